This design comes from an exercise in tuning for small area, a short achievable clock period and few clock cycles per item on the open sky130 flow, not from production work.
At most, simulation tests tie the RTL to the original design; equivalence was not proved.
Runs are listed by start time; runs that overlapped did not see each other's results, and the first one shown may already differ from the original design.
The series may have gaps, and a smaller design here may also do less where the tests do not look.
No functional check of the RTL was part of run 14.
No activity file was given, so power comes from the tool's default toggle rates.

<file path="flow/config.mk">
export PLATFORM = sky130hd
export DESIGN_NAME = multdiv
export DESIGN_NICKNAME = multdiv
export VERILOG_FILES = /design/flow/design.v
export SDC_FILE = /design/flow/constraint.sdc
export NUM_CORES = 4
export LEC_CHECK = 0
export CAP_MARGIN = 20
export CORE_MARGIN = 2
export CORE_UTILIZATION = 40
export SLEW_MARGIN = 20
</file>
<file path="flow/constraint.sdc">
create_clock -name core_clock -period 6.0 [get_ports {clock}]
set_input_delay 1.2000 -clock core_clock [delete_from_list [all_inputs] [get_ports {clock}]]
set_output_delay 1.2000 -clock core_clock [all_outputs]
set_load 0.01 [all_outputs]
</file>
<file path="flow/design.v">
module multdiv(data_operandA, data_operandB, ctrl_MULT, ctrl_DIV, clock, reset,
               data_result, data_exception, data_resultRDY);
    input [31:0] data_operandA, data_operandB;
    input ctrl_MULT, ctrl_DIV, clock, reset;
    output [31:0] data_result;
    output data_exception, data_resultRDY;
    reg busy, done, mult, negres, bzero;
    reg [5:0] count;
    reg [31:0] hi, lo, m;
    wire start;
    assign start = ctrl_MULT | ctrl_DIV;
    wire [31:0] magA, magB;
    assign magA = data_operandA[31] ? (~data_operandA + 32'd1) : data_operandA;
    assign magB = data_operandB[31] ? (~data_operandB + 32'd1) : data_operandB;
    wire [32:0] msum;
    assign msum = {1'b0, hi} + {1'b0, m};
    wire [31:0] rsh;
    wire [32:0] dsub;
    assign rsh  = {hi[30:0], lo[31]};
    assign dsub = {1'b0, rsh} - {1'b0, m};
    always @(posedge clock) begin
        if (reset) begin
            busy <= 1'b0;
            done <= 1'b0;
        end else begin
            done <= 1'b0;
            if (start) begin
                busy   <= 1'b1;
                mult   <= ctrl_MULT;
                count  <= 6'd0;
                hi     <= 32'd0;
                m      <= ctrl_MULT ? magA : magB;
                lo     <= ctrl_MULT ? magB : magA;
                negres <= data_operandA[31] ^ data_operandB[31];
                bzero  <= ~|data_operandB;
            end else if (busy) begin
                if (mult) begin
                    if (lo[0])
                        {hi, lo} <= {msum, lo[31:1]};
                    else
                        {hi, lo} <= {1'b0, hi, lo[31:1]};
                end else begin
                    hi <= dsub[32] ? rsh : dsub[31:0];
                    lo <= {lo[30:0], ~dsub[32]};
                end
                count <= count + 6'd1;
                if (count == 6'd31) begin
                    busy <= 1'b0;
                    done <= 1'b1;
                end
            end
        end
    end
    wire [31:0] res;
    assign res = negres ? (~lo + 32'd1) : lo;
    wire multovf;
    assign multovf = (|hi) | (negres ? (lo[31] & (|lo[30:0])) : lo[31]);
    assign data_resultRDY = done;
    assign data_result    = (~mult & bzero) ? 32'd0 : res;
    assign data_exception = mult ? multovf : bzero;
endmodule
</file>
<file path="flow/run.sh">
#!/bin/bash
# synth_recipe.tcl (not shown) runs the flow's synth.tcl, then flattens the netlist and writes it again
# the make line also repeats each setting of config.mk as NAME=value (left out here)
make -C /OpenROAD-flow-scripts/flow DESIGN_CONFIG=/design/flow/config.mk WORK_HOME=/design/flow/orfs CLKGATE_MAP_FILE= SYNTH_SCRIPT=/design/flow/synth_recipe.tcl finish
</file>
==> impl_metrics.csv, run 1 <==
group,metric,value,unit
setup_path,crit_arrival,3.68,ns
die,die_area,29500,sq um
setup_path,worstSetupStartpointType,"flip-flop",
run,maxCapViolations,0,
logic_synthesis,ys_seq_elements,107,
layout,n_antenna_cell,0,
cts,cts.sinks,107,
layout,fill_cells,2702,
drt,vias,10600,
cts,h-tree-depth,3,
power,p_leak,4.94,nW
hold_path,worstHoldStart,"busy$_SDFF_PP0_",
sta,fin_crit_sh,81.3,%
cts,cts_resized,0,
setup_path,timing.rr.end,"hi[20]$_SDFFCE_PN0P_",
setup_path,crit_path_max_incr_delay,0.57,ns
layout,nets,1591,
logic_synthesis,synth_flop_cell,"edfxtp_1",
drt,via_per_inst,5.75,
die,pin_count,102,
logic_synthesis,yosysWarnings,1,
setup_path,r2r-start,"lo[31]$_DFFE_PP_",
logic_synthesis,synthesis.area,11200,sq um
hold_path,min_to,"done$_SDFF_PP0_",
layout,layoutNonFillerInstCount,1836,
sta,fmax,0.205,GHz
drt,wire_per_inst,18.6,microns
placement,gp_congestion,0.898,
setup_path,cp.buffers_inverters,1,
sta,grt_setup_unrepaired,"false",
die,dieWidth,172,microns
placement,dp.cells,1820,
logic_synthesis,avgSynthCellArea,8.07,sq um
power,finalPower,2.91,mW
hold_path,hold_class,"reg -> reg",
global_route,grt_pass1_vias,10000,
setup_path,required,4.80,ns
die,die_h,172,microns
sta,worst_slew_pin_slew,1.02,ns
placement,place.port_buffers,101,
cts,path_clk_slew,0.08,ns
layout,area_delta_synth_final,14.8,%
cts,cts_setup_buffers,0,
drt,drc,0,
run_status,status,"timing/DRC/antenna clean",
logic_synthesis,seq_area_frac_synth,28.4,%
global_route,grt_usage,23.4,%
die,core,27700,sq um
logic_synthesis,ys_types,65,
setup_path,critPathMaxFanout,5,
die,floorplan.initialDensity,40.6,%
sta,finalCriticalPeriod,4.88,ns
setup_path,crit_chain,"or4_1 -> nor4b_1 -> nand3_1 -> nor3_1 -> nand3_1 -> o31ai_1 -> xor2_1 -> nor2_1 -> clkdlybuf4s50_1",
drt,final_antenna_net_count,0,
sta,fin_tns_setup,0,ns
sta,drv_slew,0,
setup_path,reg2regPathDepth,13,
drt,first_pass_iters,6,
cts,clk_path_buf_depth,2,
setup_path,crit_family,"simple AND/OR/NAND/NOR gates",
sta,setup_viol,0,
drt,drt-total-wl,34.2,mm
logic_synthesis,synth-edff-count,105,
cts,insertion_delay,0.36,ns
cts,tritoncts,"built",
die,rows,61,
setup_path,crit_top_cell,"nand3_1",
cts,cts-root-buf,"clkbuf_16",
layout,post-route-util,46.6,%
layout,multi_input_area,7630,sq um
cts,cts-hold-fix-buffers,0,
global_route,antenna_found_initial,0,
logic_synthesis,async_reset_ff_share,0,%
layout,drive_gt1_share,5.56,%
logic_synthesis,synth_cells,1393,
sta,maxSlewHeadroom,31.8,%
hold_path,min_path_cells,1,
setup_path,cp_slowest_cell,"or4_1",
global_route,grt_max_degree,88,
global_route,grt_first_pass_wirelength,54.6,mm
logic_synthesis,syn_nets,1531,
sta,skew,0.0186,ns
placement,dp_hpwl,25.7,mm
global_route,grt_overflow_total,0,
layout,regArea,3190,sq um
power,p_per_area,226,nW/um^2
setup_path,critical_path_class,"reg -> out",
setup_path,regToRegSetupSlack,1.67,ns
cts,numCtsBuffers,9,
drt,drtIter0Drc,996,
power,ir_drop,0.133,mV
sta,hold_viol,0,
setup_path,critPathCaptureType,"primary output",
synth_stat cells, types with 3 or more instances:
master | number | area share, %
a211o_1 | 4 | 0.31
a211oi_1 | 42 | 2.8
a21o_1 | 26 | 1.7
a21oi_1 | 102 | 4.5
a221oi_1 | 4 | 0.31
a22oi_1 | 5 | 0.33
a311oi_1 | 4 | 0.31
a31oi_1 | 13 | 0.72
and2_1 | 4 | 0.22
and3_1 | 14 | 0.78
buf_1 | 9 | 0.30
clkbuf_1 | 60 | 2.0
edfxtp_1 | 105 | 28
ha_1 | 68 | 7.6
inv_1 | 52 | 1.7
mux2_2 | 30 | 3.0
mux2i_1 | 19 | 1.7
nand2_1 | 161 | 5.4
nand2b_1 | 17 | 0.95
nand3_1 | 28 | 1.2
nand3b_1 | 3 | 0.20
nand4_1 | 13 | 0.72
nand4b_1 | 3 | 0.23
nor2_1 | 134 | 4.5
nor2b_1 | 16 | 0.89
nor3_1 | 18 | 0.80
nor3b_1 | 3 | 0.20
nor4_1 | 16 | 0.89
o2111ai_1 | 3 | 0.23
o211ai_1 | 12 | 0.80
o21a_1 | 13 | 0.87
o21ai_0 | 124 | 5.5
o21bai_1 | 5 | 0.33
o22ai_1 | 3 | 0.17
o31a_1 | 3 | 0.23
o31ai_1 | 40 | 2.7
o41ai_1 | 10 | 0.78
or2_2 | 7 | 0.39
or3_1 | 19 | 1.1
or4_1 | 11 | 0.73
xnor2_1 | 58 | 4.5
xor2_1 | 79 | 6.2
routing by layer:
metal  track usage, %  share of wire [%]  up-vias
li1                 -                  -     5266
met1             34.4                 49     4925
met2             37.5                 45      346
met3             2.39                5.3       17
met4             4.35               0.95        0
met5                0                  0        -
state kept, by name (all words and copies together) (netlist names):
name and cells:
busy 1, bzero 1, count 6, done 1, hi 32, lo 32
m 32, mult 1, negres 1
kinds of logic after synthesis:
family	share of synthesized area, %
simple gates	20.0
compound gates	24.3
buf+inv	4.04
flops	28.4
fa+ha+maj	7.92
mux	4.69
xor+xnor	10.7
where the power goes:
group	total (mW)	leakage [nW]	switching, mW	internal, mW
Clock	0.596	0.137	0.306	0.290
Combinational	1.30	3.75	0.744	0.561
Sequential	1.01	1.05	0.0998	0.914
Total	2.91	4.94	1.15	1.77
worst max path at each step:
| stage | startpoint | endpoint | slack (ns) | cells past startpoint |
|---|---|---|---|---|
| 2_1_floorplan | ctrl_DIV | count[0]$_SDFFCE_PN0P_ | 0.64 | 5 |
| 3_3_place_gp | data_operandB[0] | lo[26]$_DFFE_PP_ | 1.30 | 11 |
| 3_5_place_dp | data_operandB[1] | lo[27]$_DFFE_PP_ | 1.25 | 10 |
| 4_1_cts | lo[11]$_DFFE_PP_ | data_result[30] | 1.12 | 9 |
| 5_1_grt | lo[11]$_DFFE_PP_ | data_result[30] | 0.95 | 9 |
| 6_report | lo[10]$_DFFE_PP_ | data_result[30] | 1.12 | 9 |
cell usage in the layout (no fill, tap or decap), drive strengths merged, types with 14 or more instances in the layout:
| cell | n |
|---|---|
| nand3 | 28 |
| nor2b | 16 |
| buf | 19 |
| inv | 55 |
| mux2 | 30 |
| o31ai | 40 |
| nor2 | 134 |
| xor2 | 79 |
| clkdlybuf4s50 | 99 |
| nor3 | 18 |
| mux2i | 19 |
| xnor2 | 58 |
| a21o | 26 |
| nor4 | 16 |
| nand2 | 161 |
| a211oi | 42 |
| a21oi | 102 |
| edfxtp | 105 |
| or3 | 20 |
| and3 | 14 |
| ha | 68 |
| o21ai | 126 |
| nand2b | 17 |
metrics by stage:
step / area, sq um / hold WS [ns] / worst slack (ns)
2_1_floorplan: 11200 / 0.491 / 0.642
3_3_place_gp: 12600 / 0.499 / 1.30
3_5_place_dp: 12600 / 0.499 / 1.25
4_1_cts: 12900 / 0.510 / 1.12
5_1_grt: 12900 / 0.532 / 0.950
6_report: 12900 / 0.511 / 1.12
area by class of cell:
cell class | count | area share (%)
inverter | 52 | 1.51
clock inverter | 7 | 0.465
tap | 378 | 3.66
sequential | 107 | 24.7
timing repair buffer | 118 | 8.76
clock buffer | 9 | 1.74
multi-input combinational | 1165 | 59.1
Testbench counts, summed over its fixed seeds: cycles 105,608, ops 3,200.
==> inputs of run 2 (changes only) <==
==> flow/design.v (replaced) <==
module multdiv(data_operandA, data_operandB, ctrl_MULT, ctrl_DIV, clock, reset,
               data_result, data_exception, data_resultRDY);
    input [31:0] data_operandA, data_operandB;
    input ctrl_MULT, ctrl_DIV, clock, reset;
    output [31:0] data_result;
    output data_exception, data_resultRDY;
    localparam S_IDLE = 3'd0, S_FIRST = 3'd1, S_MUL = 3'd2, S_DIV = 3'd3, S_INC = 3'd4;
    reg [2:0] state;
    reg done, mult, neg, prev, bzero, big;
    reg [4:0] cnt;
    reg [33:0] x, y;
    reg [31:0] z;
    wire start = ctrl_MULT | ctrl_DIV;
    wire sa = data_operandA[31], sb = data_operandB[31];
    wire [30:0] nA = data_operandA[30:0] ^ {31{sa}};
    wire [30:0] nB = data_operandB[30:0] ^ {31{sb}};
    wire swap = ctrl_MULT & (nA < nB);    
    function [4:0] slen;
        input [30:0] v;
        reg [31:0] w;
        reg [4:0] n;
        begin
            w = {v, 1'b1};
            n[4] = |w[31:16];
            w = n[4] ? {w[31:16], 16'd0} : {w[15:0], 16'd0};
            n[3] = |w[31:24];
            w = n[3] ? w : {w[23:0], 8'd0};
            n[2] = |w[31:28];
            w = n[2] ? w : {w[27:0], 4'd0};
            n[1] = |w[31:30];
            w = n[1] ? w : {w[29:0], 2'd0};
            n[0] = w[31];
            slen = n;
        end
    endfunction
    wire ys = y[31], zs = z[31];
    wire [4:0] ly = slen(y[30:0] ^ {31{ys}});
    wire [4:0] lz = slen(z[30:0] ^ {31{zs}});
    wire [5:0] la = {1'b0, ly} + {5'd0, ys};
    wire [4:0] lb = (lz == 5'd0) ? 5'd1 : lz;
    wire [5:0] sdiff = la - {1'b0, lb};
    wire qzero = sdiff[5];               
    wire bz = ~|z;
    wire b_one = z[0] ^ prev;
    wire b_two = (z[1] & ~z[0] & ~prev) | (~z[1] & z[0] & prev);
    wire b_neg = z[1] & ~(z[0] & prev);
    reg sub;
    reg [33:0] opb;
    always @* begin
        if (state == S_FIRST && !mult) begin         
            opb = y; sub = ys;
        end else if (state == S_DIV) begin           
            opb = y; sub = ~y[33];
        end else if (state == S_INC) begin
            opb = 34'd0; sub = 1'b0;
        end else begin
            opb = b_one ? y : (b_two ? {y[32:0], 1'b0} : 34'd0);
            sub = b_neg;
        end
    end
    wire [33:0] ax = (state == S_FIRST) ? 34'd0 : x;
    wire cin = sub | (state == S_INC);
    wire [33:0] sum = ax + (opb ^ {34{sub}}) + {33'd0, cin};
    wire qbit = ~sum[33];
    wire mlast = (&z[31:1]) | ~|z[31:1];
    wire dlast = cnt == 5'd0;
    wire [31:0] qf = {z[30:0], qbit};
    always @(posedge clock) begin
        if (reset) begin
            state <= S_IDLE;
            done  <= 1'b0;
        end else begin
            done <= 1'b0;
            case (state)
                S_FIRST: begin
                    if (mult) begin
                        big  <= ({1'b0, ly} + {1'b0, lz}) > 6'd33;
                        x    <= sum;
                        y    <= {y[31:0], 2'b00};
                        z    <= {{2{z[31]}}, z[31:2]};
                        prev <= z[1];
                        if (mlast) begin
                            state <= S_IDLE;
                            done  <= 1'b1;
                        end else
                            state <= S_MUL;
                    end else begin
                        bzero <= bz;
                        neg   <= ys ^ zs;
                        if (bz | qzero) begin
                            x     <= 34'd0;
                            state <= S_IDLE;
                            done  <= 1'b1;
                        end else begin
                            x     <= sum;
                            y     <= {{2{z[31]}}, z} << sdiff[4:0];
                            z     <= 32'd0;
                            cnt   <= sdiff[4:0];
                            state <= S_DIV;
                        end
                    end
                end
                S_MUL: begin
                    x    <= sum;
                    y    <= {y[31:0], 2'b00};
                    z    <= {{2{z[31]}}, z[31:2]};
                    prev <= z[1];
                    if (mlast) begin
                        state <= S_IDLE;
                        done  <= 1'b1;
                    end
                end
                S_DIV: begin
                    if (dlast) begin
                        x <= {2'b00, qf ^ {32{neg}}};
                        if (neg) state <= S_INC;
                        else begin
                            state <= S_IDLE;
                            done  <= 1'b1;
                        end
                    end else begin
                        if (qbit)
                            x <= sum;
                        y   <= {y[33], y[33:1]};
                        z   <= {z[30:0], qbit};
                        cnt <= cnt - 5'd1;
                    end
                end
                S_INC: begin
                    x     <= sum;
                    state <= S_IDLE;
                    done  <= 1'b1;
                end
                default: ;
            endcase
            if (start) begin
                state <= S_FIRST;
                mult  <= ctrl_MULT;
                prev  <= 1'b0;
                y     <= swap ? {{2{sb}}, data_operandB} : {{2{sa}}, data_operandA};
                z     <= swap ? data_operandA : data_operandB;
            end
        end
    end
    assign data_resultRDY = done;
    assign data_result    = x[31:0];
    assign data_exception = mult ? (big | ~((&x[33:31]) | ~|x[33:31])) : bzero;
endmodule
==> impl_metrics.csv, run 2 <==
group,metric,value,unit
logic_synthesis,synth_common_cells,"a21oi_1, nand2_1, xnor2_1",
sta,skew,0.0197,ns
logic_synthesis,synthesis.area,14300,sq um
sta,drv_slew,0,
global_route,grt_max_degree,69,
die,core,35400,sq um
sta,fmax,0.170,GHz
setup_path,critPathMaxFanout,13,
power,p_switching,3.61,mW
setup_path,crit_chain,"or4_1 -> mux2i_1 -> o2111a_2 -> inv_4 -> o32a_4 -> o21ai_4 -> nor2_4 -> buf_4 -> a211oi_1 -> o221a_1 -> o21bai_2 -> ha_1 -> ha_1 -> a21o_1 -> a21oi_1 -> or4b_2 -> a31oi_2 -> or2_4 -> o21ai_1 -> buf_4 -> o22ai_1",
run_status,status,"timing/DRC/antenna clean",
layout,fin_area,17500,sq um
logic_synthesis,ys_types,82,
power,p_clk_share,13.6,%
setup_path,critical_path_class,"reg -> reg",
placement,post_dp_cell_area,16500,sq um
setup_path,cp.buffers_inverters,3,
drt,drt-total-wl,56.3,mm
global_route,grt_first_pass_wirelength,84.0,mm
setup_path,timing.rr.end,"x[18]$_DFFE_PP_",
layout,final_common_cell,"buf_4",
sta,grt_setup_unrepaired,"true",
logic_synthesis,synth_top_area_share,23.1,%
die,die_h,193,microns
drt,first_pass_iters,6,
sta,finalCriticalPeriod,5.89,ns
setup_path,worstSetupStartpointType,"flip-flop",
placement,gp_congestion,1.05,
drt,vias,14600,
logic_synthesis,yosysMostFrequentCell,"a21oi_1",
cts,insertion_delay,0.46,ns
hold_path,hold_class,"reg -> reg",
cts,clk_path_buf_depth,2,
drt,via_per_inst,6.35,
run,maxCapViolations,0,
logic_synthesis,async_reset_ff_share,0,%
layout,layoutNonFillerInstCount,2294,
cts,cts-hold-fix-buffers,0,
placement,dp.cells,2240,
hold_path,min_to,"state[1]$_SDFFE_PP0P_",
layout,n_antenna_cell,0,
die,floorplan.initialDensity,40.4,%
layout,area_delta_synth_final,22.5,%
setup_path,cp_slowest_cell,"o21ai_1",
layout,drive_gt1_share,17.3,%
setup_path,required,6.17,ns
setup_path,reg2regPathDepth,21,
placement,dp_hpwl,42.5,mm
sta,fin_tns_setup,0,ns
setup_path,crit_arrival,6.06,ns
logic_synthesis,ys_seq_elements,114,
sta,hold_viol,0,
cts,tritoncts,"built",
setup_path,critPathCaptureType,"flip-flop",
layout,nets,1972,
power,comb_power_share,70.6,%
power,sequentialPowerShare,15.8,%
sta,hold_ws,0.650,ns
logic_synthesis,yosys.area.top_type,"edfxtp_1",
placement,place_ws,0.0445,ns
global_route,antenna_found_initial,1,
setup_path,crit_path_max_incr_delay,0.71,ns
logic_synthesis,yosysWarnings,1,
logic_synthesis,synth-edff-count,110,
drt,drc,0,
drt,wire_per_inst,24.6,microns
die,die_area,37300,sq um
global_route,grt_pass1_vias,13800,
logic_synthesis,syn_nets,1854,
cts,cts.sinks,114,
power,p_per_area,456,nW/um^2
die,pin_count,102,
setup_path,crit_family,"compound AO/OA/AOI/OAI gates",
sta,maxSlewHeadroom,30.4,%
logic_synthesis,avgSynthCellArea,8.40,sq um
sta,setup_viol,0,
cts,path_clk_slew,0.06,ns
logic_synthesis,seq_area_frac_synth,23.7,%
power,p_leak,6.93,nW
setup_path,r2r-start,"y[31]$_DFFE_PP_",
placement,place.port_buffers,101,
cts,cts-root-buf,"clkbuf_16",
global_route,grt_overflow_total,0,
cts,h-tree-depth,4,
setup_path,regToRegSetupSlack,0.11,ns
die,dieWidth,193,microns
logic_synthesis,synth_cells,1702,
hold_path,worstHoldStart,"state[1]$_SDFFE_PP0P_",
drt,final_antenna_net_count,0,
die,rows,69,
sta,worst_slew_pin_slew,1.02,ns
power,finalPower,7.99,mW
hold_path,min_path_cells,2,
global_route,grt_usage,30.0,%
drt,drtIter0Drc,1674,
logic_synthesis,synth_flop_cell,"edfxtp_1",
layout,largestRegisters,"x (34), y (34), z (32)",
power,sw_frac_of_total,45.2,%
layout,post-route-util,49.5,%
sta,setup_ws,0.114,ns
logic_synthesis,yosys-top-cells-area,"edfxtp_1, mux2i_1, xnor2_1",
cts,numCtsBuffers,17,
power,p_int,4.38,mW
sta,fin_crit_sh,98.1,%
layout,final_cell_mix,"buf_4, a21oi_1, nand2_1",
power,ir_drop,0.234,mV
-- run 2: cell types whose count changed after synthesis, sizes merged, moves of 27 or more --
cell	delta
o31ai	-30
a21oi	+62
a221oi	+53
xnor2	+59
o21ai	-73
buf	+76
o22ai	+32
mux2i	+85
a22oi	+30
nand2	-31
inv	-27
and2	+35
clkbuf	+56
-- run 2: what timing repair did --
item | CTS | global route
resized for setup | 0 | 38
setup buffers | 0 | 21
endpoints found under the setup margin | 0 | 125
-- run 2: worst max path at each step --
stage,end,startpoint,depth (start not counted)
detailed placement,y[23]$_DFFE_PP_,y[31]$_DFFE_PP_,23
finish,x[18]$_DFFE_PP_,y[31]$_DFFE_PP_,21
floorplan,y[0]$_DFFE_PP_,y[20]$_DFFE_PP_,23
CTS,y[30]$_DFFE_PP_,y[31]$_DFFE_PP_,23
global route,y[24]$_DFFE_PP_,z[20]$_DFFE_PP_,26
global placement,y[23]$_DFFE_PP_,y[31]$_DFFE_PP_,23
-- run 2: kinds of logic after synthesis --
logic type,share of synthesized area [%]
fa+ha+maj,7.56
xor+xnor,10.8
compound gates,25.2
buf+inv,7.26
simple gates,14.8
flops,23.7
mux,10.8
-- run 2: power groups by stage --
stage | clock network [mW] | registers (mW) | logic, mW
2_1_floorplan | 0 | 1.17 | 3.31
3_3_place_gp | 0 | 1.27 | 5.27
3_5_place_dp | 0 | 1.28 | 5.27
4_1_cts | 1.09 | 1.26 | 5.31
5_1_grt | 1.13 | 1.27 | 6.04
6_report | 1.08 | 1.27 | 5.64
-- run 2: worst min-delay path: cells and delay by family, from the launching register on --
family	cells	cell delay, ns
simple gates	1	0.11
flops	1	0.43
compound gates	1	0.06
-- run 2: cell type report --
type / count / area [sq um]
inverters: 26 / 103
multi-input cells: 1361 / 10100
flip-flops and latches: 114 / 3380
repair buffers: 300 / 2730
clock inverters: 15 / 168
clock buffers: 17 / 425
fillers: 3436 / 17900
well taps: 461 / 577
-- run 2: metal layers --
| layer | vias to the layer above | wire [microns] | track usage [%] |
|---|---|---|---|
| met5 | - | 8 | 0 |
| met3 | 113 | 5030 | 5.65 |
| met1 | 7085 | 24100 | 41.2 |
| li1 | 6608 | - | - |
| met2 | 756 | 25000 | 46.1 |
| met4 | 2 | 2170 | 12.6 |
Testbench counts for the RTL of run 2, summed over its fixed seeds: cycles 28,161, ops 3,200.
==> inputs of run 3 (changes only) <==
==> flow/design.v (replaced) <==
module multdiv(data_operandA, data_operandB, ctrl_MULT, ctrl_DIV, clock, reset,
               data_result, data_exception, data_resultRDY);
    input [31:0] data_operandA, data_operandB;
    input ctrl_MULT, ctrl_DIV, clock, reset;
    output [31:0] data_result;
    output data_exception, data_resultRDY;
    localparam S_IDLE = 3'd0, S_FIRST = 3'd1, S_MUL = 3'd2, S_DIV = 3'd3, S_INC = 3'd4;
    reg [2:0] state;
    reg done, mult, neg, prev, bzero, big;
    reg [4:0] cnt;
    reg [33:0] x, y;
    reg [31:0] z;
    wire start = ctrl_MULT | ctrl_DIV;
    function [4:0] slen;
        input [30:0] v;
        reg [31:0] w;
        reg [4:0] n;
        begin
            w = {v, 1'b1};
            n[4] = |w[31:16];
            w = n[4] ? {w[31:16], 16'd0} : {w[15:0], 16'd0};
            n[3] = |w[31:24];
            w = n[3] ? w : {w[23:0], 8'd0};
            n[2] = |w[31:28];
            w = n[2] ? w : {w[27:0], 4'd0};
            n[1] = |w[31:30];
            w = n[1] ? w : {w[29:0], 2'd0};
            n[0] = w[31];
            slen = n;
        end
    endfunction
    wire first = state == S_FIRST;
    wire mstep = state == S_MUL;
    wire dstep = state == S_DIV;
    wire istep = state == S_INC;
    wire ys = y[33], zs = z[31];
    wire [4:0] ly = slen(y[30:0] ^ {31{ys}});
    wire [4:0] lz = slen(z[30:0] ^ {31{zs}});
    wire zlong = lz > ly;
    wire [5:0] la = {1'b0, ly} + {5'd0, ys};
    wire [4:0] lb = (lz == 5'd0) ? 5'd1 : lz;
    wire [5:0] sdiff = la - {1'b0, lb};
    wire bz = ~|z;
    wire dzero = bz | sdiff[5];           
    wire mswap = first & mult & zlong;    
    wire dfirst = first & ~mult;
    wire [4:0] shamt = mult ? 5'd0 : sdiff[4:0];
    wire [33:0] zal = {{2{zs}}, z} << shamt;
    wire b_one = z[0] ^ prev;
    wire b_two = (z[1] & ~z[0] & ~prev) | (~z[1] & z[0] & prev);
    wire b_neg = z[1] & ~(z[0] & prev);
    wire dsub = dfirst | dstep;                         
    wire [33:0] bsel = b_one ? y : (b_two ? {y[32:0], 1'b0} : 34'd0);
    wire [33:0] opb = dsub ? y : (istep ? 34'd0 : bsel);
    wire sub = dfirst ? ys : (dstep ? ~ys : (~istep & b_neg));
    wire cin = sub | istep;
    wire [33:0] ax = first ? 34'd0 : x;
    wire [33:0] sum = ax + (opb ^ {34{sub}}) + {33'd0, cin};
    wire qbit = ~sum[33];
    wire mlast = (&z[31:1]) | ~|z[31:1];
    wire dlast = cnt == 5'd0;
    wire [31:0] qf = {z[30:0], qbit} ^ {32{neg}};
    wire [33:0] x_nx = (mswap | (dfirst & dzero)) ? 34'd0 :
                       (dstep & dlast)             ? {2'b00, qf} :
                       (dstep & ~qbit)             ? x : sum;
    wire [33:0] y_nx = start                       ? {{2{data_operandA[31]}}, data_operandA} :
                       dstep                       ? {y[33], y[33:1]} :
                       (dfirst | mswap)            ? zal : {y[31:0], 2'b00};
    wire [31:0] z_nx = start                       ? data_operandB :
                       dstep                       ? {z[30:0], qbit} :
                       dfirst                      ? 32'd0 :
                       mswap                       ? y[31:0] : {{2{zs}}, z[31:2]};
    always @(posedge clock) begin
        x <= x_nx;
        y <= y_nx;
        z <= z_nx;
        prev <= start ? 1'b0 : ((first | mstep) & ~mswap) ? z[1] : prev;
        if (first) begin
            big   <= ({1'b0, ly} + {1'b0, lz}) > 6'd33;
            bzero <= bz;
            neg   <= ys ^ zs;
            cnt   <= sdiff[4:0];
        end else if (dstep)
            cnt <= cnt - 5'd1;
        if (start)
            mult <= ctrl_MULT;
    end
    always @(posedge clock) begin
        if (reset) begin
            state <= S_IDLE;
            done  <= 1'b0;
        end else begin
            done <= 1'b0;
            case (state)
                S_FIRST:
                    if (mult) begin
                        if (zlong)
                            state <= S_MUL;
                        else if (mlast) begin
                            state <= S_IDLE;
                            done  <= 1'b1;
                        end else
                            state <= S_MUL;
                    end else if (dzero) begin
                        state <= S_IDLE;
                        done  <= 1'b1;
                    end else
                        state <= S_DIV;
                S_MUL:
                    if (mlast) begin
                        state <= S_IDLE;
                        done  <= 1'b1;
                    end
                S_DIV:
                    if (dlast) begin
                        if (neg) state <= S_INC;
                        else begin
                            state <= S_IDLE;
                            done  <= 1'b1;
                        end
                    end
                S_INC: begin
                    state <= S_IDLE;
                    done  <= 1'b1;
                end
                default: ;
            endcase
            if (start)
                state <= S_FIRST;
        end
    end
    assign data_resultRDY = done;
    assign data_result    = x[31:0];
    assign data_exception = mult ? (big | ~((&x[33:31]) | ~|x[33:31])) : bzero;
endmodule
==> impl_metrics.csv, run 3 <==
group,metric,value,unit
setup_path,critPathMaxFanout,6,
cts,cts-root-buf,"clkbuf_16",
logic_synthesis,avgSynthCellArea,7.52,sq um
drt,drt-total-wl,52.7,mm
sta,maxSlewHeadroom,44.2,%
cts,insertion_delay,0.45,ns
power,finalPower,7.22,mW
logic_synthesis,synth_common_cells,"nor2_1, a21oi_1, mux2i_1",
drt,wire_per_inst,24.6,microns
die,die_area,32400,sq um
logic_synthesis,synth-edff-count,11,
run_status,status,"timing/DRC/antenna clean",
logic_synthesis,synthesis.area,12400,sq um
layout,final_cell_mix,"buf_4, nor2_1, a21oi_1",
power,sequentialPowerShare,16.8,%
logic_synthesis,yosysMostFrequentCell,"nor2_1",
setup_path,critical_path_class,"reg -> reg",
cts,cts.sinks,114,
logic_synthesis,ys_types,85,
cts,cts-hold-fix-buffers,0,
placement,dp_hpwl,40.1,mm
global_route,antenna_found_initial,0,
logic_synthesis,synth_flop_cell,"dfxtp_1",
placement,gp_congestion,0.984,
setup_path,regToRegSetupSlack,0.24,ns
logic_synthesis,synth_cells,1646,
power,sw_frac_of_total,46.9,%
placement,dp.cells,2095,
cts,tritoncts,"built",
die,pin_count,102,
setup_path,crit_top_cell,"o211ai_1",
power,p_int,3.83,mW
layout,nets,1861,
setup_path,critPathCaptureType,"flip-flop",
logic_synthesis,yosys.area.top_type,"dfxtp_1",
global_route,grt_max_degree,67,
drt,drtIter0Drc,1335,
global_route,grt_first_pass_wirelength,77.8,mm
global_route,grt_usage,31.6,%
setup_path,cp.buffers_inverters,5,
sta,fin_crit_sh,96.0,%
power,p_clk_share,14.1,%
setup_path,required,6.36,ns
sta,finalCriticalPeriod,5.76,ns
sta,skew,0.0151,ns
run,maxCapViolations,0,
cts,numCtsBuffers,17,
sta,hold_ws,0.504,ns
logic_synthesis,ys_seq_elements,114,
drt,drc,0,
power,p_switching,3.39,mW
cts,clk_path_buf_depth,2,
power,ir_drop,0.224,mV
global_route,grt_overflow_total,0,
logic_synthesis,syn_nets,1774,
setup_path,crit_path_max_incr_delay,0.59,ns
setup_path,cp_slowest_cell,"fa_2",
placement,place.port_buffers,101,
hold_path,hold_class,"reg -> reg",
power,p_leak,6.48,nW
sta,fmax,0.174,GHz
sta,setup_viol,0,
layout,layoutNonFillerInstCount,2143,
drt,via_per_inst,6.19,
power,p_per_area,480,nW/um^2
drt,final_antenna_net_count,0,
layout,final_common_cell,"buf_4",
setup_path,worstSetupStartpointType,"flip-flop",
logic_synthesis,synth_top_area_share,16.7,%
sta,hold_viol,0,
die,rows,64,
logic_synthesis,seq_area_frac_synth,19.3,%
cts,path_clk_slew,0.06,ns
cts,h-tree-depth,4,
die,floorplan.initialDensity,40.6,%
logic_synthesis,async_reset_ff_share,0,%
setup_path,crit_arrival,6.12,ns
layout,largestRegisters,"x (34), y (34), z (32)",
sta,fin_tns_setup,0,ns
sta,worst_slew_pin_slew,0.826,ns
power,comb_power_share,69.1,%
drt,vias,13300,
sta,drv_slew,0,
drt,first_pass_iters,5,
die,die_h,180,microns
layout,area_delta_synth_final,21.3,%
logic_synthesis,yosysWarnings,1,
setup_path,crit_family,"simple AND/OR/NAND/NOR gates",
die,dieWidth,180,microns
global_route,grt_pass1_vias,12600,
logic_synthesis,yosys-top-cells-area,"dfxtp_1, mux2i_1, ha_1",
layout,drive_gt1_share,14.8,%
die,core,30500,sq um
run 3: cell types whose count changed after synthesis, sizes merged, moves of 27 or more:
cell / change
nor2: +30
xor2: -27
xnor2: -42
mux2i: +31
a221oi: -57
dfxtp: +99
edfxtp: -99
run 3: final timing paths:
path | to | start | cells past startpoint
setup / recovery | y[16]$_DFF_P_ | y[33]$_DFFE_PP_ | 25
hold / removal | x[26]$_SDFFE_PP0P_ | x[26]$_SDFFE_PP0P_ | 2
setup reg to reg | y[16]$_DFF_P_ | y[33]$_DFFE_PP_ | 25
hold reg to reg | x[26]$_SDFFE_PP0P_ | x[26]$_SDFFE_PP0P_ | 2
run 3: power groups by stage:
stage	combinational [mW]	clock (mW)	sequential, mW
after floorplan	3.31	0	1.10
after global placement	4.68	0	1.21
after detailed placement	4.69	0	1.22
after CTS	4.71	1.03	1.20
after global routing	5.34	1.06	1.23
final	4.99	1.02	1.21
run 3: logic make-up (layout without fill, tap and decap cells):
kind of cell	count (synthesis)	in the layout	share of synthesized area [%]
AO/OA/AOI/OAI	502	502	27.1
AND/OR/NAND/NOR	484	485	18.8
buffers and inverters	232	331	8.71
multiplexers	147	147	12.1
flip-flops	114	114	19.3
XOR/XNOR	107	107	7.69
adder cells (fa/ha/maj)	60	60	6.31
other	0	1	0
run 3: final cells by class:
type                            count  area (sq um)
Fill cell                        3013         15500
Multi-Input combinational cell   1301          9080
Sequential cell                   114          2390
Timing Repair Buffer              260          2330
Tap cell                          396           495
Clock buffer                       20           457
Inverter                           39           151
Clock inverter                     12           104
Antenna cell                        1          2.50
run 3: metal layers:
layer | vias up | track usage [%] | routed length [microns]
li1 | 6161 | - | -
met1 | 6374 | 42.0 | 23300
met2 | 612 | 49.4 | 23300
met3 | 112 | 6.16 | 3920
met4 | 0 | 14.7 | 2240
met5 | - | 0 | 0
run 3: worst min-delay path, delay by kind of cell, from the launching register on:
kind	cells	cell delay, ns
DFF	1	0.31
AOI/OAI and AO/OA	1	0.08
buffers and inverters	1	0.07
run 3: through the flow:
step / utilization [%] / cell area (sq um) / setup slack (ns)
after floorplan: - / 12400 / 0.146
after global placement: 46.5 / 14200 / 0.0215
after detailed placement: 46.5 / 14200 / 0.00639
after CTS: 48.4 / 14800 / 0.109
after global routing: 49.2 / 15000 / -0.0143
final: 49.2 / 15000 / 0.237
run 3: repair_timing:
item | 4_1_cts | 5_1_grt
cloned | 0 | 2
endpoints found under the hold margin | 0 | 0
gates resized for setup | 1 | 32
endpoints found under the setup margin | 4 | 23
setup buffers | 0 | 13
pin swaps | 0 | 8
Testbench counts for the RTL of run 3, summed over its fixed seeds: cycles 28,877, ops 3,200.
==> inputs of run 4 (changes only) <==
--- a/flow/design.v
+++ b/flow/design.v
@@ -7,7 +7,8 @@
     localparam S_IDLE = 3'd0, S_FIRST = 3'd1, S_MUL = 3'd2, S_DIV = 3'd3, S_INC = 3'd4;
     reg [2:0] state;
     reg done, mult, neg, prev, bzero, big;
-    reg [4:0] cnt;
+    reg [4:0] cnt, ly, lz;
+    reg zres, xz;
     reg [33:0] x, y;
     reg [31:0] z;
     wire start = ctrl_MULT | ctrl_DIV;
@@ -34,8 +35,8 @@
     wire dstep = state == S_DIV;
     wire istep = state == S_INC;
     wire ys = y[33], zs = z[31];
-    wire [4:0] ly = slen(y[30:0] ^ {31{ys}});
-    wire [4:0] lz = slen(z[30:0] ^ {31{zs}});
+    wire [4:0] lA = slen(data_operandA[30:0] ^ {31{data_operandA[31]}});
+    wire [4:0] lB = slen(data_operandB[30:0] ^ {31{data_operandB[31]}});
     wire zlong = lz > ly;
     wire [5:0] la = {1'b0, ly} + {5'd0, ys};
     wire [4:0] lb = (lz == 5'd0) ? 5'd1 : lz;
@@ -54,14 +55,13 @@
     wire [33:0] opb = dsub ? y : (istep ? 34'd0 : bsel);
     wire sub = dfirst ? ys : (dstep ? ~ys : (~istep & b_neg));
     wire cin = sub | istep;
-    wire [33:0] ax = first ? 34'd0 : x;
+    wire [33:0] ax = (first | xz) ? 34'd0 : x;
     wire [33:0] sum = ax + (opb ^ {34{sub}}) + {33'd0, cin};
     wire qbit = ~sum[33];
     wire mlast = (&z[31:1]) | ~|z[31:1];
     wire dlast = cnt == 5'd0;
     wire [31:0] qf = {z[30:0], qbit} ^ {32{neg}};
-    wire [33:0] x_nx = (mswap | (dfirst & dzero)) ? 34'd0 :
-                       (dstep & dlast)             ? {2'b00, qf} :
+    wire [33:0] x_nx = (dstep & dlast)             ? {2'b00, qf} :
                        (dstep & ~qbit)             ? x : sum;
     wire [33:0] y_nx = start                       ? {{2{data_operandA[31]}}, data_operandA} :
                        dstep                       ? {y[33], y[33:1]} :
@@ -75,7 +75,13 @@
         y <= y_nx;
         z <= z_nx;
         prev <= start ? 1'b0 : ((first | mstep) & ~mswap) ? z[1] : prev;
+        xz <= mswap;
+        if (start) begin
+            ly <= lA;
+            lz <= lB;
+        end
         if (first) begin
+            zres  <= ~mult & dzero;
             big   <= ({1'b0, ly} + {1'b0, lz}) > 6'd33;
             bzero <= bz;
             neg   <= ys ^ zs;
@@ -130,6 +136,6 @@
         end
     end
     assign data_resultRDY = done;
-    assign data_result    = x[31:0];
+    assign data_result    = x[31:0] & {32{~zres}};
     assign data_exception = mult ? (big | ~((&x[33:31]) | ~|x[33:31])) : bzero;
 endmodule
==> impl_metrics.csv, run 4 <==
group,metric,value,unit
run_status,status,"timing/DRC/antenna clean",
setup_path,reg2regPathDepth,16,
drt,vias,12400,
logic_synthesis,synth_top_area_share,12.9,%
setup_path,worstSetupStartpointType,"flip-flop",
logic_synthesis,ys_seq_elements,126,
setup_path,crit_chain,"ha_1 -> a221oi_1 -> nor2b_2 -> a22oi_1 -> xnor2_1 -> ha_1 -> and2_1 -> nand4_1 -> o311a_1 -> nor3_1 -> o311ai_1 -> a21o_1 -> o41ai_1 -> nor3_1 -> nand2_1 -> buf_4",
hold_path,hold_class,"reg -> reg",
power,p_per_area,398,nW/um^2
sta,finalCriticalPeriod,5.57,ns
die,floorplan.initialDensity,40.7,%
sta,grt_setup_unrepaired,"false",
cts,h-tree-depth,4,
setup_path,crit_end,"x[15]$_DFFE_PP_",
sta,fmax,0.180,GHz
logic_synthesis,synth-edff-count,54,
sta,hold_viol,0,
drt,drtIter0Drc,1563,
setup_path,startpoint,"z[0]$_DFF_P_",
sta,maxSlewHeadroom,30.7,%
layout,fill_cells,3082,
layout,largestRegisters,"x (34), y (34), z (32)",
logic_synthesis,async_reset_ff_share,0,%
layout,nets,1742,
logic_synthesis,yosys-top-cells-area,"edfxtp_1, dfxtp_1, mux2i_1",
sta,drv_slew,0,
power,ir_drop,0.205,mV
sta,setup_viol,0,
setup_path,regToRegSetupSlack,0.43,ns
drt,first_pass_iters,5,
sta,skew,0.0108,ns
logic_synthesis,ys_types,72,
setup_path,critPathCaptureType,"flip-flop",
drt,drc,0,
cts,path_clk_slew,0.06,ns
cts,numCtsBuffers,17,
cts,insertion_delay,0.44,ns
layout,n_antenna_cell,0,
power,p_leak,5.76,nW
global_route,grt_overflow_total,0,
die,die_area,32700,sq um
die,dieWidth,181,microns
sta,fin_tns_setup,0,ns
cts,cts-root-buf,"clkbuf_16",
global_route,grt_usage,26.5,%
setup_path,timing.rr.end,"x[15]$_DFFE_PP_",
cts,clk_path_buf_depth,2,
cts,cts-hold-fix-buffers,0,
logic_synthesis,synth_flop_cell,"dfxtp_1",
setup_path,critical_path_class,"reg -> reg",
logic_synthesis,seq_area_frac_synth,24.5,%
placement,place.port_buffers,101,
sta,fin_crit_sh,92.8,%
drt,final_antenna_net_count,0,
setup_path,required,6.09,ns
logic_synthesis,yosys.area.top_type,"edfxtp_1",
placement,dp_hpwl,33.3,mm
die,die_h,181,microns
logic_synthesis,yosysWarnings,1,
logic_synthesis,avgSynthCellArea,7.80,sq um
logic_synthesis,synthesis.area,12500,sq um
setup_path,cp_slowest_cell,"nor2b_2",
setup_path,critPathMaxFanout,32,
run,maxCapViolations,0,
drt,wire_per_inst,21.6,microns
logic_synthesis,synth_common_cells,"a21oi_1, nor2_1, nand2_1",
layout,drive_gt1_share,6.33,%
layout,final_cell_mix,"a21oi_1, nor2_1, nand2_1",
die,core,30700,sq um
cts,tritoncts,"built",
cts,cts.sinks,126,
drt,via_per_inst,6.10,
die,rows,64,
setup_path,crit_path_max_incr_delay,0.55,ns
placement,gp_congestion,1.01,
layout,final_common_cell,"a21oi_1",
sta,hold_ws,0.526,ns
setup_path,r2r-start,"z[0]$_DFF_P_",
global_route,antenna_found_initial,0,
setup_path,crit_arrival,5.66,ns
logic_synthesis,yosysMostFrequentCell,"a21oi_1",
die,pin_count,102,
drt,drt-total-wl,43.6,mm
logic_synthesis,syn_nets,1732,
cts,cts_setup_buffers,0,
logic_synthesis,synth_cells,1605,
global_route,grt_pass1_vias,11400,
global_route,grt_first_pass_wirelength,67.9,mm
cts,cts_resized,0,
sta,worst_slew_pin_slew,1.04,ns
layout,area_delta_synth_final,14.8,%
global_route,grt_max_degree,65,
==> run 4: cell count changes after synthesis, sizes merged, moves of 16 or more <==
cell,previous run,this run
buf,90,26
edfxtp,11,54
mux2i,135,98
nor2b,7,42
dfxtp,103,72
o21ai,77,57
xnor2,75,55
xor2,32,49
mux4,1,17
==> run 4: cell families (layout without fill, tap and decap cells) <==
kind of cell    Yosys count  after routing  share of synthesized area, %
fa+ha+maj                59             59                          6.13
compound gates          439            439                          22.6
flops                   126            126                          24.5
simple gates            573            573                          22.5
buf+inv                 184            207                          5.67
mux                     120            120                          11.3
xor+xnor                104            104                          7.27
==> run 4: worst max-delay path: cells and delay by family, from the launching register on <==
family / cells / cell delay, ns
AO/OA/AOI/OAI: 6 / 1.91
buffers and inverters: 1 / 0.39
AND/OR/NAND/NOR: 6 / 1.44
XOR/XNOR: 1 / 0.17
adder cells (fa/ha/maj): 2 / 0.78
flip-flops: 1 / 0.53
==> run 4: final cells by class <==
cell class | count | area, sq um | share of cell area (%)
Multi-Input combinational cell | 1295 | 8790 | 61.2
Sequential cell | 126 | 3060 | 21.3
Timing Repair Buffer | 131 | 1250 | 8.69
Tap cell | 396 | 495 | 3.45
Clock buffer | 21 | 483 | 3.36
Inverter | 44 | 165 | 1.15
Clock inverter | 11 | 126 | 0.879
==> run 4: power breakdown <==
part | internal (mW) | total (mW) | switching (mW)
Clock | 0.665 | 1.09 | 0.429
Sequential | 1.19 | 1.43 | 0.247
Combinational | 1.41 | 3.19 | 1.78
==> run 4: through the flow <==
stage	cells	util [%]	power, mW	area, sq um	worst slack (ns)
final	2024	46.7	5.72	14400	0.429
after global routing	2024	46.7	6.10	14400	0.0559
after CTS	2024	46.7	5.68	14400	0.515
after detailed placement	1992	44.7	4.57	13800	0.577
after global placement	1992	44.7	4.56	13800	0.664
after floorplan	1605	-	3.66	12500	0.683
==> run 4: worst min-delay path by stage <==
stage | depth (start not counted) | to | from
2_1_floorplan | 2 | x[32]$_SDFFE_PP0N_ | x[32]$_SDFFE_PP0N_
3_3_place_gp | 2 | prev$_SDFFE_PP0P_ | prev$_SDFFE_PP0P_
3_5_place_dp | 2 | x[32]$_SDFFE_PP0N_ | x[32]$_SDFFE_PP0N_
4_1_cts | 2 | x[32]$_SDFFE_PP0N_ | x[32]$_SDFFE_PP0N_
5_1_grt | 2 | x[32]$_SDFFE_PP0N_ | x[32]$_SDFFE_PP0N_
6_report | 2 | x[32]$_SDFFE_PP0N_ | x[32]$_SDFFE_PP0N_
==> run 4: routing by layer <==
metal  wire length [microns]  track usage, %
met5                       0               0
met2                   18800            40.2
met4                    1510            9.95
met3                    3490            4.11
met1                   19800            37.9
Testbench counts for the RTL of run 4, summed over its fixed seeds: cycles 28,877, ops 3,200.
==> inputs of run 5 (changes only) <==
--- a/flow/design.v
+++ b/flow/design.v
@@ -47,13 +47,11 @@
     wire dfirst = first & ~mult;
     wire [4:0] shamt = mult ? 5'd0 : sdiff[4:0];
     wire [33:0] zal = {{2{zs}}, z} << shamt;
-    wire b_one = z[0] ^ prev;
-    wire b_two = (z[1] & ~z[0] & ~prev) | (~z[1] & z[0] & prev);
-    wire b_neg = z[1] & ~(z[0] & prev);
+    reg b_one, b_two, b_neg;
     wire dsub = dfirst | dstep;                         
     wire [33:0] bsel = b_one ? y : (b_two ? {y[32:0], 1'b0} : 34'd0);
     wire [33:0] opb = dsub ? y : (istep ? 34'd0 : bsel);
-    wire sub = dfirst ? ys : (dstep ? ~ys : (~istep & b_neg));
+    wire sub = dfirst ? ys : (dstep ? ~(x[33] ^ ys) : (~istep & b_neg));
     wire cin = sub | istep;
     wire [33:0] ax = (first | xz) ? 34'd0 : x;
     wire [33:0] sum = ax + (opb ^ {34{sub}}) + {33'd0, cin};
@@ -61,8 +59,7 @@
     wire mlast = (&z[31:1]) | ~|z[31:1];
     wire dlast = cnt == 5'd0;
     wire [31:0] qf = {z[30:0], qbit} ^ {32{neg}};
-    wire [33:0] x_nx = (dstep & dlast)             ? {2'b00, qf} :
-                       (dstep & ~qbit)             ? x : sum;
+    wire [33:0] x_nx = (dstep & dlast)             ? {2'b00, qf} : sum;
     wire [33:0] y_nx = start                       ? {{2{data_operandA[31]}}, data_operandA} :
                        dstep                       ? {y[33], y[33:1]} :
                        (dfirst | mswap)            ? zal : {y[31:0], 2'b00};
@@ -70,11 +67,15 @@
                        dstep                       ? {z[30:0], qbit} :
                        dfirst                      ? 32'd0 :
                        mswap                       ? y[31:0] : {{2{zs}}, z[31:2]};
+    wire prev_nx = start ? 1'b0 : ((first | mstep) & ~mswap) ? z[1] : prev;
     always @(posedge clock) begin
         x <= x_nx;
         y <= y_nx;
         z <= z_nx;
-        prev <= start ? 1'b0 : ((first | mstep) & ~mswap) ? z[1] : prev;
+        prev  <= prev_nx;
+        b_one <= z_nx[0] ^ prev_nx;
+        b_two <= (z_nx[1] & ~z_nx[0] & ~prev_nx) | (~z_nx[1] & z_nx[0] & prev_nx);
+        b_neg <= z_nx[1] & ~(z_nx[0] & prev_nx);
         xz <= mswap;
         if (start) begin
             ly <= lA;
==> impl_metrics.csv, run 5 <==
group,metric,value,unit
die,die_area,31400,sq um
sta,worst_slew_pin_slew,1.09,ns
setup_path,cp.buffers_inverters,3,
layout,largestRegisters,"x (34), y (34), z (32)",
logic_synthesis,synth_cells,1558,
die,die_h,177,microns
global_route,grt_overflow_total,0,
die,dieWidth,177,microns
sta,maxSlewHeadroom,27.6,%
logic_synthesis,ys_types,81,
sta,hold_viol,0,
sta,fmax,0.192,GHz
global_route,grt_max_degree,64,
logic_synthesis,seq_area_frac_synth,23.4,%
die,floorplan.initialDensity,40.5,%
layout,drive_gt1_share,5.38,%
layout,fill_cells,2961,
setup_path,crit_chain,"nand2b_1 -> inv_2 -> nand2_1 -> buf_4 -> nand3_1 -> a21oi_4 -> buf_4 -> xnor2_1 -> ha_1 -> nand2_1 -> o211ai_1 -> a211oi_1 -> o211a_1 -> o21ba_2 -> a211oi_1 -> mux2i_1 -> nand3_1 -> ha_1",
setup_path,crit_path_max_incr_delay,0.59,ns
cts,h-tree-depth,4,
drt,final_antenna_net_count,0,
cts,cts-hold-fix-buffers,0,
sta,grt_setup_unrepaired,"false",
cts,cts_setup_buffers,0,
power,p_per_area,402,nW/um^2
sta,fin_crit_sh,86.8,%
setup_path,worstSetupStartpointType,"flip-flop",
logic_synthesis,yosys.area.top_type,"dfxtp_1",
layout,final_cell_mix,"nand2_1, a21oi_1, mux2i_1",
layout,area_delta_synth_final,15.0,%
sta,drv_slew,0,
logic_synthesis,synth_top_area_share,17.9,%
logic_synthesis,avgSynthCellArea,7.69,sq um
drt,drtIter0Drc,1072,
run,maxCapViolations,0,
sta,fin_tns_setup,0,ns
cts,cts-root-buf,"clkbuf_16",
sta,skew,0.0107,ns
power,p_leak,5.59,nW
setup_path,critPathCaptureType,"flip-flop",
setup_path,critical_path_class,"reg -> reg",
drt,vias,12000,
logic_synthesis,synth_flop_cell,"dfxtp_1",
logic_synthesis,ys_seq_elements,129,
placement,dp.cells,1937,
setup_path,required,6.32,ns
placement,place_ws,0.877,ns
cts,path_clk_slew,0.06,ns
logic_synthesis,async_reset_ff_share,0,%
sta,finalCriticalPeriod,5.21,ns
logic_synthesis,synth_common_cells,"nand2_1, a21oi_1, mux2i_1",
logic_synthesis,yosysWarnings,1,
setup_path,critPathMaxFanout,20,
layout,final_common_cell,"nand2_1",
setup_path,cp_slowest_cell,"a21oi_4",
global_route,grt_pass1_vias,11100,
sta,setup_ws,0.793,ns
logic_synthesis,synthesis.area,12000,sq um
cts,numCtsBuffers,17,
die,pin_count,102,
placement,place.port_buffers,101,
sta,setup_viol,0,
layout,layoutNonFillerInstCount,1971,
logic_synthesis,syn_nets,1685,
die,rows,63,
logic_synthesis,yosys-top-cells-area,"dfxtp_1, mux2i_1, ha_1",
run_status,status,"timing/DRC/antenna clean",
placement,gp_congestion,0.982,
die,core,29600,sq um
drt,drt-total-wl,41.5,mm
cts,tritoncts,"built",
logic_synthesis,synth-edff-count,22,
logic_synthesis,yosysMostFrequentCell,"nand2_1",
cts,insertion_delay,0.43,ns
drt,drc,0,
global_route,antenna_found_initial,1,
layout,n_antenna_cell,0,
drt,wire_per_inst,21.1,microns
global_route,grt_usage,26.2,%
placement,dp_hpwl,31.7,mm
cts,cts_resized,0,
layout,nets,1695,
power,ir_drop,0.286,mV
cts,cts.sinks,129,
hold_path,hold_class,"reg -> reg",
power,finalPower,5.54,mW
cts,clk_path_buf_depth,2,
setup_path,crit_arrival,5.53,ns
global_route,grt_first_pass_wirelength,63.7,mm
drt,first_pass_iters,6,
setup_path,crit_family,"compound AO/OA/AOI/OAI gates",
drt,via_per_inst,6.09,
-- run 5: power breakdown --
| part | internal, mW | switching, mW |
|---|---|---|
| Combinational | 1.38 | 1.73 |
| Sequential | 1.10 | 0.206 |
| Clock | 0.692 | 0.435 |
| Total | 3.17 | 2.37 |
-- run 5: logic make-up (layout without fill, tap and decap cells) --
logic type                 Yosys count  after routing  synth area share, %
buffers and inverters              166            189                 5.48
and+or+nand+nor                    519            519                 21.0
AOI/OAI and AO/OA                  446            446                 24.6
DFF                                129            129                 23.4
muxes                              131            131                 11.1
xor gates and xnor gates           108            108                 8.02
adders and majority gates           59             59                 6.41
-- run 5: final timing paths --
check                                      startpoint            end  slack [ns]  depth (start not counted)
worst min register to register           prev$_DFF_P_   prev$_DFF_P_        0.57                          2
worst max-delay path            state[2]$_SDFFE_PP0P_  b_one$_DFF_P_        0.79                         18
worst max register to register  state[2]$_SDFFE_PP0P_  b_one$_DFF_P_        0.79                         18
worst min-delay path                     prev$_DFF_P_   prev$_DFF_P_        0.57                          2
-- run 5: layout make-up --
type / instances / area, sq um / share of cell area [%]
clock buffer: 17 / 425 / 3.09
clock inverter: 15 / 193 / 1.40
sequential: 129 / 2800 / 20.3
tap: 390 / 488 / 3.54
inverter: 37 / 149 / 1.08
timing repair buffer: 120 / 1160 / 8.43
multi-input combinational: 1263 / 8560 / 62.1
-- run 5: worst register-to-register path, stage by stage (launching register included) --
cell      delay [ns]
dfxtp_1         0.46
nand2b_1        0.27
inv_2           0.13
nand2_1         0.10
buf_4           0.26
nand3_1         0.16
a21oi_4         0.59
buf_4           0.42
xnor2_1         0.14
ha_1            0.41
nand2_1         0.13
o211ai_1        0.22
a211oi_1        0.09
o211a_1         0.16
o21ba_2         0.23
a211oi_1        0.59
mux2i_1         0.27
nand3_1         0.15
ha_1            0.33
-- run 5: metrics by stage --
step / instance area [sq um] / utilization (%) / hold slack, ns
after detailed placement: 13100 / 44.4 / 0.547
final: 13800 / 46.6 / 0.575
after global routing: 13800 / 46.6 / 0.579
after floorplan: 12000 / - / 0.486
after global placement: 13100 / 44.4 / 0.529
after CTS: 13800 / 46.5 / 0.559
-- run 5: metal layers --
metal | track usage (%) | vias up | share of wire (%)
li1 | - | 5710 | -
met1 | 35.2 | 5717 | 45
met2 | 42.0 | 497 | 46
met3 | 4.68 | 80 | 6.4
met4 | 9.61 | 0 | 3.2
met5 | 0 | - | 0
Testbench counts for the RTL of run 5, summed over its fixed seeds: cycles 28,877, ops 3,200.
==> inputs of run 6 (changes only) <==
--- a/flow/config.mk
+++ b/flow/config.mk
@@ -8,4 +8,5 @@
 export CAP_MARGIN = 20
 export CORE_MARGIN = 2
 export CORE_UTILIZATION = 40
+export SETUP_SLACK_MARGIN = 2.0
 export SLEW_MARGIN = 20
==> impl_metrics.csv, run 6 <==
group,metric,value,unit
setup_path,crit_arrival,4.38,ns
logic_synthesis,synth_compound_area_share,24.6,%
logic_synthesis,synth_top_family_by_area,"compound AO/OA/AOI/OAI gates",
placement,gp_congestion,0.955,
power,p_per_area,399,nW/um^2
logic_synthesis,ys_seq_elements,129,
placement,place.port_buffers,101,
global_route,antenna_found_initial,1,
layout,drive_gt1_share,14.3,%
cts,cts-root-buf,"clkbuf_16",
layout,fill_cells,2813,
setup_path,required,6.38,ns
drt,wire_per_inst,21.6,microns
cts,cts-hold-fix-buffers,0,
power,ir_drop,0.243,mV
setup_path,r2r-start,"mult$_DFFE_PP_",
run,maxCapViolations,0,
sta,skew,0.0114,ns
cts,tritoncts,"built",
die,floorplan.initialDensity,40.5,%
setup_path,critPathCaptureType,"flip-flop",
sta,hold_viol,0,
logic_synthesis,synthMuxAreaShare,11.1,%
drt,via_per_inst,6.16,
cts,path_clk_slew,0.06,ns
logic_synthesis,synth_top_area_share,17.9,%
sta,maxSlewHeadroom,27.4,%
die,rows,63,
global_route,grt_pass1_vias,11300,
logic_synthesis,ys_types,81,
logic_synthesis,synth_common_cells,"nand2_1, a21oi_1, mux2i_1",
logic_synthesis,synthAdderAreaFrac,6.41,%
power,p_leak,6.21,nW
layout,area_delta_synth_final,24.7,%
power,finalPower,5.96,mW
hold_path,worstHoldStart,"prev$_DFF_P_",
logic_synthesis,async_reset_ff_share,0,%
layout,final_common_cell,"nand2_1",
die,pin_count,102,
setup_path,worstSetupStartpointType,"flip-flop",
logic_synthesis,synth_flop_cell,"dfxtp_1",
placement,dp.cells,1938,
hold_path,hold_class,"reg -> reg",
logic_synthesis,synth-edff-count,22,
logic_synthesis,synthSimpleGateAreaFrac,21.0,%
logic_synthesis,synth_cells,1558,
logic_synthesis,yosys.area.top_type,"dfxtp_1",
sta,fin_crit_sh,66.6,%
setup_path,critPathMaxFanout,6,
sta,fin_tns_setup,0,ns
logic_synthesis,avgSynthCellArea,7.69,sq um
run_status,status,"timing/DRC/antenna clean",
cts,numCtsBuffers,17,
sta,drv_slew,0,
layout,largestRegisters,"x (34), y (34), z (32)",
cts,cts.sinks,129,
cts,h-tree-depth,4,
sta,worst_slew_pin_slew,1.09,ns
logic_synthesis,yosysWarnings,1,
global_route,grt_max_degree,85,
sta,setup_viol,0,
drt,drc,0,
die,die_area,31400,sq um
drt,vias,12600,
sta,fmax,0.250,GHz
layout,layoutNonFillerInstCount,2040,
sta,finalCriticalPeriod,4.00,ns
placement,dp_hpwl,31.0,mm
logic_synthesis,seq_area_frac_synth,23.4,%
global_route,grt_overflow_total,0,
die,dieWidth,177,microns
setup_path,startpoint,"mult$_DFFE_PP_",
die,die_h,177,microns
logic_synthesis,synthesis.area,12000,sq um
logic_synthesis,yosys-top-cells-area,"dfxtp_1, mux2i_1, ha_1",
die,core,29600,sq um
cts,clk_path_buf_depth,2,
cts,insertion_delay,0.44,ns
global_route,grt_usage,26.3,%
drt,drtIter0Drc,1315,
layout,final_cell_mix,"nand2_1, a21oi_1, mux2i_1",
logic_synthesis,syn_nets,1685,
sta,grt_setup_unrepaired,"true",
sta,hold_ws,0.566,ns
setup_path,critical_path_class,"reg -> reg",
drt,first_pass_iters,8,
logic_synthesis,yosysMostFrequentCell,"nand2_1",
drt,drt-total-wl,44.1,mm
global_route,grt_first_pass_wirelength,64.1,mm
layout,nets,1763,
drt,final_antenna_net_count,0,
logic_synthesis,synth-xor-area-share,8.02,%
run 6: cell count changes in the layout (fill, tap and decap cells not counted), sizes merged, moves of 2 or more:
cell / previous run / this run
inv: 36 / 42
dlymetal6s2s: 0 / 13
nand2b: 12 / 14
bufinv: 4 / 0
buf: 19 / 81
clkbuf: 17 / 20
clkinv: 10 / 7
clkdlybuf4s50: 101 / 85
dlygate4sd2: 0 / 2
run 6: final cells by class:
cell class              count  area [sq um]  share of cell area (%)
clock inverters            15           123                   0.821
multi-input cells        1266          9060                    60.6
inverters                  37           161                    1.08
clock buffers              17           425                    2.85
well taps                 390           488                    3.27
diodes                      1          2.50                  0.0168
flip-flops and latches    129          2810                    18.8
repair buffers            185          1870                    12.5
run 6: kinds of logic after synthesis:
family | after synthesis
DFF | 129
muxes | 131
xor gates and xnor gates | 108
AOI/OAI and AO/OA | 446
buffers and inverters | 166
and+or+nand+nor | 519
adders and majority gates | 59
run 6: per-stage QoR:
stage / setup slack, ns / instance area [sq um] / util, %
2_1_floorplan: 2.02 / 12000 / -
3_3_place_gp: 1.14 / 13100 / 44.4
3_5_place_dp: 0.980 / 13100 / 44.4
4_1_cts: 1.95 / 14100 / 47.7
5_1_grt: 1.84 / 14900 / 50.5
6_report: 2.00 / 14900 / 50.5
run 6: metal layers:
layer	GRT usage [%]	routed length [microns]	up-vias	part of all wire, %
li1	-	-	5851	-
met1	34.6	18900	5997	43
met2	42.6	20300	607	46
met3	4.27	3240	104	7.4
met4	11.2	1630	2	3.7
met5	0	13	-	0.029
run 6: critical path, stage by stage, from the launching register on:
cell	delay, ns
edfxtp_1	0.47
nor2b_4	0.20
a211o_1	0.31
a21oi_4	0.19
buf_12	0.18
buf_8	0.11
buf_6	0.10
xnor2_2	0.05
ha_1	0.38
nor3_2	0.07
o211ai_1	0.24
nand3b_1	0.15
a21o_1	0.20
o21ba_4	0.23
a211oi_4	0.32
mux2i_1	0.24
nand3_1	0.16
ha_2	0.35
run 6: final timing paths:
path	endpoint	slack, ns	cells after the start
setup / recovery	b_one$_DFF_P_	2.00	17
hold / removal	prev$_DFF_P_	0.57	2
setup reg to reg	b_one$_DFF_P_	2.00	17
hold reg to reg	prev$_DFF_P_	0.57	2
run 6: power by group:
part | switching (mW) | internal, mW
Sequential | 0.216 | 1.10
Clock | 0.463 | 0.538
Combinational | 1.95 | 1.69
Total | 2.63 | 3.33
run 6: timing repair:
item / in CTS / in global routing
hold endpoints to repair: 0 / 0
resized for setup: 63 / 101
setup endpoints to repair: 65 / 55
buffers inserted: 19 / 42
pin swaps: 18 / 49
cloned: 2 / 5
==> inputs of run 7 (changes only) <==
==> flow/design.v (replaced) <==
module multdiv(data_operandA, data_operandB, ctrl_MULT, ctrl_DIV, clock, reset,
               data_result, data_exception, data_resultRDY);
    input [31:0] data_operandA, data_operandB;
    input ctrl_MULT, ctrl_DIV, clock, reset;
    output [31:0] data_result;
    output data_exception, data_resultRDY;
    reg st_first, st_mul, st_div, st_inc, done;
    reg mult, neg, prev, bzero, zres, big;
    reg [4:0] cnt, lA, lB;
    reg [33:0] x, y;
    reg [31:0] z;
    reg s_y, s_2y, sub, cin, azero;
    wire start = ctrl_MULT | ctrl_DIV;
    function [4:0] slen;
        input [30:0] v;
        reg [31:0] w;
        reg [4:0] n;
        begin
            w = {v, 1'b1};
            n[4] = |w[31:16];
            w = n[4] ? {w[31:16], 16'd0} : {w[15:0], 16'd0};
            n[3] = |w[31:24];
            w = n[3] ? w : {w[23:0], 8'd0};
            n[2] = |w[31:28];
            w = n[2] ? w : {w[27:0], 4'd0};
            n[1] = |w[31:30];
            w = n[1] ? w : {w[29:0], 2'd0};
            n[0] = w[31];
            slen = n;
        end
    endfunction
    wire sa = data_operandA[31], sb = data_operandB[31];
    wire [4:0] lA_in = slen(data_operandA[30:0] ^ {31{sa}});
    wire [4:0] lB_in = slen(data_operandB[30:0] ^ {31{sb}});
    wire ys = y[33], zs = z[31];
    wire zlong = mult & (lB > lA);
    wire bz = ~|z;
    wire [5:0] sdiff = ({1'b0, lA} + {5'd0, ys}) - {1'b0, (lB == 5'd0) ? 5'd1 : lB};
    wire dzero = bz | sdiff[5];
    wire [4:0] shamt = mult ? 5'd0 : sdiff[4:0];
    wire [33:0] opb = ({34{s_y}} & y) | ({34{s_2y}} & {y[32:0], 1'b0});
    wire [33:0] ax = azero ? 34'd0 : x;
    wire [33:0] sum = ax + (opb ^ {34{sub}}) + {33'd0, cin};
    wire qbit = ~sum[33];
    wire mswap = st_first & zlong;          
    wire dfirst = st_first & ~mult;
    wire mlast = (&z[31:1]) | ~|z[31:1];
    wire dlast = cnt == 5'd0;
    wire [31:0] qf = {z[30:0], qbit} ^ {32{neg}};
    wire [33:0] zal = {{2{zs}}, z} << shamt;
    wire [33:0] x_nx = (st_div & dlast)    ? {2'b00, qf} : sum;
    wire [33:0] y_nx = start               ? {{2{sa}}, data_operandA} :
                       st_div              ? {ys, y[33:1]} :
                       (dfirst | mswap)    ? zal : {y[31:0], 2'b00};
    wire [31:0] z_nx = start               ? data_operandB :
                       st_div              ? {z[30:0], qbit} :
                       dfirst              ? 32'd0 :
                       mswap               ? y[31:0] : {{2{zs}}, z[31:2]};
    wire prev_nx = ~start & ~mswap & z[1];
    wire z1n = start ? data_operandB[1] : mswap ? y[1] : z[3];
    wire z0n = start ? data_operandB[0] : mswap ? y[0] : z[2];
    wire pn  = ~start & ~mswap & z[1];
    wire d_one = z0n ^ pn;
    wire d_two = (z1n & ~z0n & ~pn) | (~z1n & z0n & pn);
    wire d_neg = z1n & ~(z0n & pn);
    wire dsub = ~(sum[33] ^ ys);            
    always @(posedge clock) begin
        x <= x_nx;
        y <= y_nx;
        z <= z_nx;
        prev <= prev_nx;
        azero <= start | mswap;
        if (start & ctrl_DIV) begin          
            s_y <= 1'b1; s_2y <= 1'b0; sub <= sa; cin <= sa;
        end else if (dfirst) begin           
            s_y <= 1'b1; s_2y <= 1'b0; sub <= ~zs; cin <= ~zs;
        end else if (st_div & dlast) begin   
            s_y <= 1'b0; s_2y <= 1'b0; sub <= 1'b0; cin <= 1'b1;
        end else if (st_div) begin
            s_y <= 1'b1; s_2y <= 1'b0; sub <= dsub; cin <= dsub;
        end else begin
            s_y <= d_one; s_2y <= d_two; sub <= d_neg; cin <= d_neg;
        end
        if (start) begin
            mult <= ctrl_MULT;
            neg  <= sa ^ sb;
            lA   <= lA_in;
            lB   <= lB_in;
        end
        if (st_first) begin
            big   <= ({1'b0, lA} + {1'b0, lB}) > 6'd33;
            zres  <= dfirst & dzero;
            bzero <= bz;
            cnt   <= sdiff[4:0];
        end else if (st_div)
            cnt <= cnt - 5'd1;
    end
    always @(posedge clock) begin
        if (reset) begin
            st_first <= 1'b0;
            st_mul   <= 1'b0;
            st_div   <= 1'b0;
            st_inc   <= 1'b0;
            done     <= 1'b0;
        end else begin
            st_first <= start;
            st_mul   <= ~start & ((st_first & mult & (zlong | ~mlast)) | (st_mul & ~mlast));
            st_div   <= ~start & ((dfirst & ~dzero) | (st_div & ~dlast));
            st_inc   <= ~start & st_div & dlast & neg;
            done     <= ~start & ((st_first & mult & ~zlong & mlast) | (st_mul & mlast) |
                                  (dfirst & dzero) | (st_div & dlast & ~neg) | st_inc);
        end
    end
    assign data_resultRDY = done;
    assign data_result    = x[31:0] & {32{~zres}};
    assign data_exception = mult ? (big | ~((&x[33:31]) | ~|x[33:31])) : bzero;
endmodule
--- a/flow/config.mk
+++ b/flow/config.mk
@@ -8,5 +8,4 @@
 export CAP_MARGIN = 20
 export CORE_MARGIN = 2
 export CORE_UTILIZATION = 40
-export SETUP_SLACK_MARGIN = 2.0
 export SLEW_MARGIN = 20
==> impl_metrics.csv, run 7 <==
group,metric,value,unit
layout,layoutNonFillerInstCount,1965,
setup_path,regToRegSetupSlack,1.20,ns
layout,nets,1683,
global_route,grt_usage,26.9,%
sta,setup_ws,1.20,ns
drt,dr_wl_met3,2.74,mm
logic_synthesis,yosys-top-cells-area,"dfxtp_1, mux2i_1, ha_1",
cts,cts.sinks,130,
setup_path,reg2regPathDepth,13,
logic_synthesis,synthesis.area,12200,sq um
cts,cts_resized,0,
sta,skew,0.0132,ns
die,die_area,32000,sq um
sta,drv_slew,0,
cts,numCtsBuffers,17,
run_status,status,"timing/DRC/antenna clean",
setup_path,crit_arrival,5.05,ns
setup_path,crit_chain,"o41ai_1 -> ha_1 -> inv_1 -> ha_1 -> fa_1 -> nand2b_1 -> buf_4 -> mux2i_1 -> mux2i_1 -> mux2_2 -> a211oi_1 -> a21oi_1 -> o31ai_1",
setup_path,critPathCaptureType,"flip-flop",
sta,grt_setup_unrepaired,"false",
placement,gp_congestion,0.966,
die,rows,64,
logic_synthesis,synth-edff-count,22,
setup_path,cp_slowest_cell,"nand2b_1",
hold_path,hold_class,"reg -> reg",
sta,fin_crit_sh,80.0,%
die,pin_count,102,
sta,setup_viol,0,
placement,dp.cells,1933,
layout,largestRegisters,"x (34), y (34), z (32)",
layout,n_antenna_cell,0,
layout,final_cell_mix,"nor2_1, mux2i_1, a21oi_1",
layout,fin_area,14000,sq um
drt,vias,11900,
logic_synthesis,ys_types,87,
die,dieWidth,179,microns
setup_path,crit_end,"y[33]$_DFFE_PP_",
drt,drt-total-wl,43.2,mm
logic_synthesis,async_reset_ff_share,0,%
placement,post_dp_cell_area,13400,sq um
setup_path,worstSetupStartpointType,"flip-flop",
setup_path,crit_family,"compound AO/OA/AOI/OAI gates",
sta,hold_viol,0,
setup_path,cp.buffers_inverters,2,
cts,insertion_delay,0.45,ns
layout,final_common_cell,"nor2_1",
sta,worst_slew_pin_slew,1.11,ns
logic_synthesis,synth_cells,1543,
power,p_leak,5.67,nW
run,maxCapViolations,0,
logic_synthesis,seq_area_frac_synth,23.1,%
logic_synthesis,synth_flop_cell,"dfxtp_1",
setup_path,path_depth,13,
sta,hold_ws,0.465,ns
placement,place.port_buffers,101,
setup_path,r2r-start,"lB[3]$_DFFE_PN_",
drt,drc,0,
layout,drive_gt1_share,7.01,%
global_route,grt_first_pass_wirelength,65.8,mm
sta,maxSlewHeadroom,25.9,%
power,finalPower,4.74,mW
drt,final_antenna_net_count,0,
global_route,grt_max_degree,70,
power,ir_drop,0.265,mV
logic_synthesis,yosys.area.top_type,"dfxtp_1",
global_route,grt_overflow_total,0,
die,core,30300,sq um
drt,drtIter0Drc,1327,
drt,wire_per_inst,22.0,microns
sta,fin_tns_setup,0,ns
placement,dp_hpwl,32.9,mm
logic_synthesis,synth_top_area_share,17.7,%
cts,cts-root-buf,"clkbuf_16",
global_route,grt_pass1_vias,11000,
logic_synthesis,yosysWarnings,1,
drt,first_pass_iters,6,
power,p_per_area,339,nW/um^2
logic_synthesis,yosysMostFrequentCell,"nor2_1",
drt,maxUsedRoutingLayer,"met4",
drt,wl_met2,19.2,mm
logic_synthesis,syn_nets,1670,
cts,tritoncts,"built",
cts,path_clk_slew,0.07,ns
setup_path,critical_path_class,"reg -> reg",
setup_path,required,6.26,ns
die,floorplan.initialDensity,40.3,%
cts,clk_path_buf_depth,2,
logic_synthesis,avgSynthCellArea,7.93,sq um
sta,finalCriticalPeriod,4.80,ns
layout,area_delta_synth_final,14.3,%
logic_synthesis,ys_seq_elements,130,
drt,wl_met1,19.9,mm
placement,place_ws,1.03,ns
layout,post-route-util,46.1,%
die,die_h,179,microns
sta,fmax,0.208,GHz
logic_synthesis,synth_common_cells,"nor2_1, mux2i_1, a21oi_1",
setup_path,critPathMaxFanout,21,
drt,via_per_inst,6.05,
cts,h-tree-depth,4,
setup_path,timing.rr.end,"y[33]$_DFFE_PP_",
cts,cts-hold-fix-buffers,0,
hold_path,min_path_cells,2,
cts,cts_setup_buffers,0,
global_route,antenna_found_initial,0,
setup_path,crit_path_max_incr_delay,0.83,ns
setup_path,startpoint,"lB[3]$_DFFE_PN_",
-- run 7: changes by cell type in the layout (fill, tap and decap cells not counted), moves of 13 or more --
cell             before  now
nand2_1             156   99
buf_4                61   23
nor2b_1              39   73
nor2_1              118  137
and2_1               34   17
clkdlybuf4s50_1      85  101
dlymetal6s2s_1       13    0
-- run 7: final cells by class --
class                   instances  area (sq um)
inverters                      37           141
clock buffers                  21           504
clock inverters                11           110
multi-input cells            1246          8730
well taps                     396           495
repair buffers                124          1180
flip-flops and latches        130          2830
fillers                      3012         16400
-- run 7: worst min-delay path by stage --
stage | startpoint | to
4_1_cts | st_mul$_SDFF_PP0_ | st_mul$_SDFF_PP0_
3_3_place_gp | st_mul$_SDFF_PP0_ | st_mul$_SDFF_PP0_
2_1_floorplan | st_mul$_SDFF_PP0_ | st_mul$_SDFF_PP0_
6_report | st_mul$_SDFF_PP0_ | st_mul$_SDFF_PP0_
5_1_grt | st_mul$_SDFF_PP0_ | st_mul$_SDFF_PP0_
3_5_place_dp | st_mul$_SDFF_PP0_ | st_mul$_SDFF_PP0_
-- run 7: logic make-up (layout without fill, tap and decap cells) --
family / Yosys count / after routing / share of synthesized area [%]
fa+ha+maj: 59 / 59 / 6.28
xor+xnor: 110 / 110 / 7.87
buf+inv: 167 / 193 / 5.90
flops: 130 / 130 / 23.1
compound gates: 429 / 429 / 23.3
simple gates: 495 / 495 / 20.4
mux: 153 / 153 / 13.2
-- run 7: layer usage --
layer | vias to the layer above | GRT usage (%)
met5 | - | 0
met3 | 69 | 3.82
met1 | 5681 | 37.7
met4 | 0 | 10.1
li1 | 5632 | -
met2 | 514 | 41.7
-- run 7: power by group --
part,leakage (nW),internal (mW),switching (mW)
registers,1.12,1.09,0.237
clock network,0.301,0.652,0.463
logic,4.25,1.05,1.24
-- run 7: worst register-to-register path, stage by stage, from the launching register on --
cell and delay, ns:
edfxtp_1 0.51, o41ai_1 0.50, ha_1 0.31, inv_1 0.06, ha_1 0.19, fa_1 0.51
nand2b_1 0.83, buf_4 0.35, mux2i_1 0.26, mux2i_1 0.16, mux2_2 0.35, a211oi_1 0.26
a21oi_1 0.09, o31ai_1 0.24
Testbench counts for the RTL of run 7, summed over its fixed seeds: cycles 28,877, ops 3,200.
==> inputs of run 8 (changes only) <==
--- a/flow/config.mk
+++ b/flow/config.mk
@@ -8,4 +8,5 @@
 export CAP_MARGIN = 20
 export CORE_MARGIN = 2
 export CORE_UTILIZATION = 40
+export SETUP_SLACK_MARGIN = 2.6
 export SLEW_MARGIN = 20
==> impl_metrics.csv, run 8 <==
group,metric,value,unit
cts,cts-root-buf,"clkbuf_16",
logic_synthesis,async_reset_ff_share,0,%
layout,n_antenna_cell,0,
die,floorplan.initialDensity,40.3,%
drt,drtIter0Drc,1437,
global_route,antenna_found_initial,0,
sta,setup_viol,0,
power,p_int,3.16,mW
die,die_h,179,microns
setup_path,crit_arrival,3.73,ns
sta,hold_ws,0.454,ns
die,die_area,32000,sq um
global_route,grt_max_degree,71,
layout,nets,1780,
cts,numCtsBuffers,17,
hold_path,min_path_cells,2,
sta,grt_setup_unrepaired,"true",
layout,final_cell_mix,"nor2_1, a21oi_1, nand2_1",
layout,final_common_cell,"nor2_1",
power,sequentialPowerShare,24.8,%
sta,fin_crit_sh,59.3,%
die,rows,64,
die,dieWidth,179,microns
power,comb_power_share,56.2,%
layout,drive_gt1_share,23.0,%
run,maxCapViolations,0,
cts,h-tree-depth,4,
placement,dp.cells,1937,
cts,cts-hold-fix-buffers,0,
layout,largestRegisters,"x (34), y (34), z (32)",
power,p_leak,6.35,nW
logic_synthesis,seq_area_frac_synth,23.1,%
sta,fin_tns_setup,0,ns
cts,clk_path_buf_depth,2,
sta,drv_slew,0,
power,ir_drop,0.244,mV
setup_path,reg2regPathDepth,14,
drt,first_pass_iters,6,
logic_synthesis,synth-edff-count,22,
cts,cts.sinks,130,
setup_path,required,6.17,ns
global_route,grt_overflow_total,0,
drt,wire_per_inst,23.5,microns
die,core,30300,sq um
setup_path,regToRegSetupSlack,2.44,ns
drt,vias,12800,
sta,hold_viol,0,
global_route,grt_pass1_vias,11800,
drt,via_per_inst,6.20,
logic_synthesis,yosys.area.top_type,"dfxtp_1",
layout,layoutNonFillerInstCount,2062,
placement,place.port_buffers,101,
logic_synthesis,yosysWarnings,1,
logic_synthesis,ys_seq_elements,130,
logic_synthesis,synth_cells,1543,
placement,dp_hpwl,33.9,mm
logic_synthesis,syn_nets,1670,
power,sw_frac_of_total,41.6,%
cts,insertion_delay,0.43,ns
power,p_switching,2.25,mW
placement,place_ws,0.967,ns
sta,setup_ws,2.44,ns
logic_synthesis,yosysMostFrequentCell,"nor2_1",
power,p_clk_share,19.0,%
setup_path,r2r-start,"lB[1]$_DFFE_PN_",
sta,skew,0.0140,ns
logic_synthesis,ys_types,87,
logic_synthesis,yosys-top-cells-area,"dfxtp_1, mux2i_1, ha_1",
drt,drt-total-wl,48.4,mm
die,pin_count,102,
logic_synthesis,synth_common_cells,"nor2_1, mux2i_1, a21oi_1",
sta,maxSlewHeadroom,39.6,%
logic_synthesis,avgSynthCellArea,7.93,sq um
global_route,grt_first_pass_wirelength,71.6,mm
setup_path,worstSetupStartpointType,"flip-flop",
cts,path_clk_slew,0.07,ns
hold_path,worstHoldStart,"st_mul$_SDFF_PP0_",
sta,fmax,0.281,GHz
logic_synthesis,synth_flop_cell,"dfxtp_1",
logic_synthesis,synth_top_area_share,17.7,%
setup_path,critPathMaxFanout,5,
run_status,status,"timing/DRC/antenna clean",
layout,area_delta_synth_final,30.7,%
placement,gp_congestion,1.07,
power,p_per_area,338,nW/um^2
hold_path,min_to,"st_mul$_SDFF_PP0_",
sta,worst_slew_pin_slew,0.903,ns
hold_path,hold_class,"reg -> reg",
global_route,grt_usage,29.5,%
setup_path,timing.rr.end,"y[33]$_DFFE_PP_",
sta,finalCriticalPeriod,3.56,ns
cts,tritoncts,"built",
setup_path,critPathCaptureType,"flip-flop",
drt,final_antenna_net_count,0,
power,finalPower,5.41,mW
setup_path,critical_path_class,"reg -> reg",
drt,drc,0,
logic_synthesis,synthesis.area,12200,sq um
run 8: cell families after synthesis:
| kind of cell | count (synthesis) | synth area share (%) |
|---|---|---|
| adders and majority gates | 59 | 6.28 |
| muxes | 153 | 13.2 |
| AOI/OAI and AO/OA | 429 | 23.3 |
| xor gates and xnor gates | 110 | 7.87 |
| DFF | 130 | 23.1 |
| and+or+nand+nor | 495 | 20.4 |
| buffers and inverters | 167 | 5.90 |
run 8: how the worst max path moves through the flow:
stage                            from               to  depth (start not counted)
floorplan           data_operandB[17]  lB[0]$_DFFE_PN_                         10
global route          lB[1]$_DFFE_PN_  y[33]$_DFFE_PP_                         14
CTS                   lB[1]$_DFFE_PN_  y[33]$_DFFE_PP_                         13
detailed placement  data_operandB[31]  lB[1]$_DFFE_PN_                         10
global placement    data_operandB[31]  lB[1]$_DFFE_PN_                         11
finish                lB[1]$_DFFE_PN_  y[33]$_DFFE_PP_                         14
run 8: final cells by class:
cell class	instances	area, sq um
fill	2819	14400
multi-input combinational	1248	9840
sequential	130	2850
timing repair buffer	219	2090
tap	396	495
clock buffer	20	468
inverter	37	149
clock inverter	12	95.1
run 8: timing repair:
item	4_1_cts	5_1_grt
buffers inserted	52	35
pin swaps	40	59
gates resized for setup	266	133
endpoints found under the setup margin	105	56
gates cloned	4	2
run 8: routing by layer:
| metal | vias up | GRT usage (%) | wire length [microns] |
|---|---|---|---|
| met5 | - | 0 | 0 |
| met4 | 0 | 13.6 | 2190 |
| met3 | 132 | 5.77 | 4130 |
| met2 | 694 | 45.4 | 21400 |
| met1 | 6107 | 39.9 | 20600 |
| li1 | 5853 | - | - |
run 8: worst max-delay path: stages (launching register included):
cell and delay, ns:
edfxtp_1 0.43, o41ai_2 0.35, ha_1 0.17, inv_2 0.05
ha_4 0.15, fa_2 0.61, nor2b_4 0.20, buf_6 0.15
mux4_2 0.35, mux2i_4 0.21, nor2_2 0.06, a211oi_2 0.25
a211oi_2 0.08, a21oi_1 0.15, o31ai_1 0.08
run 8: stage by stage:
| stage | area [sq um] | utilization, % |
|---|---|---|
| 2_1_floorplan | 12300 | - |
| 3_3_place_gp | 13500 | 44.4 |
| 3_5_place_dp | 13500 | 44.4 |
| 4_1_cts | 15200 | 50.2 |
| 5_1_grt | 16000 | 52.7 |
| 6_report | 16000 | 52.7 |
run 8: power groups by stage:
stage	clock, mW	combinational, mW	sequential (mW)
5_1_grt	1.07	3.24	1.35
3_5_place_dp	0	2.27	1.35
2_1_floorplan	0	1.73	1.18
6_report	1.03	3.04	1.34
4_1_cts	1.03	2.70	1.33
3_3_place_gp	0	2.26	1.35
==> inputs of run 9 (changes only) <==
--- a/flow/config.mk
+++ b/flow/config.mk
@@ -8,5 +8,5 @@
 export CAP_MARGIN = 20
 export CORE_MARGIN = 2
 export CORE_UTILIZATION = 40
-export SETUP_SLACK_MARGIN = 2.6
+export SETUP_SLACK_MARGIN = 3.0
 export SLEW_MARGIN = 20
==> impl_metrics.csv, run 9 <==
group,metric,value,unit
run_status,status,"timing/DRC/antenna clean",
drt,drc,0,
global_route,grt_first_pass_wirelength,71.5,mm
layout,largestRegisters,"x (34), y (34), z (32)",
placement,gp_congestion,0.967,
drt,drtIter0Drc,1484,
power,p_int,3.36,mW
die,pin_count,102,
cts,clk_path_buf_depth,2,
power,p_switching,2.33,mW
drt,first_pass_iters,8,
sta,setup_viol,0,
logic_synthesis,synth_common_cells,"nor2_1, mux2i_1, a21oi_1",
sta,fin_crit_sh,59.7,%
logic_synthesis,synthMuxAreaShare,13.2,%
layout,nets,1838,
sta,skew,0.00993,ns
global_route,antenna_found_initial,0,
die,rows,64,
logic_synthesis,yosys-top-cells-area,"dfxtp_1, mux2i_1, ha_1",
power,p_per_area,338,nW/um^2
sta,setup_ws,2.42,ns
logic_synthesis,yosysMostFrequentCell,"nor2_1",
drt,via_per_inst,6.17,
die,die_area,32000,sq um
power,comb_power_share,58.5,%
die,dieWidth,179,microns
power,p_clk_share,18.0,%
drt,drt-total-wl,49.2,mm
sta,fmax,0.279,GHz
drt,vias,13100,
logic_synthesis,synth-edff-count,22,
setup_path,worstSetupStartpointType,"flip-flop",
cts,insertion_delay,0.43,ns
layout,drive_gt1_share,26.6,%
setup_path,critPathMaxFanout,7,
logic_synthesis,syn_nets,1670,
logic_synthesis,synthesis.area,12200,sq um
logic_synthesis,ys_types,87,
setup_path,required,6.38,ns
layout,final_cell_mix,"nor2_1, buf_4, dfxtp_1",
logic_synthesis,yosys.area.top_type,"dfxtp_1",
power,p_leak,7.06,nW
hold_path,hold_class,"reg -> reg",
logic_synthesis,synth_top_family_by_area,"compound AO/OA/AOI/OAI gates",
global_route,grt_overflow_total,0,
power,sw_frac_of_total,41.0,%
global_route,grt_usage,29.3,%
logic_synthesis,synth-xor-area-share,7.87,%
cts,h-tree-depth,4,
setup_path,critPathCaptureType,"flip-flop",
logic_synthesis,avgSynthCellArea,7.93,sq um
drt,final_antenna_net_count,0,
sta,grt_setup_unrepaired,"true",
run,maxCapViolations,0,
sta,drv_slew,0,
sta,hold_viol,0,
placement,place.port_buffers,101,
layout,fill_cells,2681,
cts,numCtsBuffers,17,
cts,tritoncts,"built",
logic_synthesis,synthAdderAreaFrac,6.28,%
logic_synthesis,synth_flop_cell,"dfxtp_1",
power,ir_drop,0.251,mV
logic_synthesis,yosysWarnings,1,
global_route,grt_pass1_vias,12000,
setup_path,critical_path_class,"reg -> reg",
logic_synthesis,synth_compound_area_share,23.3,%
die,die_h,179,microns
logic_synthesis,async_reset_ff_share,0,%
cts,cts.sinks,130,
layout,area_delta_synth_final,37.4,%
logic_synthesis,synth_top_area_share,17.7,%
die,floorplan.initialDensity,40.3,%
drt,wire_per_inst,23.2,microns
sta,finalCriticalPeriod,3.58,ns
sta,hold_ws,0.475,ns
sta,worst_slew_pin_slew,0.940,ns
placement,place_ws,0.954,ns
power,sequentialPowerShare,23.5,%
cts,cts-hold-fix-buffers,0,
logic_synthesis,seq_area_frac_synth,23.1,%
cts,path_clk_slew,0.07,ns
layout,multi_input_area,10000,sq um
layout,final_common_cell,"nor2_1",
die,core,30300,sq um
layout,n_antenna_cell,0,
setup_path,crit_arrival,3.96,ns
logic_synthesis,synthSimpleGateAreaFrac,20.4,%
logic_synthesis,ys_seq_elements,130,
logic_synthesis,synth_cells,1543,
placement,dp_hpwl,32.4,mm
cts,cts-root-buf,"clkbuf_16",
sta,maxSlewHeadroom,37.3,%
layout,regArea,2840,sq um
global_route,grt_max_degree,88,
sta,fin_tns_setup,0,ns
==> run 9: stage by stage <==
stage / total power, mW / utilization [%] / instance area [sq um] / instances
2_1_floorplan: 3.01 / - / 12600 / 1543
3_3_place_gp: 3.62 / 44.6 / 13500 / 1928
6_report: 5.69 / 55.4 / 16800 / 2120
5_1_grt: 5.95 / 55.4 / 16800 / 2120
4_1_cts: 5.29 / 52.5 / 15900 / 2083
3_5_place_dp: 3.63 / 44.6 / 13500 / 1928
==> run 9: kinds of logic after synthesis <==
group	Yosys count
flip-flops	130
adder cells (fa/ha/maj)	59
AO/OA/AOI/OAI	429
buffers and inverters	167
multiplexers	153
XOR/XNOR	110
AND/OR/NAND/NOR	495
==> run 9: cell type report <==
| class | instances | share of cell area (%) |
|---|---|---|
| clock inverter | 15 | 0.781 |
| timing repair buffer | 275 | 16.5 |
| sequential | 130 | 16.9 |
| multi-input combinational | 1250 | 59.5 |
| tap | 396 | 2.95 |
| clock buffer | 17 | 2.53 |
| inverter | 37 | 0.856 |
==> run 9: path summary, 6_finish.rpt <==
check                       to  slack, ns  cells past startpoint               from
max              y[17]$_DFF_P_       2.42                     15    lB[2]$_DFFE_PN_
min          st_mul$_SDFF_PP0_       0.47                      2  st_mul$_SDFF_PP0_
max reg2reg      y[17]$_DFF_P_       2.42                     15    lB[2]$_DFFE_PN_
min reg2reg  st_mul$_SDFF_PP0_       0.47                      2  st_mul$_SDFF_PP0_
==> run 9: timing repair <==
item | 4_1_cts | 5_1_grt
pin swaps | 68 | 50
resized for setup | 307 | 144
gates cloned | 6 | 2
setup buffers | 117 | 35
endpoints found under the setup margin | 143 | 123
==> run 9: routing by layer <==
| layer | vias up | wire [microns] | share of wire (%) | GRT usage (%) |
|---|---|---|---|---|
| met2 | 740 | 22300 | 45 | 46.7 |
| met4 | 0 | 2360 | 4.8 | 11.7 |
| met1 | 6221 | 20000 | 41 | 39.3 |
| li1 | 5971 | - | - | - |
| met3 | 157 | 4550 | 9.2 | 5.07 |
| met5 | - | 0 | 0 | 0 |
==> run 9: critical path, stage by stage (launching register included) <==
cell      delay [ns]
edfxtp_1        0.41
o41ai_2         0.37
ha_1            0.29
inv_2           0.07
ha_4            0.13
fa_2            0.48
nand2b_4        0.12
buf_6           0.10
buf_12          0.16
mux2i_4         0.26
mux2i_1         0.13
mux2_4          0.31
o32ai_2         0.13
mux2i_2         0.15
o211ai_1        0.24
o21a_1          0.16
==> run 9: power by group through the flow <==
stage                     Clock (mW)  Combinational [mW]  Sequential [mW]
final                           1.02                3.33             1.33
after global routing            1.07                3.54             1.34
after CTS                       1.03                2.95             1.31
after detailed placement           0                2.28             1.36
after global placement             0                2.26             1.35
after floorplan                    0                1.83             1.18
==> inputs of run 10 (changes only) <==
--- a/flow/config.mk
+++ b/flow/config.mk
@@ -7,6 +7,6 @@
 export LEC_CHECK = 0
 export CAP_MARGIN = 20
 export CORE_MARGIN = 2
-export CORE_UTILIZATION = 40
-export SETUP_SLACK_MARGIN = 3.0
+export CORE_UTILIZATION = 60
+export SETUP_SLACK_MARGIN = 2.6
 export SLEW_MARGIN = 20
==> impl_metrics.csv, run 10 <==
group,metric,value,unit
placement,dp.cells,1805,
drt,drtIter0Drc,1737,
cts,insertion_delay,0.44,ns
logic_synthesis,yosys-top-cells-area,"dfxtp_1, mux2i_1, ha_1",
drt,final_antenna_net_count,0,
sta,fmax,0.265,GHz
power,sequentialPowerShare,24.7,%
logic_synthesis,avgSynthCellArea,7.93,sq um
sta,fin_tns_setup,0,ns
power,ir_drop,0.256,mV
global_route,grt_pass1_vias,12100,
die,rows,52,
layout,area_delta_synth_final,29.2,%
placement,gp_congestion,1.04,
setup_path,critPathMaxFanout,5,
sta,setup_viol,0,
global_route,grt_overflow_total,0,
sta,drv_slew,0,
layout,drive_gt1_share,22.2,%
die,die_h,147,microns
placement,post_dp_cell_area,13300,sq um
power,p_per_area,344,nW/um^2
setup_path,cp.buffers_inverters,2,
logic_synthesis,ys_seq_elements,130,
layout,final_common_cell,"nor2_1",
logic_synthesis,synth_cells,1543,
layout,n_antenna_cell,0,
logic_synthesis,yosys.area.top_type,"dfxtp_1",
logic_synthesis,synth_top_area_share,17.7,%
setup_path,crit_top_cell,"mux2i_1",
power,comb_power_share,56.0,%
drt,drc,0,
logic_synthesis,synth_common_cells,"nor2_1, mux2i_1, a21oi_1",
placement,place.port_buffers,101,
sta,worst_slew_pin_slew,1.07,ns
setup_path,crit_chain,"o41ai_2 -> ha_1 -> inv_2 -> ha_4 -> fa_2 -> buf_12 -> nand2b_2 -> mux2i_1 -> mux2i_1 -> mux2i_1 -> a211o_1 -> nand3_1 -> a31oi_1",
layout,largestRegisters,"x (34), y (34), z (32)",
setup_path,crit_family,"multiplexers",
sta,maxSlewHeadroom,28.7,%
setup_path,crit_path_max_incr_delay,0.51,ns
die,floorplan.initialDensity,60.9,%
drt,via_per_inst,6.88,
layout,final_cell_mix,"nor2_1, a21oi_1, dfxtp_1",
layout,nets,1790,
drt,drt-total-wl,47.4,mm
run,maxCapViolations,0,
global_route,grt_usage,40.0,%
die,die_area,21600,sq um
setup_path,required,6.35,ns
power,p_int,3.19,mW
cts,cts.sinks,130,
logic_synthesis,yosysMostFrequentCell,"nor2_1",
logic_synthesis,syn_nets,1670,
drt,first_pass_iters,7,
cts,cts-hold-fix-buffers,0,
layout,fin_area,15800,sq um
global_route,grt_max_degree,53,
sta,hold_viol,0,
sta,grt_setup_unrepaired,"true",
setup_path,crit_arrival,4.12,ns
cts,numCtsBuffers,17,
run_status,status,"timing/DRC/antenna clean",
die,core,20100,sq um
logic_synthesis,synthesis.area,12200,sq um
logic_synthesis,ys_types,87,
setup_path,critical_path_class,"reg -> reg",
sta,fin_crit_sh,62.9,%
power,p_clk_share,19.3,%
cts,h-tree-depth,4,
setup_path,worstSetupStartpointType,"flip-flop",
setup_path,critPathCaptureType,"flip-flop",
drt,vias,13400,
power,p_switching,2.25,mW
sta,skew,0.0126,ns
cts,tritoncts,"built",
cts,cts-root-buf,"clkbuf_16",
drt,wire_per_inst,24.3,microns
die,pin_count,102,
logic_synthesis,synth_flop_cell,"dfxtp_1",
setup_path,cp_slowest_cell,"fa_2",
logic_synthesis,seq_area_frac_synth,23.1,%
logic_synthesis,yosysWarnings,1,
layout,post-route-util,78.6,%
placement,dp_hpwl,30.6,mm
logic_synthesis,synth-edff-count,22,
cts,path_clk_slew,0.06,ns
power,sw_frac_of_total,41.4,%
logic_synthesis,async_reset_ff_share,0,%
global_route,antenna_found_initial,0,
die,dieWidth,147,microns
global_route,grt_first_pass_wirelength,67.7,mm
sta,finalCriticalPeriod,3.77,ns
power,p_leak,6.36,nW
layout,layoutNonFillerInstCount,1946,
hold_path,hold_class,"reg -> reg",
cts,clk_path_buf_depth,2,
run 10: cell counts after synthesis:
No cell type changed its count.
run 10: logic make-up after synthesis:
kind of cell | Yosys count | synth area share [%]
mux | 153 | 13.2
flops | 130 | 23.1
xor+xnor | 110 | 7.87
simple gates | 495 | 20.4
compound gates | 429 | 23.3
buf+inv | 167 | 5.90
fa+ha+maj | 59 | 6.28
run 10: layer usage:
layer | global-route usage, % | wire, microns | up-vias
li1 | - | - | 5872
met1 | 52.6 | 17600 | 6218
met2 | 63.0 | 20900 | 1056
met3 | 7.61 | 6000 | 238
met4 | 20.2 | 2940 | 2
met5 | 0 | 26 | -
run 10: cell type report:
type	count	area, sq um
multi-input cells	1252	9730
fillers	1380	4300
repair buffers	224	2160
inverters	37	146
flip-flops and latches	130	2840
well taps	270	338
clock buffers	19	475
repair inverters	1	7.51
clock inverters	13	104
run 10: worst paths after layout:
check | from | end | slack [ns] | cells past startpoint
max | lB[1]$_DFFE_PN_ | y[31]$_DFF_P_ | 2.23 | 13
min | st_mul$_SDFF_PP0_ | st_mul$_SDFF_PP0_ | 0.46 | 2
max reg2reg | lB[1]$_DFFE_PN_ | y[31]$_DFF_P_ | 2.23 | 13
min reg2reg | st_mul$_SDFF_PP0_ | st_mul$_SDFF_PP0_ | 0.46 | 2
run 10: worst min-delay path, delay by kind of cell (launching register included):
family,cells,cell delay [ns]
flops,1,0.31
compound gates,1,0.05
simple gates,1,0.05
run 10: timing repair:
| item | 4_1_cts | 5_1_grt |
|---|---|---|
| pin swaps | 33 | 51 |
| resized for setup | 198 | 149 |
| setup buffers | 57 | 41 |
| setup endpoints to repair | 72 | 45 |
| cloned | 6 | 4 |
run 10: power groups by stage:
stage               clock network [mW]  registers [mW]  logic [mW]
floorplan                            0            1.18        1.73
global placement                     0            1.34        2.20
detailed placement                   0            1.34        2.22
CTS                               1.04            1.32        2.52
global route                      1.08            1.35        3.22
finish                            1.05            1.34        3.05
run 10: per-stage QoR:
stage          setup slack, ns  hold WS [ns]  total power, mW
2_1_floorplan             2.53         0.436             2.92
3_3_place_gp              1.17         0.445             3.54
3_5_place_dp              1.03         0.450             3.57
4_1_cts                   2.45         0.458             4.88
5_1_grt                   2.18         0.493             5.65
6_report                  2.23         0.458             5.44
==> inputs of run 11 (changes only) <==
==> flow/flow/run.sh (new file) <==
#!/bin/bash
# Standard layout, with the ports buffered by a small plain buffer instead
# of the delay cell buffer_ports picks by default.
set -euo pipefail
bash standard.sh "BUFFER_PORTS_ARGS=-buffer_cell sky130_fd_sc_hd__buf_2" finish > standard.log 2>&1
==> flow/standard.sh (new file) <==
#!/bin/bash
# synth_recipe.tcl (not shown) runs the flow's synth.tcl, then flattens the netlist and writes it again
# the make line also repeats each setting of config.mk as NAME=value (left out here)
make -C /OpenROAD-flow-scripts/flow DESIGN_CONFIG=/design/flow/config.mk WORK_HOME=/design/flow/orfs CLKGATE_MAP_FILE= SYNTH_SCRIPT=/design/flow/synth_recipe.tcl "${@:-finish}"
--- a/flow/config.mk
+++ b/flow/config.mk
@@ -7,6 +7,6 @@
 export LEC_CHECK = 0
 export CAP_MARGIN = 20
 export CORE_MARGIN = 2
-export CORE_UTILIZATION = 60
+export CORE_UTILIZATION = 40
 export SETUP_SLACK_MARGIN = 2.6
 export SLEW_MARGIN = 20
removed: flow/run.sh
==> impl_metrics.csv, run 11 <==
group,metric,value,unit
placement,gp_congestion,0.970,
setup_path,crit_chain,"o41ai_2 -> ha_1 -> inv_2 -> ha_4 -> fa_2 -> nand2b_4 -> buf_12 -> mux2i_4 -> mux2i_1 -> mux2_4 -> o32ai_2 -> mux2i_1 -> o211ai_1 -> o21a_1",
sta,worst_slew_pin_slew,1.08,ns
run_status,status,"timing/DRC/antenna clean",
global_route,antenna_found_initial,0,
layout,nets,1779,
setup_path,critPathCaptureType,"flip-flop",
placement,place.port_buffers,101,
sta,skew,0.0128,ns
setup_path,critPathMaxFanout,9,
global_route,grt_first_pass_wirelength,67.4,mm
sta,finalCriticalPeriod,3.67,ns
die,die_h,179,microns
logic_synthesis,synth-edff-count,22,
run,maxCapViolations,0,
layout,fin_area,15300,sq um
cts,path_clk_slew,0.06,ns
sta,fmax,0.272,GHz
logic_synthesis,synth_flop_cell,"dfxtp_1",
die,core,30300,sq um
logic_synthesis,yosys-top-cells-area,"dfxtp_1, mux2i_1, ha_1",
logic_synthesis,avgSynthCellArea,7.93,sq um
layout,drive_gt1_share,25.7,%
setup_path,worstSetupStartpointType,"flip-flop",
cts,cts-hold-fix-buffers,0,
power,p_per_area,338,nW/um^2
drt,via_per_inst,6.11,
global_route,grt_max_degree,75,
setup_path,cp_slowest_cell,"fa_2",
cts,cts.sinks,130,
setup_path,cp.buffers_inverters,2,
logic_synthesis,synth_top_area_share,17.7,%
sta,grt_setup_unrepaired,"true",
logic_synthesis,seq_area_frac_synth,23.1,%
drt,vias,12600,
global_route,grt_usage,27.4,%
layout,final_cell_mix,"nor2_1, a21oi_1, nand2_1",
logic_synthesis,yosys.area.top_type,"dfxtp_1",
cts,h-tree-depth,4,
drt,drt-total-wl,45.7,mm
setup_path,critical_path_class,"reg -> reg",
cts,numCtsBuffers,17,
layout,area_delta_synth_final,25.4,%
logic_synthesis,yosysMostFrequentCell,"nor2_1",
drt,final_antenna_net_count,0,
sta,hold_viol,0,
die,dieWidth,179,microns
setup_path,required,6.37,ns
logic_synthesis,yosysWarnings,1,
layout,largestRegisters,"x (34), y (34), z (32)",
sta,fin_tns_setup,0,ns
logic_synthesis,synth_cells,1543,
drt,first_pass_iters,5,
layout,n_antenna_cell,0,
sta,fin_crit_sh,61.2,%
power,ir_drop,0.219,mV
cts,cts-root-buf,"clkbuf_16",
sta,drv_slew,0,
cts,tritoncts,"built",
setup_path,crit_family,"compound AO/OA/AOI/OAI gates",
logic_synthesis,async_reset_ff_share,0,%
die,floorplan.initialDensity,40.3,%
power,p_leak,6.30,nW
layout,final_common_cell,"nor2_1",
placement,post_dp_cell_area,12900,sq um
die,pin_count,102,
cts,insertion_delay,0.43,ns
sta,setup_viol,0,
logic_synthesis,ys_types,87,
placement,dp_hpwl,32.5,mm
cts,clk_path_buf_depth,2,
drt,drc,0,
setup_path,crit_arrival,4.05,ns
logic_synthesis,synthesis.area,12200,sq um
drt,wire_per_inst,22.2,microns
global_route,grt_pass1_vias,11500,
die,rows,64,
logic_synthesis,synth_common_cells,"nor2_1, mux2i_1, a21oi_1",
global_route,grt_overflow_total,0,
logic_synthesis,ys_seq_elements,130,
logic_synthesis,syn_nets,1670,
setup_path,crit_top_cell,"mux2i_1",
drt,drtIter0Drc,1228,
die,die_area,32000,sq um
setup_path,crit_path_max_incr_delay,0.51,ns
sta,maxSlewHeadroom,28.2,%
hold_path,hold_class,"reg -> reg",
run 11: cell counts after synthesis:
No cell type changed its count.
run 11: cell families (layout without fill, tap and decap cells):
family          count (synthesis)  count (layout)  share of synthesized area (%)
compound gates                429             429                           23.3
xor+xnor                      110             110                           7.87
mux                           153             153                           13.2
buf+inv                       167             286                           5.90
flops                         130             130                           23.1
fa+ha+maj                      59              59                           6.28
simple gates                  495             498                           20.4
run 11: power by group:
group / leakage (nW) / switching [mW] / internal (mW)
clock: 0.273 / 0.427 / 0.605
sequential: 1.12 / 0.240 / 1.09
combinational: 4.90 / 1.46 / 1.36
total: 6.30 / 2.13 / 3.06
run 11: cell type report:
type	instances	area (sq um)
Fill cell	2886	15000
Multi-Input combinational cell	1249	9590
Sequential cell	130	2850
Timing Repair Buffer	216	1690
Tap cell	396	495
Clock buffer	20	468
Inverter	37	141
Clock inverter	12	106
Timing Repair inverter	1	7.51
run 11: through the flow:
step | power [mW] | hold WS (ns) | std cells | util, % | worst slack, ns
2_1_floorplan | 2.92 | 0.436 | 1543 | - | 2.53
3_3_place_gp | 3.50 | 0.442 | 1932 | 42.6 | 1.45
3_5_place_dp | 3.51 | 0.459 | 1932 | 42.6 | 1.36
4_1_cts | 4.89 | 0.468 | 2017 | 48.0 | 2.39
5_1_grt | 5.45 | 0.478 | 2061 | 50.6 | 2.27
6_report | 5.19 | 0.468 | 2061 | 50.6 | 2.33
run 11: layer usage:
metal | vias to the layer above | routed length [microns] | share of wire, % | track usage, %
li1 | 5839 | - | - | -
met1 | 5961 | 19700 | 43 | 38.0
met2 | 676 | 20100 | 44 | 42.0
met3 | 127 | 3770 | 8.2 | 3.99
met4 | 0 | 2150 | 4.7 | 12.5
met5 | - | 0 | 0 | 0
run 11: what timing repair did:
| action | CTS | global route |
|---|---|---|
| setup endpoints to repair | 68 | 46 |
| gates resized for setup | 135 | 105 |
| gates cloned | 4 | 1 |
| buffers inserted | 49 | 42 |
| pin swaps | 35 | 47 |
run 11: worst reg2reg max path, delay by kind of cell, from the launching register on:
family	cells	cell delay (ns)
adders and majority gates	3	0.93
muxes	4	0.80
AOI/OAI and AO/OA	4	0.96
and+or+nand+nor	1	0.17
DFF	1	0.50
buffers and inverters	2	0.26
run 11: path summary, 6_finish.rpt:
check | cells past startpoint | to | startpoint | slack [ns]
hold / removal | 2 | st_mul$_SDFF_PP0_ | st_mul$_SDFF_PP0_ | 0.47
setup reg to reg | 14 | y[16]$_DFF_P_ | lB[1]$_DFFE_PN_ | 2.33
hold reg to reg | 2 | st_mul$_SDFF_PP0_ | st_mul$_SDFF_PP0_ | 0.47
setup / recovery | 14 | y[16]$_DFF_P_ | lB[1]$_DFFE_PN_ | 2.33
==> inputs of run 12 (changes only) <==
--- a/flow/design.v
+++ b/flow/design.v
@@ -6,36 +6,34 @@
     output data_exception, data_resultRDY;
     reg st_first, st_mul, st_div, st_inc, done;
     reg mult, neg, prev, bzero, zres, big;
-    reg [4:0] cnt, lA, lB;
+    reg [4:0] cnt, lB;
+    reg [5:0] lA;
     reg [33:0] x, y;
     reg [31:0] z;
     reg s_y, s_2y, sub, cin, azero;
     wire start = ctrl_MULT | ctrl_DIV;
-    function [4:0] slen;
-        input [30:0] v;
-        reg [31:0] w;
-        reg [4:0] n;
+    function [5:0] slen;
+        input [31:0] v;
+        reg [31:0] hi;
+        integer i;
         begin
-            w = {v, 1'b1};
-            n[4] = |w[31:16];
-            w = n[4] ? {w[31:16], 16'd0} : {w[15:0], 16'd0};
-            n[3] = |w[31:24];
-            w = n[3] ? w : {w[23:0], 8'd0};
-            n[2] = |w[31:28];
-            w = n[2] ? w : {w[27:0], 4'd0};
-            n[1] = |w[31:30];
-            w = n[1] ? w : {w[29:0], 2'd0};
-            n[0] = w[31];
-            slen = n;
+            hi[31] = 1'b0;
+            for (i = 30; i >= 0; i = i - 1)
+                hi[i] = hi[i+1] | v[i+1];
+            slen = 6'd0;
+            for (i = 0; i < 32; i = i + 1)
+                slen = slen | ((v[i] & ~hi[i]) ? i + 1 : 0);
         end
     endfunction
     wire sa = data_operandA[31], sb = data_operandB[31];
-    wire [4:0] lA_in = slen(data_operandA[30:0] ^ {31{sa}});
-    wire [4:0] lB_in = slen(data_operandB[30:0] ^ {31{sb}});
+    wire [30:0] nA = data_operandA[30:0] ^ {31{sa}};
+    wire [30:0] nB = data_operandB[30:0] ^ {31{sb}};
+    wire [5:0] lA_in = slen((ctrl_DIV & sa) ? {nA, 1'b1} : {1'b0, nA});
+    wire [5:0] lB_in = slen({1'b0, nB[30:1], nB[0] | ctrl_DIV});
     wire ys = y[33], zs = z[31];
-    wire zlong = mult & (lB > lA);
+    wire zlong = mult & ({1'b0, lB} > lA);
     wire bz = ~|z;
-    wire [5:0] sdiff = ({1'b0, lA} + {5'd0, ys}) - {1'b0, (lB == 5'd0) ? 5'd1 : lB};
+    wire [5:0] sdiff = lA - {1'b0, lB};
     wire dzero = bz | sdiff[5];
     wire [4:0] shamt = mult ? 5'd0 : sdiff[4:0];
     wire [33:0] opb = ({34{s_y}} & y) | ({34{s_2y}} & {y[32:0], 1'b0});
@@ -85,10 +83,10 @@
             mult <= ctrl_MULT;
             neg  <= sa ^ sb;
             lA   <= lA_in;
-            lB   <= lB_in;
+            lB   <= lB_in[4:0];
         end
         if (st_first) begin
-            big   <= ({1'b0, lA} + {1'b0, lB}) > 6'd33;
+            big   <= (lA + {1'b0, lB}) > 6'd33;
             zres  <= dfirst & dzero;
             bzero <= bz;
             cnt   <= sdiff[4:0];
==> flow/run.sh (new file) <==
#!/bin/bash
# synth_recipe.tcl (not shown) runs the flow's synth.tcl, then flattens the netlist and writes it again
# the make line also repeats each setting of config.mk as NAME=value (left out here)
make -C /OpenROAD-flow-scripts/flow DESIGN_CONFIG=/design/flow/config.mk WORK_HOME=/design/flow/orfs CLKGATE_MAP_FILE= SYNTH_SCRIPT=/design/flow/synth_recipe.tcl finish
removed: flow/flow/run.sh
removed: flow/standard.sh
==> impl_metrics.csv, run 12 <==
group,metric,value,unit
run_status,status,"timing/DRC/antenna clean",
setup_path,timing.rr.end,"sub$_DFF_P_",
die,die_area,31900,sq um
logic_synthesis,yosysWarnings,1,
global_route,grt_overflow_total,0,
layout,final_cell_mix,"nor2_1, a21oi_1, nand2_1",
cts,cts-root-buf,"clkbuf_16",
sta,hold_viol,0,
die,die_h,179,microns
layout,n_antenna_cell,0,
layout,drive_gt1_share,14.8,%
cts,cts.sinks,131,
cts,path_clk_slew,0.07,ns
setup_path,cp_slowest_cell,"dfxtp_4",
die,rows,63,
placement,place.port_buffers,101,
setup_path,reg2regPathDepth,14,
hold_path,min_path_cells,2,
setup_path,worstSetupStartpointType,"flip-flop",
cts,insertion_delay,0.43,ns
logic_synthesis,yosys-top-cells-area,"dfxtp_1, mux2i_1, a21oi_1",
drt,drc,0,
die,dieWidth,179,microns
power,p_leak,5.93,nW
cts,cts-hold-fix-buffers,0,
setup_path,cp.buffers_inverters,2,
sta,worst_slew_pin_slew,0.981,ns
logic_synthesis,ys_types,82,
logic_synthesis,synth_flop_cell,"dfxtp_1",
layout,final_common_cell,"nor2_1",
sta,grt_setup_unrepaired,"true",
drt,drtIter0Drc,1440,
sta,fin_crit_sh,58.1,%
layout,largestRegisters,"x (34), y (34), z (32)",
cts,clk_path_buf_depth,2,
logic_synthesis,synth-edff-count,23,
global_route,grt_usage,28.3,%
power,p_per_area,319,nW/um^2
setup_path,crit_path_max_incr_delay,0.39,ns
sta,finalCriticalPeriod,3.48,ns
sta,fin_tns_setup,0,ns
setup_path,crit_arrival,3.81,ns
drt,wire_per_inst,23.0,microns
global_route,grt_max_degree,89,
die,floorplan.initialDensity,40.8,%
logic_synthesis,synthesis.area,12200,sq um
die,pin_count,102,
global_route,grt_pass1_vias,11300,
drt,first_pass_iters,5,
cts,numCtsBuffers,17,
logic_synthesis,synth_common_cells,"a21oi_1, nor2_1, nand2_1",
run,maxCapViolations,0,
setup_path,crit_family,"compound AO/OA/AOI/OAI gates",
placement,dp.cells,1944,
setup_path,r2r-start,"s_y$_SDFF_PP1_",
logic_synthesis,synth_top_area_share,17.7,%
setup_path,critPathMaxFanout,6,
die,core,29900,sq um
logic_synthesis,yosys.area.top_type,"dfxtp_1",
logic_synthesis,seq_area_frac_synth,23.4,%
layout,layoutNonFillerInstCount,2021,
cts,h-tree-depth,4,
sta,drv_slew,0,
logic_synthesis,async_reset_ff_share,0,%
placement,gp_congestion,1.02,
global_route,grt_first_pass_wirelength,68.6,mm
logic_synthesis,avgSynthCellArea,7.79,sq um
layout,area_delta_synth_final,22.7,%
logic_synthesis,synth_cells,1567,
setup_path,required,6.33,ns
sta,maxSlewHeadroom,34.6,%
setup_path,critPathCaptureType,"flip-flop",
setup_path,crit_chain,"buf_12 -> buf_12 -> a22oi_1 -> xnor2_1 -> ha_1 -> and3_2 -> and4_2 -> a2111oi_4 -> nor2_2 -> a31oi_4 -> a31oi_4 -> xnor2_2 -> nand4_1 -> a22oi_2",
drt,via_per_inst,6.18,
logic_synthesis,ys_seq_elements,131,
cts,tritoncts,"built",
setup_path,regToRegSetupSlack,2.52,ns
setup_path,critical_path_class,"reg -> reg",
logic_synthesis,syn_nets,1684,
sta,fmax,0.287,GHz
layout,nets,1735,
drt,vias,12500,
sta,skew,0.0138,ns
power,finalPower,4.78,mW
hold_path,hold_class,"reg -> reg",
drt,final_antenna_net_count,0,
power,ir_drop,0.235,mV
logic_synthesis,yosysMostFrequentCell,"a21oi_1",
hold_path,min_to,"cin$_DFF_P_",
placement,dp_hpwl,33.0,mm
global_route,antenna_found_initial,0,
sta,setup_viol,0,
hold_path,worstHoldStart,"st_div$_SDFF_PP0_",
sta,hold_ws,0.558,ns
drt,drt-total-wl,46.4,mm
-- run 12: cell count changes after synthesis, moves of 10 or more --
| cell | previous run | this run |
|---|---|---|
| and2_1 | 17 | 4 |
| ha_1 | 55 | 45 |
| a21oi_1 | 119 | 139 |
| o21a_1 | 18 | 5 |
| buf_2 | 6 | 17 |
| o22ai_1 | 43 | 30 |
| inv_1 | 33 | 52 |
| nand2_1 | 99 | 129 |
| mux2i_1 | 135 | 94 |
| mux4_2 | 5 | 22 |
| o21ai_0 | 55 | 92 |
-- run 12: area by class of cell --
cell class | count | area, sq um
Inverter | 54 | 209
Tap cell | 390 | 488
Clock buffer | 19 | 443
Sequential cell | 131 | 2870
Multi-Input combinational cell | 1247 | 9160
Clock inverter | 13 | 126
Fill cell | 2893 | 14900
Timing Repair Buffer | 167 | 1670
-- run 12: cell families (layout without fill, tap and decap cells) --
family / after synthesis / after routing / share of synthesized area [%]
multiplexers: 124 / 124 / 12.5
flip-flops: 131 / 131 / 23.4
AND/OR/NAND/NOR: 495 / 498 / 19.9
XOR/XNOR: 111 / 111 / 7.97
adder cells (fa/ha/maj): 49 / 49 / 5.27
buffers and inverters: 192 / 253 / 6.33
AO/OA/AOI/OAI: 465 / 465 / 24.7
-- run 12: worst register-to-register path, stage by stage, from the launching register on --
cell and delay (ns):
dfxtp_4 0.39, buf_12 0.16, buf_12 0.13, a22oi_1 0.19, xnor2_1 0.18, ha_1 0.31, and3_2 0.23, and4_2 0.28
a2111oi_4 0.33, nor2_2 0.08, a31oi_4 0.24, a31oi_4 0.18, xnor2_2 0.22, nand4_1 0.18, a22oi_2 0.28
-- run 12: worst max-delay path by stage --
stage	startpoint	endpoint	slack [ns]	cells past startpoint
floorplan	s_y$_SDFF_PP1_	x[30]$_DFF_P_	2.63	16
global placement	ctrl_DIV	sub$_DFF_P_	1.46	10
detailed placement	ctrl_DIV	sub$_DFF_P_	1.47	10
CTS	lB[0]$_DFFE_PN_	sub$_DFF_P_	2.49	13
global route	s_y$_SDFF_PP1_	sub$_DFF_P_	2.44	13
finish	s_y$_SDFF_PP1_	sub$_DFF_P_	2.52	14
-- run 12: timing repair --
action | 4_1_cts | 5_1_grt
setup endpoints to repair | 103 | 78
buffers inserted | 10 | 30
pin swaps | 8 | 22
cloned | 3 | 2
resized for setup | 60 | 103
-- run 12: metal layers --
layer / wire [microns] / global-route usage, % / part of all wire (%)
met1: 20200 / 39.4 / 43
met4: 1810 / 10.4 / 3.9
met3: 4260 / 5.67 / 9.2
met2: 20200 / 43.1 / 43
met5: 0 / 0 / 0
-- run 12: power breakdown --
part           internal [mW]  switching (mW)
Clock                  0.589           0.457
Combinational           1.14            1.24
Sequential              1.10           0.258
-- run 12: through the flow --
step | util [%] | instance area (sq um) | setup WS [ns]
4_1_cts | 47.8 | 14300 | 2.49
3_3_place_gp | 44.7 | 13400 | 1.46
5_1_grt | 50.1 | 15000 | 2.44
3_5_place_dp | 44.7 | 13400 | 1.47
6_report | 50.1 | 15000 | 2.52
2_1_floorplan | - | 12200 | 2.63
Testbench counts for the RTL of run 12, summed over its fixed seeds: cycles 28,877, ops 3,200.
==> inputs of run 13 (changes only) <==
==> flow/flow/run.sh (new file) <==
#!/bin/bash
# Standard layout, with the ports buffered by a small plain buffer instead
# of the delay cell buffer_ports picks by default.
set -euo pipefail
bash standard.sh "BUFFER_PORTS_ARGS=-buffer_cell sky130_fd_sc_hd__buf_2" finish > standard.log 2>&1
==> flow/standard.sh (new file) <==
#!/bin/bash
# synth_recipe.tcl (not shown) runs the flow's synth.tcl, then flattens the netlist and writes it again
# the make line also repeats each setting of config.mk as NAME=value (left out here)
make -C /OpenROAD-flow-scripts/flow DESIGN_CONFIG=/design/flow/config.mk WORK_HOME=/design/flow/orfs CLKGATE_MAP_FILE= SYNTH_SCRIPT=/design/flow/synth_recipe.tcl "${@:-finish}"
removed: flow/run.sh
==> impl_metrics.csv, run 13 <==
group,metric,value,unit
power,p_clk_share,24.9,%
logic_synthesis,synth_common_cells,"a21oi_1, nor2_1, nand2_1",
power,p_per_area,331,nW/um^2
setup_path,critical_path_class,"reg -> reg",
sta,fmax,0.290,GHz
sta,grt_setup_unrepaired,"true",
sta,hold_viol,0,
placement,post_dp_cell_area,12800,sq um
logic_synthesis,async_reset_ff_share,0,%
die,pin_count,102,
logic_synthesis,yosysWarnings,1,
setup_path,regToRegSetupSlack,2.56,ns
drt,final_antenna_net_count,0,
logic_synthesis,yosysMostFrequentCell,"a21oi_1",
global_route,grt_usage,27.4,%
logic_synthesis,yosys-top-cells-area,"dfxtp_1, mux2i_1, a21oi_1",
drt,wire_per_inst,22.5,microns
power,comb_power_share,46.3,%
die,floorplan.initialDensity,40.8,%
global_route,grt_pass1_vias,10900,
hold_path,worstHoldStart,"st_inc$_SDFF_PP0_",
drt,drc,0,
logic_synthesis,ys_types,82,
sta,maxSlewHeadroom,32.6,%
layout,final_cell_mix,"nor2_1, a21oi_1, nand2_1",
layout,final_common_cell,"nor2_1",
power,sequentialPowerShare,28.8,%
setup_path,critPathCaptureType,"flip-flop",
die,die_h,179,microns
layout,fin_area,14200,sq um
layout,nets,1719,
logic_synthesis,synth_flop_cell,"dfxtp_1",
global_route,grt_first_pass_wirelength,66.3,mm
logic_synthesis,synth-edff-count,23,
layout,area_delta_synth_final,16.2,%
cts,path_clk_slew,0.06,ns
setup_path,required,6.31,ns
cts,cts.sinks,131,
layout,post-route-util,47.4,%
cts,tritoncts,"built",
die,core,29900,sq um
die,die_area,31900,sq um
sta,finalCriticalPeriod,3.44,ns
global_route,grt_overflow_total,0,
power,p_leak,5.79,nW
logic_synthesis,seq_area_frac_synth,23.4,%
cts,numCtsBuffers,17,
drt,first_pass_iters,6,
layout,n_antenna_cell,0,
setup_path,startpoint,"lB[0]$_DFFE_PN_",
cts,h-tree-depth,4,
drt,drtIter0Drc,1335,
die,dieWidth,179,microns
global_route,grt_max_degree,57,
logic_synthesis,yosys.area.top_type,"dfxtp_1",
drt,drt-total-wl,45.1,mm
sta,fin_tns_setup,0,ns
sta,setup_viol,0,
logic_synthesis,ys_seq_elements,131,
cts,insertion_delay,0.44,ns
logic_synthesis,avgSynthCellArea,7.79,sq um
sta,fin_crit_sh,57.4,%
power,p_switching,1.88,mW
power,ir_drop,0.206,mV
run_status,status,"timing/DRC/antenna clean",
logic_synthesis,synthesis.area,12200,sq um
cts,cts-hold-fix-buffers,0,
sta,worst_slew_pin_slew,1.01,ns
placement,gp_congestion,1.01,
cts,cts-root-buf,"clkbuf_16",
placement,place.port_buffers,101,
run,maxCapViolations,0,
sta,skew,0.0154,ns
drt,via_per_inst,6.14,
global_route,antenna_found_initial,0,
logic_synthesis,synth_top_area_share,17.7,%
setup_path,crit_arrival,3.75,ns
power,sw_frac_of_total,40.0,%
layout,drive_gt1_share,18.4,%
hold_path,hold_class,"reg -> reg",
setup_path,r2r-start,"lB[0]$_DFFE_PN_",
placement,dp_hpwl,32.4,mm
sta,drv_slew,0,
cts,clk_path_buf_depth,2,
setup_path,worstSetupStartpointType,"flip-flop",
setup_path,critPathMaxFanout,18,
logic_synthesis,syn_nets,1684,
power,p_int,2.82,mW
layout,largestRegisters,"x (34), y (34), z (32)",
die,rows,63,
logic_synthesis,synth_cells,1567,
drt,vias,12300,
==> run 13: cell counts after synthesis <==
No cell type changed its count.
==> run 13: power by group through the flow <==
stage | registers, mW | logic, mW | clock network (mW)
finish | 1.35 | 2.17 | 1.17
floorplan | 1.18 | 1.53 | 0
global placement | 1.36 | 1.88 | 0
global route | 1.37 | 2.36 | 1.21
detailed placement | 1.36 | 1.89 | 0
CTS | 1.35 | 1.99 | 1.17
==> run 13: through the flow <==
| stage | setup slack [ns] | hold slack (ns) | std cells | total power [mW] |
|---|---|---|---|---|
| 3_3_place_gp | 1.87 | 0.518 | 1935 | 3.24 |
| 2_1_floorplan | 2.63 | 0.490 | 1567 | 2.71 |
| 5_1_grt | 2.50 | 0.594 | 2005 | 4.94 |
| 6_report | 2.56 | 0.550 | 2005 | 4.70 |
| 4_1_cts | 2.61 | 0.560 | 1979 | 4.51 |
| 3_5_place_dp | 1.69 | 0.541 | 1935 | 3.25 |
==> run 13: final timing paths <==
path	to	depth (start not counted)
worst min-delay path	done$_SDFF_PP0_	2
worst max register to register	y[19]$_DFF_P_	11
worst max-delay path	y[19]$_DFF_P_	11
worst min register to register	done$_SDFF_PP0_	2
==> run 13: cells by family (layout without fill, tap and decap cells) <==
family                   count (synthesis)  count (layout)  synth area share [%]
AO/OA/AOI/OAI                          465             465                  24.7
XOR/XNOR                               111             111                  7.97
adder cells (fa/ha/maj)                 49              49                  5.27
buffers and inverters                  192             237                  6.33
flip-flops                             131             131                  23.4
multiplexers                           124             124                  12.5
AND/OR/NAND/NOR                        495             498                  19.9
==> run 13: timing repair <==
| action | 4_1_cts | 5_1_grt |
|---|---|---|
| setup endpoints to repair | 64 | 46 |
| cloned | 2 | 2 |
| resized for setup | 45 | 60 |
| setup buffers | 10 | 24 |
| pin swaps | 3 | 8 |
==> run 13: cell type report <==
type	instances	area (sq um)
clock inverters	13	205
repair buffers	151	988
inverters	54	206
flip-flops and latches	131	2880
clock buffers	19	433
multi-input cells	1247	8970
fillers	2931	15700
well taps	390	488
==> run 13: layer usage <==
metal | GRT usage [%] | share of wire (%)
met3 | 5.69 | 9.2
met2 | 41.4 | 43
met4 | 10.3 | 4.4
met1 | 38.2 | 43
met5 | 0 | 0
==> run 13: critical path, stage by stage, from the launching register on <==
cell and delay, ns:
edfxtp_1 0.52, ha_2 0.25, inv_1 0.05, fa_2 0.54, nor2b_4 0.34, buf_12 0.21
mux4_2 0.38, mux2i_1 0.27, mux2i_1 0.16, a221o_1 0.34, a21oi_1 0.14, o21ai_0 0.10
==> inputs of run 14 (changes only) <==
--- a/flow/design.v
+++ b/flow/design.v
@@ -5,9 +5,8 @@
     output [31:0] data_result;
     output data_exception, data_resultRDY;
     reg st_first, st_mul, st_div, st_inc, done;
-    reg mult, neg, prev, bzero, zres, big;
-    reg [4:0] cnt, lB;
-    reg [5:0] lA;
+    reg mult, neg, prev, bzero, zres, big, zlong, dzero;
+    reg [4:0] cnt, shamt;
     reg [33:0] x, y;
     reg [31:0] z;
     reg s_y, s_2y, sub, cin, azero;
@@ -28,14 +27,11 @@
     wire sa = data_operandA[31], sb = data_operandB[31];
     wire [30:0] nA = data_operandA[30:0] ^ {31{sa}};
     wire [30:0] nB = data_operandB[30:0] ^ {31{sb}};
-    wire [5:0] lA_in = slen((ctrl_DIV & sa) ? {nA, 1'b1} : {1'b0, nA});
-    wire [5:0] lB_in = slen({1'b0, nB[30:1], nB[0] | ctrl_DIV});
+    wire [5:0] lA = slen((ctrl_DIV & sa) ? {nA, 1'b1} : {1'b0, nA});
+    wire [5:0] lB = slen({1'b0, nB[30:1], nB[0] | ctrl_DIV});
+    wire bz = ~|data_operandB;
+    wire [5:0] sdiff = lA - lB;
     wire ys = y[33], zs = z[31];
-    wire zlong = mult & ({1'b0, lB} > lA);
-    wire bz = ~|z;
-    wire [5:0] sdiff = lA - {1'b0, lB};
-    wire dzero = bz | sdiff[5];
-    wire [4:0] shamt = mult ? 5'd0 : sdiff[4:0];
     wire [33:0] opb = ({34{s_y}} & y) | ({34{s_2y}} & {y[32:0], 1'b0});
     wire [33:0] ax = azero ? 34'd0 : x;
     wire [33:0] sum = ax + (opb ^ {34{sub}}) + {33'd0, cin};
@@ -80,15 +76,14 @@
             s_y <= d_one; s_2y <= d_two; sub <= d_neg; cin <= d_neg;
         end
         if (start) begin
-            mult <= ctrl_MULT;
-            neg  <= sa ^ sb;
-            lA   <= lA_in;
-            lB   <= lB_in[4:0];
-        end
-        if (st_first) begin
-            big   <= (lA + {1'b0, lB}) > 6'd33;
-            zres  <= dfirst & dzero;
+            mult  <= ctrl_MULT;
+            neg   <= sa ^ sb;
+            zlong <= ctrl_MULT & (lB > lA);
+            big   <= (lA + lB) > 6'd33;
+            dzero <= bz | sdiff[5];
+            zres  <= ctrl_DIV & (bz | sdiff[5]);
             bzero <= bz;
+            shamt <= ctrl_MULT ? 5'd0 : sdiff[4:0];
             cnt   <= sdiff[4:0];
         end else if (st_div)
             cnt <= cnt - 5'd1;
==> impl_metrics.csv, run 14 <==
group,metric,value,unit
layout,final_cell_mix,"nand2_1, a21oi_1, nor2_1",
die,dieWidth,177,microns
sta,maxSlewHeadroom,31.8,%
sta,fin_crit_sh,64.1,%
logic_synthesis,syn_nets,1719,
logic_synthesis,synthesis.area,12000,sq um
drt,drtIter0Drc,1662,
layout,n_antenna_cell,0,
placement,place.port_buffers,101,
power,p_per_area,313,nW/um^2
logic_synthesis,seq_area_frac_synth,22.8,%
setup_path,worstSetupStartpointType,"primary input",
layout,drive_gt1_share,25.0,%
logic_synthesis,synth_common_cells,"nand2_1, a21oi_1, nor2_1, o21ai_0, dfxtp_1",
cts,numCtsBuffers,17,
logic_synthesis,yosysMostFrequentCell,"nand2_1",
logic_synthesis,yosysWarnings,1,
sta,finalCriticalPeriod,3.85,ns
die,die_area,31400,sq um
setup_path,critical_path_class,"in -> reg",
setup_path,cp_slowest_cell,"or3_1",
logic_synthesis,synth_top_area_share,18.0,%
die,rows,63,
die,floorplan.initialDensity,40.6,%
logic_synthesis,ys_types,80,
sta,hold_ws,0.484,ns
logic_synthesis,async_reset_ff_share,0,%
layout,final_common_cell,"nand2_1",
global_route,antenna_found_initial,0,
logic_synthesis,synth-edff-count,19,
drt,drc,0,
setup_path,crit_path_max_incr_delay,0.38,ns
setup_path,crit_arrival,4.03,ns
cts,tritoncts,"built",
cts,insertion_delay,0.43,ns
drt,wire_per_inst,22.2,microns
global_route,grt_overflow_total,0,
setup_path,crit_chain,"buf_2 -> or3_1 -> or3_4 -> o21ai_2 -> and2_4 -> nand2b_4 -> inv_2 -> a221o_1 -> a21oi_2 -> and4_1 -> ha_2 -> o21bai_4 -> a21oi_2 -> nor2_1 -> nor2_1 -> nor2_1 -> nor2_1 -> xnor2_1 -> nand2b_1 -> and2_1",
hold_path,hold_class,"reg -> reg",
setup_path,crit_family,"simple AND/OR/NAND/NOR gates",
logic_synthesis,synth_cells,1601,
sta,drv_slew,0,
power,p_leak,6.02,nW
global_route,grt_usage,29.0,%
layout,fill_cells,2841,
setup_path,critPathCaptureType,"flip-flop",
sta,worst_slew_pin_slew,1.02,ns
setup_path,cp.buffers_inverters,2,
sta,skew,0.0137,ns
die,pin_count,102,
drt,drt-total-wl,46.5,mm
cts,cts-hold-fix-buffers,0,
sta,hold_viol,0,
die,die_h,177,microns
setup_path,required,6.18,ns
layout,nets,1808,
layout,area_delta_synth_final,24.7,%
power,ir_drop,0.159,mV
global_route,grt_max_degree,71,
cts,clk_path_buf_depth,2,
drt,via_per_inst,6.14,
placement,dp_hpwl,31.9,mm
layout,largestRegisters,"x (34), y (34), z (32)",
cts,path_clk_slew,0.06,ns
sta,fin_tns_setup,0,ns
logic_synthesis,avgSynthCellArea,7.49,sq um
sta,setup_viol,0,
cts,cts.sinks,127,
run,maxCapViolations,0,
cts,h-tree-depth,4,
setup_path,crit_top_cell,"nor2_1",
logic_synthesis,yosys-top-cells-area,"dfxtp_1, a21oi_1, nand2_1",
placement,gp_congestion,0.959,
drt,final_antenna_net_count,0,
run_status,status,"timing/DRC/antenna clean",
sta,grt_setup_unrepaired,"true",
setup_path,critPathMaxFanout,4,
die,core,29600,sq um
global_route,grt_pass1_vias,11800,
logic_synthesis,synth_flop_cell,"dfxtp_1",
drt,vias,12900,
logic_synthesis,ys_seq_elements,127,
global_route,grt_first_pass_wirelength,69.7,mm
layout,post-route-util,50.6,%
logic_synthesis,yosys.area.top_type,"dfxtp_1",
drt,first_pass_iters,6,
sta,fmax,0.260,GHz
cts,cts-root-buf,"clkbuf_16",
## run 14: cell types whose count changed in the layout (fill, tap and decap cells not counted), sizes merged, moves of 18 or more
cell,change
buf,+53
mux2i,-58
nand2,+77
nor2,-25
o21ai,+29
o22ai,-18
## run 14: layout make-up
type / count / area, sq um / area share [%]
sequential: 127 / 2780 / 18.6
inverter: 45 / 188 / 1.25
clock inverter: 12 / 158 / 1.05
clock buffer: 20 / 458 / 3.06
tap: 390 / 488 / 3.26
multi-input combinational: 1296 / 9260 / 61.9
timing repair buffer: 203 / 1630 / 10.9
## run 14: power by group
| part | internal, mW | total (mW) | switching (mW) |
|---|---|---|---|
| combinational | 1.06 | 2.25 | 1.19 |
| clock | 0.682 | 1.10 | 0.423 |
| sequential | 1.07 | 1.32 | 0.251 |
## run 14: through the flow
step | std cells | instance area (sq um) | power, mW | setup WS [ns]
final | 2093 | 15000 | 4.68 | 2.15
after global placement | 1980 | 12700 | 3.21 | 1.10
after floorplan | 1601 | 12100 | 2.67 | 1.92
after global routing | 2093 | 15000 | 4.94 | 1.90
after CTS | 2064 | 14400 | 4.47 | 2.19
after detailed placement | 1980 | 12700 | 3.23 | 0.994
## run 14: worst min-delay path, stage by stage, from the launching register on
cell and delay [ns]:
dfxtp_1 0.31, nand2_1 0.06, a211oi_1 0.06
## run 14: path summary, 6_finish.rpt
| path | startpoint | end | slack (ns) | cells past startpoint |
|---|---|---|---|---|
| worst min register to register | st_mul$_SDFF_PP0_ | st_mul$_SDFF_PP0_ | 0.48 | 2 |
| worst max-delay path | data_operandB[25] | zres$_DFFE_PN_ | 2.15 | 20 |
| worst min-delay path | st_mul$_SDFF_PP0_ | st_mul$_SDFF_PP0_ | 0.48 | 2 |
| worst max register to register | s_y$_SDFF_PP1_ | x[28]$_DFF_P_ | 2.63 | 15 |
## run 14: cell families (layout without fill, tap and decap cells)
| group | after synthesis | after routing | share of synthesized area [%] |
|---|---|---|---|
| simple gates | 567 | 567 | 22.7 |
| compound gates | 496 | 496 | 26.4 |
| buf+inv | 178 | 280 | 5.78 |
| flops | 127 | 127 | 22.8 |
| xor+xnor | 107 | 107 | 7.94 |
| mux | 76 | 76 | 8.92 |
| fa+ha+maj | 50 | 50 | 5.46 |
## run 14: layer usage
layer  global-route usage [%]  vias up  share of wire, %
li1                         -     5990                 -
met1                     39.6     6043                42
met2                     43.7      713                43
met3                     5.41      114               9.5
met4                     14.6        0               5.3
met5                        0        -                 0
## run 14: what timing repair did
action | 4_1_cts | 5_1_grt
setup endpoints to repair | 83 | 26
pin swaps | 55 | 66
setup buffers | 46 | 29
gates cloned | 6 | 0
resized for setup | 128 | 89
==> inputs of run 15 (changes only) <==
--- a/flow/design.v
+++ b/flow/design.v
@@ -5,8 +5,9 @@
     output [31:0] data_result;
     output data_exception, data_resultRDY;
     reg st_first, st_mul, st_div, st_inc, done;
-    reg mult, neg, prev, bzero, zres, big, zlong, dzero;
-    reg [4:0] cnt, shamt;
+    reg mult, neg, prev, bzero, zres, big;
+    reg [4:0] cnt, lB;
+    reg [5:0] lA;
     reg [33:0] x, y;
     reg [31:0] z;
     reg s_y, s_2y, sub, cin, azero;
@@ -27,11 +28,14 @@
     wire sa = data_operandA[31], sb = data_operandB[31];
     wire [30:0] nA = data_operandA[30:0] ^ {31{sa}};
     wire [30:0] nB = data_operandB[30:0] ^ {31{sb}};
-    wire [5:0] lA = slen((ctrl_DIV & sa) ? {nA, 1'b1} : {1'b0, nA});
-    wire [5:0] lB = slen({1'b0, nB[30:1], nB[0] | ctrl_DIV});
-    wire bz = ~|data_operandB;
-    wire [5:0] sdiff = lA - lB;
+    wire [5:0] lA_in = slen((ctrl_DIV & sa) ? {nA, 1'b1} : {1'b0, nA});
+    wire [5:0] lB_in = slen({1'b0, nB[30:1], nB[0] | ctrl_DIV});
     wire ys = y[33], zs = z[31];
+    wire zlong = mult & ({1'b0, lB} > lA);
+    wire bz = ~|z;
+    wire [5:0] sdiff = lA - {1'b0, lB};
+    wire dzero = bz | sdiff[5];
+    wire [4:0] shamt = mult ? 5'd0 : sdiff[4:0];
     wire [33:0] opb = ({34{s_y}} & y) | ({34{s_2y}} & {y[32:0], 1'b0});
     wire [33:0] ax = azero ? 34'd0 : x;
     wire [33:0] sum = ax + (opb ^ {34{sub}}) + {33'd0, cin};
@@ -76,14 +80,15 @@
             s_y <= d_one; s_2y <= d_two; sub <= d_neg; cin <= d_neg;
         end
         if (start) begin
-            mult  <= ctrl_MULT;
-            neg   <= sa ^ sb;
-            zlong <= ctrl_MULT & (lB > lA);
-            big   <= (lA + lB) > 6'd33;
-            dzero <= bz | sdiff[5];
-            zres  <= ctrl_DIV & (bz | sdiff[5]);
+            mult <= ctrl_MULT;
+            neg  <= sa ^ sb;
+            lA   <= lA_in;
+            lB   <= lB_in[4:0];
+        end
+        if (st_first) begin
+            big   <= (lA + {1'b0, lB}) > 6'd33;
+            zres  <= dfirst & dzero;
             bzero <= bz;
-            shamt <= ctrl_MULT ? 5'd0 : sdiff[4:0];
             cnt   <= sdiff[4:0];
         end else if (st_div)
             cnt <= cnt - 5'd1;
--- a/flow/config.mk
+++ b/flow/config.mk
@@ -8,5 +8,7 @@
 export CAP_MARGIN = 20
 export CORE_MARGIN = 2
 export CORE_UTILIZATION = 40
+export CTS_BUF_LIST = sky130_fd_sc_hd__clkbuf_4 sky130_fd_sc_hd__clkbuf_8
+export CTS_CLUSTER_SIZE = 24
 export SETUP_SLACK_MARGIN = 2.6
 export SLEW_MARGIN = 20
==> impl_metrics.csv, run 15 <==
group,metric,value,unit
run_status,status,"timing/DRC/antenna clean",
die,dieWidth,179,microns
drt,final_antenna_net_count,0,
cts,cts.sinks,131,
logic_synthesis,ys_types,82,
setup_path,cp.buffers_inverters,3,
sta,skew,0.0152,ns
logic_synthesis,avgSynthCellArea,7.79,sq um
logic_synthesis,synth_cells,1567,
logic_synthesis,synth_top_area_share,17.7,%
placement,dp_hpwl,32.4,mm
setup_path,worstSetupStartpointType,"flip-flop",
layout,area_delta_synth_final,16.1,%
drt,wire_per_inst,22.6,microns
setup_path,crit_chain,"ha_2 -> inv_2 -> fa_2 -> nor2b_4 -> buf_12 -> buf_8 -> mux4_2 -> mux2i_2 -> mux2i_1 -> a221o_1 -> a21oi_1 -> o21ai_0",
drt,drtIter0Drc,1413,
layout,largestRegisters,"x (34), y (34), z (32)",
drt,first_pass_iters,9,
setup_path,reg2regPathDepth,12,
setup_path,crit_path_max_incr_delay,0.54,ns
sta,grt_setup_unrepaired,"true",
setup_path,startpoint,"lB[0]$_DFFE_PN_",
die,core,29900,sq um
drt,drc,0,
sta,hold_viol,0,
run,maxCapViolations,0,
setup_path,regToRegSetupSlack,2.56,ns
power,p_leak,5.73,nW
logic_synthesis,yosys-top-cells-area,"dfxtp_1, mux2i_1, a21oi_1",
logic_synthesis,async_reset_ff_share,0,%
sta,fin_tns_setup,0,ns
power,p_int,2.65,mW
cts,cts-root-buf,"clkbuf_8",
sta,finalCriticalPeriod,3.44,ns
sta,maxSlewHeadroom,29.8,%
layout,nets,1723,
sta,setup_viol,0,
placement,place.port_buffers,101,
logic_synthesis,synthesis.area,12200,sq um
layout,final_common_cell,"nor2_1",
layout,fin_area,14200,sq um
global_route,antenna_found_initial,0,
setup_path,r2r-start,"lB[0]$_DFFE_PN_",
logic_synthesis,syn_nets,1684,
die,die_area,31900,sq um
layout,multi_input_area,9090,sq um
setup_path,crit_arrival,3.80,ns
drt,drt-total-wl,45.4,mm
die,floorplan.initialDensity,40.8,%
drt,vias,12400,
logic_synthesis,ys_seq_elements,131,
layout,n_antenna_cell,0,
global_route,grt_pass1_vias,10900,
power,comb_power_share,50.2,%
cts,tritoncts,"built",
power,sequentialPowerShare,29.8,%
power,p_switching,1.89,mW
global_route,grt_usage,27.6,%
setup_path,critPathCaptureType,"flip-flop",
placement,post_dp_cell_area,12800,sq um
logic_synthesis,yosys.area.top_type,"dfxtp_1",
layout,drive_gt1_share,20.2,%
sta,worst_slew_pin_slew,1.05,ns
sta,fin_crit_sh,57.4,%
die,pin_count,102,
power,ir_drop,0.141,mV
power,sw_frac_of_total,41.6,%
cts,insertion_delay,0.48,ns
layout,post-route-util,47.4,%
logic_synthesis,seq_area_frac_synth,23.4,%
cts,numCtsBuffers,17,
layout,fill_cells,2926,
setup_path,crit_family,"adder cells",
die,rows,63,
placement,gp_congestion,1.01,
global_route,grt_first_pass_wirelength,66.7,mm
hold_path,worstHoldStart,"st_inc$_SDFF_PP0_",
cts,h-tree-depth,4,
setup_path,critical_path_class,"reg -> reg",
layout,final_cell_mix,"nor2_1, a21oi_1, nand2_1",
sta,hold_ws,0.555,ns
cts,path_clk_slew,0.08,ns
setup_path,critPathMaxFanout,7,
logic_synthesis,synth-edff-count,23,
power,p_per_area,320,nW/um^2
cts,clk_path_buf_depth,2,
global_route,grt_overflow_total,0,
setup_path,cp_slowest_cell,"edfxtp_1",
logic_synthesis,yosysWarnings,1,
drt,via_per_inst,6.18,
sta,fmax,0.290,GHz
layout,regArea,2880,sq um
die,die_h,179,microns
logic_synthesis,synth_common_cells,"a21oi_1, nor2_1, nand2_1",
logic_synthesis,synth_flop_cell,"dfxtp_1",
power,p_clk_share,20.0,%
hold_path,hold_class,"reg -> reg",
setup_path,path_depth,12,
global_route,grt_max_degree,57,
hold_path,min_path_cells,2,
setup_path,required,6.36,ns
sta,drv_slew,0,
logic_synthesis,yosysMostFrequentCell,"a21oi_1",
[run 15: cell types whose count changed after synthesis, sizes merged, moves of 15 or more]
cell	previous run	this run
o21ai	122	93
o22ai	12	30
buf	29	44
nand2	206	129
nor2	116	140
mux2i	36	94
[run 15: cell families (layout without fill, tap and decap cells)]
family                   count (synthesis)  in the layout  share of synthesized area [%]
multiplexers                           124            124                           12.5
flip-flops                             131            131                           23.4
adder cells (fa/ha/maj)                 49             49                           5.27
AND/OR/NAND/NOR                        495            498                           19.9
AO/OA/AOI/OAI                          465            465                           24.7
buffers and inverters                  192            241                           6.33
XOR/XNOR                               111            111                           7.97
[run 15: layer usage]
metal | part of all wire, % | global-route usage (%)
met2 | 43 | 41.9
met5 | 0 | 0
met3 | 9.1 | 5.75
met1 | 43 | 38.4
met4 | 4.0 | 9.89
[run 15: power by group through the flow]
stage               sequential [mW]  combinational, mW  clock, mW
finish                         1.35               2.28      0.906
global route                   1.37               2.46      0.949
CTS                            1.34               2.00      0.908
detailed placement             1.36               1.89          0
global placement               1.36               1.88          0
floorplan                      1.18               1.53          0
[run 15: timing repair]
action	in CTS	in global routing
resized for setup	51	87
setup endpoints to repair	64	46
setup buffers	14	24
cloned	2	2
hold buffers	0	0
pin swaps	6	25
[run 15: layout make-up]
class,count,share of cell area (%)
Clock inverter,13,1.45
Tap cell,390,3.45
Clock buffer,19,1.76
Sequential cell,131,20.3
Inverter,54,1.46
Timing Repair Buffer,155,7.33
Multi-Input combinational cell,1247,64.2
[run 15: worst paths after layout]
kind / end
worst max-delay path: y[18]$_DFF_P_
worst min register to register: done$_SDFF_PP0_
worst max register to register: y[18]$_DFF_P_
worst min-delay path: done$_SDFF_PP0_
[run 15: tightest hold or removal path, stage by stage, from the launching register on]
cell and delay, ns:
dfxtp_1 0.30, nor2_1 0.10, a311oi_1 0.11
[run 15: stage by stage]
step | power [mW] | cells | setup slack [ns]
2_1_floorplan | 2.71 | 1567 | 2.63
3_3_place_gp | 3.24 | 1935 | 1.87
3_5_place_dp | 3.25 | 1935 | 1.69
4_1_cts | 4.25 | 1983 | 2.50
5_1_grt | 4.78 | 2009 | 2.49
6_report | 4.53 | 2009 | 2.56
Testbench counts for the RTL of run 15, summed over its fixed seeds: cycles 28,877, ops 3,200.
==> inputs of run 16 (changes only) <==
--- a/flow/config.mk
+++ b/flow/config.mk
@@ -10,5 +10,5 @@
 export CORE_UTILIZATION = 40
 export CTS_BUF_LIST = sky130_fd_sc_hd__clkbuf_4 sky130_fd_sc_hd__clkbuf_8
 export CTS_CLUSTER_SIZE = 24
-export SETUP_SLACK_MARGIN = 2.6
+export SETUP_SLACK_MARGIN = 2.3
 export SLEW_MARGIN = 20
==> impl_metrics.csv, run 16 <==
group,metric,value,unit
setup_path,crit_chain,"inv_1 -> fa_1 -> a21o_1 -> a21oi_2 -> o2111ai_4 -> buf_6 -> mux2i_1 -> a21oi_1 -> and3b_1 -> a21oi_1 -> nor4_1",
setup_path,regToRegSetupSlack,2.44,ns
power,comb_power_share,47.5,%
drt,via_per_inst,6.08,
sta,maxSlewHeadroom,31.0,%
setup_path,crit_top_cell,"a21oi_1",
drt,drc,0,
die,rows,63,
placement,gp_congestion,0.999,
cts,cts-root-buf,"clkbuf_8",
die,pin_count,102,
sta,fin_tns_setup,0,ns
setup_path,worstSetupStartpointType,"flip-flop",
die,floorplan.initialDensity,40.8,%
power,p_clk_share,20.4,%
placement,dp_hpwl,32.8,mm
cts,path_clk_slew,0.08,ns
cts,clk_path_buf_depth,2,
logic_synthesis,syn_nets,1684,
global_route,grt_overflow_total,0,
sta,skew,0.0181,ns
run,maxCapViolations,0,
drt,wl_met2,18.5,mm
logic_synthesis,ys_seq_elements,131,
layout,largestRegisters,"x (34), y (34), z (32)",
layout,final_common_cell,"a21oi_1",
drt,vias,12100,
layout,nets,1698,
hold_path,hold_class,"reg -> reg",
sta,grt_setup_unrepaired,"false",
logic_synthesis,yosysMostFrequentCell,"a21oi_1",
logic_synthesis,yosysWarnings,1,
global_route,grt_first_pass_wirelength,65.6,mm
logic_synthesis,avgSynthCellArea,7.79,sq um
power,p_leak,5.57,nW
sta,hold_viol,0,
power,sw_frac_of_total,42.1,%
sta,drv_slew,0,
logic_synthesis,synth_top_area_share,17.7,%
drt,drtIter0Drc,1637,
sta,setup_viol,0,
logic_synthesis,synth_compound_area_share,24.7,%
power,ir_drop,0.123,mV
logic_synthesis,ys_types,82,
hold_path,min_to,"done$_SDFF_PP0_",
logic_synthesis,synthSimpleGateAreaFrac,19.9,%
setup_path,cp_slowest_cell,"edfxtp_1",
placement,post_dp_cell_area,12800,sq um
sta,fin_crit_sh,59.3,%
power,p_switching,1.77,mW
power,p_int,2.44,mW
global_route,grt_pass1_vias,10800,
cts,cts.sinks,131,
setup_path,critPathMaxFanout,36,
logic_synthesis,synth_top_family_by_area,"compound AO/OA/AOI/OAI gates",
logic_synthesis,seq_area_frac_synth,23.4,%
setup_path,timing.rr.end,"s_2y$_SDFF_PP0_",
die,die_area,31900,sq um
layout,final_cell_mix,"a21oi_1, nor2_1, nand2_1",
layout,fin_area,13500,sq um
logic_synthesis,synth_cells,1567,
drt,wl_met1,19.5,mm
global_route,grt_usage,27.2,%
logic_synthesis,yosys.area.top_type,"dfxtp_1",
layout,area_delta_synth_final,10.3,%
drt,final_antenna_net_count,0,
hold_path,worstHoldStart,"st_inc$_SDFF_PP0_",
global_route,antenna_found_initial,0,
die,dieWidth,179,microns
logic_synthesis,yosys-top-cells-area,"dfxtp_1, mux2i_1, a21oi_1",
placement,place_ws,1.82,ns
sta,setup_ws,2.44,ns
logic_synthesis,synthesis.area,12200,sq um
layout,post-route-util,45.1,%
sta,hold_ws,0.544,ns
power,sequentialPowerShare,32.1,%
cts,tritoncts,"built",
power,p_per_area,313,nW/um^2
sta,finalCriticalPeriod,3.56,ns
sta,fmax,0.281,GHz
hold_path,min_path_cells,2,
die,core,29900,sq um
die,die_h,179,microns
drt,maxUsedRoutingLayer,"met4",
drt,dr_wl_met3,4.07,mm
logic_synthesis,synthMuxAreaShare,12.5,%
setup_path,required,6.33,ns
setup_path,crit_arrival,3.89,ns
logic_synthesis,synthAdderAreaFrac,5.27,%
logic_synthesis,async_reset_ff_share,0,%
logic_synthesis,synth_flop_cell,"dfxtp_1",
layout,n_antenna_cell,0,
cts,numCtsBuffers,17,
cts,insertion_delay,0.47,ns
setup_path,crit_path_max_incr_delay,0.54,ns
placement,place.port_buffers,101,
global_route,grt_max_degree,63,
setup_path,r2r-start,"lB[1]$_DFFE_PN_",
layout,drive_gt1_share,14.7,%
drt,drt-total-wl,43.8,mm
logic_synthesis,synth_common_cells,"a21oi_1, nor2_1, nand2_1",
logic_synthesis,synth-edff-count,23,
cts,h-tree-depth,4,
drt,wire_per_inst,22.1,microns
setup_path,reg2regPathDepth,11,
logic_synthesis,synth-xor-area-share,7.97,%
setup_path,critPathCaptureType,"flip-flop",
sta,worst_slew_pin_slew,1.04,ns
run_status,status,"timing/DRC/antenna clean",
drt,first_pass_iters,6,
setup_path,critical_path_class,"reg -> reg",
run 16: cell types whose count changed in the layout (fill, tap and decap cells not counted), moves of 8 or more:
cell / change
mux2i_4: -8
mux2i_1: +32
mux2i_2: -24
buf_4: -12
run 16: stage by stage:
| step | instances | power [mW] |
|---|---|---|
| 3_3_place_gp | 1940 | 3.26 |
| 6_report | 1984 | 4.21 |
| 2_1_floorplan | 1567 | 2.71 |
| 5_1_grt | 1984 | 4.47 |
| 4_1_cts | 1972 | 4.14 |
| 3_5_place_dp | 1940 | 3.27 |
run 16: repair_timing:
action | in CTS | in global routing
setup buffers | 0 | 10
endpoints found under the setup margin | 20 | 37
gates cloned | 0 | 2
pin swaps | 0 | 3
resized for setup | 9 | 18
hold buffers | 0 | 0
run 16: routing by layer:
| layer | vias up | global-route usage [%] |
|---|---|---|
| met2 | 608 | 40.2 |
| met5 | - | 0 |
| met3 | 84 | 4.50 |
| met1 | 5629 | 39.4 |
| met4 | 0 | 9.93 |
| li1 | 5738 | - |
run 16: layout make-up:
type	count	area [sq um]
multi-input cells	1246	8710
clock buffers	22	290
well taps	390	488
repair buffers	131	756
clock inverters	10	148
flip-flops and latches	131	2870
inverters	54	206
fillers	3003	16400
run 16: how the worst max path moves through the flow:
| stage | end | cells past startpoint | start | slack [ns] |
|---|---|---|---|---|
| after floorplan | x[30]$_DFF_P_ | 16 | s_y$_SDFF_PP1_ | 2.53 |
| after global placement | lA[0]$_DFFE_PN_ | 10 | ctrl_DIV | 1.84 |
| after detailed placement | lA[0]$_DFFE_PN_ | 10 | ctrl_DIV | 1.82 |
| after CTS | y[3]$_DFF_P_ | 12 | lB[1]$_DFFE_PN_ | 2.30 |
| after global routing | x[28]$_DFF_P_ | 14 | y[0]$_DFF_P_ | 2.32 |
| final | s_2y$_SDFF_PP0_ | 11 | lB[1]$_DFFE_PN_ | 2.44 |
run 16: power groups by stage:
stage                     sequential, mW  clock, mW  combinational [mW]
after CTS                           1.34      0.869                1.93
after detailed placement            1.36          0                1.91
after global routing                1.37      0.918                2.18
after global placement              1.36          0                1.90
final                               1.35      0.859                2.00
after floorplan                     1.18          0                1.53
run 16: kinds of logic after synthesis:
| kind of cell | count (synthesis) |
|---|---|
| buf+inv | 192 |
| xor+xnor | 111 |
| simple gates | 495 |
| mux | 124 |
| compound gates | 465 |
| fa+ha+maj | 49 |
| flops | 131 |
run 16: worst max-delay path, delay by kind of cell, from the launching register on:
family | cells | cell delay [ns]
AOI/OAI and AO/OA | 5 | 0.92
and+or+nand+nor | 2 | 0.60
DFF | 1 | 0.54
adders and majority gates | 1 | 0.51
buffers and inverters | 2 | 0.45
muxes | 1 | 0.36
==> inputs of run 17 (changes only) <==
--- a/flow/config.mk
+++ b/flow/config.mk
@@ -10,5 +10,5 @@
 export CORE_UTILIZATION = 40
 export CTS_BUF_LIST = sky130_fd_sc_hd__clkbuf_4 sky130_fd_sc_hd__clkbuf_8
 export CTS_CLUSTER_SIZE = 24
-export SETUP_SLACK_MARGIN = 2.3
+export SETUP_SLACK_MARGIN = 2.9
 export SLEW_MARGIN = 20
==> impl_metrics.csv, run 17 <==
group,metric,value,unit
setup_path,worstSetupStartpointType,"flip-flop",
logic_synthesis,synth_cells,1567,
hold_path,worstHoldStart,"st_inc$_SDFF_PP0_",
setup_path,critPathMaxFanout,9,
sta,drv_slew,0,
cts,path_clk_slew,0.09,ns
power,finalPower,4.72,mW
hold_path,min_to,"done$_SDFF_PP0_",
placement,gp_congestion,1.01,
drt,drc,0,
global_route,antenna_found_initial,0,
logic_synthesis,yosys-top-cells-area,"dfxtp_1, mux2i_1, a21oi_1",
logic_synthesis,ys_types,82,
logic_synthesis,synth_common_cells,"a21oi_1, nor2_1, nand2_1",
sta,fin_tns_setup,0,ns
run,maxCapViolations,0,
setup_path,crit_arrival,3.67,ns
drt,wire_per_inst,22.4,microns
cts,cts.sinks,131,
setup_path,r2r-start,"lB[0]$_DFFE_PN_",
setup_path,path_depth,13,
sta,fmax,0.302,GHz
hold_path,min_path_cells,2,
logic_synthesis,synth-edff-count,23,
layout,nets,1799,
power,ir_drop,0.141,mV
die,rows,63,
setup_path,cp_slowest_cell,"edfxtp_1",
drt,drtIter0Drc,1370,
logic_synthesis,synthesis.area,12200,sq um
drt,first_pass_iters,6,
layout,post-route-util,50.8,%
sta,worst_slew_pin_slew,1.10,ns
logic_synthesis,seq_area_frac_synth,23.4,%
setup_path,crit_top_cell,"nand2_1",
layout,drive_gt1_share,26.8,%
power,p_per_area,311,nW/um^2
setup_path,crit_path_max_incr_delay,0.53,ns
hold_path,hold_class,"reg -> reg",
placement,place.port_buffers,101,
setup_path,cp.buffers_inverters,3,
cts,clk_path_buf_depth,2,
drt,drt-total-wl,46.8,mm
cts,h-tree-depth,4,
die,die_h,179,microns
logic_synthesis,syn_nets,1684,
global_route,grt_usage,28.6,%
layout,final_common_cell,"nor2_1",
sta,finalCriticalPeriod,3.31,ns
power,p_leak,6.25,nW
layout,final_cell_mix,"nor2_1, nand2_1, a21oi_1",
setup_path,regToRegSetupSlack,2.69,ns
global_route,grt_max_degree,94,
setup_path,crit_family,"adder cells",
drt,dr_wl_met3,4.25,mm
sta,setup_viol,0,
placement,dp_hpwl,32.3,mm
logic_synthesis,yosysWarnings,1,
sta,grt_setup_unrepaired,"true",
sta,skew,0.0210,ns
die,die_area,31900,sq um
layout,largestRegisters,"x (34), y (34), z (32)",
global_route,grt_pass1_vias,11600,
drt,wl_met2,20.1,mm
global_route,grt_overflow_total,0,
sta,maxSlewHeadroom,26.4,%
run_status,status,"timing/DRC/antenna clean",
setup_path,reg2regPathDepth,13,
logic_synthesis,yosys.area.top_type,"dfxtp_1",
setup_path,critical_path_class,"reg -> reg",
drt,via_per_inst,6.11,
drt,maxUsedRoutingLayer,"met4",
setup_path,crit_chain,"ha_2 -> inv_2 -> fa_2 -> nor2b_4 -> buf_12 -> bufbuf_16 -> mux4_2 -> nand2_1 -> nand2_1 -> o211ai_1 -> a311oi_1 -> a211oi_1 -> a21oi_1",
setup_path,timing.rr.end,"y[26]$_DFF_P_",
cts,tritoncts,"built",
setup_path,critPathCaptureType,"flip-flop",
sta,fin_crit_sh,55.2,%
logic_synthesis,async_reset_ff_share,0,%
die,pin_count,102,
die,dieWidth,179,microns
cts,numCtsBuffers,17,
die,floorplan.initialDensity,40.8,%
layout,n_antenna_cell,0,
logic_synthesis,yosysMostFrequentCell,"a21oi_1",
logic_synthesis,synth_top_area_share,17.7,%
logic_synthesis,synth_flop_cell,"dfxtp_1",
setup_path,required,6.36,ns
cts,cts-root-buf,"clkbuf_8",
drt,wl_met1,20.5,mm
die,core,29900,sq um
drt,vias,12700,
global_route,grt_first_pass_wirelength,69.3,mm
logic_synthesis,ys_seq_elements,131,
drt,final_antenna_net_count,0,
cts,insertion_delay,0.48,ns
sta,hold_viol,0,
layout,area_delta_synth_final,24.5,%
logic_synthesis,avgSynthCellArea,7.79,sq um
-- run 17: cell counts after synthesis --
No cell type changed its count.
-- run 17: how the worst max path moves through the flow --
stage,start,to,slack (ns)
global route,lB[0]$_DFFE_PN_,y[26]$_DFF_P_,2.58
detailed placement,ctrl_DIV,lA[0]$_DFFE_PN_,1.65
floorplan,data_operandB[31],lB[2]$_DFFE_PN_,2.84
global placement,ctrl_DIV,lA[0]$_DFFE_PN_,1.78
CTS,y[0]$_DFF_P_,x[30]$_DFF_P_,2.76
finish,lB[0]$_DFFE_PN_,y[26]$_DFF_P_,2.69
-- run 17: stage by stage --
| stage | cell area [sq um] | worst slack [ns] | hold WS [ns] | instances |
|---|---|---|---|---|
| after floorplan | 12200 | 2.84 | 0.490 | 1567 |
| after global placement | 12800 | 1.78 | 0.520 | 1937 |
| after detailed placement | 12800 | 1.65 | 0.534 | 1937 |
| after CTS | 14400 | 2.76 | 0.558 | 2039 |
| after global routing | 15200 | 2.58 | 0.577 | 2085 |
| final | 15200 | 2.69 | 0.559 | 2085 |
-- run 17: layer usage --
metal / GRT usage, % / vias to the layer above
met3: 6.22 / 100
met1: 39.8 / 6064
li1: - / 5946
met5: 0 / -
met2: 42.7 / 634
met4: 11.9 / 0
-- run 17: area by class of cell --
| cell class | count | area, sq um |
|---|---|---|
| Multi-Input combinational cell | 1247 | 9400 |
| Inverter | 54 | 206 |
| Clock inverter | 14 | 128 |
| Clock buffer | 18 | 241 |
| Timing Repair Buffer | 231 | 1830 |
| Tap cell | 390 | 488 |
| Fill cell | 2842 | 14700 |
| Sequential cell | 131 | 2880 |
-- run 17: power by group --
part	internal (mW)	leakage [nW]	switching, mW
clock network	0.338	0.194	0.422
registers	1.10	1.13	0.243
logic	1.27	4.92	1.35
total	2.70	6.25	2.02
-- run 17: what timing repair did --
item	CTS	global route
cloned	7	2
setup endpoints to repair	75	65
buffers inserted	63	43
pin swaps	48	54
hold buffers	0	0
resized for setup	152	70
-- run 17: tightest hold or removal path, cell delays in order, from the launching register on --
cell      delay, ns
dfxtp_1        0.31
nor2_1         0.10
a311oi_1       0.11
-- run 17: kinds of logic after synthesis --
| kind of cell | after synthesis | share of synthesized area [%] |
|---|---|---|
| mux | 124 | 12.5 |
| flops | 131 | 23.4 |
| compound gates | 465 | 24.7 |
| fa+ha+maj | 49 | 5.27 |
| buf+inv | 192 | 6.33 |
| xor+xnor | 111 | 7.97 |
| simple gates | 495 | 19.9 |
==> inputs of run 18 (changes only) <==
--- a/flow/design.v
+++ b/flow/design.v
@@ -44,14 +44,14 @@
     wire dfirst = st_first & ~mult;
     wire mlast = (&z[31:1]) | ~|z[31:1];
     wire dlast = cnt == 5'd0;
-    wire [31:0] qf = {z[30:0], qbit} ^ {32{neg}};
+    wire [31:0] qf = {z[30:0] ^ {31{neg}}, qbit | neg};
     wire [33:0] zal = {{2{zs}}, z} << shamt;
     wire [33:0] x_nx = (st_div & dlast)    ? {2'b00, qf} : sum;
     wire [33:0] y_nx = start               ? {{2{sa}}, data_operandA} :
                        st_div              ? {ys, y[33:1]} :
                        (dfirst | mswap)    ? zal : {y[31:0], 2'b00};
-    wire [31:0] z_nx = start               ? data_operandB :
-                       st_div              ? {z[30:0], qbit} :
+    wire [31:0] z_nx = (st_div & ~start)   ? {z[30:0], qbit} :
+                       start               ? data_operandB :
                        dfirst              ? 32'd0 :
                        mswap               ? y[31:0] : {{2{zs}}, z[31:2]};
     wire prev_nx = ~start & ~mswap & z[1];
@@ -62,23 +62,31 @@
     wire d_two = (z1n & ~z0n & ~pn) | (~z1n & z0n & pn);
     wire d_neg = z1n & ~(z0n & pn);
     wire dsub = ~(sum[33] ^ ys);            
+    wire dmid = st_div & ~dlast & ~start;
+    reg s_y_nx, s_2y_nx, sub_nx, cin_nx;
+    always @* begin
+        if (start & ctrl_DIV) begin          
+            s_y_nx = 1'b1; s_2y_nx = 1'b0; sub_nx = sa; cin_nx = sa;
+        end else if (dfirst) begin           
+            s_y_nx = 1'b1; s_2y_nx = 1'b0; sub_nx = ~zs; cin_nx = ~zs;
+        end else if (st_div & dlast) begin   
+            s_y_nx = 1'b0; s_2y_nx = 1'b0; sub_nx = 1'b0; cin_nx = 1'b1;
+        end else if (st_div) begin
+            s_y_nx = 1'b1; s_2y_nx = 1'b0; sub_nx = 1'b0; cin_nx = 1'b0;
+        end else begin
+            s_y_nx = d_one; s_2y_nx = d_two; sub_nx = d_neg; cin_nx = d_neg;
+        end
+    end
     always @(posedge clock) begin
         x <= x_nx;
         y <= y_nx;
         z <= z_nx;
         prev <= prev_nx;
         azero <= start | mswap;
-        if (start & ctrl_DIV) begin          
-            s_y <= 1'b1; s_2y <= 1'b0; sub <= sa; cin <= sa;
-        end else if (dfirst) begin           
-            s_y <= 1'b1; s_2y <= 1'b0; sub <= ~zs; cin <= ~zs;
-        end else if (st_div & dlast) begin   
-            s_y <= 1'b0; s_2y <= 1'b0; sub <= 1'b0; cin <= 1'b1;
-        end else if (st_div) begin
-            s_y <= 1'b1; s_2y <= 1'b0; sub <= dsub; cin <= dsub;
-        end else begin
-            s_y <= d_one; s_2y <= d_two; sub <= d_neg; cin <= d_neg;
-        end
+        s_y  <= s_y_nx;
+        s_2y <= s_2y_nx;
+        sub  <= dmid ? dsub : sub_nx;
+        cin  <= dmid ? dsub : cin_nx;
         if (start) begin
             mult <= ctrl_MULT;
             neg  <= sa ^ sb;
@@ -104,9 +112,9 @@
             st_first <= start;
             st_mul   <= ~start & ((st_first & mult & (zlong | ~mlast)) | (st_mul & ~mlast));
             st_div   <= ~start & ((dfirst & ~dzero) | (st_div & ~dlast));
-            st_inc   <= ~start & st_div & dlast & neg;
+            st_inc   <= ~start & st_div & dlast & neg & ~qbit;
             done     <= ~start & ((st_first & mult & ~zlong & mlast) | (st_mul & mlast) |
-                                  (dfirst & dzero) | (st_div & dlast & ~neg) | st_inc);
+                                  (dfirst & dzero) | (st_div & dlast & (~neg | qbit)) | st_inc);
         end
     end
     assign data_resultRDY = done;
--- a/flow/config.mk
+++ b/flow/config.mk
@@ -10,5 +10,5 @@
 export CORE_UTILIZATION = 40
 export CTS_BUF_LIST = sky130_fd_sc_hd__clkbuf_4 sky130_fd_sc_hd__clkbuf_8
 export CTS_CLUSTER_SIZE = 24
-export SETUP_SLACK_MARGIN = 2.9
+export SETUP_SLACK_MARGIN = 2.0
 export SLEW_MARGIN = 20
==> impl_metrics.csv, run 18 <==
group,metric,value,unit
layout,multi_input_area,8560,sq um
global_route,grt_max_degree,60,
power,sequentialPowerShare,32.1,%
logic_synthesis,synth-edff-count,23,
placement,dp_hpwl,31.2,mm
logic_synthesis,synth_cells,1580,
cts,cts-root-buf,"clkbuf_8",
logic_synthesis,synth_top_area_share,17.9,%
drt,drc,0,
setup_path,critPathCaptureType,"flip-flop",
setup_path,critical_path_class,"reg -> reg",
logic_synthesis,avgSynthCellArea,7.62,sq um
logic_synthesis,ys_types,76,
drt,drt-total-wl,42.1,mm
drt,via_per_inst,6.01,
drt,first_pass_iters,6,
global_route,grt_first_pass_wirelength,64.0,mm
power,p_int,2.38,mW
power,sw_frac_of_total,42.8,%
sta,finalCriticalPeriod,3.86,ns
sta,maxSlewHeadroom,27.8,%
setup_path,worstSetupStartpointType,"flip-flop",
die,die_h,178,microns
logic_synthesis,async_reset_ff_share,0,%
logic_synthesis,yosysMostFrequentCell,"nor2_1",
layout,area_delta_synth_final,9.15,%
logic_synthesis,synthesis.area,12000,sq um
sta,setup_viol,0,
logic_synthesis,synth_flop_cell,"dfxtp_1",
die,core,29600,sq um
sta,grt_setup_unrepaired,"true",
logic_synthesis,yosys-top-cells-area,"dfxtp_1, mux2i_1, edfxtp_1",
setup_path,regToRegSetupSlack,2.14,ns
logic_synthesis,seq_area_frac_synth,23.7,%
sta,worst_slew_pin_slew,1.08,ns
cts,insertion_delay,0.47,ns
run_status,status,"timing/DRC/antenna clean",
drt,final_antenna_net_count,0,
power,p_leak,5.54,nW
power,comb_power_share,48.5,%
logic_synthesis,ys_seq_elements,131,
sta,fmax,0.259,GHz
cts,cts_setup_buffers,0,
logic_synthesis,yosys.area.top_type,"dfxtp_1",
layout,largestRegisters,"x (34), y (34), z (32)",
logic_synthesis,yosysWarnings,1,
drt,vias,12000,
cts,h-tree-depth,4,
layout,drive_gt1_share,12.0,%
setup_path,required,6.39,ns
placement,gp_congestion,0.972,
layout,post-route-util,44.4,%
power,p_per_area,316,nW/um^2
drt,wire_per_inst,21.2,microns
global_route,antenna_found_initial,0,
power,ir_drop,0.154,mV
power,p_clk_share,19.4,%
global_route,grt_overflow_total,0,
drt,drtIter0Drc,1166,
setup_path,crit_arrival,4.25,ns
layout,final_cell_mix,"nor2_1, nand2_1, a21oi_1",
cts,clk_path_buf_depth,2,
cts,cts-hold-fix-buffers,0,
logic_synthesis,synth_common_cells,"nor2_1, nand2_1, a21oi_1",
sta,hold_viol,0,
die,rows,63,
global_route,grt_usage,26.5,%
setup_path,critPathMaxFanout,11,
layout,regArea,2860,sq um
hold_path,hold_class,"reg -> reg",
cts,cts.sinks,131,
run,maxCapViolations,0,
sta,fin_crit_sh,64.3,%
cts,numCtsBuffers,17,
sta,fin_tns_setup,0,ns
layout,nets,1704,
sta,drv_slew,0,
die,die_area,31500,sq um
logic_synthesis,syn_nets,1697,
sta,skew,0.0161,ns
global_route,grt_pass1_vias,11100,
die,pin_count,102,
die,dieWidth,178,microns
placement,place.port_buffers,101,
cts,path_clk_slew,0.09,ns
cts,tritoncts,"built",
layout,fill_cells,3098,
layout,n_antenna_cell,0,
die,floorplan.initialDensity,40.6,%
power,p_switching,1.77,mW
==> run 18: changes by cell type in the layout (fill, tap and decap cells not counted), sizes merged, moves of 5 or more <==
cell,change
buf,-109
and3,-6
inv,-12
o21ai,+30
mux2i,+33
a311oi,-6
mux2,+5
o211ai,+10
mux4,-21
nand2,+6
==> run 18: critical path, stage by stage (launching register included) <==
cell	delay, ns
edfxtp_1	0.40
inv_1	0.07
ha_1	0.13
inv_1	0.06
fa_1	0.40
a21o_1	0.18
a21oi_1	0.35
xnor2_1	0.26
nor2_1	0.77
o21ai_0	0.54
o221ai_1	0.37
mux2i_1	0.11
o21ai_0	0.15
==> run 18: kinds of logic (layout without fill, tap and decap cells) <==
logic type | after synthesis | count (layout) | share of synthesized area, %
DFF | 131 | 131 | 23.7
and+or+nand+nor | 482 | 482 | 18.8
xor gates and xnor gates | 107 | 107 | 7.78
muxes | 141 | 141 | 12.0
AOI/OAI and AO/OA | 493 | 493 | 26.7
buffers and inverters | 177 | 197 | 5.77
adders and majority gates | 49 | 49 | 5.34
==> run 18: final timing paths <==
kind	startpoint	to	cells after the start
setup / recovery	lA[0]$_DFFE_PN_	y[17]$_DFF_P_	12
hold / removal	st_mul$_SDFF_PP0_	st_mul$_SDFF_PP0_	2
setup reg to reg	lA[0]$_DFFE_PN_	y[17]$_DFF_P_	12
hold reg to reg	st_mul$_SDFF_PP0_	st_mul$_SDFF_PP0_	2
==> run 18: area by class of cell <==
class	instances	share of cell area, %
clock buffers	19	1.89
clock inverters	13	1.23
inverters	47	1.34
multi-input cells	1272	65.1
flip-flops and latches	131	21.8
well taps	390	3.71
repair buffers	118	4.96
==> run 18: metal layers <==
| metal | share of wire (%) | wire [microns] | global-route usage [%] |
|---|---|---|---|
| met1 | 43 | 18200 | 35.0 |
| met2 | 45 | 19000 | 42.2 |
| met3 | 6.7 | 2820 | 3.79 |
| met4 | 4.6 | 1960 | 12.5 |
| met5 | 0.22 | 91 | 2.08 |
==> run 18: timing repair <==
action | in CTS | in global routing
pin swaps | 0 | 0
resized for setup | 2 | 10
endpoints found under the setup margin | 17 | 15
==> run 18: through the flow <==
step	area, sq um	hold WS, ns	std cells	worst slack [ns]	power, mW
after floorplan	12000	0.489	1580	2.41	2.74
after CTS	13100	0.545	1989	2.04	4.11
after global routing	13100	0.573	1990	1.96	4.40
final	13100	0.547	1990	2.14	4.15
after global placement	12700	0.521	1957	1.91	3.29
after detailed placement	12700	0.533	1957	1.85	3.30
==> run 18: power by group through the flow <==
stage / clock network (mW) / registers, mW / logic (mW)
after floorplan: 0 / 1.19 / 1.55
after global placement: 0 / 1.34 / 1.95
after detailed placement: 0 / 1.35 / 1.96
after CTS: 0.812 / 1.33 / 1.97
after global routing: 0.841 / 1.35 / 2.20
final: 0.805 / 1.33 / 2.01
Testbench counts for the RTL of run 18, summed over its fixed seeds: cycles 28,660, ops 3,200.
==> inputs of run 19 (changes only) <==
==> flow/flow/run.sh (replaced) <==
#!/bin/bash
# Standard layout, with the ports buffered by a small plain buffer instead
# of the delay cell buffer_ports picks by default, and gates off the critical
# paths downsized after global routing.
set -euo pipefail
bash standard.sh "BUFFER_PORTS_ARGS=-buffer_cell sky130_fd_sc_hd__buf_2" \
    "POST_GLOBAL_ROUTE_TCL=$(pwd)/flow/recover.tcl" finish > standard.log 2>&1
==> flow/flow/recover.tcl (new file) <==
# After global routing's timing repair: downsize gates off the critical paths
# while keeping the setup margin the repair aimed for.
global_route -start_incremental
repair_timing -recover_power 100 -setup_margin $::env(SETUP_SLACK_MARGIN) -verbose
detailed_placement
global_route -end_incremental
--- a/flow/config.mk
+++ b/flow/config.mk
@@ -10,5 +10,5 @@
 export CORE_UTILIZATION = 40
 export CTS_BUF_LIST = sky130_fd_sc_hd__clkbuf_4 sky130_fd_sc_hd__clkbuf_8
 export CTS_CLUSTER_SIZE = 24
-export SETUP_SLACK_MARGIN = 2.0
+export SETUP_SLACK_MARGIN = 2.3
 export SLEW_MARGIN = 20
==> impl_metrics.csv, run 19 <==
group,metric,value,unit
layout,regArea,2870,sq um
logic_synthesis,syn_nets,1697,
die,dieWidth,178,microns
power,finalPower,4.17,mW
setup_path,regToRegSetupSlack,1.51,ns
logic_synthesis,synth_cells,1580,
setup_path,timing.rr.end,"done$_SDFF_PP0_",
logic_synthesis,synthSimpleGateAreaFrac,18.8,%
drt,maxUsedRoutingLayer,"met5",
logic_synthesis,synth_flop_cell,"dfxtp_1",
die,rows,63,
hold_path,hold_class,"reg -> reg",
sta,hold_ws,0.546,ns
sta,drv_slew,113,
layout,drive_gt1_share,10.3,%
drt,vias,12000,
sta,hold_viol,0,
global_route,antenna_found_initial,0,
layout,final_common_cell,"a21oi_1",
setup_path,crit_arrival,4.86,ns
placement,place.port_buffers,101,
logic_synthesis,synth_top_area_share,17.9,%
global_route,grt_usage,26.6,%
setup_path,r2r-start,"s_y$_SDFF_PP1_",
drt,first_pass_iters,6,
global_route,grt_pass1_vias,11100,
sta,skew,0.0144,ns
logic_synthesis,seq_area_frac_synth,23.7,%
drt,wire_per_inst,21.2,microns
logic_synthesis,synth-edff-count,23,
sta,fin_tns_setup,0,ns
logic_synthesis,yosys-top-cells-area,"dfxtp_1, mux2i_1, edfxtp_1",
logic_synthesis,synth_compound_area_share,26.7,%
hold_path,min_path_cells,2,
die,pin_count,102,
logic_synthesis,yosysWarnings,1,
power,p_per_area,315,nW/um^2
run_status,failed_checks,"capacitance limit, slew limit",
placement,dp_hpwl,31.2,mm
setup_path,critPathCaptureType,"flip-flop",
layout,final_cell_mix,"a21oi_1, nor2_1, nand2_1",
drt,wl_met1,18.5,mm
logic_synthesis,synthMuxAreaShare,12.0,%
layout,fin_area,13200,sq um
cts,insertion_delay,0.46,ns
drt,drt-total-wl,42.6,mm
setup_path,critPathMaxFanout,17,
layout,n_antenna_cell,0,
cts,h-tree-depth,4,
sta,finalCriticalPeriod,4.49,ns
global_route,grt_max_degree,60,
logic_synthesis,synth_top_family_by_area,"compound AO/OA/AOI/OAI gates",
placement,post_dp_cell_area,12700,sq um
setup_path,reg2regPathDepth,14,
sta,worst_slew_pin_slew,2.30,ns
cts,tritoncts,"built",
cts,cts-root-buf,"clkbuf_8",
logic_synthesis,yosys.area.top_type,"dfxtp_1",
logic_synthesis,synth-xor-area-share,7.78,%
drt,final_antenna_net_count,0,
run_status,status,"complete, but fails checks",
cts,clk_path_buf_depth,2,
logic_synthesis,avgSynthCellArea,7.62,sq um
drt,drtIter0Drc,1255,
power,p_leak,5.49,nW
power,ir_drop,0.154,mV
logic_synthesis,async_reset_ff_share,0,%
die,die_h,178,microns
logic_synthesis,yosysMostFrequentCell,"nor2_1",
cts,numCtsBuffers,17,
global_route,grt_first_pass_wirelength,64.1,mm
cts,cts.sinks,131,
logic_synthesis,ys_seq_elements,131,
drt,dr_wl_met3,2.92,mm
layout,largestRegisters,"x (34), y (34), z (32)",
sta,setup_viol,0,
hold_path,worstHoldStart,"st_mul$_SDFF_PP0_",
logic_synthesis,synthesis.area,12000,sq um
logic_synthesis,ys_types,76,
hold_path,min_to,"st_mul$_SDFF_PP0_",
run,maxCapViolations,3,
sta,maxSlewHeadroom,-53.0,%
layout,fill_cells,3112,
logic_synthesis,synthAdderAreaFrac,5.34,%
sta,fin_crit_sh,74.8,%
die,floorplan.initialDensity,40.6,%
setup_path,required,6.37,ns
drt,drc,0,
cts,cts-hold-fix-buffers,0,
placement,gp_congestion,0.972,
logic_synthesis,synth_common_cells,"nor2_1, nand2_1, a21oi_1",
sta,fmax,0.223,GHz
setup_path,critical_path_class,"reg -> reg",
layout,area_delta_synth_final,9.64,%
global_route,grt_overflow_total,0,
setup_path,worstSetupStartpointType,"flip-flop",
die,core,29600,sq um
placement,dp.cells,1957,
drt,wl_met2,19.0,mm
layout,nets,1723,
layout,multi_input_area,8510,sq um
cts,cts_resized,11,
drt,via_per_inst,5.99,
cts,cts_setup_buffers,2,
cts,path_clk_slew,0.09,ns
layout,layoutNonFillerInstCount,2009,
die,die_area,31500,sq um
[run 19: cell types whose count changed in the layout (fill, tap and decap cells not counted), moves of 2 or more]
cell | previous run | this run
nor2_2 | 1 | 3
clkbuf_4 | 2 | 4
a21boi_0 | 0 | 2
buf_2 | 101 | 65
a21oi_4 | 2 | 0
or2_2 | 3 | 1
clkbuf_1 | 0 | 40
dfxtp_1 | 104 | 102
buf_6 | 1 | 3
buf_4 | 14 | 25
a21oi_1 | 132 | 135
[run 19: final cells by class]
cell class                      instances  area share, %
Inverter                               47           1.34
Sequential cell                       131           21.7
Timing Repair Buffer                  137           5.69
Clock buffer                           19           1.89
Tap cell                              390           3.69
Clock inverter                         13           1.22
Multi-Input combinational cell       1272           64.5
[run 19: worst max-delay path: stages (launching register included)]
cell	delay (ns)
dfxtp_1	0.43
clkbuf_1	0.57
a22oi_1	0.24
xnor2_1	0.27
ha_1	0.28
a211oi_1	0.23
o21ai_0	0.25
o2111ai_1	0.36
a21oi_1	0.23
a21boi_0	0.33
o21ai_2	0.15
o41ai_4	0.40
xnor2_2	0.20
a21o_1	0.22
a211oi_1	0.23
[run 19: cell families after synthesis]
group,Yosys count
buf+inv,177
mux,141
fa+ha+maj,49
compound gates,493
simple gates,482
xor+xnor,107
flops,131
[run 19: per-stage QoR]
step / utilization [%] / setup slack [ns]
floorplan: - / 2.41
global placement: 42.8 / 1.91
detailed placement: 42.8 / 1.85
CTS: 44.3 / 2.29
finish: 44.6 / 1.51
[run 19: report_power, final]
group / switching [mW] / internal (mW)
combinational: 1.16 / 0.871
clock: 0.384 / 0.419
sequential: 0.232 / 1.10
[run 19: worst max-delay path by stage]
stage                              start          endpoint  slack (ns)  cells after the start
after floorplan           s_y$_SDFF_PP1_  x[32]$_SDFF_PP0_        2.41                     17
after global placement          ctrl_DIV     z[11]$_DFF_P_        1.91                      6
after detailed placement        ctrl_DIV      z[9]$_DFF_P_        1.85                      6
after CTS                 s_y$_SDFF_PP1_  x[32]$_SDFF_PP0_        2.29                     16
final                     s_y$_SDFF_PP1_   done$_SDFF_PP0_        1.51                     14
[run 19: metal layers]
metal	vias to the layer above	GRT usage, %
li1	5791	-
met1	5641	35.2
met2	495	42.1
met3	109	3.79
met4	2	12.6
met5	-	2.08
==> inputs of run 20 (changes only) <==
==> flow/flow/run.sh (replaced) <==
#!/bin/bash
# Standard layout, with the ports buffered by a small plain buffer instead
# of the delay cell buffer_ports picks by default.
set -euo pipefail
bash standard.sh "BUFFER_PORTS_ARGS=-buffer_cell sky130_fd_sc_hd__buf_2" finish > standard.log 2>&1
removed: flow/flow/recover.tcl
==> impl_metrics.csv, run 20 <==
group,metric,value,unit
setup_path,worstSetupStartpointType,"flip-flop",
global_route,grt_pass1_vias,11100,
logic_synthesis,synth_cells,1580,
sta,worst_slew_pin_slew,0.966,ns
drt,via_per_inst,6.01,
setup_path,cp.buffers_inverters,0,
logic_synthesis,ys_seq_elements,131,
global_route,grt_max_degree,60,
layout,drive_gt1_share,14.0,%
logic_synthesis,yosys-top-cells-area,"dfxtp_1, mux2i_1, edfxtp_1",
sta,setup_viol,0,
layout,largestRegisters,"x (34), y (34), z (32)",
placement,dp_hpwl,31.2,mm
setup_path,crit_family,"compound AO/OA/AOI/OAI gates",
global_route,grt_overflow_total,0,
logic_synthesis,syn_nets,1697,
logic_synthesis,synth-edff-count,23,
logic_synthesis,async_reset_ff_share,0,%
cts,path_clk_slew,0.09,ns
power,p_leak,5.66,nW
power,finalPower,4.21,mW
layout,area_delta_synth_final,11.1,%
drt,vias,12100,
logic_synthesis,yosysWarnings,1,
die,pin_count,102,
sta,fin_crit_sh,59.8,%
sta,finalCriticalPeriod,3.59,ns
run_status,status,"timing/DRC/antenna clean",
layout,fin_area,13400,sq um
die,dieWidth,178,microns
setup_path,crit_chain,"a22oi_1 -> xnor2_1 -> ha_1 -> a21o_1 -> a21oi_1 -> o21ai_0 -> a32oi_1 -> a21boi_2 -> o21ai_2 -> o41ai_4 -> xnor2_2 -> a21o_1 -> a211oi_2",
sta,grt_setup_unrepaired,"true",
power,ir_drop,0.156,mV
logic_synthesis,yosysMostFrequentCell,"nor2_1",
drt,drtIter0Drc,1301,
logic_synthesis,synth_flop_cell,"dfxtp_1",
logic_synthesis,yosys.area.top_type,"dfxtp_1",
die,die_area,31500,sq um
die,floorplan.initialDensity,40.6,%
sta,setup_ws,2.41,ns
die,die_h,178,microns
setup_path,startpoint,"y[21]$_DFF_P_",
setup_path,crit_top_cell,"a21o_1",
drt,wire_per_inst,21.2,microns
setup_path,r2r-start,"y[21]$_DFF_P_",
layout,final_common_cell,"nand2_1",
setup_path,critical_path_class,"reg -> reg",
placement,gp_congestion,0.972,
global_route,grt_usage,26.6,%
cts,cts-root-buf,"clkbuf_8",
global_route,antenna_found_initial,0,
cts,h-tree-depth,4,
drt,first_pass_iters,7,
run,maxCapViolations,0,
sta,drv_slew,0,
setup_path,critPathCaptureType,"flip-flop",
sta,maxSlewHeadroom,35.6,%
setup_path,crit_path_max_incr_delay,0.57,ns
sta,fin_tns_setup,0,ns
cts,cts.sinks,131,
placement,place_ws,1.85,ns
sta,hold_viol,0,
hold_path,hold_class,"reg -> reg",
drt,drc,0,
placement,dp.cells,1957,
power,p_per_area,315,nW/um^2
layout,layoutNonFillerInstCount,2009,
setup_path,critPathMaxFanout,6,
logic_synthesis,synth_common_cells,"nor2_1, nand2_1, a21oi_1",
die,rows,63,
setup_path,required,6.39,ns
layout,nets,1723,
placement,place.port_buffers,101,
layout,final_cell_mix,"nand2_1, nor2_1, a21oi_1",
logic_synthesis,synthesis.area,12000,sq um
drt,final_antenna_net_count,0,
cts,numCtsBuffers,17,
setup_path,crit_arrival,3.98,ns
hold_path,worstHoldStart,"st_mul$_SDFF_PP0_",
setup_path,cp_slowest_cell,"dfxtp_1",
logic_synthesis,seq_area_frac_synth,23.7,%
layout,n_antenna_cell,0,
cts,tritoncts,"built",
sta,fmax,0.279,GHz
die,core,29600,sq um
cts,insertion_delay,0.47,ns
cts,cts-hold-fix-buffers,0,
drt,drt-total-wl,42.6,mm
global_route,grt_first_pass_wirelength,64.1,mm
logic_synthesis,ys_types,76,
placement,post_dp_cell_area,12700,sq um
cts,clk_path_buf_depth,2,
sta,skew,0.0139,ns
logic_synthesis,synth_top_area_share,17.9,%
logic_synthesis,avgSynthCellArea,7.62,sq um
run 20: cell counts after synthesis:
No cell type changed its count.
run 20: final cells by class:
class	count	area (sq um)
multi-input cells	1272	8610
inverters	47	176
fillers	3071	16200
repair buffers	137	832
well taps	390	488
flip-flops and latches	131	2870
clock buffers	19	249
clock inverters	13	161
run 20: final timing paths:
check / endpoint / slack (ns) / depth (start not counted)
hold / removal: st_mul$_SDFF_PP0_ / 0.54 / 2
setup / recovery: done$_SDFF_PP0_ / 2.41 / 13
hold reg to reg: st_mul$_SDFF_PP0_ / 0.54 / 2
setup reg to reg: done$_SDFF_PP0_ / 2.41 / 13
run 20: cells by family (layout without fill, tap and decap cells):
family                   after synthesis  in the layout  synth area share (%)
XOR/XNOR                             107            107                  7.78
AND/OR/NAND/NOR                      482            482                  18.8
AO/OA/AOI/OAI                        493            493                  26.7
flip-flops                           131            131                  23.7
adder cells (fa/ha/maj)               49             49                  5.34
multiplexers                         141            141                  12.0
buffers and inverters                177            216                  5.77
run 20: repair_timing:
action / CTS / global route
setup endpoints to repair: 44 / 49
gates cloned: 0 / 1
resized for setup: 11 / 26
pin swaps: 1 / 9
buffers inserted: 2 / 16
run 20: layer usage:
metal / vias to the layer above / global-route usage [%] / routed length [microns]
met5: - / 2.08 / 91
met4: 2 / 12.6 / 2010
met3: 98 / 3.79 / 2800
met2: 497 / 42.1 / 19200
met1: 5690 / 35.2 / 18500
li1: 5783 / - / -
run 20: power by group:
| part | leakage (nW) | total, mW | switching (mW) | internal [mW] |
|---|---|---|---|---|
| registers | 1.13 | 1.33 | 0.233 | 1.10 |
| clock network | 0.202 | 0.803 | 0.384 | 0.419 |
| logic | 4.33 | 2.08 | 1.18 | 0.902 |
run 20: through the flow:
stage               hold WS [ns]  utilization [%]
floorplan                  0.489                -
global placement           0.521             42.8
detailed placement         0.533             42.8
CTS                        0.545             44.3
global route               0.573             45.2
finish                     0.543             45.2
run 20: worst reg2reg max path, cell delays in order (launching register included):
cell and delay [ns]:
dfxtp_1 0.57, a22oi_1 0.16, xnor2_1 0.30, ha_1 0.36, a21o_1 0.21, a21oi_1 0.16
o21ai_0 0.16, a32oi_1 0.22, a21boi_2 0.21, o21ai_2 0.11, o41ai_4 0.41, xnor2_2 0.21
a21o_1 0.23, a211oi_2 0.21
==> inputs of run 21 (changes only) <==
==> flow/flow/run.sh (replaced) <==
#!/bin/bash
# Standard layout, with the ports buffered by a small plain buffer instead
# of the delay cell buffer_ports picks by default.
set -euo pipefail
bash standard.sh "BUFFER_PORTS_ARGS=-buffer_cell sky130_fd_sc_hd__buf_1" finish > standard.log 2>&1
--- a/flow/config.mk
+++ b/flow/config.mk
@@ -5,10 +5,10 @@
 export SDC_FILE = /design/flow/constraint.sdc
 export NUM_CORES = 4
 export LEC_CHECK = 0
-export CAP_MARGIN = 20
+export CAP_MARGIN = 10
 export CORE_MARGIN = 2
 export CORE_UTILIZATION = 40
 export CTS_BUF_LIST = sky130_fd_sc_hd__clkbuf_4 sky130_fd_sc_hd__clkbuf_8
 export CTS_CLUSTER_SIZE = 24
 export SETUP_SLACK_MARGIN = 2.3
-export SLEW_MARGIN = 20
+export SLEW_MARGIN = 10
==> impl_metrics.csv, run 21 <==
group,metric,value,unit
sta,setup_viol,0,
logic_synthesis,seq_area_frac_synth,23.7,%
cts,numCtsBuffers,17,
drt,first_pass_iters,9,
power,p_leak,5.36,nW
cts,insertion_delay,0.46,ns
logic_synthesis,yosys.area.top_type,"dfxtp_1",
logic_synthesis,syn_nets,1697,
hold_path,worstHoldStart,"st_mul$_SDFF_PP0_",
setup_path,required,6.32,ns
logic_synthesis,synth_flop_cell,"dfxtp_1",
setup_path,timing.rr.end,"y[13]$_DFF_P_",
sta,grt_setup_unrepaired,"true",
global_route,grt_util_met1,35.3,%
hold_path,min_to,"st_mul$_SDFF_PP0_",
sta,fmax,0.279,GHz
drt,drtIter0Drc,1241,
cts,h-tree-depth,4,
hold_path,min_path_cells,2,
setup_path,critical_path_class,"reg -> reg",
power,p_per_area,317,nW/um^2
hold_path,hold_class,"reg -> reg",
die,dieWidth,178,microns
sta,maxSlewHeadroom,22.8,%
cts,cts-root-buf,"clkbuf_8",
setup_path,cp_slowest_cell,"nor2_1",
setup_path,cp.buffers_inverters,3,
setup_path,regToRegSetupSlack,2.42,ns
setup_path,crit_top_cell,"inv_1",
logic_synthesis,synthesis.area,12000,sq um
setup_path,crit_arrival,3.91,ns
global_route,grtUsageMet3,3.73,%
die,pin_count,102,
placement,dp_hpwl,31.0,mm
drt,drt-total-wl,42.2,mm
sta,finalCriticalPeriod,3.58,ns
global_route,grt_usage,26.1,%
die,die_area,31500,sq um
logic_synthesis,ys_seq_elements,131,
drt,drc,0,
drt,final_antenna_net_count,0,
global_route,grt_first_pass_wirelength,63.5,mm
logic_synthesis,synth_common_cells,"nor2_1, nand2_1, a21oi_1",
cts,tritoncts,"built",
logic_synthesis,yosysMostFrequentCell,"nor2_1",
setup_path,worstSetupStartpointType,"flip-flop",
setup_path,crit_family,"compound AO/OA/AOI/OAI gates",
layout,final_common_cell,"nand2_1",
run,maxCapViolations,0,
layout,n_antenna_cell,0,
cts,clk_path_buf_depth,2,
cts,path_clk_slew,0.09,ns
sta,hold_viol,0,
die,core,29600,sq um
sta,fin_tns_setup,0,ns
layout,drive_gt1_share,8.32,%
cts,cts.sinks,131,
logic_synthesis,synth_cells,1580,
logic_synthesis,yosysWarnings,1,
setup_path,r2r-start,"lA[0]$_DFFE_PN_",
die,floorplan.initialDensity,40.6,%
layout,post-route-util,44.9,%
global_route,busiest_layer,"met2",
global_route,grt_overflow_total,0,
sta,drv_slew,0,
layout,area_delta_synth_final,10.4,%
sta,fin_crit_sh,59.7,%
placement,gp_congestion,0.982,
die,rows,63,
layout,final_cell_mix,"nand2_1, nor2_1, a21oi_1",
global_route,antenna_found_initial,0,
setup_path,crit_path_max_incr_delay,0.81,ns
drt,via_per_inst,6.06,
drt,wire_per_inst,21.0,microns
logic_synthesis,avgSynthCellArea,7.62,sq um
setup_path,crit_chain,"inv_1 -> ha_1 -> inv_1 -> fa_1 -> inv_1 -> nor2_1 -> nor3_1 -> a21oi_1 -> mux2i_1 -> a221o_1 -> o211ai_1 -> o21ai_0",
setup_path,critPathCaptureType,"flip-flop",
placement,place.port_buffers,101,
logic_synthesis,synth_top_area_share,17.9,%
cts,cts-hold-fix-buffers,0,
layout,nets,1727,
global_route,grt_pass1_vias,11200,
global_route,met2_usage,41.9,%
run_status,status,"timing/DRC/antenna clean",
setup_path,reg2regPathDepth,12,
die,die_h,178,microns
logic_synthesis,yosys-top-cells-area,"dfxtp_1, mux2i_1, edfxtp_1",
logic_synthesis,ys_types,76,
logic_synthesis,synth-edff-count,23,
power,finalPower,4.21,mW
logic_synthesis,async_reset_ff_share,0,%
sta,skew,0.0166,ns
drt,vias,12200,
sta,worst_slew_pin_slew,1.16,ns
power,ir_drop,0.144,mV
setup_path,critPathMaxFanout,12,
global_route,grt_max_degree,85,
layout,largestRegisters,"x (34), y (34), z (32)",
==> run 21: cell counts after synthesis <==
Identical to the previous run, type by type.
==> run 21: final cells by class <==
type	instances	area, sq um
Multi-Input combinational cell	1273	8620
Inverter	47	176
Timing Repair Buffer	140	732
Clock buffer	17	234
Clock inverter	15	180
Sequential cell	131	2870
Tap cell	390	488
Fill cell	3052	16300
==> run 21: kinds of logic after synthesis <==
family / Yosys count / share of synthesized area, %
buffers and inverters: 177 / 5.77
AO/OA/AOI/OAI: 493 / 26.7
AND/OR/NAND/NOR: 482 / 18.8
multiplexers: 141 / 12.0
XOR/XNOR: 107 / 7.78
adder cells (fa/ha/maj): 49 / 5.34
flip-flops: 131 / 23.7
==> run 21: stage by stage <==
stage / instances / area [sq um] / setup WS [ns] / hold slack [ns]
6_report: 2013 / 13300 / 2.42 / 0.549
5_1_grt: 2013 / 13300 / 2.23 / 0.567
4_1_cts: 1992 / 13000 / 2.28 / 0.547
3_5_place_dp: 1959 / 12600 / 1.97 / 0.535
3_3_place_gp: 1959 / 12600 / 2.00 / 0.529
2_1_floorplan: 1580 / 12000 / 2.41 / 0.489
==> run 21: worst register-to-register path, stage by stage, from the launching register on <==
cell,delay (ns)
edfxtp_1,0.40
inv_1,0.07
ha_1,0.13
inv_1,0.06
fa_1,0.51
inv_1,0.07
nor2_1,0.81
nor3_1,0.12
a21oi_1,0.42
mux2i_1,0.25
a221o_1,0.38
o211ai_1,0.12
o21ai_0,0.12
==> run 21: metal layers <==
layer / part of all wire (%) / vias up
met1: 43 / 5794
li1: - / 5788
met5: 0 / -
met3: 7.2 / 94
met2: 46 / 530
met4: 3.6 / 0
==> run 21: repair_timing <==
action,CTS,global route
buffers inserted,1,19
cloned,0,2
setup endpoints to repair,36,35
resized for setup,9,34
pin swaps,1,19
==> run 21: worst max-delay path by stage <==
stage               startpoint                to  slack [ns]  depth (start not counted)
6_report       lA[0]$_DFFE_PN_     y[13]$_DFF_P_        2.42                         12
3_5_place_dp   lA[0]$_DFFE_PN_      y[4]$_DFF_P_        1.97                         16
5_1_grt         s_y$_SDFF_PP1_  x[32]$_SDFF_PP0_        2.23                         17
4_1_cts        lA[0]$_DFFE_PN_      y[4]$_DFF_P_        2.28                         16
2_1_floorplan   s_y$_SDFF_PP1_  x[32]$_SDFF_PP0_        2.41                         17
3_3_place_gp   lA[0]$_DFFE_PN_      y[5]$_DFF_P_        2.00                         16
==> run 21: power breakdown <==
| group | total [mW] | internal [mW] | switching, mW |
|---|---|---|---|
| clock | 0.812 | 0.414 | 0.398 |
| combinational | 2.08 | 0.889 | 1.19 |
| sequential | 1.32 | 1.10 | 0.224 |
==> inputs of run 22 (changes only) <==
==> flow/flow/run.sh (replaced) <==
#!/bin/bash
# Standard layout, with the ports buffered by a small plain buffer instead
# of the delay cell buffer_ports picks by default.
set -euo pipefail
bash standard.sh "BUFFER_PORTS_ARGS=-buffer_cell sky130_fd_sc_hd__buf_2" finish > standard.log 2>&1
==> flow/config.mk (replaced) <==
export PLATFORM = sky130hd
export DESIGN_NAME = multdiv
export DESIGN_NICKNAME = multdiv
export VERILOG_FILES = /design/flow/design.v
export SDC_FILE = /design/flow/constraint.sdc
export NUM_CORES = 4
export LEC_CHECK = 0
export CAP_MARGIN = 20
export CORE_MARGIN = 2
export CORE_UTILIZATION = 55
export CTS_BUF_LIST = sky130_fd_sc_hd__clkbuf_4 sky130_fd_sc_hd__clkbuf_8
export CTS_CLUSTER_SIZE = 24
export SETUP_SLACK_MARGIN = 2.3
export SLEW_MARGIN = 20
==> impl_metrics.csv, run 22 <==
group,metric,value,unit
layout,layoutNonFillerInstCount,1891,
power,p_leak,5.62,nW
setup_path,crit_arrival,3.98,ns
logic_synthesis,seq_area_frac_synth,23.7,%
logic_synthesis,yosysMostFrequentCell,"nor2_1",
logic_synthesis,synth_flop_cell,"dfxtp_1",
setup_path,crit_end,"done$_SDFF_PP0_",
logic_synthesis,synth_cells,1580,
setup_path,cp.buffers_inverters,1,
setup_path,cp_slowest_cell,"o41ai_4",
cts,cts-root-buf,"clkbuf_8",
cts,cts.sinks,131,
drt,drtIter0Drc,1317,
logic_synthesis,async_reset_ff_share,0,%
setup_path,critPathCaptureType,"flip-flop",
layout,final_cell_mix,"nand2_1, nor2_1, a21oi_1",
drt,via_per_inst,6.44,
setup_path,crit_family,"compound AO/OA/AOI/OAI gates",
cts,numCtsBuffers,17,
placement,gp_congestion,1.05,
die,pin_count,102,
sta,fin_tns_setup,0,ns
sta,hold_viol,0,
sta,fin_crit_sh,59.4,%
sta,setup_viol,0,
logic_synthesis,avgSynthCellArea,7.62,sq um
layout,nets,1715,
die,die_h,152,microns
drt,final_antenna_net_count,0,
run_status,status,"timing/DRC/antenna clean",
cts,insertion_delay,0.50,ns
cts,clk_path_buf_depth,2,
layout,largestRegisters,"x (34), y (34), z (32)",
cts,tritoncts,"built",
logic_synthesis,ys_seq_elements,131,
power,p_per_area,317,nW/um^2
logic_synthesis,synthesis.area,12000,sq um
layout,drive_gt1_share,13.5,%
global_route,grt_first_pass_wirelength,65.7,mm
setup_path,regToRegSetupSlack,2.44,ns
setup_path,critPathMaxFanout,9,
drt,drc,0,
logic_synthesis,syn_nets,1697,
cts,h-tree-depth,4,
setup_path,critical_path_class,"reg -> reg",
drt,wire_per_inst,22.5,microns
sta,skew,0.0243,ns
global_route,grt_overflow_total,0,
drt,vias,12200,
setup_path,reg2regPathDepth,14,
global_route,grt_max_degree,92,
cts,cts-hold-fix-buffers,0,
global_route,grt_pass1_vias,11600,
global_route,antenna_found_initial,0,
sta,drv_slew,0,
drt,drt-total-wl,42.6,mm
cts,path_clk_slew,0.10,ns
layout,area_delta_synth_final,9.23,%
sta,fmax,0.281,GHz
hold_path,hold_class,"reg -> reg",
layout,fill_cells,2049,
sta,worst_slew_pin_slew,0.947,ns
setup_path,required,6.42,ns
placement,place.port_buffers,101,
setup_path,path_depth,14,
logic_synthesis,ys_types,76,
logic_synthesis,yosys.area.top_type,"dfxtp_1",
placement,dp_hpwl,31.3,mm
die,dieWidth,152,microns
placement,dp.cells,1848,
logic_synthesis,yosysWarnings,1,
run,maxCapViolations,0,
logic_synthesis,synth_top_area_share,17.9,%
layout,n_antenna_cell,0,
logic_synthesis,synth-edff-count,23,
global_route,grt_usage,35.9,%
logic_synthesis,synth_common_cells,"nor2_1, nand2_1, a21oi_1",
sta,finalCriticalPeriod,3.56,ns
sta,maxSlewHeadroom,36.9,%
sta,grt_setup_unrepaired,"true",
die,floorplan.initialDensity,55.5,%
power,ir_drop,0.166,mV
setup_path,r2r-start,"s_y$_SDFF_PP1_",
logic_synthesis,yosys-top-cells-area,"dfxtp_1, mux2i_1, edfxtp_1",
die,core,21700,sq um
drt,first_pass_iters,6,
setup_path,crit_chain,"buf_4 -> a22oi_1 -> xnor2_1 -> ha_1 -> a21oi_2 -> o21ai_1 -> a311o_1 -> a32oi_1 -> a21boi_2 -> o21ai_2 -> o41ai_4 -> xnor2_2 -> a21o_1 -> a211oi_2",
die,rows,54,
layout,final_common_cell,"nand2_1",
setup_path,worstSetupStartpointType,"flip-flop",
setup_path,crit_path_max_incr_delay,0.42,ns
setup_path,startpoint,"s_y$_SDFF_PP1_",
setup_path,timing.rr.end,"done$_SDFF_PP0_",
die,die_area,23100,sq um
## run 22: power by group
group          leakage [nW]  switching [mW]  internal [mW]
Combinational          4.28            1.16          0.885
Clock                 0.199           0.471          0.315
Sequential             1.13           0.241           1.10
Total                  5.62            1.87           2.30
## run 22: routing by layer
layer	track usage [%]	wire length, microns
met5	0	0
met4	20.4	2470
met3	6.45	3410
met2	56.0	18800
met1	47.0	17900
## run 22: area by class of cell
class | count | area (sq um) | area share (%)
repair buffers | 129 | 791 | 6.01
clock buffers | 17 | 234 | 1.78
well taps | 280 | 350 | 2.66
clock inverters | 15 | 153 | 1.16
flip-flops and latches | 131 | 2870 | 21.8
inverters | 47 | 176 | 1.34
multi-input cells | 1272 | 8590 | 65.2
## run 22: how the worst min path moves through the flow
stage                                  from  cells past startpoint  slack [ns]                 to
after global placement    st_mul$_SDFF_PP0_                      2        0.51  st_mul$_SDFF_PP0_
after floorplan           st_mul$_SDFF_PP0_                      2        0.49  st_mul$_SDFF_PP0_
after detailed placement  st_mul$_SDFF_PP0_                      2        0.56  st_mul$_SDFF_PP0_
after CTS                 st_mul$_SDFF_PP0_                      2        0.58  st_mul$_SDFF_PP0_
after global routing      st_inc$_SDFF_PP0_                      2        0.66    done$_SDFF_PP0_
final                     st_mul$_SDFF_PP0_                      2        0.58  st_mul$_SDFF_PP0_
## run 22: what timing repair did
item / CTS / global route
setup buffers: 1 / 8
gates resized for setup: 7 / 24
endpoints found under the setup margin: 44 / 29
pin swaps: 0 / 4
## run 22: cell families (layout without fill, tap and decap cells)
group,after synthesis,count (layout),synth area share [%]
muxes,141,141,12.0
buffers and inverters,177,208,5.77
AOI/OAI and AO/OA,493,493,26.7
xor gates and xnor gates,107,107,7.78
adders and majority gates,49,49,5.34
and+or+nand+nor,482,482,18.8
DFF,131,131,23.7
## run 22: tightest hold or removal path, delay by kind of cell (launching register included)
family | cells | cell delay [ns]
AO/OA/AOI/OAI | 2 | 0.21
flip-flops | 1 | 0.32
## run 22: through the flow
stage	power [mW]	hold slack (ns)	setup slack, ns	area, sq um	utilization [%]
final	4.17	0.580	2.44	13200	60.7
after global routing	4.41	0.659	2.25	13200	60.7
after global placement	3.29	0.513	1.97	12500	57.8
after CTS	4.08	0.579	2.30	13000	59.8
after detailed placement	3.30	0.564	1.88	12500	57.8
after floorplan	2.74	0.489	2.41	12000	-
==> inputs of run 23 (changes only) <==
--- a/flow/config.mk
+++ b/flow/config.mk
@@ -7,8 +7,9 @@
 export LEC_CHECK = 0
 export CAP_MARGIN = 20
 export CORE_MARGIN = 2
-export CORE_UTILIZATION = 55
+export CORE_UTILIZATION = 40
 export CTS_BUF_LIST = sky130_fd_sc_hd__clkbuf_4 sky130_fd_sc_hd__clkbuf_8
 export CTS_CLUSTER_SIZE = 24
+export GPL_ROUTABILITY_DRIVEN = 0
 export SETUP_SLACK_MARGIN = 2.3
 export SLEW_MARGIN = 20
==> impl_metrics.csv, run 23 <==
group,metric,value,unit
die,dieWidth,178,microns
sta,fin_tns_setup,0,ns
die,pin_count,102,
logic_synthesis,yosysWarnings,1,
cts,h-tree-depth,4,
logic_synthesis,ys_types,76,
sta,maxSlewHeadroom,31.6,%
power,finalPower,4.13,mW
setup_path,critPathCaptureType,"flip-flop",
logic_synthesis,syn_nets,1697,
logic_synthesis,synth_common_cells,"nor2_1, nand2_1, a21oi_1",
sta,skew,0.0195,ns
run_status,status,"timing/DRC/antenna clean",
cts,numCtsBuffers,17,
global_route,grt_usage,26.5,%
layout,area_delta_synth_final,10.0,%
logic_synthesis,yosys-top-cells-area,"dfxtp_1, mux2i_1, edfxtp_1",
sta,setup_viol,0,
cts,tritoncts,"built",
sta,setup_ws,2.45,ns
die,die_area,31500,sq um
run,maxCapViolations,0,
logic_synthesis,synth_cells,1580,
cts,cts-hold-fix-buffers,0,
sta,fmax,0.282,GHz
hold_path,hold_class,"reg -> reg",
cts,cts-root-buf,"clkbuf_8",
logic_synthesis,synth_flop_cell,"dfxtp_1",
global_route,grt_pass1_vias,11300,
sta,finalCriticalPeriod,3.55,ns
drt,vias,12100,
cts,cts.sinks,131,
logic_synthesis,synth_top_area_share,17.9,%
setup_path,crit_chain,"a22oi_1 -> xnor2_1 -> ha_1 -> a21oi_2 -> a21oi_1 -> a311o_1 -> a32oi_1 -> a21boi_2 -> o21ai_2 -> o41ai_4 -> buf_4 -> xnor2_2 -> a21o_1 -> a211oi_2",
logic_synthesis,synthesis.area,12000,sq um
drt,via_per_inst,6.04,
sta,hold_viol,0,
setup_path,required,6.39,ns
cts,path_clk_slew,0.09,ns
global_route,grt_first_pass_wirelength,64.0,mm
logic_synthesis,yosys.area.top_type,"dfxtp_1",
drt,drt-total-wl,42.4,mm
power,ir_drop,0.157,mV
layout,drive_gt1_share,13.0,%
die,rows,63,
layout,final_common_cell,"nand2_1",
setup_path,crit_arrival,3.94,ns
layout,final_cell_mix,"nand2_1, nor2_1, a21oi_1",
die,floorplan.initialDensity,40.6,%
power,p_leak,5.58,nW
sta,grt_setup_unrepaired,"false",
layout,largestRegisters,"x (34), y (34), z (32)",
cts,insertion_delay,0.48,ns
logic_synthesis,avgSynthCellArea,7.62,sq um
die,core,29600,sq um
placement,post_dp_cell_area,12700,sq um
setup_path,crit_path_max_incr_delay,0.61,ns
layout,fin_area,13300,sq um
global_route,antenna_found_initial,0,
placement,place_ws,1.89,ns
logic_synthesis,yosysMostFrequentCell,"nor2_1",
setup_path,cp_slowest_cell,"dfxtp_1",
sta,worst_slew_pin_slew,1.02,ns
global_route,grt_overflow_total,0,
layout,nets,1710,
layout,n_antenna_cell,0,
placement,dp_hpwl,31.2,mm
cts,clk_path_buf_depth,2,
drt,final_antenna_net_count,0,
drt,drtIter0Drc,1405,
drt,first_pass_iters,8,
drt,wire_per_inst,21.2,microns
power,p_per_area,312,nW/um^2
die,die_h,178,microns
global_route,grt_max_degree,92,
setup_path,worstSetupStartpointType,"flip-flop",
setup_path,critPathMaxFanout,6,
placement,place.port_buffers,101,
logic_synthesis,seq_area_frac_synth,23.7,%
logic_synthesis,async_reset_ff_share,0,%
drt,drc,0,
logic_synthesis,ys_seq_elements,131,
sta,drv_slew,0,
sta,fin_crit_sh,59.1,%
logic_synthesis,synth-edff-count,23,
setup_path,critical_path_class,"reg -> reg",
==> run 23: cell count changes in the layout (fill, tap and decap cells not counted), sizes merged <==
cell / before / now
buf: 129 / 123
bufinv: 0 / 1
clkbuf: 17 / 19
clkinv: 1 / 7
clkinvlp: 1 / 2
inv: 60 / 51
==> run 23: final cells by class <==
class | instances | area, sq um
inverter | 47 | 176
clock buffer | 18 | 241
timing repair buffer | 124 | 752
clock inverter | 14 | 131
fill | 3098 | 16400
sequential | 131 | 2870
multi-input combinational | 1272 | 8600
tap | 390 | 488
==> run 23: final timing paths <==
kind / slack, ns / cells after the start / from / to
worst max-delay path: 2.45 / 14 / y[19]$_DFF_P_ / done$_SDFF_PP0_
worst max register to register: 2.45 / 14 / y[19]$_DFF_P_ / done$_SDFF_PP0_
worst min-delay path: 0.55 / 2 / st_mul$_SDFF_PP0_ / st_mul$_SDFF_PP0_
worst min register to register: 0.55 / 2 / st_mul$_SDFF_PP0_ / st_mul$_SDFF_PP0_
==> run 23: report_power, final <==
part | switching (mW) | leakage [nW] | internal, mW
sequential | 0.241 | 1.13 | 1.10
clock | 0.405 | 0.187 | 0.337
combinational | 1.17 | 4.26 | 0.886
==> run 23: kinds of logic (layout without fill, tap and decap cells) <==
| family | after synthesis | after routing | share of synthesized area, % |
|---|---|---|---|
| simple gates | 482 | 482 | 18.8 |
| compound gates | 493 | 493 | 26.7 |
| flops | 131 | 131 | 23.7 |
| xor+xnor | 107 | 107 | 7.78 |
| mux | 141 | 141 | 12.0 |
| buf+inv | 177 | 203 | 5.77 |
| fa+ha+maj | 49 | 49 | 5.34 |
==> run 23: layer usage <==
layer	part of all wire (%)	vias up	track usage (%)
li1	-	5754	-
met1	42	5677	34.1
met2	45	500	42.1
met3	7.3	125	4.58
met4	5.6	0	14.1
met5	0	-	0
==> run 23: repair_timing <==
| action | CTS | global route |
|---|---|---|
| endpoints found under the setup margin | 21 | 30 |
| setup buffers | 0 | 3 |
| cloned | 0 | 1 |
| pin swaps | 0 | 3 |
| resized for setup | 10 | 21 |
==> run 23: critical path: cells and delay by family, from the launching register on <==
kind	cells	cell delay (ns)
AOI/OAI and AO/OA	10	2.00
DFF	1	0.61
adders and majority gates	1	0.39
xor gates and xnor gates	2	0.30
buffers and inverters	1	0.19
==> run 23: stage by stage <==
stage / hold slack, ns / util [%] / std cells
after floorplan: 0.489 / - / 1580
after global placement: 0.516 / 42.8 / 1958
after detailed placement: 0.529 / 42.8 / 1958
after CTS: 0.542 / 44.1 / 1990
after global routing: 0.591 / 44.7 / 1996
final: 0.552 / 44.7 / 1996
==> inputs of run 24 (changes only) <==
--- a/flow/config.mk
+++ b/flow/config.mk
@@ -7,7 +7,7 @@
 export LEC_CHECK = 0
 export CAP_MARGIN = 20
 export CORE_MARGIN = 2
-export CORE_UTILIZATION = 40
+export CORE_UTILIZATION = 55
 export CTS_BUF_LIST = sky130_fd_sc_hd__clkbuf_4 sky130_fd_sc_hd__clkbuf_8
 export CTS_CLUSTER_SIZE = 24
 export GPL_ROUTABILITY_DRIVEN = 0
==> impl_metrics.csv, run 24 <==
group,metric,value,unit
die,floorplan.initialDensity,55.5,%
power,ir_drop,0.163,mV
cts,numCtsBuffers,17,
logic_synthesis,synthesis.area,12000,sq um
cts,insertion_delay,0.48,ns
logic_synthesis,ys_seq_elements,131,
logic_synthesis,synth_cells,1580,
logic_synthesis,synth_top_area_share,17.9,%
power,finalPower,4.14,mW
logic_synthesis,synth_top_family_by_area,"compound AO/OA/AOI/OAI gates",
sta,skew,0.0147,ns
logic_synthesis,yosysWarnings,1,
placement,dp_hpwl,30.6,mm
logic_synthesis,synth-edff-count,23,
die,die_h,152,microns
cts,clk_path_buf_depth,2,
run,maxCapViolations,0,
logic_synthesis,yosysMostFrequentCell,"nor2_1",
layout,drive_gt1_share,14.0,%
global_route,grt_first_pass_wirelength,63.6,mm
setup_path,critPathCaptureType,"flip-flop",
logic_synthesis,avgSynthCellArea,7.62,sq um
logic_synthesis,async_reset_ff_share,0,%
setup_path,critPathMaxFanout,6,
drt,drt-total-wl,41.8,mm
layout,nets,1719,
sta,fmax,0.282,GHz
sta,worst_slew_pin_slew,1.02,ns
setup_path,worstSetupStartpointType,"flip-flop",
die,core,21700,sq um
drt,wire_per_inst,22.1,microns
placement,post_dp_cell_area,12500,sq um
setup_path,critical_path_class,"reg -> reg",
layout,final_common_cell,"nand2_1",
global_route,grt_overflow_total,0,
run_status,status,"timing/DRC/antenna clean",
layout,post-route-util,60.8,%
drt,via_per_inst,6.49,
drt,final_antenna_net_count,0,
cts,cts-hold-fix-buffers,0,
hold_path,min_path_cells,2,
sta,grt_setup_unrepaired,"false",
layout,area_delta_synth_final,9.44,%
layout,n_antenna_cell,0,
logic_synthesis,synthMuxAreaShare,12.0,%
logic_synthesis,ys_types,76,
die,die_area,23100,sq um
sta,finalCriticalPeriod,3.55,ns
die,rows,54,
global_route,grt_pass1_vias,11200,
logic_synthesis,yosys.area.top_type,"dfxtp_1",
setup_path,crit_arrival,3.94,ns
sta,drv_slew,0,
logic_synthesis,synth_common_cells,"nor2_1, nand2_1, a21oi_1",
logic_synthesis,synthSimpleGateAreaFrac,18.8,%
global_route,grt_max_degree,92,
sta,fin_tns_setup,0,ns
drt,first_pass_iters,6,
cts,cts-root-buf,"clkbuf_8",
setup_path,reg2regPathDepth,13,
logic_synthesis,synth_flop_cell,"dfxtp_1",
die,pin_count,102,
global_route,antenna_found_initial,0,
sta,fin_crit_sh,59.2,%
global_route,grt_usage,34.9,%
logic_synthesis,synth-xor-area-share,7.78,%
logic_synthesis,synthAdderAreaFrac,5.34,%
die,dieWidth,152,microns
placement,place.port_buffers,101,
logic_synthesis,syn_nets,1697,
drt,drtIter0Drc,1351,
sta,hold_viol,0,
cts,tritoncts,"built",
power,p_per_area,314,nW/um^2
hold_path,hold_class,"reg -> reg",
cts,path_clk_slew,0.09,ns
cts,h-tree-depth,4,
cts,cts.sinks,131,
layout,final_cell_mix,"nand2_1, nor2_1, a21oi_1",
logic_synthesis,yosys-top-cells-area,"dfxtp_1, mux2i_1, edfxtp_1",
sta,maxSlewHeadroom,31.6,%
layout,fin_area,13200,sq um
logic_synthesis,seq_area_frac_synth,23.7,%
sta,hold_ws,0.570,ns
logic_synthesis,synth_compound_area_share,26.7,%
power,p_leak,5.62,nW
drt,drc,0,
sta,setup_viol,0,
setup_path,required,6.39,ns
drt,vias,12300,
layout,largestRegisters,"x (34), y (34), z (32)",
## run 24: cell counts after synthesis
No cell type changed its count.
## run 24: worst max-delay path, stage by stage, from the launching register on
cell and delay [ns]:
dfxtp_1 0.59, a22oi_1 0.18, xnor2_1 0.16, ha_1 0.39, a21oi_2 0.17, a21oi_1 0.08
a311o_1 0.38, a32oi_1 0.16, a21boi_2 0.22, o21ai_2 0.11, o41ai_4 0.41, xnor2_2 0.18
a21o_1 0.23, a211oi_2 0.20
## run 24: worst paths after layout
kind | start | to | slack, ns
worst max register to register | y[19]$_DFF_P_ | done$_SDFF_PP0_ | 2.45
worst max-delay path | y[19]$_DFF_P_ | done$_SDFF_PP0_ | 2.45
worst min register to register | st_mul$_SDFF_PP0_ | st_mul$_SDFF_PP0_ | 0.57
worst min-delay path | st_mul$_SDFF_PP0_ | st_mul$_SDFF_PP0_ | 0.57
## run 24: through the flow
stage,setup WS [ns],std cells
floorplan,2.41,1580
global placement,1.99,1847
detailed placement,1.84,1847
CTS,2.28,1881
global route,2.30,1895
finish,2.45,1895
## run 24: what timing repair did
item / CTS / global route
endpoints found under the setup margin: 43 / 31
hold endpoints to repair: 0 / 0
pin swaps: 1 / 9
gates resized for setup: 10 / 27
cloned: 0 / 0
setup buffers: 2 / 12
## run 24: routing by layer
| layer | share of wire (%) | up-vias | GRT usage (%) |
|---|---|---|---|
| met2 | 45 | 653 | 54.7 |
| met3 | 8.7 | 151 | 5.79 |
| met1 | 40 | 5717 | 46.3 |
| met4 | 5.9 | 0 | 18.7 |
| met5 | 0 | - | 0 |
| li1 | - | 5784 | - |
## run 24: area by class of cell
type / count / area [sq um]
sequential: 131 / 2870
fill: 2027 / 8500
tap: 280 / 350
clock inverter: 15 / 141
timing repair buffer: 133 / 800
clock buffer: 17 / 234
multi-input combinational: 1272 / 8610
inverter: 47 / 176
## run 24: where the power goes
group,internal (mW),switching (mW)
sequential,1.10,0.257
clock,0.303,0.430
combinational,0.900,1.16
## run 24: cells by family after synthesis
kind of cell / after synthesis
multiplexers: 141
AO/OA/AOI/OAI: 493
buffers and inverters: 177
AND/OR/NAND/NOR: 482
flip-flops: 131
adder cells (fa/ha/maj): 49
XOR/XNOR: 107
==> inputs of run 25 (changes only) <==
--- a/flow/config.mk
+++ b/flow/config.mk
@@ -7,9 +7,9 @@
 export LEC_CHECK = 0
 export CAP_MARGIN = 20
 export CORE_MARGIN = 2
-export CORE_UTILIZATION = 55
+export CORE_UTILIZATION = 40
 export CTS_BUF_LIST = sky130_fd_sc_hd__clkbuf_4 sky130_fd_sc_hd__clkbuf_8
 export CTS_CLUSTER_SIZE = 24
 export GPL_ROUTABILITY_DRIVEN = 0
-export SETUP_SLACK_MARGIN = 2.3
+export SETUP_SLACK_MARGIN = 2.5
 export SLEW_MARGIN = 20
==> impl_metrics.csv, run 25 <==
group,metric,value,unit
run_status,status,"timing/DRC/antenna clean",
drt,drtIter0Drc,1443,
placement,dp.cells,1957,
setup_path,crit_arrival,3.81,ns
logic_synthesis,syn_nets,1697,
layout,area_delta_synth_final,13.9,%
power,p_leak,5.76,nW
drt,maxUsedRoutingLayer,"met4",
logic_synthesis,ys_types,76,
placement,post_dp_cell_area,12700,sq um
global_route,grt_first_pass_wirelength,64.2,mm
drt,final_antenna_net_count,0,
logic_synthesis,seq_area_frac_synth,23.7,%
drt,dr_wl_met3,3.58,mm
cts,h-tree-depth,4,
sta,hold_ws,0.536,ns
setup_path,regToRegSetupSlack,2.58,ns
layout,layoutNonFillerInstCount,2016,
logic_synthesis,yosys-top-cells-area,"dfxtp_1, mux2i_1, edfxtp_1",
sta,maxSlewHeadroom,24.9,%
logic_synthesis,synth-edff-count,23,
sta,finalCriticalPeriod,3.42,ns
logic_synthesis,synth_top_area_share,17.9,%
power,ir_drop,0.180,mV
logic_synthesis,yosysWarnings,1,
setup_path,critPathMaxFanout,17,
layout,post-route-util,46.3,%
drt,via_per_inst,6.11,
run,maxCapViolations,0,
setup_path,worstSetupStartpointType,"flip-flop",
sta,grt_setup_unrepaired,"true",
die,core,29600,sq um
sta,fin_tns_setup,0,ns
cts,insertion_delay,0.47,ns
logic_synthesis,synthesis.area,12000,sq um
die,dieWidth,178,microns
power,finalPower,4.32,mW
setup_path,reg2regPathDepth,16,
setup_path,critical_path_class,"reg -> reg",
placement,dp_hpwl,30.7,mm
drt,wl_met1,18.0,mm
sta,skew,0.0149,ns
sta,hold_viol,0,
global_route,grt_overflow_total,0,
cts,path_clk_slew,0.09,ns
logic_synthesis,synth_flop_cell,"dfxtp_1",
drt,wire_per_inst,21.4,microns
drt,drc,0,
die,rows,63,
hold_path,worstHoldStart,"st_mul$_SDFF_PP0_",
layout,n_antenna_cell,0,
hold_path,min_path_cells,2,
placement,place_ws,1.93,ns
drt,vias,12300,
global_route,grt_pass1_vias,11200,
setup_path,required,6.39,ns
layout,nets,1730,
sta,setup_ws,2.58,ns
cts,tritoncts,"built",
logic_synthesis,async_reset_ff_share,0,%
cts,cts-hold-fix-buffers,0,
layout,regArea,2880,sq um
global_route,antenna_found_initial,0,
logic_synthesis,synth_cells,1580,
layout,final_common_cell,"nand2_1",
logic_synthesis,synth_common_cells,"nor2_1, nand2_1, a21oi_1",
setup_path,r2r-start,"s_y$_SDFF_PP1_",
layout,largestRegisters,"x (34), y (34), z (32)",
cts,numCtsBuffers,17,
setup_path,timing.rr.end,"done$_SDFF_PP0_",
die,die_area,31500,sq um
cts,cts-root-buf,"clkbuf_8",
sta,fin_crit_sh,56.9,%
die,floorplan.initialDensity,40.6,%
logic_synthesis,avgSynthCellArea,7.62,sq um
cts,clk_path_buf_depth,2,
die,die_h,178,microns
layout,multi_input_area,8820,sq um
drt,drt-total-wl,43.1,mm
global_route,grt_usage,26.4,%
setup_path,critPathCaptureType,"flip-flop",
sta,worst_slew_pin_slew,1.13,ns
cts,cts.sinks,131,
layout,fill_cells,2972,
sta,setup_viol,0,
drt,first_pass_iters,7,
logic_synthesis,ys_seq_elements,131,
drt,wl_met2,19.2,mm
layout,fin_area,13700,sq um
layout,drive_gt1_share,16.7,%
sta,fmax,0.293,GHz
die,pin_count,102,
placement,place.port_buffers,101,
global_route,grt_max_degree,92,
power,p_per_area,315,nW/um^2
logic_synthesis,yosysMostFrequentCell,"nor2_1",
sta,drv_slew,0,
hold_path,min_to,"st_mul$_SDFF_PP0_",
layout,final_cell_mix,"nand2_1, nor2_1, a21oi_1",
logic_synthesis,yosys.area.top_type,"dfxtp_1",
hold_path,hold_class,"reg -> reg",
run 25: cell counts after synthesis:
Identical to the previous run, type by type.
run 25: routing by layer:
metal  GRT usage [%]  up-vias
met5               0        -
li1                -     5812
met2            41.7      609
met1            34.8     5745
met3            4.26      159
met4            13.2        0
run 25: repair_timing:
| action | CTS | global route |
|---|---|---|
| cloned | 2 | 4 |
| buffers inserted | 5 | 15 |
| pin swaps | 10 | 17 |
| setup endpoints to repair | 52 | 44 |
| gates resized for setup | 24 | 63 |
run 25: kinds of logic (layout without fill, tap and decap cells):
| group | Yosys count | in the layout | share of synthesized area [%] |
|---|---|---|---|
| compound gates | 493 | 493 | 26.7 |
| xor+xnor | 107 | 107 | 7.78 |
| fa+ha+maj | 49 | 49 | 5.34 |
| buf+inv | 177 | 221 | 5.77 |
| flops | 131 | 131 | 23.7 |
| mux | 141 | 141 | 12.0 |
| simple gates | 482 | 484 | 18.8 |
run 25: worst max-delay path: stages (launching register included):
cell and delay [ns]:
dfxtp_4 0.36, buf_4 0.14, bufbuf_16 0.28, a22oi_2 0.19, xnor2_1 0.11, ha_1 0.37, nand4_1 0.16, nor2_2 0.07
and2_1 0.18, a32oi_1 0.17, a21boi_2 0.22, o21ai_2 0.11, o41ai_4 0.30, buf_6 0.19, xnor2_4 0.11, a21o_1 0.20
a211oi_2 0.20
run 25: how the worst max path moves through the flow:
stage               startpoint               end  slack [ns]
4_1_cts        s_2y$_SDFF_PP0_     x[19]$_DFF_P_        2.48
6_report        s_y$_SDFF_PP1_   done$_SDFF_PP0_        2.58
5_1_grt         s_y$_SDFF_PP1_  x[32]$_SDFF_PP0_        2.37
3_5_place_dp   s_2y$_SDFF_PP0_     x[19]$_DFF_P_        1.93
3_3_place_gp   s_2y$_SDFF_PP0_     x[19]$_DFF_P_        2.00
2_1_floorplan   s_y$_SDFF_PP1_  x[32]$_SDFF_PP0_        2.51
run 25: cell type report:
class / instances / area share, %
clock buffer: 18 / 1.76
clock inverter: 14 / 1.22
inverter: 47 / 1.29
multi-input combinational: 1274 / 64.3
sequential: 131 / 21.0
tap: 390 / 3.56
timing repair buffer: 142 / 6.89
run 25: where the power goes:
| group | switching [mW] | internal, mW |
|---|---|---|
| Clock | 0.416 | 0.387 |
| Combinational | 1.22 | 0.953 |
| Sequential | 0.249 | 1.10 |
==> inputs of run 26 (changes only) <==
--- a/flow/config.mk
+++ b/flow/config.mk
@@ -9,7 +9,8 @@
 export CORE_MARGIN = 2
 export CORE_UTILIZATION = 40
 export CTS_BUF_LIST = sky130_fd_sc_hd__clkbuf_4 sky130_fd_sc_hd__clkbuf_8
-export CTS_CLUSTER_SIZE = 24
+export CTS_CLUSTER_DIAMETER = 60
+export CTS_CLUSTER_SIZE = 32
 export GPL_ROUTABILITY_DRIVEN = 0
-export SETUP_SLACK_MARGIN = 2.5
+export SETUP_SLACK_MARGIN = 2.3
 export SLEW_MARGIN = 20
==> impl_metrics.csv, run 26 <==
group,metric,value,unit
run_status,status,"timing/DRC/antenna clean",
global_route,grt_overflow_total,0,
layout,nets,1710,
setup_path,critPathMaxFanout,6,
sta,fmax,0.282,GHz
sta,setup_ws,2.45,ns
logic_synthesis,ys_types,76,
setup_path,crit_path_max_incr_delay,0.61,ns
die,dieWidth,178,microns
power,p_leak,5.58,nW
setup_path,timing.rr.end,"done$_SDFF_PP0_",
sta,setup_viol,0,
cts,cts-hold-fix-buffers,0,
drt,drc,0,
layout,area_delta_synth_final,10.0,%
sta,worst_slew_pin_slew,1.02,ns
logic_synthesis,ys_seq_elements,131,
cts,path_clk_slew,0.09,ns
power,finalPower,4.13,mW
global_route,antenna_found_initial,0,
layout,drive_gt1_share,13.0,%
setup_path,crit_end,"done$_SDFF_PP0_",
logic_synthesis,async_reset_ff_share,0,%
hold_path,worstHoldStart,"st_mul$_SDFF_PP0_",
setup_path,r2r-start,"y[19]$_DFF_P_",
logic_synthesis,yosysMostFrequentCell,"nor2_1",
die,rows,63,
logic_synthesis,yosys-top-cells-area,"dfxtp_1, mux2i_1, edfxtp_1",
logic_synthesis,seq_area_frac_synth,23.7,%
global_route,grt_usage,26.5,%
placement,place_ws,1.89,ns
setup_path,worstSetupStartpointType,"flip-flop",
drt,final_antenna_net_count,0,
die,die_h,178,microns
logic_synthesis,synth_flop_cell,"dfxtp_1",
logic_synthesis,synth_cells,1580,
die,floorplan.initialDensity,40.6,%
layout,fill_cells,3098,
layout,largestRegisters,"x (34), y (34), z (32)",
setup_path,crit_family,"compound AO/OA/AOI/OAI gates",
drt,vias,12100,
setup_path,critical_path_class,"reg -> reg",
global_route,grt_max_degree,92,
logic_synthesis,avgSynthCellArea,7.62,sq um
die,die_area,31500,sq um
sta,finalCriticalPeriod,3.55,ns
setup_path,crit_arrival,3.94,ns
global_route,grt_first_pass_wirelength,64.0,mm
global_route,grt_pass1_vias,11300,
drt,wire_per_inst,21.2,microns
sta,fin_tns_setup,0,ns
cts,insertion_delay,0.48,ns
drt,drt-total-wl,42.4,mm
cts,h-tree-depth,4,
logic_synthesis,yosys.area.top_type,"dfxtp_1",
placement,dp_hpwl,31.2,mm
drt,first_pass_iters,8,
sta,skew,0.0195,ns
die,pin_count,102,
sta,grt_setup_unrepaired,"false",
cts,numCtsBuffers,17,
setup_path,crit_chain,"a22oi_1 -> xnor2_1 -> ha_1 -> a21oi_2 -> a21oi_1 -> a311o_1 -> a32oi_1 -> a21boi_2 -> o21ai_2 -> o41ai_4 -> buf_4 -> xnor2_2 -> a21o_1 -> a211oi_2",
layout,final_common_cell,"nand2_1",
layout,regArea,2870,sq um
setup_path,path_depth,14,
power,ir_drop,0.157,mV
layout,n_antenna_cell,0,
logic_synthesis,syn_nets,1697,
cts,clk_path_buf_depth,2,
sta,fin_crit_sh,59.1,%
logic_synthesis,yosysWarnings,1,
sta,maxSlewHeadroom,31.6,%
layout,multi_input_area,8600,sq um
cts,cts-root-buf,"clkbuf_8",
cts,cts.sinks,131,
hold_path,hold_class,"reg -> reg",
logic_synthesis,synth-edff-count,23,
logic_synthesis,synth_top_area_share,17.9,%
cts,tritoncts,"built",
run,maxCapViolations,0,
setup_path,reg2regPathDepth,14,
layout,post-route-util,44.7,%
setup_path,cp.buffers_inverters,1,
layout,final_cell_mix,"nand2_1, nor2_1, a21oi_1",
logic_synthesis,synth_common_cells,"nor2_1, nand2_1, a21oi_1",
setup_path,regToRegSetupSlack,2.45,ns
setup_path,required,6.39,ns
setup_path,cp_slowest_cell,"dfxtp_1",
drt,via_per_inst,6.04,
power,p_per_area,312,nW/um^2
placement,place.port_buffers,101,
setup_path,critPathCaptureType,"flip-flop",
drt,drtIter0Drc,1405,
sta,hold_viol,0,
sta,drv_slew,0,
die,core,29600,sq um
logic_synthesis,synthesis.area,12000,sq um
setup_path,startpoint,"y[19]$_DFF_P_",
==> run 26: cell counts after synthesis <==
Identical to the previous run, type by type.
==> run 26: worst reg2reg max path: cells and delay by family (launching register included) <==
family / cells / cell delay [ns]
AO/OA/AOI/OAI: 10 / 2.00
XOR/XNOR: 2 / 0.30
adder cells (fa/ha/maj): 1 / 0.39
buffers and inverters: 1 / 0.19
flip-flops: 1 / 0.61
==> run 26: final cells by class <==
type	count	area share [%]
Inverter	47	1.33
Clock buffer	18	1.82
Sequential cell	131	21.6
Multi-Input combinational cell	1272	64.9
Tap cell	390	3.68
Timing Repair Buffer	124	5.67
Clock inverter	14	0.991
==> run 26: worst min-delay path by stage <==
stage | depth (start not counted) | end | slack, ns
3_5_place_dp | 2 | st_mul$_SDFF_PP0_ | 0.53
5_1_grt | 2 | st_mul$_SDFF_PP0_ | 0.59
6_report | 2 | st_mul$_SDFF_PP0_ | 0.55
3_3_place_gp | 2 | st_mul$_SDFF_PP0_ | 0.52
2_1_floorplan | 2 | st_mul$_SDFF_PP0_ | 0.49
4_1_cts | 2 | st_mul$_SDFF_PP0_ | 0.54
==> run 26: routing by layer <==
metal,global-route usage (%),part of all wire (%),vias to the layer above
met5,0,0,-
met4,14.1,5.6,0
met3,4.58,7.3,125
met2,42.1,45,500
met1,34.1,42,5677
li1,-,-,5754
==> run 26: power by group <==
| group | switching [mW] | total (mW) | internal (mW) |
|---|---|---|---|
| Combinational | 1.17 | 2.05 | 0.886 |
| Clock | 0.405 | 0.743 | 0.337 |
| Sequential | 0.241 | 1.34 | 1.10 |
| Total | 1.81 | 4.13 | 2.32 |
==> run 26: logic make-up after synthesis <==
kind of cell             Yosys count  share of synthesized area [%]
buffers and inverters            177                           5.77
adder cells (fa/ha/maj)           49                           5.34
multiplexers                     141                           12.0
AO/OA/AOI/OAI                    493                           26.7
XOR/XNOR                         107                           7.78
AND/OR/NAND/NOR                  482                           18.8
flip-flops                       131                           23.7
==> run 26: through the flow <==
stage | cell area (sq um) | hold slack (ns) | std cells
2_1_floorplan | 12000 | 0.489 | 1580
4_1_cts | 13100 | 0.542 | 1990
6_report | 13300 | 0.552 | 1996
5_1_grt | 13300 | 0.591 | 1996
3_5_place_dp | 12700 | 0.529 | 1958
3_3_place_gp | 12700 | 0.516 | 1958
==> run 26: timing repair <==
| action | 4_1_cts | 5_1_grt |
|---|---|---|
| pin swaps | 0 | 3 |
| gates resized for setup | 10 | 21 |
| buffers inserted | 0 | 3 |
| setup endpoints to repair | 21 | 30 |
| cloned | 0 | 1 |
==> inputs of run 27 (changes only) <==
--- a/flow/design.v
+++ b/flow/design.v
@@ -87,11 +87,11 @@
         s_2y <= s_2y_nx;
         sub  <= dmid ? dsub : sub_nx;
         cin  <= dmid ? dsub : cin_nx;
+        lA <= lA_in;                         
+        lB <= lB_in[4:0];
         if (start) begin
             mult <= ctrl_MULT;
             neg  <= sa ^ sb;
-            lA   <= lA_in;
-            lB   <= lB_in[4:0];
         end
         if (st_first) begin
             big   <= (lA + {1'b0, lB}) > 6'd33;
--- a/flow/config.mk
+++ b/flow/config.mk
@@ -9,8 +9,7 @@
 export CORE_MARGIN = 2
 export CORE_UTILIZATION = 40
 export CTS_BUF_LIST = sky130_fd_sc_hd__clkbuf_4 sky130_fd_sc_hd__clkbuf_8
-export CTS_CLUSTER_DIAMETER = 60
-export CTS_CLUSTER_SIZE = 32
+export CTS_CLUSTER_SIZE = 24
 export GPL_ROUTABILITY_DRIVEN = 0
 export SETUP_SLACK_MARGIN = 2.3
 export SLEW_MARGIN = 20
==> impl_metrics.csv, run 27 <==
group,metric,value,unit
run_status,status,"timing/DRC/antenna clean",
hold_path,min_path_cells,2,
drt,via_per_inst,6.02,
sta,worst_slew_pin_slew,1.01,ns
logic_synthesis,synth_common_cells,"nor2_1, nand2_1, a21oi_1",
die,dieWidth,177,microns
setup_path,crit_path_max_incr_delay,0.55,ns
power,p_per_area,301,nW/um^2
die,die_h,177,microns
placement,post_dp_cell_area,12600,sq um
cts,cts-root-buf,"clkbuf_8",
drt,drtIter0Drc,1195,
cts,insertion_delay,0.48,ns
hold_path,hold_class,"reg -> reg",
logic_synthesis,yosysWarnings,1,
logic_synthesis,async_reset_ff_share,0,%
sta,grt_setup_unrepaired,"true",
placement,place.port_buffers,101,
setup_path,required,6.41,ns
global_route,grt_max_degree,85,
global_route,grt_overflow_total,0,
setup_path,r2r-start,"sub$_DFF_P_",
die,core,29500,sq um
setup_path,critical_path_class,"reg -> reg",
cts,cts.sinks,131,
cts,path_clk_slew,0.09,ns
drt,wire_per_inst,20.9,microns
logic_synthesis,ys_types,76,
sta,setup_ws,2.47,ns
power,ir_drop,0.133,mV
layout,fill_cells,3008,
die,floorplan.initialDensity,40.5,%
sta,fmax,0.283,GHz
layout,multi_input_area,8590,sq um
logic_synthesis,synth_flop_cell,"dfxtp_1",
sta,fin_crit_sh,58.9,%
setup_path,cp.buffers_inverters,1,
power,p_switching,1.70,mW
drt,first_pass_iters,6,
sta,fin_tns_setup,0,ns
layout,fin_area,13100,sq um
logic_synthesis,ys_seq_elements,131,
setup_path,worstSetupStartpointType,"flip-flop",
logic_synthesis,synthesis.area,11900,sq um
power,sequentialPowerShare,33.7,%
logic_synthesis,yosys-top-cells-area,"dfxtp_1, mux2i_1, a21oi_1",
setup_path,critPathMaxFanout,18,
drt,drt-total-wl,41.6,mm
sta,setup_viol,0,
die,rows,63,
power,comb_power_share,47.7,%
setup_path,crit_top_cell,"fa_1",
global_route,grt_usage,26.3,%
hold_path,worstHoldStart,"st_mul$_SDFF_PP0_",
setup_path,cp_slowest_cell,"dfxtp_4",
setup_path,timing.rr.end,"x[32]$_SDFF_PP0_",
power,p_clk_share,18.6,%
layout,final_cell_mix,"nand2_1, nor2_1, a21oi_1",
placement,place_ws,1.95,ns
cts,h-tree-depth,4,
layout,drive_gt1_share,12.7,%
die,pin_count,102,
power,sw_frac_of_total,43.2,%
global_route,grt_pass1_vias,11200,
drt,vias,12000,
placement,dp_hpwl,31.1,mm
drt,final_antenna_net_count,0,
hold_path,min_to,"st_mul$_SDFF_PP0_",
logic_synthesis,synth-edff-count,12,
cts,numCtsBuffers,17,
setup_path,regToRegSetupSlack,2.47,ns
setup_path,reg2regPathDepth,14,
logic_synthesis,synth_top_area_share,20.0,%
run,maxCapViolations,0,
sta,hold_viol,0,
global_route,antenna_found_initial,0,
layout,final_common_cell,"nand2_1",
layout,area_delta_synth_final,9.64,%
logic_synthesis,synth_cells,1580,
setup_path,crit_family,"compound AO/OA/AOI/OAI gates",
sta,drv_slew,0,
drt,drc,0,
layout,regArea,2760,sq um
logic_synthesis,avgSynthCellArea,7.55,sq um
global_route,grt_first_pass_wirelength,63.6,mm
logic_synthesis,yosys.area.top_type,"dfxtp_1",
power,p_leak,5.55,nW
logic_synthesis,seq_area_frac_synth,23.0,%
cts,tritoncts,"built",
power,p_int,2.24,mW
setup_path,crit_arrival,3.94,ns
logic_synthesis,syn_nets,1697,
sta,maxSlewHeadroom,32.3,%
logic_synthesis,yosysMostFrequentCell,"nor2_1",
die,die_area,31200,sq um
setup_path,crit_chain,"xnor2_1 -> fa_1 -> inv_1 -> fa_1 -> nor2b_1 -> o31a_1 -> o211ai_2 -> a21oi_2 -> a31oi_4 -> o21ai_4 -> a221oi_4 -> o211ai_1 -> or3_1 -> nand3_1",
cts,clk_path_buf_depth,2,
setup_path,critPathCaptureType,"flip-flop",
sta,skew,0.0167,ns
layout,nets,1707,
layout,largestRegisters,"x (34), y (34), z (32)",
sta,finalCriticalPeriod,3.53,ns
layout,n_antenna_cell,0,
## run 27: worst max-delay path by stage
stage | startpoint | end | slack [ns] | depth (start not counted)
2_1_floorplan | s_y$_SDFF_PP1_ | x[32]$_SDFF_PP0_ | 2.41 | 17
3_3_place_gp | sub$_DFF_P_ | x[32]$_SDFF_PP0_ | 2.01 | 14
3_5_place_dp | sub$_DFF_P_ | x[32]$_SDFF_PP0_ | 1.95 | 14
4_1_cts | sub$_DFF_P_ | x[32]$_SDFF_PP0_ | 2.24 | 14
5_1_grt | s_2y$_SDFF_PP0_ | x[19]$_DFF_P_ | 2.21 | 13
6_report | sub$_DFF_P_ | x[32]$_SDFF_PP0_ | 2.47 | 14
## run 27: power by group through the flow
stage / logic (mW) / clock network, mW / registers (mW)
2_1_floorplan: 1.45 / 0 / 1.17
3_3_place_gp: 1.79 / 0 / 1.34
3_5_place_dp: 1.80 / 0 / 1.34
4_1_cts: 1.81 / 0.745 / 1.32
5_1_grt: 2.05 / 0.786 / 1.34
6_report: 1.88 / 0.734 / 1.33
## run 27: what timing repair did
action	4_1_cts	5_1_grt
buffers inserted	0	3
endpoints found under the hold margin	0	0
hold buffers	0	0
setup endpoints to repair	17	24
resized for setup	5	16
## run 27: cell families (layout without fill, tap and decap cells)
kind of cell             count (synthesis)  in the layout  share of synthesized area (%)
adder cells (fa/ha/maj)                 49             49                           5.39
AO/OA/AOI/OAI                          493            493                           26.9
buffers and inverters                  177            200                           5.83
AND/OR/NAND/NOR                        482            482                           19.0
flip-flops                             131            131                           23.0
XOR/XNOR                               107            107                           7.85
multiplexers                           141            141                           12.1
## run 27: layer usage
metal | vias to the layer above | GRT usage (%) | wire length, microns
met5 | - | 0 | 0
met4 | 0 | 14.4 | 2210
met2 | 505 | 41.4 | 18600
met1 | 5634 | 34.3 | 17600
met3 | 118 | 4.42 | 3180
li1 | 5744 | - | -
## run 27: worst reg2reg max path: stages, from the launching register on
cell and delay (ns):
dfxtp_4 0.55, xnor2_1 0.15, fa_1 0.44, inv_1 0.10
fa_1 0.21, nor2b_1 0.07, o31a_1 0.29, o211ai_2 0.22
a21oi_2 0.12, a31oi_4 0.25, o21ai_4 0.13, a221oi_4 0.29
o211ai_1 0.20, or3_1 0.38, nand3_1 0.08
## run 27: layout make-up
type                            instances  area share (%)
Inverter                               47            1.35
Timing Repair Buffer                  121            5.37
Sequential cell                       131            21.1
Clock buffer                           18            1.85
Multi-Input combinational cell       1272            65.7
Tap cell                              390            3.73
Clock inverter                         14           0.985
## run 27: per-stage QoR
step | total power [mW] | cells | hold slack (ns) | util, %
after floorplan | 2.62 | 1580 | 0.489 | -
after global placement | 3.13 | 1956 | 0.516 | 42.6
after detailed placement | 3.14 | 1956 | 0.528 | 42.6
after CTS | 3.88 | 1988 | 0.542 | 43.9
after global routing | 4.18 | 1993 | 0.603 | 44.4
final | 3.94 | 1993 | 0.535 | 44.4
Testbench counts for the RTL of run 27, summed over its fixed seeds: cycles 28,660, ops 3,200.

afterwards: timing with drivers on the ports:
The results above use ideal ports. As a check the final layouts listed here were re-extracted and re-timed, cells and wires unchanged.
Step 1: set_driving_cell puts a clkbuf_16 on clock and a buf_2 on each other input, an assumption about the parent block.
Step 2 adds t to the input delays and takes it off the output delays; t is the mean of the earliest and latest rising clock arrival at the registers after step 1. Input paths then give back, and output paths get back, about the clock's delay inside the block.
Three values: no drivers, after step 1, after step 2; two values: the first two.
run | t, ns | setup slack, ns | hold WS [ns] | slew at the worst register clock pin (ns) | worst data-port slew with drivers (ns)
run 1 | 0.403 | 1.123 / 1.074 / 1.211 | 0.511 / 0.511 / 0.511 | 0.09 / 0.09 | 0.05
run 2 | 0.497 | 0.114 / 0.114 / 0.114 | 0.650 / 0.650 / 0.650 | 0.07 / 0.07 | 0.06
run 3 | 0.494 | 0.237 / 0.237 / 0.237 | 0.504 / 0.504 / 0.504 | 0.07 / 0.07 | 0.05
run 4 | 0.482 | 0.429 / 0.429 / 0.429 | 0.526 / 0.526 / 0.526 | 0.06 / 0.06 | 0.04
run 5 | 0.478 | 0.793 / 0.793 / 0.793 | 0.575 / 0.575 / 0.575 | 0.07 / 0.07 | 0.04
run 6 | 0.485 | 2.002 / 2.002 / 1.658 | 0.566 / 0.566 / 0.566 | 0.07 / 0.07 | 0.04
run 7 | 0.489 | 1.203 / 1.203 / 0.938 | 0.465 / 0.465 / 0.465 | 0.07 / 0.07 | 0.04
run 8 | 0.480 | 2.440 / 2.440 / 2.021 | 0.454 / 0.454 / 0.454 | 0.07 / 0.07 | 0.05
run 9 | 0.474 | 2.418 / 2.418 / 2.131 | 0.475 / 0.475 / 0.475 | 0.07 / 0.07 | 0.06
run 10 | 0.481 | 2.228 / 2.228 / 1.991 | 0.458 / 0.458 / 0.458 | 0.07 / 0.07 | 0.06
run 11 | 0.479 | 2.327 / 2.327 / 2.085 | 0.468 / 0.468 / 0.468 | 0.07 / 0.07 | 0.06
run 12 | 0.478 | 2.517 / 2.517 / 2.266 | 0.558 / 0.558 / 0.558 | 0.07 / 0.07 | 0.04
run 13 | 0.481 | 2.557 / 2.557 / 2.328 | 0.550 / 0.550 / 0.550 | 0.07 / 0.07 | 0.04
run 14 | 0.475 | 2.154 / 1.987 / 1.512 | 0.484 / 0.484 / 0.484 | 0.07 / 0.07 | 0.24
run 15 | 0.520 | 2.558 / 2.558 / 2.227 | 0.555 / 0.555 / 0.555 | 0.09 / 0.09 | 0.04
run 16 | 0.499 | 2.439 / 2.439 / 1.996 | 0.544 / 0.544 / 0.544 | 0.09 / 0.09 | 0.04
run 17 | 0.518 | 2.687 / 2.687 / 2.438 | 0.559 / 0.559 / 0.559 | 0.10 / 0.10 | 0.06
run 18 | 0.505 | 2.145 / 2.145 / 1.817 | 0.547 / 0.547 / 0.547 | 0.09 / 0.09 | 0.04
run 19 | 0.506 | 1.510 / 1.510 / 1.071 | 0.546 / 0.546 / 0.546 | 0.09 / 0.09 | 0.04
run 20 | 0.512 | 2.411 / 2.411 / 2.100 | 0.543 / 0.543 / 0.543 | 0.09 / 0.09 | 0.04
run 21 | 0.497 | 2.416 / 2.416 / 2.050 | 0.549 / 0.549 / 0.549 | 0.09 / 0.09 | 0.04
run 22 | 0.530 | 2.438 / 2.438 / 2.049 | 0.580 / 0.580 / 0.580 | 0.11 / 0.11 | 0.03
run 23 | 0.513 | 2.453 / 2.453 / 2.111 | 0.552 / 0.552 / 0.552 | 0.10 / 0.10 | 0.04
run 24 | 0.514 | 2.450 / 2.450 / 2.131 | 0.570 / 0.570 / 0.570 | 0.09 / 0.09 | 0.03
run 25 | 0.508 | 2.585 / 2.585 / 2.162 | 0.536 / 0.536 / 0.536 | 0.09 / 0.09 | 0.04
run 26 | 0.513 | 2.453 / 2.453 / 2.111 | 0.552 / 0.552 / 0.552 | 0.10 / 0.10 | 0.04
run 27 | 0.514 | 2.466 / 2.466 / 2.229 | 0.535 / 0.535 / 0.535 | 0.09 / 0.09 | 0.03
The setup slack of run 14, which loses most, moves by -0.167 ns with the drivers and by -0.642 ns with both steps.
